Background: an optimization exercise with open tools, aiming at small area. Do not read the settings as production practice.
At most, simulation tests tie the RTL to the original design; equivalence was not proved.
The runs stand in the order in which they began. Some may have run side by side, so a run need not build on the results above it, and the first need not be the original design.
The series may have gaps, and a smaller design here may also do less where the tests do not look.
Function not checked in runs 3 to 7: the RTL went through the layout flow alone.
Power figures rest on the tool's default switching activity, not on a simulated workload.

**config.mk**
```make
export PLATFORM = sky130hd
export DESIGN_NAME = clock_project_top
export DESIGN_NICKNAME = clock_project_top
export VERILOG_FILES = /design/flow/design.v
export SDC_FILE = /design/flow/constraint.sdc
export NUM_CORES = 4
export LEC_CHECK = 0
export CAP_MARGIN = 20
export CORE_MARGIN = 2
export CORE_UTILIZATION = 40
export SLEW_MARGIN = 20
```
**constraint.sdc**
```tcl
create_clock -name core_clock -period 20.0 [get_ports {CLK100MHZ}]
set_input_delay 4.0000 -clock core_clock [delete_from_list [all_inputs] [get_ports {CLK100MHZ}]]
set_output_delay 4.0000 -clock core_clock [all_outputs]
set_load 0.01 [all_outputs]
```
**design.v**
```verilog
`timescale 1ns / 1ps
module debouncer(
        input btn,
        input clk,
        input por,
        output d_btn
        );
    reg delay1, delay2, delay3;
    always @(posedge clk)
    if (por)
    begin
        delay1 <= 1'b0;
        delay2 <= 1'b0;
        delay3 <= 1'b0;
    end
    else
    begin
        delay1 <= btn;
        delay2 <= delay1;
        delay3 <= delay2;
    end
    assign d_btn = delay1 & delay2 & ~delay3;
endmodule
`timescale 1ns / 1ps
module hexled(
    input [5:0] val,
    input rst,
    output [5:0] led
); 
    reg [5:0] disp;
    always @(*) 
        begin
            if (rst)
                disp <= 6'b0;   
            else
                disp <= val;       
        end
    assign led = disp;    
endmodule
`timescale 1ns / 1ps
module hex7seg #(
    parameter CNT_W = 18
) (
    input [31:0] val,
    input cclk, rst, por,
    output [7:0] seg,  
    output [7:0] dig   
);
    reg [CNT_W-1:0] cnt; 
    always @(posedge cclk)  
        if (rst | por) 
           cnt <= {CNT_W{1'b0}};
        else 
           cnt <= cnt + 1;
    wire [2:0] mpx;
    assign mpx = cnt[CNT_W-1:CNT_W-3];
    assign dig = 8'b00000001 << mpx; 
    reg [3:0] digit;
    always @(*) 
        case(mpx)
            3'b000: digit = val[3:0];     
            3'b001: digit = val[7:4];     
            3'b010: digit = val[11:8];    
            3'b011: digit = val[15:12];   
            3'b100: digit = val[19:16];   
            3'b101: digit = val[23:20];   
            3'b110: digit = val[27:24];   
            3'b111: digit = val[31:28];   
        endcase
    reg [7:0] disp;
    wire dp;
    assign dp = ~(mpx == 3'b010 || mpx == 3'b110);
    always @(*) 
        case(digit)
            4'h0: disp = {dp, 7'b0000001};  
            4'h1: disp = {dp, 7'b1001111};  
            4'h2: disp = {dp, 7'b0010010};  
            4'h3: disp = {dp, 7'b0000110};  
            4'h4: disp = {dp, 7'b1001100};  
            4'h5: disp = {dp, 7'b0100100};  
            4'h6: disp = {dp, 7'b0100000};  
            4'h7: disp = {dp, 7'b0001111};  
            4'h8: disp = {dp, 7'b0000000};  
            4'h9: disp = {dp, 7'b0000100};  
            default: disp = 8'hFF; 
        endcase
    assign seg = disp;
endmodule
`timescale 1ns / 1ps
module rategen #(
        parameter CLK_FREQ = 100_000_000
    ) (
        input clk, rst, por,
        output cy
    );
    reg [29:0] Q;  
    always @(posedge clk) 
        begin 
            if (rst | cy | por) 
                Q <= 0;
             else 
                Q <= Q + 1;
       end
    assign cy = (Q == CLK_FREQ - 1);
endmodule
`timescale 1ns / 1ps
module bcd_unit_counter #(
        parameter R = 0, N = 59, D = 0
    ) (
        input clk, rst, por,
        input ce, 
        input load_en,
        input [5:0] load_data,       
        output [5:0] q,
        output cout
    );
    reg [5:0] q_reg;
    wire q_reg_cout;
  always @(posedge clk) 
        if (por)
            q_reg <= 6'd0;
        else if (rst)
            q_reg <= D;
        else if (load_en)
            q_reg <= load_data;
        else if (ce) 
            if (q_reg_cout)
                q_reg <= R;
            else
                q_reg <= q_reg + 1;
    assign q_reg_cout = (q_reg == N); 
    assign q = q_reg;
    assign cout = q_reg_cout;
endmodule
`timescale 1ns / 1ps
module day_counter(
        input clk,
        input rst,
        input por,
        input ce,              
        input [3:0] month_tens,
        input [3:0] month_units,input load_en,
        input [4:0] load_day,
        output reg [3:0] du,   
        output reg [3:0] dt,   
        output reg cout        
    );
    reg [4:0] max_days; 
    wire [5:0] current_day; 
    assign current_day = dt*10 + du;
    always @(*)
        case({month_tens, month_units})
            8'h01, 8'h03, 8'h05, 8'h07, 8'h08, 8'h10, 8'h12: max_days = 31;
            8'h04, 8'h06, 8'h09, 8'h11: max_days = 30;
            8'h02: max_days = 28; 
            default: max_days = 28;
        endcase
    always @(posedge clk) 
        begin
            if (por)
                begin
                    du <= 4'd0;
                    dt <= 4'd0;
                    cout <= 0;
                end
            else if (rst) 
                begin
                    du <= 4'd7;
                    dt <= 4'd1;
                    cout <= 0;
                end 
            else if (load_en)
                begin
                    du <= load_day % 10;
                    dt <= load_day / 10;
                    cout <= 0;
                end
            else if (ce) 
                begin
                    if (current_day == max_days) 
                        begin
                            du <= 4'd1;
                            dt <= 4'd0;
                            cout <= 1;
                        end
                    else
                        begin
                            cout <= 0;
                            if (du == 4'd9) 
                                begin
                                    du <= 4'd0;
                                    dt <= dt + 1;
                                end 
                            else
                                du <= du + 1;
                        end
                end
        end
endmodule
`timescale 1ns / 1ps
module time_core #(
        parameter CLK_FREQ = 100_000_000,
        parameter CNT_W = 18
    ) (
        input clk,
        input rst,
        input por,
        input load_settings,       
        input [5:0] load_sec,
        input [5:0] load_min,
        input [4:0] load_hour,
        input [4:0] load_day,
        input [3:0] load_month,
        output [3:0] actual_month,
        output [4:0] actual_day, actual_hour,
        output [5:0] actual_min, actual_sec,       
        output [7:0] segm,   
        output [7:0] dign,
        output [5:0] led
    );
    wire [5:0] sec, min, l;
        wire [4:0] hour;  
        wire [3:0] month;  
    wire [31:0] hex;
    wire [7:0] seg, dig;
    wire day_ce, hour_ce, min_ce, sec_ce;
    wire [3:0] mot, mou, dt, du, ht, hu, mit, miu;
    wire ce;
    rategen #(.CLK_FREQ(CLK_FREQ)) rategenerator(.clk(clk), .rst(rst), .por(por), .cy(ce));
    bcd_unit_counter #(0, 59, 0) counter_sec (
        .clk(clk), 
        .rst(rst), 
        .por(por),
        .ce(ce),
        .load_en(load_settings),
        .load_data(load_sec),
        .q(sec), 
        .cout(sec_ce)
    );
    bcd_unit_counter #(0, 59, 20) counter_min (
        .clk(clk), 
        .rst(rst), 
        .por(por),
        .ce(ce&sec_ce),
        .load_en(load_settings),
        .load_data(load_min),
        .q(min), 
        .cout(min_ce)
    );        
   bcd_unit_counter #(0, 23, 4) counter_hour (
        .clk(clk), 
        .rst(rst), 
        .por(por),
        .ce(ce&sec_ce&min_ce),
        .load_en(load_settings),
        .load_data({1'b0, load_hour}),
        .q(hour), 
        .cout(hour_ce)
    );
    day_counter day_counter (
        .clk(clk),
        .rst(rst),
        .por(por),
        .ce(ce&sec_ce&min_ce&hour_ce),
        .load_en(load_settings),
        .load_day(load_day),
        .month_tens(mot),
        .month_units(mou),
        .du(du),
        .dt(dt),
        .cout(day_ce)
    );
     bcd_unit_counter #(1, 12, 8) counter_month (
        .clk(clk), 
        .rst(rst), 
        .por(por),
        .ce(ce&sec_ce&min_ce&hour_ce&day_ce),
        .load_en(load_settings),
        .load_data({2'b0, load_month}), 
        .q(month), 
        .cout()
    );
    hex7seg #(.CNT_W(CNT_W)) segdecoder ( 
        .val(hex), 
        .cclk(clk), 
        .rst(rst), 
        .por(por),
        .seg(seg), 
        .dig(dig)
    );
    hexled seconds_display (
        .val(sec),
        .rst(rst),
        .led(l)    
    );
    assign miu = min % 10;
    assign mit = min / 10;
    assign hu = hour % 10;
    assign ht = hour / 10;
    assign mou = month % 10;
    assign mot = month / 10;
    assign actual_month = month;
    assign actual_day   = dt * 10 + du;
    assign actual_hour  = hour;
    assign actual_min   = min;
    assign actual_sec  = sec;
    assign hex = { mot, mou, dt, du, ht, hu, mit, miu };
    assign segm = seg;
    assign dign = ~dig; 
    assign led = l;
endmodule
`timescale 1ns / 1ps
module set_control #(
        parameter CNT_W = 18,
        parameter BLINK_BIT = 25
    ) (
        input clk,
        input por,
        input rst, ent, ret, bstep,
        input is_alarm_going_off,
        input [5:0] sw,
        output [7:0] segm, dign,
        output [5:0] led,
        output set_done,
        output [5:0] out_sec,
        output [5:0] out_min,
        output [4:0] out_hour,
        output [4:0] out_day,
        output [3:0] out_month
    );
    parameter MONTHS  = 3'b000;
    parameter DAYS    = 3'b001;
    parameter HOURS   = 3'b010;
    parameter MINUTES = 3'b011;
    parameter SECONDS = 3'b100;
    parameter DONE    = 3'b101;
    reg done;
    reg [2:0] state;
    reg [5:0] set_sec, set_min;
    reg [4:0] set_hour, set_day;
    reg [3:0] set_month;
    reg [5:0] disp_sec, disp_min;
    reg [4:0] disp_hour, disp_day;
    reg [3:0] disp_month;
    wire [31:0] hex;
    wire [7:0] seg, dig;
    wire [3:0] mot, mou, dt, du, ht, hu, mit, miu;
    wire [5:0] seconds;
    always @(posedge clk)
        begin 
            if (por)
                begin
                    state <= MONTHS;
                    done  <= 0;
                    set_month <= 0;
                    set_day <= 0;
                    set_hour <= 0;
                    set_min <= 0;
                    set_sec <= 0;
                end
            else if (rst) 
                begin
                    state <= MONTHS;
                    done  <= 0;
                    set_month <= 1; 
                    set_day <= 1;
                    set_hour <= 0; 
                    set_min <= 0; 
                    set_sec <= 0;
                end
            else 
                begin
                    if (ret)
                        state <= MONTHS;
                    else if (bstep) 
                        begin
                            case (state)
                                MONTHS:  state <= MONTHS;
                                DAYS:    state <= MONTHS;
                                HOURS:   state <= DAYS;
                                MINUTES: state <= HOURS;
                                SECONDS: state <= MINUTES;
                                DONE:    state <= SECONDS;
                            endcase
                        end            
                    else if (ent && is_alarm_going_off == 0)
                        begin
                            case (state)
                                MONTHS: 
                                    begin 
                                        set_month <= sw[3:0];
                                        if (set_month > 12) 
                                            set_month <= 12;
                                        else if (set_month < 1) 
                                            set_month <= 1;
                                        state <= DAYS;
                                    end
                                DAYS: 
                                    begin
                                        set_day <= sw[4:0];
                                        if (set_day < 1) 
                                            set_day <= 1;
                                        else
                                            begin
                                                case (set_month)
                                                    4'd1, 4'd3, 4'd5, 4'd7, 4'd8, 4'd10, 4'd12: 
                                                        set_day <= (set_day > 31) ? 31 : set_day;
                                                    4'd4, 4'd6, 4'd9, 4'd11: 
                                                        set_day <= (set_day > 30) ? 30 : set_day;
                                                    4'd2: 
                                                        set_day <= (set_day > 28) ? 28 : set_day;                      
                                                    default:
                                                        set_day <= (set_day > 28) ? 28 : set_day;
                                                endcase
                                            end
                                        state <= HOURS;
                                    end  
                                HOURS: 
                                    begin 
                                        set_hour <= (sw[4:0] > 23) ? 23 : sw[4:0];
                                        state <= MINUTES;
                                    end
                                MINUTES: 
                                    begin
                                        set_min <= (sw[5:0] > 59) ? 59 : sw[5:0];
                                        state <= SECONDS;
                                    end
                                SECONDS: 
                                    begin
                                        set_sec <= (sw[5:0] > 59) ? 59 : sw[5:0];
                                        state <= DONE;
                                    end
                                DONE:
                                    begin
                                        done <= 1;
                                        state <= MONTHS;
                                    end
                            endcase 
                        end
                    else
                        done <= 0;
                end
        end
    reg [BLINK_BIT:0] blink_cnt;
    wire blink_enable;
    reg [7:0] dig_mask;
    always @(posedge clk) 
        begin
            if (por)
                blink_cnt <= 0;
            else
                blink_cnt <= blink_cnt + 1;
        end
    assign blink_enable = blink_cnt[BLINK_BIT];
    always @(*)
        begin 
            disp_month = (set_month < 1) ? 1 : set_month; 
            disp_day   = (set_day < 1) ? 1 : set_day; 
            disp_hour  = set_hour;
            disp_min   = set_min;
            disp_sec   = set_sec;
            dig_mask   = 8'b11111111;
            begin
                case (state)
                    MONTHS: 
                        begin
                            disp_month = sw[3:0];
                            if (disp_month > 12) disp_month = 12;
                            else if (disp_month < 1) disp_month = 1;
                            if (blink_enable) dig_mask = 8'b00111111;
                            else dig_mask = 8'b11111111;
                        end
                    DAYS: 
                        begin
                            disp_day = sw[4:0];
                            if (disp_day < 1) disp_day = 1;
                            else
                                begin
                                    case (disp_month)
                                        4'd1, 4'd3, 4'd5, 4'd7, 4'd8, 4'd10, 4'd12: 
                                            disp_day = (disp_day > 31) ? 31 : disp_day;
                                        4'd4, 4'd6, 4'd9, 4'd11: 
                                            disp_day = (disp_day > 30) ? 30 : disp_day;
                                        4'd2: 
                                            disp_day = (disp_day > 28) ? 28 : disp_day;                      
                                        default:
                                            disp_day = (disp_day > 28) ? 28 : disp_day;
                                    endcase
                                end
                            if (blink_enable) dig_mask = 8'b11001111;
                            else dig_mask = 8'b11111111;
                        end
                    HOURS: 
                        begin
                            disp_hour = (sw[4:0] > 23) ? 23 : sw[4:0]; 
                            if (blink_enable) dig_mask = 8'b11110011;
                            else dig_mask = 8'b11111111;
                        end
                    MINUTES: 
                        begin
                            disp_min = (sw[5:0] > 59) ? 59 : sw[5:0];
                            if (blink_enable) dig_mask = 8'b11111100;
                            else dig_mask = 8'b11111111;
                        end
                    SECONDS:
                        begin
                            disp_sec = (sw[5:0] > 59) ? 59 : sw[5:0];
                            if (blink_enable) disp_sec = 6'b0;
                            else dig_mask = 8'b11111111; 
                        end
                    default: dig_mask = 8'b11111111;
                endcase 
            end
        end
        hex7seg #(.CNT_W(CNT_W)) segdecoder ( 
            .val(hex), 
            .cclk(clk), 
            .rst(rst), 
            .por(por),
            .seg(seg), 
            .dig(dig)
        );
        hexled seconds_display (
            .val(seconds),
            .rst(rst),
            .led(led)    
        );
        assign miu = disp_min % 10;
        assign mit = disp_min / 10;
        assign hu  = disp_hour % 10;
        assign ht  = disp_hour / 10;
        assign du  = disp_day % 10;
        assign dt  = disp_day / 10;
        assign mou = disp_month % 10;
        assign mot = disp_month / 10;
        assign out_sec   = set_sec;
        assign out_min   = set_min;
        assign out_hour  = set_hour;
        assign out_day   = set_day;
        assign out_month = set_month;
        assign hex = { mot, mou, dt, du, ht, hu, mit, miu };
        assign segm = seg;
        assign dign = ~(dig & dig_mask);
        assign set_done = done;
        assign seconds  = disp_sec;
endmodule
`timescale 1ns / 1ps
module RGB_controller #(
        parameter CLK_FREQ = 100_000_000
    ) (
        input  GCLK,  
        input  por,
        input  [3:0] alarm_state_in,  
        output reg [2:0] RGB_LED_1_O, 
        output reg [2:0] RGB_LED_2_O
    );
    parameter [7:0] MAX_BRIGHTNESS = 8'd4;
    parameter ALARM_IDLE_MODE   = 4'b1000;  
    parameter ALARM_ACTIVE_MODE = 4'b1001;  
    parameter ALARM_WAKE_MODE   = 4'b1010;  
    localparam [7:0]  WINDOW       = 8'b11111111;
    localparam [19:0] DELTA_COUNT_MAX = CLK_FREQ / 100;
    localparam [25:0] BLINK_COUNT_MAX = CLK_FREQ / 2;
    localparam [8:0]  VAL_COUNT_MAX = 9'b101111111;
    reg [7:0]  windowcount;
    reg [19:0] deltacount;
    reg [8:0]  valcount;
    reg [7:0] incVal;
    reg [7:0] decVal;
    reg [7:0] redVal, greenVal, blueVal;
    reg [7:0] redVal2, greenVal2, blueVal2;
    reg [25:0] blink_counter; 
    reg blink_enable;
    always @(posedge GCLK) begin
        if (por)
            windowcount <= 0;
        else if (windowcount < WINDOW)
            windowcount <= windowcount + 1;
        else
            windowcount <= 0;
    end
    always @(posedge GCLK) begin
        if (por)
            deltacount <= 0;
        else if (deltacount < DELTA_COUNT_MAX)
            deltacount <= deltacount + 1;
        else
            deltacount <= 0;
    end
    always @(posedge GCLK) begin
        if (por)
            valcount <= 0;
        else if (deltacount == 0) begin
            if (valcount < VAL_COUNT_MAX)
                valcount <= valcount + 1;
            else
                valcount <= 0;
        end
    end
    always @(*) begin
        incVal = {1'b0, valcount[6:0]};
        decVal[7] = 1'b0;
        decVal[6:0] = ~valcount[6:0];
    end
    always @(posedge GCLK) begin
        if (por) begin
            blink_counter <= 0;
            blink_enable <= 1'b0;
        end
        else if (blink_counter < BLINK_COUNT_MAX)  
            blink_counter <= blink_counter + 1;
        else begin
            blink_counter <= 0;
            blink_enable <= ~blink_enable; 
        end
    end
    always @(*) begin
        redVal   = 8'd0;
        greenVal = 8'd0;
        blueVal  = 8'd0;
        case (alarm_state_in)
            ALARM_WAKE_MODE: begin  
                if (blink_enable)
                    begin
                        redVal   = 8'hFF;
                        greenVal = 8'd0;
                        blueVal  = 8'd0;
                    end
            end
            ALARM_ACTIVE_MODE: begin  
                case (valcount[8:7])
                    2'b00: begin
                        redVal   = (incVal   > MAX_BRIGHTNESS) ? MAX_BRIGHTNESS : incVal;
                        greenVal = (decVal   > MAX_BRIGHTNESS) ? MAX_BRIGHTNESS : decVal;
                        blueVal  = 8'd0;
                    end
                    2'b01: begin
                        redVal   = (decVal   > MAX_BRIGHTNESS) ? MAX_BRIGHTNESS : decVal;
                        greenVal = 8'd0;
                        blueVal  = (incVal   > MAX_BRIGHTNESS) ? MAX_BRIGHTNESS : incVal;
                    end
                    default: begin
                        redVal   = 8'd0;
                        greenVal = (incVal   > MAX_BRIGHTNESS) ? MAX_BRIGHTNESS : incVal;
                        blueVal  = (decVal   > MAX_BRIGHTNESS) ? MAX_BRIGHTNESS : decVal;
                    end
                endcase 
            end
            default: begin 
            end
        endcase
        redVal2   = redVal;
        greenVal2 = greenVal;
        blueVal2  = blueVal;
    end
    always @(posedge GCLK) begin
        if (por) begin
            RGB_LED_1_O <= 3'b000;
            RGB_LED_2_O <= 3'b000;
        end else begin
        RGB_LED_1_O[2] <= (redVal   > windowcount);
        RGB_LED_1_O[1] <= (greenVal > windowcount);
        RGB_LED_1_O[0] <= (blueVal  > windowcount);
        RGB_LED_2_O[2] <= (redVal2   > windowcount);
        RGB_LED_2_O[1] <= (greenVal2 > windowcount);
        RGB_LED_2_O[0] <= (blueVal2  > windowcount);
        end
    end
endmodule
`timescale 1ns / 1ps
module alarm_control #(
        parameter CLK_FREQ = 100_000_000,
        parameter CNT_W = 18,
        parameter BLINK_BIT = 25
    ) (
        input clk,
        input por,
        input rst, ent, ret, bstep,
        input [4:0] uart_alarm_hour, 
        input [5:0] uart_alarm_minute,
        input is_uart_set,
        input [5:0] sw,
        input [4:0] actual_hour,
        input [5:0] actual_min, actual_sec,
        output [7:0] segm, dign,
        output alm_set_done,
        output is_alarm_going_off,
        output [2:0] rgb_led_1, rgb_led_2
    );
    parameter ALARM_SET_HOURS   = 4'b0000;
    parameter ALARM_SET_MINUTES = 4'b0001;
    parameter ALARM_SET_DONE    = 4'b0010;
    parameter ALARM_IDLE_MODE   = 4'b1000; 
    parameter ALARM_ACTIVE_MODE = 4'b1001; 
    parameter ALARM_WAKE_MODE   = 4'b1010;
    reg [3:0] alarm_state; 
    reg [3:0] set_state;  
    reg alm_set_done_flag;
    wire ent_wake_off_pulse;
    wire is_alarm_going_off_w;
    wire is_alarm_time;
    wire [2:0] rgb_l_1, rbg_l_2;
    wire [31:0] hex; 
    wire [7:0] seg, dig;
    wire [3:0] ht, hu, mt, mu;
    reg [5:0] alm_min;
    reg [4:0] alm_hour;
    reg [5:0] display_min;
    reg [4:0] display_hour;
    reg ent_prev, bstep_prev;
    wire ent_pulse, bstep_pulse;
    assign ent_pulse = ent && ~ent_prev;
    assign bstep_pulse = bstep && ~bstep_prev;
    assign alm_set_done = alm_set_done_flag;
    assign is_alarm_going_off = (alarm_state == ALARM_WAKE_MODE);
    assign is_alarm_time = (alarm_state == ALARM_ACTIVE_MODE) &&
                           (actual_hour == alm_hour) && 
                           (actual_min == alm_min) &&
                           (actual_sec == 6'd0);
    assign ent_wake_off_pulse = (alarm_state == ALARM_WAKE_MODE) ? ent_pulse : 1'b0;
    always @(posedge clk)
        begin 
            if (rst | por) 
                begin
                    set_state   <= ALARM_SET_HOURS;
                    alarm_state <= ALARM_IDLE_MODE;
                    alm_hour    <= 4'd0; 
                    alm_min     <= 6'd0;
                    alm_set_done_flag <= 1'b0;
                    ent_prev <= 1'b0;
                    bstep_prev <= 1'b0;
                end
            else
                begin
                    ent_prev <= ent;
                    bstep_prev <= bstep;
                    alm_set_done_flag <= 1'b0;
                    if (is_alarm_time) begin
                        alarm_state <= ALARM_WAKE_MODE;
                    end
                    else if (ent_wake_off_pulse) begin
                        alarm_state <= ALARM_IDLE_MODE;
                    end
                    else if ((alarm_state == ALARM_IDLE_MODE) && ent_pulse) begin
                        alarm_state <= ALARM_SET_HOURS;
                        set_state   <= ALARM_SET_HOURS;
                    end
                    else if (is_uart_set) begin
                        alm_hour <= uart_alarm_hour;
                        alm_min  <= uart_alarm_minute;
                        alarm_state <= ALARM_ACTIVE_MODE; 
                    end
                    else begin
                        case (alarm_state)
                            ALARM_IDLE_MODE: begin
                            end
                            ALARM_SET_HOURS, ALARM_SET_MINUTES, ALARM_SET_DONE: begin
                                if (ret) begin
                                    alarm_state <= ALARM_IDLE_MODE; 
                                    set_state   <= ALARM_SET_HOURS;
                                end
                                else if (bstep_pulse)
                                    begin
                                        case (set_state)
                                            ALARM_SET_HOURS:   set_state <= ALARM_SET_HOURS;
                                            ALARM_SET_MINUTES: set_state <= ALARM_SET_HOURS;
                                            ALARM_SET_DONE:    set_state <= ALARM_SET_MINUTES;
                                        endcase 
                                    end
                                else if (ent_pulse)
                                    begin
                                        case (set_state)
                                            ALARM_SET_HOURS: 
                                                begin
                                                    alm_hour <= (sw[4:0] > 23) ? 23 : sw[4:0];
                                                    set_state <= ALARM_SET_MINUTES;
                                                end
                                            ALARM_SET_MINUTES:
                                                begin
                                                    alm_min  <= (sw[5:0] > 59) ? 59 : sw[5:0];
                                                    set_state <= ALARM_SET_DONE;
                                                end
                                            ALARM_SET_DONE:
                                                begin 
                                                    alarm_state <= ALARM_ACTIVE_MODE;
                                                    set_state   <= ALARM_SET_HOURS;
                                                    alm_set_done_flag <= 1'b1;
                                                end 
                                        endcase 
                                    end
                            end 
                            ALARM_ACTIVE_MODE: begin
                                if (ret)
                                    alarm_state <= ALARM_IDLE_MODE;
                            end
                            ALARM_WAKE_MODE: begin
                            end
                            default: alarm_state <= ALARM_IDLE_MODE;
                        endcase
                    end
                end
        end
    reg [BLINK_BIT:0] blink_cnt;
    wire blink_enable;
    reg [7:0] dig_mask;
    always @(posedge clk) 
        begin
            if (por)
                blink_cnt <= 0;
            else
                blink_cnt <= blink_cnt + 1;
        end
    assign blink_enable = blink_cnt[BLINK_BIT];
    always @(*)
        begin 
            if (alarm_state >= ALARM_SET_HOURS && alarm_state <= ALARM_SET_DONE) begin
                display_hour = alm_hour;
                display_min  = alm_min;
            end else begin
                display_hour = alm_hour;
                display_min  = alm_min;
            end
            dig_mask = 8'b11111111;
            if (alarm_state >= ALARM_SET_HOURS && alarm_state <= ALARM_SET_DONE) begin 
                case (set_state)
                    ALARM_SET_HOURS:
                        begin 
                            display_hour = (sw[4:0] > 23) ? 23 : sw[4:0]; 
                            if (blink_enable)
                                dig_mask = 8'b11110011; 
                            else
                                dig_mask = 8'b11111111;
                        end
                    ALARM_SET_MINUTES: 
                        begin
                            display_min  = (sw[5:0]) > 59 ? 59 : sw[5:0];
                            if (blink_enable)
                                dig_mask = 8'b11111100;
                            else
                                dig_mask = 8'b11111111;
                        end
                    default: dig_mask = 8'b11111111;
                endcase 
            end
        end
        hex7seg #(.CNT_W(CNT_W)) segdecoder ( 
            .val(hex), 
            .cclk(clk), 
            .rst(rst), 
            .por(por),
            .seg(seg), 
            .dig(dig)
        );
        RGB_controller #(.CLK_FREQ(CLK_FREQ)) RGB_contoller(
            .GCLK(clk),
            .por(por),
            .alarm_state_in(alarm_state), 
            .RGB_LED_1_O(rgb_led_1), 
            .RGB_LED_2_O(rgb_led_2)
        );
        assign mu = display_min % 10;
        assign mt = display_min / 10;
        assign hu = display_hour % 10;
        assign ht = display_hour / 10;
        assign hex = { 16'hFFFF, ht, hu, mt, mu };
        assign segm = seg;
        assign dign = ~(dig & dig_mask);
endmodule
`timescale 1ns / 1ps
module uart_rx #(
            parameter CLK_FREQ = 100_000_000,
            parameter BAUD_RATE = 9600
        )(
            input clk,
            input rst,
            input por,
            input rx_in,       
            output reg [7:0] rx_data, 
            output reg rx_done,     
            output reg rx_error     
    );
    localparam OVERSAMPLE = 16; 
    localparam CLK_PER_OS = CLK_FREQ / (BAUD_RATE * OVERSAMPLE); 
    reg [15:0] os_counter;
    reg os_tick;
    always @(posedge clk) begin
        if (rst | por) begin
            os_counter <= 0;
            os_tick <= 0;
        end else begin
            if (os_counter == CLK_PER_OS - 1) begin
                os_counter <= 0;
                os_tick <= 1;
            end else begin
                os_counter <= os_counter + 1;
                os_tick <= 0;
            end
        end
    end
    localparam IDLE = 3'd0;
    localparam START_BIT = 3'd1;
    localparam DATA_BITS = 3'd2;
    localparam STOP_BIT = 3'd3;
    reg [2:0] state;
    reg [3:0] bit_count;
    reg [7:0] data_buffer;
    reg [3:0] os_bit_count; 
    reg rx_in_r;
    always @(posedge clk)
        if (por)
            rx_in_r <= 1'b1;
        else
            rx_in_r <= rx_in;
    always @(posedge clk) begin
        rx_done <= 1'b0;
        rx_error <= 1'b0;
        if (por) begin
            state <= IDLE;
            bit_count <= 0;
            data_buffer <= 0;
            os_bit_count <= 0;
            rx_data <= 0;
        end else if (rst) begin
            state <= IDLE;
        end else if (os_tick) begin
            case (state)
                IDLE: begin
                    if (rx_in_r == 1'b0) begin
                        state <= START_BIT;
                        os_bit_count <= 1;
                    end
                end
                START_BIT: begin
                    if (os_bit_count == OVERSAMPLE / 2) begin 
                        if (rx_in_r == 1'b0) begin 
                            state <= DATA_BITS;
                            os_bit_count <= 0;
                            bit_count <= 0;
                            data_buffer <= 0;
                        end else begin
                            state <= IDLE;
                        end
                    end else begin
                        os_bit_count <= os_bit_count + 1;
                    end
                end
                DATA_BITS: begin
                    if (os_bit_count == OVERSAMPLE - 1) begin
                        data_buffer <= {rx_in_r, data_buffer[7:1]};
                        os_bit_count <= 0;
                        if (bit_count == 7) begin
                            state <= STOP_BIT;
                        end else begin
                            bit_count <= bit_count + 1;
                        end
                    end else begin
                        os_bit_count <= os_bit_count + 1;
                    end
                end
                STOP_BIT: begin
                    if (os_bit_count == OVERSAMPLE - 1) begin
                        if (rx_in_r == 1'b1) begin
                            rx_data <= data_buffer;
                            rx_done <= 1'b1;
                            state <= IDLE;
                        end else begin
                            rx_error <= 1'b1;
                            state <= IDLE;
                        end
                    end else begin
                        os_bit_count <= os_bit_count + 1;
                    end
                end
            endcase
        end
    end
endmodule
`timescale 1ns / 1ps
module uart_tx #(
        parameter CLK_FREQ = 100_000_000, 
        parameter BAUD_RATE = 9600         
    ) (
        input clk,           
        input rst,           
        input por,
        input tx_start,      
        input [7:0] tx_data,  
        output tx_busy,       
        output reg tx         
    );
    localparam BAUD_CNT_MAX = (CLK_FREQ / BAUD_RATE) - 1; 
    localparam [2:0] 
        IDLE  = 3'd0,
        START = 3'd1,
        DATA  = 3'd2,
        STOP  = 3'd3;
    reg [2:0] state;
    reg [$clog2(BAUD_CNT_MAX):0] baud_cnt; 
    reg [3:0] bit_cnt;                    
    reg [7:0] data_reg;                    
    wire baud_tick = (baud_cnt == BAUD_CNT_MAX);
    assign tx_busy = (state != IDLE);
    always @(posedge clk) begin
        if (por)
            begin
                state <= IDLE;
                tx    <= 1'b1;
                baud_cnt <= 0;
                bit_cnt <= 0;
                data_reg <= 0;
            end
        else if (rst) 
            begin
                state <= IDLE;
                tx    <= 1'b1; 
                baud_cnt <= 0;
                bit_cnt <= 0;
            end 
        else 
            begin
                if (state != IDLE) 
                    begin
                        if (baud_tick) 
                            baud_cnt <= 0;
                        else
                            baud_cnt <= baud_cnt + 1;
                    end 
                else 
                    begin
                        baud_cnt <= 0;
                    end
            case (state)
                IDLE: begin
                    tx <= 1'b1; 
                    if (tx_start) begin
                        data_reg <= tx_data; 
                        bit_cnt <= 0;
                        state <= START;       
                    end
                end
                START: begin
                    tx <= 1'b0; 
                    if (baud_tick) begin
                        state <= DATA;
                    end
                end
                DATA: begin
                    tx <= data_reg[0]; 
                    if (baud_tick) begin
                        data_reg <= data_reg >> 1; 
                        bit_cnt <= bit_cnt + 1;
                        if (bit_cnt == 7) begin
                            state <= STOP;
                        end
                    end
                end
                STOP: begin
                    tx <= 1'b1;
                    if (baud_tick) begin
                        state <= IDLE;
                    end
                end
                default: state <= IDLE;
            endcase
        end
    end
endmodule
`timescale 1ns / 1ps
module clock_project_top (
        input CLK100MHZ, 
        input por_n,
        input btn_rst, btn_set, btn_alm, btn_ent, btn_ret, btn_bstep,
        input [5:0] SW,
        input  rx,
        output tx,
        output reg [7:0] a_to_g,
        output reg [7:0] an,
        output reg [5:0] LED,
        output [2:0] I_RGB_LED, II_RGB_LED
    );
    localparam CLK_FREQ  = 307_200;
    localparam CNT_W     = 10;
    localparam BLINK_BIT = 18;
    wire por = ~por_n;
    parameter CLOCK = 2'b00;
    parameter SET   = 2'b01;
    parameter ALARM = 2'b10;
    parameter IDLE     = 3'b000;
    parameter MONTHS   = 3'b001;
    parameter DAYS     = 3'b010;
    parameter HOURS    = 3'b011;
    parameter MINUTES  = 3'b100;
    parameter SECONDS  = 3'b101;
    parameter ALARM_HOURS    = 3'b110;
    parameter ALARM_MINUTES  = 3'b111;
    parameter TX_IDLE  = 3'b000;
    parameter TX_MARKER= 3'b001;
    parameter TX_TYPE  = 3'b110;  
    parameter TX_VALUE = 3'b111;
    reg [1:0] mode;
    reg [1:0] next_mode;
    wire set_done, alm_set_done;
    wire is_alarm_going_off_w;
    wire [5:0] actual_min, actual_sec; 
    wire [4:0] actual_day, actual_hour;
    wire [3:0] actual_month;
    reg [3:0] month_reg;
    reg [4:0] day_reg;
    reg [4:0] hour_reg;
    reg [5:0] min_reg;
    reg [5:0] sec_reg;
    wire month_change = (actual_month != month_reg);
    wire day_change   = (actual_day   != day_reg);
    wire hour_change  = (actual_hour  != hour_reg);
    wire min_change   = (actual_min   != min_reg);
    wire sec_change   = (actual_sec   != sec_reg);
    reg is_uart_alarm_set;
    reg [4:0] uart_alarm_hour;
    reg [5:0] uart_alarm_minute;
    reg [3:0] new_month;
    reg [4:0] new_day;
    reg [4:0] new_hour;
    reg [5:0] new_minute;
    reg [5:0] new_second;
    reg [2:0] tx_state;
    reg [7:0] tx_type_r;
    reg [7:0] tx_value_r;
    reg uart_tx_start; 
    reg [7:0] uart_data_to_send;   
    wire uart_tx_busy;
    reg [2:0] uart_rx_state; 
    reg uart_set_pulse;
    wire [7:0] rx_data;
    wire rx_data_valid;
    reg final_load_time_en;
    reg [3:0] final_load_month;
    reg [4:0] final_load_day;
    reg [4:0] final_load_hour;
    reg [5:0] final_load_min;
    reg [5:0] final_load_sec;
    wire [5:0] set_sec, set_min;
    wire [4:0] set_hour, set_day;
    wire [3:0] set_month;
    wire btn_set_d, btn_alm_d, btn_ent_d, btn_ret_d, btn_bstep_d;
    reg btn_rst_time, btn_ent_set, btn_rst_set, btn_bstep_set, btn_bstep_alm, btn_ent_alm, btn_rst_alm;
    wire [7:0] seg_time, seg_set, seg_alarm;
    wire [7:0] dig_time, dig_set, dig_alarm;
    wire [5:0] led_time, led_set, led_alarm;
    reg load_settings_reg;
    reg set_done_prev, alm_set_done_prev;
    wire set_done_pulse, alm_set_done_pulse; 
    assign set_done_pulse = set_done & ~set_done_prev; 
    assign alm_set_done_pulse = alm_set_done & ~alm_set_done_prev;
    always @(posedge CLK100MHZ)        
        if (por)
        begin
            set_done_prev <= 1'b0;
            alm_set_done_prev <= 1'b0;
            mode <= CLOCK;
            load_settings_reg <= 1'b0;
        end
        else
        begin            
            set_done_prev <= set_done;
            alm_set_done_prev <= alm_set_done; 
            mode <= next_mode;
            if (set_done_pulse)
                load_settings_reg <= 1'b1;
            else 
                load_settings_reg <= 1'b0;
        end
    always @(*)
        begin
            next_mode     = mode;
            btn_rst_time  = 1'b0; 
            btn_ent_set   = 1'b0;
            btn_rst_set   = 1'b0;
            btn_bstep_set = 1'b0;
            btn_bstep_alm = 1'b0;
            btn_ent_alm   = 1'b0;
            btn_rst_alm   = 1'b0;
            final_load_time_en = load_settings_reg;
            final_load_month   = set_month;
            final_load_day     = set_day;
            final_load_hour    = set_hour;
            final_load_min     = set_min;
            final_load_sec     = set_sec;
            a_to_g = seg_time; 
            an     = dig_time;
            LED    = led_time;
            if (uart_set_pulse) begin
                final_load_time_en = 1'b1;
                final_load_month = new_month;
                final_load_day   = new_day;
                final_load_hour  = new_hour;
                final_load_min   = new_minute;
                final_load_sec   = new_second;
            end
            case (mode) 
                CLOCK: begin
                    btn_rst_time  = ~btn_rst; 
                    if (btn_set_d) 
                        next_mode = SET; 
                    else if (btn_alm_d)
                        next_mode = ALARM; 
                end
                SET: begin
                    btn_ent_set   = btn_ent_d;  
                    btn_rst_set   = ~btn_rst;    
                    btn_bstep_set = btn_bstep_d; 
                    a_to_g = seg_set;
                    an     = dig_set;
                    LED    = led_set;
                    if (set_done_pulse) 
                        next_mode = CLOCK;
                    else if (btn_ret_d) 
                        next_mode = CLOCK;
                    else if (~btn_rst)
                        next_mode = CLOCK;
                end
                ALARM: begin
                    btn_bstep_alm = btn_bstep_d; 
                    btn_rst_alm   = ~btn_rst;
                    btn_ent_alm   = btn_ent_d;
                    a_to_g = seg_alarm;
                    an     = dig_alarm;
                    LED    = 6'b0;
                    if (alm_set_done_pulse) 
                        next_mode = CLOCK; 
                    else if (btn_ret_d)
                        next_mode = CLOCK;
                    else if (~btn_rst)
                        next_mode = CLOCK;
                end
                default: begin
                    next_mode = CLOCK;
                end
            endcase
        end
    always @(posedge CLK100MHZ) 
        if (por)
        begin
            uart_set_pulse <= 1'b0;
            is_uart_alarm_set <= 1'b0;
            uart_rx_state <= IDLE;
            new_month <= 4'h0;
            new_day <= 5'h0;
            new_hour <= 5'h0;
            new_minute <= 6'h0;
            new_second <= 6'h0;
            uart_alarm_hour <= 5'h0;
            uart_alarm_minute <= 6'h0;
        end
        else
        begin
            uart_set_pulse <= 1'b0;
            is_uart_alarm_set <= 1'b0;
            if (rx_data_valid) 
                begin
                    case (uart_rx_state)
                        IDLE: begin
                            if (rx_data == 8'hAA) begin
                                uart_rx_state <= MONTHS;
                            end
                            else if (rx_data == 8'hBB) begin 
                                uart_rx_state <= ALARM_HOURS;
                            end
                        end
                        MONTHS: begin
                            if (rx_data >= 8'd1 && rx_data <= 8'd12) begin 
                                new_month <= rx_data;
                                uart_rx_state <= DAYS;
                            end else begin
                                uart_rx_state <= IDLE; 
                            end
                        end
                        DAYS: begin 
                            if (rx_data >= 8'd1 && rx_data <= 8'd31) begin
                                new_day <= rx_data;
                                uart_rx_state <= HOURS;
                            end else begin
                                uart_rx_state <= IDLE; 
                            end
                        end
                        HOURS: begin
                            if (rx_data < 8'd24) begin 
                                new_hour <= rx_data;
                                uart_rx_state <= MINUTES;
                            end else begin
                                uart_rx_state <= IDLE; 
                            end
                        end
                        MINUTES: begin 
                            if (rx_data < 8'd60) begin
                                new_minute <= rx_data;
                                uart_rx_state <= SECONDS; 
                            end else begin
                                uart_rx_state <= IDLE; 
                            end
                        end
                        SECONDS: begin
                            if (rx_data < 8'd60) begin
                                new_second <= rx_data;
                                uart_set_pulse <= 1'b1;
                                uart_rx_state <= IDLE;
                            end else begin
                                uart_rx_state <= IDLE; 
                            end
                        end
                        ALARM_HOURS: begin
                            if (rx_data < 8'd24) begin 
                                uart_alarm_hour <= rx_data;
                                uart_rx_state <= ALARM_MINUTES;
                            end else begin
                                uart_rx_state <= IDLE; 
                            end
                        end
                        ALARM_MINUTES: begin
                            if (rx_data < 8'd60) begin 
                                uart_alarm_minute <= rx_data;
                                is_uart_alarm_set <= 1'b1;
                                uart_rx_state <= IDLE;
                            end else begin
                                uart_rx_state <= IDLE; 
                            end
                        end                        
                        default: uart_rx_state <= IDLE;
                    endcase
                end
        end
    always @(posedge CLK100MHZ) 
        begin
            if (por)
                begin
                    uart_tx_start <= 1'b0;
                    tx_state <= TX_IDLE;
                    tx_type_r <= 8'b0;
                    tx_value_r <= 8'b0;
                    uart_data_to_send <= 8'b0;
                    month_reg <= 4'd0;
                    day_reg   <= 5'd0;
                    hour_reg  <= 5'd0;
                    min_reg   <= 6'd0;
                    sec_reg   <= 6'd0;
                end
            else if (~btn_rst) 
                begin
                    uart_tx_start <= 1'b0;
                    tx_state <= TX_IDLE;
                    month_reg <= 4'd0;
                    day_reg   <= 5'd0;
                    hour_reg  <= 5'd0;
                    min_reg   <= 6'd0;
                    sec_reg   <= 6'd0;
                end 
           else
                begin
                    if (~uart_tx_busy) begin 
                        case (tx_state)
                            TX_IDLE: begin
                                if (month_change) begin
                                    tx_type_r <= 8'hB4; 
                                    tx_value_r <= {4'b0000, actual_month};
                                    tx_state <= TX_TYPE;
                                    month_reg <= actual_month;
                                end
                                else if (day_change) begin
                                    tx_type_r <= 8'hB3; 
                                    tx_value_r <= {3'b000, actual_day};
                                    tx_state <= TX_TYPE;
                                    day_reg <= actual_day;
                                end
                                else if (hour_change) begin
                                    tx_type_r <= 8'hB2; 
                                    tx_value_r <= {3'b000, actual_hour};
                                    tx_state <= TX_TYPE;
                                    hour_reg <= actual_hour;
                                end
                                else if (min_change) begin
                                    tx_type_r <= 8'hB1; 
                                    tx_value_r <= {2'b00, actual_min};
                                    tx_state <= TX_TYPE;
                                    min_reg <= actual_min;
                                end
                                else if (sec_change) begin
                                    tx_type_r <= 8'hB0; 
                                    tx_value_r <= {2'b00, actual_sec};
                                    tx_state <= TX_TYPE;
                                    sec_reg <= actual_sec;
                                end
                            end
                            TX_TYPE: begin
                                uart_data_to_send <= tx_type_r;
                                uart_tx_start <= 1'b1;
                                tx_state <= TX_MARKER;
                            end
                            TX_MARKER: begin
                                uart_data_to_send <= 8'hBE;
                                uart_tx_start <= 1'b1;
                                tx_state <= TX_VALUE;
                            end
                            TX_VALUE: begin 
                                uart_data_to_send <= tx_value_r;
                                uart_tx_start <= 1'b1;
                                tx_state <= TX_IDLE;
                            end
                            default: tx_state <= TX_IDLE;
                        endcase
                    end
                else
                    uart_tx_start <= 1'b0;
            end
        end
    debouncer enter_debouncer(.btn(btn_ent), .clk(CLK100MHZ), .por(por), .d_btn(btn_ent_d));
    debouncer set_debouncer(.btn(btn_set), .clk(CLK100MHZ), .por(por), .d_btn(btn_set_d));
    debouncer alarm_debouncer(.btn(btn_alm), .clk(CLK100MHZ), .por(por), .d_btn(btn_alm_d));
    debouncer return_debouncer(.btn(btn_ret), .clk(CLK100MHZ), .por(por), .d_btn(btn_ret_d));
    debouncer back_step_debouncer(.btn(btn_bstep), .clk(CLK100MHZ), .por(por), .d_btn(btn_bstep_d));
    time_core #(.CLK_FREQ(CLK_FREQ), .CNT_W(CNT_W)) time_core(
        .clk(CLK100MHZ),
        .por(por),
        .rst(btn_rst_time),
        .load_settings(final_load_time_en), 
        .load_sec(final_load_sec),
        .load_min(final_load_min),
        .load_hour(final_load_hour),
        .load_day(final_load_day),
        .load_month(final_load_month),
        .actual_month(actual_month),
        .actual_day(actual_day),    
        .actual_hour(actual_hour),
        .actual_min(actual_min),
        .actual_sec(actual_sec),
        .segm(seg_time),
        .dign(dig_time),
        .led(led_time)
    );
    set_control #(.CNT_W(CNT_W), .BLINK_BIT(BLINK_BIT)) set_control (
        .clk(CLK100MHZ), 
        .por(por),
        .rst(btn_rst_set), 
        .ent(btn_ent_set),
        .ret(btn_ret_d),
        .bstep(btn_bstep_set),
        .is_alarm_going_off(is_alarm_going_off_w),
        .sw(SW),
        .segm(seg_set), 
        .dign(dig_set),
        .led(led_set),
        .set_done(set_done),
        .out_sec(set_sec),
        .out_min(set_min),
        .out_hour(set_hour),
        .out_day(set_day),
        .out_month(set_month)
    );
    alarm_control #(.CLK_FREQ(CLK_FREQ), .CNT_W(CNT_W), .BLINK_BIT(BLINK_BIT)) alarm_control(
        .clk(CLK100MHZ),
        .por(por),
        .rst(btn_rst_alm), 
        .ent(btn_ent_alm),
        .ret(btn_ret_d),
        .bstep(btn_bstep_alm),
        .actual_hour(actual_hour),
        .actual_min(actual_min),
        .actual_sec(actual_sec),
        .uart_alarm_hour(uart_alarm_hour),
        .uart_alarm_minute(uart_alarm_minute),
        .is_uart_set(is_uart_alarm_set),
        .sw(SW),
        .segm(seg_alarm), 
        .dign(dig_alarm),
        .alm_set_done(alm_set_done),
        .is_alarm_going_off(is_alarm_going_off_w),
        .rgb_led_1(I_RGB_LED),
        .rgb_led_2(II_RGB_LED)
    );
    uart_rx #(
            .CLK_FREQ  (CLK_FREQ),
            .BAUD_RATE (9600)
        ) uart_rx (
            .clk(CLK100MHZ),
            .rst(1'b0), 
            .por(por),
            .rx_in(rx),           
            .rx_data(rx_data),       
            .rx_done(rx_data_valid)
    );
    uart_tx #(
            .CLK_FREQ(CLK_FREQ), 
            .BAUD_RATE(9600)
        ) uart_tx (
            .clk(CLK100MHZ),        
            .rst(~btn_rst),         
            .por(por),
            .tx_start(uart_tx_start),
            .tx_data(uart_data_to_send),
            .tx_busy(uart_tx_busy),
            .tx(tx)                 
    );
endmodule
```
**run.sh**
```bash
#!/bin/bash
# synth_recipe.tcl (not shown) runs the flow's synth.tcl, then flattens the netlist and writes it again
# the make line also repeats each setting of config.mk as NAME=value (left out here)
make -C /OpenROAD-flow-scripts/flow DESIGN_CONFIG=/design/flow/config.mk WORK_HOME=/design/flow/orfs CLKGATE_MAP_FILE= SYNTH_SCRIPT=/design/flow/synth_recipe.tcl finish
```
==> flow_summary.toml, run 1 <==
[clocking]
cts_tree = "built"
cts_resized = 0
htreeDepth = 2
root_buffer = "clkbuf_16"
cts_made_buffers = 47
cts_setup_buffers = 0
clock_latency_ns = 0.60
cts.path.max_buffers = 3
path_clk_slew_ns = 0.07
clkSinkCount = 419
postCtsHoldBufs = 0

[power]
clockPowerShare = 0.472
p_comb_frac = 0.089
p_int_mw = 1.48
powerDensity_nw_per_um2 = 73.1
sequentialPowerShare = 0.439
p_switching_uw = 490
peakVddDrop_mv = 0.0696
p_sw_frac = 0.249
p_leak_nw = 9.97

[timing]
fmaxAchievable_mhz = 75.1
rsz0062_at_grt = "false"
whs_ns = 0.424
worst_pin_slew_ns = 1.10
tns_ns = 0
hold_violations = 0
clock_skew_ns = 0.0308
drv_slew = 0
period_share = 0.666
max_slew_margin = 0.268
setup_viol = 0
period_needed_ns = 13.32

[floorplan]
die_y_um = 251
core_area_um2 = 60400
io_pins = 44
rows = 90
die_w_um = 251
start_util = 0.405
die-area_um2 = 63000

[routing]
drc_errors = 0
route.detailed.wl_per_inst_um = 17.6
drtIter0Drc = 1427
num_vias = 21700
postRouteWirelength_um = 67700
vias_per_cell = 5.66
firstDrtPassIters = 5
ant_nets = 0

[setup_path]
max_stage_delay_ns = 0.55
worstSetupPathType = "input pin to output port"
start_kind = "input pin"
path_cells = "clkdlybuf4s50_1, buf_4, nor2b_1, nand3_1, nand3_1, o21a_1, ha_1, inv_1, a221oi_1, a311oi_2, nor2_1, or3_1, o211a_1, ha_1, a221oi_1, o21ai_1, nor2_1, o31a_1, a21bo_1, a31oi_1, clkdlybuf4s50_1"
path_delay_family = "compound AO/OA/AOI/OAI gates"
critical_path.max_fanout = 31
crit_arrival_ns = 9.32
critPathSlowestCell = "clkdlybuf4s50_1"
end_kind = "output port"
critPathBufInv = 4
cp.required_ns = 16.00

[yosys]
syn_inst = 3069
netlist_area_um2 = 24400
yosysUniqueCellTypes = 110
yosys_warnings = 17
synthFlopType = "dfxtp_1"
synth_edf_count = 0
ys_seq_area_frac = 0.344
synth-seq-cells = 419
synth_area_per_cell_um2 = 7.96
async_reset_ff_frac = 0

[global_routing]
antenna_found_initial = 1
grt_max_degree = 76
gr-total-overflow = 0
grt_pass1_wl_um = 109000
grt_pass1_vias = 20400
track_usage = 0.210

[cells_and_area]
fin_nets = 3138
regMostFlops = "time_core.rategenerator.Q"
layout_common_cells = "nor2_1 (444), dfxtp_1 (419), nand2_1 (269)"
regArea_um2 = 8390
reg.largest.list = "time_core.rategenerator.Q x30, alarm_control.RGB_contoller.blink_counter x26, alarm_control.RGB_contoller.deltacount x20"
nFillCells = 5965
drive_gt1_frac = 0.0621
largest_register_ffs = 30
multi_input_area_um2 = 15000
syn2layout_area_growth_pct = 10.5
final_common_cell = "nor2_1"

[placement]
dpl.hpwl_um = 48500
io_buffer_count = 43
gp_congestion = 0.931

[worst_hold_path]
hp-class = "flip-flop to flip-flop"

[run]
maxCapViolations = 0

[run_status]
status = "no timing/DRC/antenna violations"
[final cells by class]
| class | instances | area share |
|---|---|---|
| multi-input combinational | 2393 | 0.556 |
| sequential | 419 | 0.311 |
| clock buffer | 60 | 0.0492 |
| tap | 782 | 0.0363 |
| timing repair buffer | 64 | 0.0216 |
| inverter | 95 | 0.0133 |
| clock inverter | 27 | 0.0131 |
| antenna | 1 | 0.0000927 |
[final timing paths]
| kind | startpoint | to | slack, ns | cells after the start |
|---|---|---|---|---|
| setup / recovery | SW[3] | a_to_g[1] | 6.68 | 21 |
| setup reg to reg | time_core.rategenerator.Q[0]$_SDFF_PP0_ | time_core.day_counter.du[2]$_SDFFE_PN0P_ | 15.82 | 12 |
| hold / removal | set_done_prev$_SDFF_PN0_ | load_settings_reg$_SDFF_PN0_ | 0.42 | 1 |
| hold reg to reg | set_done_prev$_SDFF_PN0_ | load_settings_reg$_SDFF_PN0_ | 0.42 | 1 |
[worst reg2reg max path: cells and delay by family (launching register included)]
family | cells | cell delay, ns
AOI/OAI and AO/OA | 4 | 0.84
and+or+nand+nor | 7 | 2.67
adders and majority gates | 1 | 0.21
DFF | 1 | 0.37
[cell usage after synthesis, types with 8 or more instances]
cell / n / area share
nor2_1: 444 / 0.068
dfxtp_1: 419 / 0.34
nand2_1: 270 / 0.042
a21oi_1: 190 / 0.039
o21ai_0: 144 / 0.030
clkbuf_1: 141 / 0.022
nand3_1: 135 / 0.028
mux2i_1: 110 / 0.045
xor2_1: 107 / 0.038
ha_1: 102 / 0.052
inv_1: 91 / 0.014
xnor2_1: 76 / 0.027
nor3_1: 61 / 0.013
and3_1: 59 / 0.015
nand4_1: 46 / 0.012
and2_1: 43 / 0.011
nand2b_1: 40 / 0.010
a211oi_1: 38 / 0.012
a31oi_1: 34 / 0.0087
nor2b_1: 34 / 0.0087
or3_1: 32 / 0.0082
o211ai_1: 25 / 0.0077
nand3b_1: 23 / 0.0071
nor4_1: 21 / 0.0054
or2_2: 20 / 0.0051
a22oi_1: 19 / 0.0058
o22ai_1: 19 / 0.0049
buf_1: 17 / 0.0026
a21o_1: 16 / 0.0049
nor3b_1: 15 / 0.0046
buf_2: 14 / 0.0029
o21ai_1: 11 / 0.0023
a221oi_1: 10 / 0.0036
and4_1: 10 / 0.0036
mux2_2: 10 / 0.0046
o21a_1: 10 / 0.0031
o221a_2: 10 / 0.0046
buf_4: 9 / 0.0028
o31a_1: 9 / 0.0032
o31ai_1: 9 / 0.0028
a2bb2oi_1: 8 / 0.0029
o211a_1: 8 / 0.0033
[per-stage QoR]
stage               utilization  cells  setup WS [ns]  total power [mW]  instance area [um2]
global placement          0.419   3753           6.74              1.05                25300
CTS                       0.447   3840           6.69              2.00                27000
detailed placement        0.419   3753           6.71              1.06                25300
floorplan                     -   3092           8.38             0.997                24500
global route              0.447   3840           6.23              2.05                27000
finish                    0.447   3841           6.68              1.97                27000
[cell families (layout without fill, tap and decap cells)]
family / Yosys count / in the layout / synth area share
other: 1 / 25 / 0.000154
DFF: 419 / 419 / 0.344
adders and majority gates: 104 / 104 / 0.0535
buffers and inverters: 280 / 246 / 0.0464
muxes: 125 / 125 / 0.0534
and+or+nand+nor: 1298 / 1298 / 0.259
xor gates and xnor gates: 183 / 183 / 0.0656
AOI/OAI and AO/OA: 659 / 659 / 0.179
[routing by layer]
metal | part of all wire | up-vias | GRT usage | routed length, um
li1 | - | 10700 | - | -
met1 | 0.46 | 10300 | 0.282 | 31100
met2 | 0.45 | 581 | 0.340 | 30400
met3 | 0.057 | 133 | 0.0312 | 3860
met4 | 0.035 | 0 | 0.0791 | 2380
met5 | 0 | - | 0 | 0
[power groups by stage]
stage / Sequential, mW / Combinational (mW) / Clock (mW)
2_1_floorplan: 0.878 / 0.120 / 0
3_3_place_gp: 0.884 / 0.171 / 0
3_5_place_dp: 0.885 / 0.174 / 0
4_1_cts: 0.867 / 0.175 / 0.955
5_1_grt: 0.869 / 0.193 / 0.988
6_report: 0.867 / 0.175 / 0.931
==> run 2, diff against run 1 <==
==> design.v (replaced) <==
`timescale 1ns / 1ps
module clock_project_top (
        input CLK100MHZ,
        input por_n,
        input btn_rst, btn_set, btn_alm, btn_ent, btn_ret, btn_bstep,
        input [5:0] SW,
        input  rx,
        output tx,
        output reg [7:0] a_to_g,
        output reg [7:0] an,
        output reg [5:0] LED,
        output [2:0] I_RGB_LED, II_RGB_LED
    );
    parameter SEC_HI     = 299;
    parameter SCAN_W     = 10;
    parameter BLINK_BIT  = 18;
    parameter DELTA_MAX  = 3072;     
    parameter RBLINK_MAX = 153600;   
    localparam SEC_W   = SCAN_W + 9;
    localparam [SEC_W-1:0] SEC_LAST = ((SEC_HI + 1) << SCAN_W) - 1;
    localparam DELTA_W = $clog2(DELTA_MAX + 1);
    localparam RBLK_W  = $clog2(RBLINK_MAX + 1);
    wire clk = CLK100MHZ;
    wire por = ~por_n;
    reg [2:0] db_set, db_alm, db_ent, db_ret, db_bst;
    always @(posedge clk)
        if (por) begin
            db_set <= 3'b0;
            db_alm <= 3'b0;
            db_ent <= 3'b0;
            db_ret <= 3'b0;
            db_bst <= 3'b0;
        end else begin
            db_set <= {db_set[1:0], btn_set};
            db_alm <= {db_alm[1:0], btn_alm};
            db_ent <= {db_ent[1:0], btn_ent};
            db_ret <= {db_ret[1:0], btn_ret};
            db_bst <= {db_bst[1:0], btn_bstep};
        end
    wire set_p = db_set[0] & db_set[1] & ~db_set[2];
    wire alm_p = db_alm[0] & db_alm[1] & ~db_alm[2];
    wire ent_p = db_ent[0] & db_ent[1] & ~db_ent[2];
    wire ret_p = db_ret[0] & db_ret[1] & ~db_ret[2];
    wire bst_p = db_bst[0] & db_bst[1] & ~db_bst[2];
    reg [BLINK_BIT:0] fcnt;
    always @(posedge clk)
        if (por)
            fcnt <= 0;
        else
            fcnt <= fcnt + 1'b1;
    wire       blink   = fcnt[BLINK_BIT];
    wire [7:0] window  = fcnt[7:0];
    wire       os_tick = ~fcnt[0];
    reg [1:0] mode;
    wire m_set = mode[0];
    wire m_alm = mode[1];
    wire m_clk = ~(mode[0] | mode[1]);
    wire rst_time = m_clk & ~btn_rst;
    wire rst_set  = m_set & ~btn_rst;
    wire rst_alm  = m_alm & ~btn_rst;
    wire ent_set  = m_set & ent_p;
    wire bst_set  = m_set & bst_p;
    wire ent_alm  = m_alm & ent_p;
    wire bst_alm  = m_alm & bst_p;
    reg done, done_prev, load_set;
    reg alm_done;
    wire set_done_pulse = done & ~done_prev;
    reg [1:0] next_mode;
    always @(*) begin
        if (m_set)
            next_mode = (set_done_pulse | ret_p | ~btn_rst) ? 2'b00 : 2'b01;
        else if (m_alm)
            next_mode = (alm_done | ret_p | ~btn_rst) ? 2'b00 : 2'b10;
        else
            next_mode = set_p ? 2'b01 : (alm_p ? 2'b10 : 2'b00);
    end
    always @(posedge clk)
        if (por) begin
            mode      <= 2'b00;
            done_prev <= 1'b0;
            load_set  <= 1'b0;
        end else begin
            mode      <= next_mode;
            done_prev <= done;
            load_set  <= set_done_pulse;
        end
    reg       rx_r;
    reg [1:0] rxst;         
    reg [3:0] osb;
    reg [8:0] rsh;          
    reg       rx_done;
    wire [7:0] rxd = rsh[8:1];
    always @(posedge clk)
        if (por)
            rx_r <= 1'b1;
        else
            rx_r <= rx;
    always @(posedge clk) begin
        rx_done <= 1'b0;
        if (por)
            rxst <= 2'd0;
        else if (os_tick)
            case (rxst)
                2'd0: if (~rx_r) begin
                          rxst <= 2'd1;
                          osb  <= 4'd1;
                      end
                2'd1: if (osb == 4'd8) begin
                          if (~rx_r) begin
                              rxst <= 2'd2;
                              osb  <= 4'd0;
                          end else
                              rxst <= 2'd0;
                      end else
                          osb <= osb + 1'b1;
                2'd2: begin
                          osb <= osb + 1'b1;
                          if (osb == 4'd15 && rsh[1])
                              rxst <= 2'd3;
                      end
                2'd3: begin
                          osb <= osb + 1'b1;
                          if (osb == 4'd15) begin
                              rx_done <= rx_r;
                              rxst    <= 2'd0;
                          end
                      end
            endcase
    end
    always @(posedge clk)
        if (os_tick) begin
            if (rxst == 2'd1 && osb == 4'd8)
                rsh <= 9'h100;
            else if (rxst == 2'd2 && osb == 4'd15)
                rsh <= {rx_r, rsh[8:1]};
        end
    reg [2:0] cst;
    reg uart_set_pulse, uart_alm_pulse;
    reg [3:0] n_mon;
    reg [4:0] n_day, n_hour, ua_hour;
    reg [5:0] n_min;
    always @(posedge clk)
        if (por) begin
            cst            <= 3'd0;
            uart_set_pulse <= 1'b0;
            uart_alm_pulse <= 1'b0;
        end else begin
            uart_set_pulse <= 1'b0;
            uart_alm_pulse <= 1'b0;
            if (rx_done)
                case (cst)
                    3'd0: if (rxd == 8'hAA) cst <= 3'd1;
                          else if (rxd == 8'hBB) cst <= 3'd6;
                    3'd1: cst <= (rxd >= 8'd1 && rxd <= 8'd12) ? 3'd2 : 3'd0;
                    3'd2: cst <= (rxd >= 8'd1 && rxd <= 8'd31) ? 3'd3 : 3'd0;
                    3'd3: cst <= (rxd < 8'd24) ? 3'd4 : 3'd0;
                    3'd4: cst <= (rxd < 8'd60) ? 3'd5 : 3'd0;
                    3'd5: begin
                              uart_set_pulse <= (rxd < 8'd60);
                              cst <= 3'd0;
                          end
                    3'd6: cst <= (rxd < 8'd24) ? 3'd7 : 3'd0;
                    3'd7: begin
                              uart_alm_pulse <= (rxd < 8'd60);
                              cst <= 3'd0;
                          end
                endcase
        end
    always @(posedge clk)
        if (rx_done)
            case (cst)
                3'd1: n_mon   <= rxd[3:0];
                3'd2: n_day   <= rxd[4:0];
                3'd3: n_hour  <= rxd[4:0];
                3'd4: n_min   <= rxd[5:0];
                3'd6: ua_hour <= rxd[4:0];
                default: ;
            endcase
    wire [5:0] c59 = (SW > 6'd59) ? 6'd59 : SW;
    wire [4:0] c23 = (SW[4:0] > 5'd23) ? 5'd23 : SW[4:0];
    wire [3:0] c12 = (SW[3:0] > 4'd12) ? 4'd12 : ((SW[3:0] == 4'd0) ? 4'd1 : SW[3:0]);
    function [4:0] mdays4;
        input [3:0] m;
        case (m)
            4'd1, 4'd3, 4'd5, 4'd7, 4'd8, 4'd10, 4'd12: mdays4 = 5'd31;
            4'd4, 4'd6, 4'd9, 4'd11:                    mdays4 = 5'd30;
            default:                                     mdays4 = 5'd28;
        endcase
    endfunction
    localparam A_IDLE = 3'b000, A_ACT = 3'b001, A_WAKE = 3'b010,
               A_SH   = 3'b100, A_SM  = 3'b101, A_SD   = 3'b110;
    reg [2:0] ast;
    reg [4:0] alm_hour;
    reg [5:0] alm_min;
    wire ringing = (ast == A_WAKE);
    localparam S_MON = 3'd0, S_DAY = 3'd1, S_HOUR = 3'd2, S_MIN = 3'd3,
               S_SEC = 3'd4, S_DONE = 3'd5;
    reg [2:0] sst;
    reg [3:0] set_month;
    reg [4:0] set_day, set_hour;
    reg [5:0] set_min, set_sec;
    wire [4:0] sd_max = mdays4(set_month);
    always @(posedge clk)
        if (por) begin
            sst       <= S_MON;
            done      <= 1'b0;
            set_month <= 4'd0;
            set_day   <= 5'd0;
            set_hour  <= 5'd0;
            set_min   <= 6'd0;
            set_sec   <= 6'd0;
        end else if (rst_set) begin
            sst       <= S_MON;
            done      <= 1'b0;
            set_month <= 4'd1;
            set_day   <= 5'd1;
            set_hour  <= 5'd0;
            set_min   <= 6'd0;
            set_sec   <= 6'd0;
        end else if (ret_p)
            sst <= S_MON;
        else if (bst_set)
            case (sst)
                S_DAY:  sst <= S_MON;
                S_HOUR: sst <= S_DAY;
                S_MIN:  sst <= S_HOUR;
                S_SEC:  sst <= S_MIN;
                S_DONE: sst <= S_SEC;
                default: ;
            endcase
        else if (ent_set & ~ringing)
            case (sst)
                S_MON: begin
                    if (set_month > 4'd12) set_month <= 4'd12;
                    else if (set_month == 4'd0) set_month <= 4'd1;
                    else set_month <= SW[3:0];
                    sst <= S_DAY;
                end
                S_DAY: begin
                    if (set_day == 5'd0) set_day <= 5'd1;
                    else if (set_day > sd_max) set_day <= sd_max;
                    sst <= S_HOUR;
                end
                S_HOUR: begin
                    set_hour <= c23;
                    sst <= S_MIN;
                end
                S_MIN: begin
                    set_min <= c59;
                    sst <= S_SEC;
                end
                S_SEC: begin
                    set_sec <= c59;
                    sst <= S_DONE;
                end
                S_DONE: begin
                    done <= 1'b1;
                    sst <= S_MON;
                end
                default: ;
            endcase
        else
            done <= 1'b0;
    wire [3:0] sm_nz = (set_month == 4'd0) ? 4'd1 : set_month;
    wire [3:0] disp_month = (sst == S_MON) ? c12 : sm_nz;
    wire [4:0] dd_max = mdays4(sm_nz);
    wire [4:0] disp_day = (sst == S_DAY) ?
                          ((SW[4:0] == 5'd0) ? 5'd1 : ((SW[4:0] > dd_max) ? dd_max : SW[4:0])) :
                          ((set_day == 5'd0) ? 5'd1 : set_day);
    wire [4:0] disp_hour = (sst == S_HOUR) ? c23 : set_hour;
    wire [5:0] disp_min  = (sst == S_MIN) ? c59 : set_min;
    wire [5:0] disp_sec  = (sst == S_SEC) ? (blink ? 6'd0 : c59) : set_sec;
    reg [SEC_W-1:0] q;        
    reg [5:0] sec, min;
    reg [4:0] hour;
    reg [6:0] day;
    reg       day_cout;
    reg [5:0] month;
    wire cy    = ((q & SEC_LAST) == SEC_LAST);
    wire sec59 = ((sec & 6'd59) == 6'd59);
    wire min59 = ((min & 6'd59) == 6'd59);
    wire hr23  = ((hour & 5'd23) == 5'd23);
    reg [4:0] max_days;
    always @(*)
        case (month)
            6'd1, 6'd3, 6'd5, 6'd7, 6'd8, 6'd10, 6'd12: max_days = 5'd31;
            6'd4, 6'd6, 6'd9, 6'd11:                    max_days = 5'd30;
            default:                                     max_days = 5'd28;
        endcase
    wire load_time = load_set | uart_set_pulse;
    wire [5:0] l_sec   = uart_set_pulse ? rxd[5:0] : set_sec;
    wire [5:0] l_min   = uart_set_pulse ? n_min    : set_min;
    wire [4:0] l_hour  = uart_set_pulse ? n_hour   : set_hour;
    wire [4:0] l_day   = uart_set_pulse ? n_day    : set_day;
    wire [3:0] l_month = uart_set_pulse ? n_mon    : set_month;
    wire ce_min   = cy & sec59;
    wire ce_hour  = ce_min & min59;
    wire ce_day   = ce_hour & hr23;
    wire ce_month = ce_day & day_cout;
    always @(posedge clk)
        if (por | rst_time | cy)
            q <= 0;
        else
            q <= q + 1'b1;
    always @(posedge clk)
        if (por) begin
            sec      <= 6'd0;
            min      <= 6'd0;
            hour     <= 5'd0;
            day      <= 7'd0;
            day_cout <= 1'b0;
            month    <= 6'd0;
        end else if (rst_time) begin
            sec      <= 6'd0;
            min      <= 6'd20;
            hour     <= 5'd4;
            day      <= 7'd17;
            day_cout <= 1'b0;
            month    <= 6'd8;
        end else if (load_time) begin
            sec      <= l_sec;
            min      <= l_min;
            hour     <= l_hour;
            day      <= {2'b00, l_day};
            day_cout <= 1'b0;
            month    <= {2'b00, l_month};
        end else begin
            if (cy)
                sec <= sec59 ? 6'd0 : sec + 1'b1;
            if (ce_min)
                min <= min59 ? 6'd0 : min + 1'b1;
            if (ce_hour)
                hour <= hr23 ? 5'd0 : hour + 1'b1;
            if (ce_day) begin
                if (day[5:0] == {1'b0, max_days}) begin
                    day      <= 7'd1;
                    day_cout <= 1'b1;
                end else begin
                    day      <= day + 1'b1;
                    day_cout <= 1'b0;
                end
            end
            if (ce_month)
                month <= (month == 6'd12) ? 6'd1 : month + 1'b1;
        end
    wire is_alarm_time = (ast == A_ACT) && (hour == alm_hour) &&
                         (min == alm_min) && (sec == 6'd0);
    always @(posedge clk)
        if (por | rst_alm) begin
            ast      <= A_IDLE;
            alm_hour <= 5'd0;
            alm_min  <= 6'd0;
            alm_done <= 1'b0;
        end else begin
            alm_done <= 1'b0;
            if (is_alarm_time)
                ast <= A_WAKE;
            else if (ringing & ent_alm)
                ast <= A_IDLE;
            else if ((ast == A_IDLE) & ent_alm)
                ast <= A_SH;
            else if (uart_alm_pulse) begin
                alm_hour <= ua_hour;
                alm_min  <= rxd[5:0];
                ast      <= A_ACT;
            end else if (ast[2]) begin
                if (ret_p)
                    ast <= A_IDLE;
                else if (bst_alm) begin
                    if (ast == A_SM) ast <= A_SH;
                    else if (ast == A_SD) ast <= A_SM;
                end else if (ent_alm)
                    case (ast)
                        A_SH: begin
                            alm_hour <= c23;
                            ast <= A_SM;
                        end
                        A_SM: begin
                            alm_min <= c59;
                            ast <= A_SD;
                        end
                        A_SD: begin
                            ast <= A_ACT;
                            alm_done <= 1'b1;
                        end
                        default: ;
                    endcase
            end else if ((ast == A_ACT) & ret_p)
                ast <= A_IDLE;
        end
    wire [4:0] adisp_hour = (ast == A_SH) ? c23 : alm_hour;
    wire [5:0] adisp_min  = (ast == A_SM) ? c59 : alm_min;
    reg [DELTA_W-1:0] delta;
    reg [8:0]         valc;
    reg [RBLK_W-1:0]  rbc;
    reg               rblink;
    reg [2:0]         rgb;
    always @(posedge clk)
        if (por) begin
            delta  <= 0;
            valc   <= 9'd0;
            rbc    <= 0;
            rblink <= 1'b0;
        end else begin
            if ((delta & DELTA_MAX) == DELTA_MAX)
                delta <= 0;
            else
                delta <= delta + 1'b1;
            if (delta == 0)
                valc <= ((valc & 9'd383) == 9'd383) ? 9'd0 : valc + 1'b1;
            if ((rbc & RBLINK_MAX) == RBLINK_MAX) begin
                rbc    <= 0;
                rblink <= ~rblink;
            end else
                rbc <= rbc + 1'b1;
        end
    wire       wlow = ~|window[7:2];
    wire [6:0] incv = valc[6:0];
    wire [6:0] decv = ~valc[6:0];
    wire inc_on = wlow & ((|incv[6:2]) | (incv[1:0] > window[1:0]));
    wire dec_on = wlow & ((|decv[6:2]) | (decv[1:0] > window[1:0]));
    wire fade   = (ast == A_ACT);
    reg r_on, g_on, b_on;
    always @(*) begin
        r_on = 1'b0;
        g_on = 1'b0;
        b_on = 1'b0;
        if (ringing)
            r_on = rblink & ~&window;
        else if (fade)
            case (valc[8:7])
                2'b00: begin
                    r_on = inc_on;
                    g_on = dec_on;
                end
                2'b01: begin
                    r_on = dec_on;
                    b_on = inc_on;
                end
                default: begin
                    g_on = inc_on;
                    b_on = dec_on;
                end
            endcase
    end
    always @(posedge clk)
        if (por)
            rgb <= 3'b000;
        else
            rgb <= {r_on, g_on, b_on};
    assign I_RGB_LED  = rgb;
    assign II_RGB_LED = rgb;
    reg [1:0] tst;          
    reg [2:0] ttype;        
    reg       ustart;
    reg [3:0] r_mon;
    reg [4:0] r_day, r_hour;
    reg [5:0] r_min, r_sec;
    reg [9:0] tsh;          
    reg [4:0] baud;
    reg       tx_r;
    wire tbusy = |tsh;
    always @(posedge clk)
        if (por | ~btn_rst) begin
            ustart <= 1'b0;
            tst    <= 2'd0;
            r_mon  <= 4'd0;
            r_day  <= 5'd0;
            r_hour <= 5'd0;
            r_min  <= 6'd0;
            r_sec  <= 6'd0;
        end else if (~tbusy) begin
            case (tst)
                2'd0: begin
                    tst <= 2'd1;
                    if (month[3:0] != r_mon)
                        r_mon <= month[3:0];
                    else if (day[4:0] != r_day)
                        r_day <= day[4:0];
                    else if (hour != r_hour)
                        r_hour <= hour;
                    else if (min != r_min)
                        r_min <= min;
                    else if (sec != r_sec)
                        r_sec <= sec;
                    else
                        tst <= 2'd0;
                end
                2'd1: begin
                    ustart <= 1'b1;
                    tst <= 2'd2;
                end
                2'd2: begin
                    ustart <= 1'b1;
                    tst <= 2'd3;
                end
                2'd3: begin
                    ustart <= 1'b1;
                    tst <= 2'd0;
                end
            endcase
        end else
            ustart <= 1'b0;
    always @(posedge clk)
        if (~tbusy && tst == 2'd0) begin
            if (month[3:0] != r_mon)   ttype <= 3'd4;
            else if (day[4:0] != r_day) ttype <= 3'd3;
            else if (hour != r_hour)    ttype <= 3'd2;
            else if (min != r_min)      ttype <= 3'd1;
            else                        ttype <= 3'd0;
        end
    reg [5:0] tvalue;
    always @(*)
        case (ttype)
            3'd4:    tvalue = {2'b00, r_mon};
            3'd3:    tvalue = {1'b0, r_day};
            3'd2:    tvalue = {1'b0, r_hour};
            3'd1:    tvalue = r_min;
            default: tvalue = r_sec;
        endcase
    wire [7:0] tdata = (tst == 2'd2) ? {5'b10110, ttype} : {2'b00, tvalue};
    always @(posedge clk)
        if (por | ~btn_rst) begin
            tsh  <= 10'd0;
            baud <= 5'd0;
            tx_r <= 1'b1;
        end else if (~tbusy) begin
            baud <= 5'd0;
            tx_r <= 1'b1;
            if (ustart)
                tsh <= {1'b1, tdata, 1'b0};
        end else begin
            baud <= baud + 1'b1;
            tx_r <= tsh[0];
            if (&baud)
                tsh <= {1'b0, tsh[9:1]};
        end
    assign tx = tx_r;
    reg [SCAN_W-1:0] cnt_set, cnt_alm;
    always @(posedge clk)
        if (por | rst_set)
            cnt_set <= 0;
        else
            cnt_set <= cnt_set + 1'b1;
    always @(posedge clk)
        if (por | rst_alm)
            cnt_alm <= 0;
        else
            cnt_alm <= cnt_alm + 1'b1;
    wire [2:0] mpx = m_set ? cnt_set[SCAN_W-1:SCAN_W-3] :
                     m_alm ? cnt_alm[SCAN_W-1:SCAN_W-3] :
                             q[SCAN_W-1:SCAN_W-3];
    reg [6:0] fval;
    always @(*)
        case (mpx[2:1])
            2'd0: fval = m_set ? {1'b0, disp_min}  : m_alm ? {1'b0, adisp_min}  : {1'b0, min};
            2'd1: fval = m_set ? {2'b0, disp_hour} : m_alm ? {2'b0, adisp_hour} : {2'b0, hour};
            2'd2: fval = m_set ? {2'b0, disp_day}  : day;
            default: fval = m_set ? {3'b0, disp_month} : {1'b0, month};
        endcase
    wire [3:0] tens  = fval / 7'd10;
    wire [3:0] units = fval - tens * 4'd10;
    wire [3:0] digit = mpx[0] ? tens : units;
    reg [6:0] seg;
    always @(*)
        case (digit)
            4'd0: seg = 7'b0000001;
            4'd1: seg = 7'b1001111;
            4'd2: seg = 7'b0010010;
            4'd3: seg = 7'b0000110;
            4'd4: seg = 7'b1001100;
            4'd5: seg = 7'b0100100;
            4'd6: seg = 7'b0100000;
            4'd7: seg = 7'b0001111;
            4'd8: seg = 7'b0000000;
            default: seg = 7'b0000100;
        endcase
    wire blank_seg = m_alm & mpx[2];
    wire dp = ~(mpx[1] & ~mpx[0]);
    wire blank_dig = blink & (
        (m_set & ((sst == S_MON  && mpx[2:1] == 2'd3) ||
                  (sst == S_DAY  && mpx[2:1] == 2'd2) ||
                  (sst == S_HOUR && mpx[2:1] == 2'd1) ||
                  (sst == S_MIN  && mpx[2:1] == 2'd0))) |
        (m_alm & ((ast == A_SH && mpx[2:1] == 2'd1) ||
                  (ast == A_SM && mpx[2:1] == 2'd0))));
    always @(*) begin
        a_to_g = blank_seg ? 8'hFF : {dp, seg};
        an     = blank_dig ? 8'hFF : ~(8'b1 << mpx);
        LED    = (~btn_rst | m_alm) ? 6'd0 : (m_set ? disp_sec : sec);
    end
endmodule
==> run 2 against run 1 <==
Register-to-register slack gained 0.54 ns; synthesized area is 36% lower; highest routed layer unchanged; via count decreased by 38%.
==> flow_summary.toml, run 2 <==
[run_status]
status = "no timing/DRC/antenna violations"

[floorplan]
start_util = 0.404
die_y_um = 201
die_w_um = 201
rows = 72
core_area_um2 = 38500
io_pins = 44
die-area_um2 = 40400

[clocking]
root_buffer = "clkbuf_16"
cts.path.max_buffers = 3
postCtsHoldBufs = 0
clkSinkCount = 288
cts_setup_buffers = 0
path_clk_slew_ns = 0.06
htreeDepth = 2
cts_tree = "built"
clock_latency_ns = 0.53
cts_made_buffers = 34
cts_resized = 0

[placement]
gp_congestion = 0.960
io_buffer_count = 43
dpl.hpwl_um = 30200

[yosys]
async_reset_ff_frac = 0
synth_most_common_cell = "nor2_1"
synth_area_leaders = "dfxtp_1 (32%), edfxtp_1 (7.7%), nor2_1 (6.8%), nand2_1 (4.5%), xor2_1 (4.4%)"
yosysUniqueCellTypes = 92
yosys_warnings = 1
synthFlopType = "dfxtp_1"
synth_area_per_cell_um2 = 8.23
netlist_area_um2 = 15500
synth-seq-cells = 288
synth_top_area_share = 0.320
synth_top_area_cell = "dfxtp_1"
yosys-top-cells-count = "nor2_1 (283), dfxtp_1 (248), nand2_1 (186), a21oi_1 (109), clkbuf_1 (90)"
ys_seq_area_frac = 0.397
synth_edf_count = 40
syn_inst = 1887

[setup_path]
path_delay_family = "compound AO/OA/AOI/OAI gates"
max_stage_delay_ns = 0.77
worstSetupPathType = "input pin to output port"
cp.required_ns = 16.00
path_cells = "clkdlybuf4s50_1, a21oi_1, mux2i_1, o221a_2, a31oi_1, a31oi_4, or4_1, o211ai_1, ha_1, o41a_1, o31ai_1, nor2_1, o32ai_1, a22o_1, or2_1, ha_1, fa_1, nand2b_1, mux2_1, and4_1, mux2i_1, nand2_1, o21ai_1, clkdlybuf4s50_1"
critPathBufInv = 2
start_kind = "input pin"
critical_path.max_fanout = 18
critPathSlowestCell = "clkdlybuf4s50_1"
end_kind = "output port"
crit_arrival_ns = 10.50

[timing]
hold_violations = 0
drv_slew = 0
max_slew_margin = 0.382
period_share = 0.725
clock_skew_ns = 0.0177
tns_ns = 0
worst_pin_slew_ns = 0.924
fmaxAchievable_mhz = 69.0
period_needed_ns = 14.50
rsz0062_at_grt = "false"
setup_viol = 0

[cells_and_area]
nFillCells = 3883
syn2layout_area_growth_pct = 11.7
drive_gt1_frac = 0.0566
layout_common_cells = "nor2_1 (283), dfxtp_1 (247), nand2_1 (186)"
fin_nets = 1922
final_common_cell = "nor2_1"
reg.largest.list = "fcnt x19, q x19, rbc x18"

[routing]
route.detailed.wl_per_inst_um = 17.5
firstDrtPassIters = 5
num_vias = 13500
ant_nets = 0
postRouteWirelength_um = 42100
vias_per_cell = 5.59
drc_errors = 0
drtIter0Drc = 1075

[power]
power.total_mw = 1.34
powerDensity_nw_per_um2 = 77.2
p_leak_nw = 6.20
peakVddDrop_mv = 0.0488

[worst_hold_path]
hp-class = "flip-flop to flip-flop"

[global_routing]
track_usage = 0.206
antenna_found_initial = 1
gr-total-overflow = 0
grt_pass1_wl_um = 68200
grt_pass1_vias = 12700
grt_max_degree = 59

[run]
maxCapViolations = 0
run 2: worst paths after layout:
path                         from                    end  slack, ns  cells past startpoint
max                         SW[3]              a_to_g[3]       5.50                     24
min          done_prev$_SDFF_PN0_    load_set$_SDFF_PN0_       0.42                      1
max reg2reg   tsh[3]$_SDFFE_PP0P_  r_sec[0]$_SDFFE_PP0P_      16.36                      9
min reg2reg  done_prev$_SDFF_PN0_    load_set$_SDFF_PN0_       0.42                      1
run 2: area by class of cell:
type                    instances  area, um2  share of cell area
multi-input cells            1424       8680               0.500
flip-flops and latches        288       6170               0.356
clock buffers                  48        963              0.0555
diodes                          1       2.50            0.000144
well taps                     518        648              0.0374
clock inverters                14        119             0.00685
inverters                      60        225              0.0130
repair buffers                 58        543              0.0313
run 2: cells by family after synthesis:
kind of cell,Yosys count,share of synthesized area
AND/OR/NAND/NOR,808,0.247
AO/OA/AOI/OAI,372,0.156
flip-flops,288,0.397
buffers and inverters,175,0.0449
XOR/XNOR,131,0.0739
multiplexers,70,0.0462
adder cells (fa/ha/maj),43,0.0348
run 2: power breakdown:
group          switching, mW  internal [mW]  total (mW)
Sequential            0.0154          0.596       0.612
Clock                  0.248          0.352       0.600
Combinational         0.0744         0.0537       0.128
run 2: routing by layer:
| metal | vias to the layer above | global-route usage | share of wire |
|---|---|---|---|
| li1 | 6599 | - | - |
| met4 | 0 | 0.0717 | 0.032 |
| met5 | - | 0 | 0 |
| met2 | 396 | 0.341 | 0.46 |
| met3 | 104 | 0.0349 | 0.060 |
| met1 | 6368 | 0.270 | 0.45 |
run 2: worst register-to-register path: stages (launching register included):
cell and delay, ns:
dfxtp_1 0.32, nor4_1 0.31, nand3_1 0.40, inv_1 0.33, nand2_1 0.25, nor2_1 0.57, nand2_1 0.41, or3b_2 0.67
a21oi_1 0.20, nor2_1 0.06
run 2: metrics by stage:
step / instances / worst slack (ns) / util / hold WS, ns / instance area [um2]
2_1_floorplan: 1887 / 7.24 / - / 0.399 / 15500
6_report: 2411 / 5.50 / 0.451 / 0.422 / 17300
5_1_grt: 2411 / 5.10 / 0.451 / 0.437 / 17300
4_1_cts: 2410 / 5.57 / 0.451 / 0.422 / 17300
3_5_place_dp: 2348 / 5.58 / 0.422 / 0.414 / 16300
3_3_place_gp: 2348 / 5.69 / 0.422 / 0.416 / 16300
==> run 3, diff against run 2 <==
--- a/design.v
+++ b/design.v
@@ -280,13 +280,7 @@
     wire sec59 = ((sec & 6'd59) == 6'd59);
     wire min59 = ((min & 6'd59) == 6'd59);
     wire hr23  = ((hour & 5'd23) == 5'd23);
-    reg [4:0] max_days;
-    always @(*)
-        case (month)
-            6'd1, 6'd3, 6'd5, 6'd7, 6'd8, 6'd10, 6'd12: max_days = 5'd31;
-            6'd4, 6'd6, 6'd9, 6'd11:                    max_days = 5'd30;
-            default:                                     max_days = 5'd28;
-        endcase
+    wire [4:0] max_days = mdays4(month[3:0]);
     wire load_time = load_set | uart_set_pulse;
     wire [5:0] l_sec   = uart_set_pulse ? rxd[5:0] : set_sec;
     wire [5:0] l_min   = uart_set_pulse ? n_min    : set_min;
@@ -556,7 +550,7 @@
             2'd0: fval = m_set ? {1'b0, disp_min}  : m_alm ? {1'b0, adisp_min}  : {1'b0, min};
             2'd1: fval = m_set ? {2'b0, disp_hour} : m_alm ? {2'b0, adisp_hour} : {2'b0, hour};
             2'd2: fval = m_set ? {2'b0, disp_day}  : day;
-            default: fval = m_set ? {3'b0, disp_month} : {1'b0, month};
+            default: fval = m_set ? {3'b0, disp_month} : {3'b0, month[3:0]};
         endcase
     wire [3:0] tens  = fval / 7'd10;
     wire [3:0] units = fval - tens * 4'd10;
--- a/config.mk
+++ b/config.mk
@@ -5,7 +5,9 @@
 export SDC_FILE = /design/flow/constraint.sdc
 export NUM_CORES = 4
 export LEC_CHECK = 0
+export ABC_AREA = 1
 export CAP_MARGIN = 20
 export CORE_MARGIN = 2
-export CORE_UTILIZATION = 40
+export CORE_UTILIZATION = 70
+export PLACE_DENSITY = 0.75
 export SLEW_MARGIN = 20
==> run 3 against run 2 <==
Synthesized area is 1.0% lower; via count increased by 13%; critical endpoint is now a_to_g[0]; design area is 1.3% lower; flip-flop and latch count did not move; die area shrank 43%; fmax rose by 12%; first-iteration DRC count up 61%.
==> flow_summary.toml, run 3 <==
[placement]
dpl.hpwl_um = 31400
gp_congestion = 1.02
pre_cts_ws_ns = 7.14
io_buffer_count = 43
dpl.cell_count = 2421

[yosys]
yosys-top-cells-count = "nand2_1 (351), inv_1 (324), nor2_1 (250), dfxtp_1 (248), o21ai_0 (173)"
syn_inst = 2144
synth_top_area_share = 0.323
synth_area_leaders = "dfxtp_1 (32%), nand2_1 (8.6%), inv_1 (7.9%), edfxtp_1 (7.8%), nor2_1 (6.1%)"
synthFlopType = "dfxtp_1"
synth_edf_count = 40
yosysUniqueCellTypes = 60
yosys_warnings = 1
synth-seq-cells = 288
synth_top_area_cell = "dfxtp_1"
synth_area_per_cell_um2 = 7.17
async_reset_ff_frac = 0
synth_most_common_cell = "nand2_1"
netlist_area_um2 = 15400
ys_seq_area_frac = 0.401

[global_routing]
antenna_found_initial = 0
track_usage = 0.373
grt_pass1_vias = 14300
grt_pass1_wl_um = 71000
grt_max_degree = 41
gr-total-overflow = 0

[routing]
num_vias = 15200
drt-met1-wl_um = 17700
top_layer_used = "met4"
wl_met2_um = 20200
ant_nets = 0
postRouteWirelength_um = 44500
route.detailed.wl_per_inst_um = 18.0
drtIter0Drc = 1728
drc_errors = 0
met3WireLength_um = 4470
firstDrtPassIters = 6
vias_per_cell = 6.14

[clocking]
htreeDepth = 1
root_buffer = "clkbuf_16"
clock_latency_ns = 0.57
cts_made_buffers = 31
clkSinkCount = 288
cts_setup_buffers = 0
cts_tree = "built"
path_clk_slew_ns = 0.06
cts.path.max_buffers = 3
postCtsHoldBufs = 0
cts_resized = 0

[power]
p_switching_uw = 397
p_int_mw = 1.06
p_leak_nw = 7.01
p_comb_frac = 0.135
peakVddDrop_mv = 0.0942
powerDensity_nw_per_um2 = 84.8
p_sw_frac = 0.273
power.total_mw = 1.45
clockPowerShare = 0.430
sequentialPowerShare = 0.434

[timing]
whs_ns = 0.420
period_share = 0.648
fmaxAchievable_mhz = 77.2
hold_violations = 0
worst_pin_slew_ns = 1.07
setup_viol = 0
max_slew_margin = 0.280
period_needed_ns = 12.95
tns_ns = 0
clock_skew_ns = 0.00954
setup_slack_ns = 7.05
rsz0062_at_grt = "false"
drv_slew = 0

[setup_path]
critical_path.max_fanout = 10
start_kind = "input pin"
critPathSlowestCell = "clkdlybuf4s50_1"
crit_path_frequent_cell = "nand2_1"
worstSetupPathType = "input pin to output port"
worst-r2r-setup-slack_ns = 16.12
path_delay_family = "simple AND/OR/NAND/NOR gates"
cp.required_ns = 16.00
critPathBufInv = 4
end_kind = "output port"
r2r_cells = 9
crit_arrival_ns = 8.95
rr_endpoint = "q[18]$_SDFF_PP0_"
max_stage_delay_ns = 0.74
r2r-start = "mode[1]$_SDFF_PP0_"

[worst_hold_path]
worstHoldStart = "done_prev$_SDFF_PN0_"
hp-class = "flip-flop to flip-flop"
hold_path_end = "load_set$_SDFF_PN0_"
min_delay_path_depth = 1

[floorplan]
core_area_um2 = 21700
die-area_um2 = 23200
start_util = 0.709
die_y_um = 152
die_w_um = 152
rows = 54
io_pins = 44

[cells_and_area]
reg.largest.list = "fcnt x19, q x19, rbc x18"
syn2layout_area_growth_pct = 11.5
fin_cells = 2479
fin_nets = 2230
final_common_cell = "nand2_1"
layout_common_cells = "nand2_1 (351), inv_1 (324), nor2_1 (250)"
n_antenna_cell = 0
drive_gt1_frac = 0.0632

[run_status]
status = "no timing/DRC/antenna violations"

[run]
maxCapViolations = 0
## run 3: cell types whose count changed after synthesis, moves of 18 or more
cell,change
nand3_1,+18
o21ai_0,+103
nor2_1,-33
nand2_1,+165
inv_1,+266
mux2i_1,-58
nor3_1,+33
a21oi_1,+37
xor2_1,-42
clkbuf_1,-45
and2_1,-34
and3_1,-24
xnor2_1,-44
## run 3: cell type report
class                      count  area [um2]
multi-input combinational   1455        7660
clock buffer                  41         927
tap                          280         350
clock inverter                17         218
inverter                     343        1290
timing repair buffer          55         515
fill                        1546        4560
sequential                   288        6170
## run 3: logic make-up (layout without fill, tap and decap cells)
family                     count (synthesis)  in the layout  synth area share
muxes                                      1              1          0.000651
adders and majority gates                 41             41            0.0339
and+or+nand+nor                          906            906             0.262
buffers and inverters                    401            456             0.101
DFF                                      288            288             0.401
AOI/OAI and AO/OA                        462            462             0.176
xor gates and xnor gates                  45             45            0.0256
## run 3: metal layers
metal	GRT usage	up-vias
li1	-	7220
met5	0	-
met1	0.486	6962
met2	0.603	861
met3	0.0697	183
met4	0.174	0
## run 3: worst max path at each step
stage / from / to / slack [ns] / cells after the start
after CTS: SW[4] / a_to_g[3] / 7.12 / 28
after floorplan: SW[3] / a_to_g[2] / 8.77 / 27
after global placement: SW[4] / a_to_g[0] / 7.30 / 27
after detailed placement: SW[4] / a_to_g[3] / 7.14 / 28
final: SW[3] / a_to_g[0] / 7.05 / 27
after global routing: SW[3] / a_to_g[3] / 6.55 / 28
## run 3: per-stage QoR
stage | cell area, um2 | utilization
after floorplan | 15400 | -
after global placement | 16000 | 0.737
after detailed placement | 16000 | 0.737
after CTS | 17100 | 0.789
after global routing | 17100 | 0.790
final | 17100 | 0.790
## run 3: power groups by stage
stage / sequential (mW) / clock [mW] / combinational, mW
floorplan: 0.635 / 0 / 0.140
CTS: 0.630 / 0.625 / 0.193
finish: 0.631 / 0.625 / 0.196
detailed placement: 0.642 / 0 / 0.189
global placement: 0.641 / 0 / 0.182
global route: 0.633 / 0.652 / 0.220
==> run 4, diff against run 3 <==
--- a/config.mk
+++ b/config.mk
@@ -9,5 +9,7 @@
 export CAP_MARGIN = 20
 export CORE_MARGIN = 2
 export CORE_UTILIZATION = 70
+export CTS_BUF_LIST = sky130_fd_sc_hd__clkbuf_4
+export CTS_CLUSTER_SIZE = 20
 export PLACE_DENSITY = 0.75
 export SLEW_MARGIN = 20
==> run 4 against run 3 <==
Fmax is essentially flat; first-iteration DRC count fell by 16%; non-clock buffer count is the same; flip-flop and latch count unchanged; critical path depth stayed put; critical path type unchanged; clock skew rose by 0.043 ns; synthesized area unchanged; core utilization decreased by 0.85 points; setup slack better by 0.0097 ns; highest routed layer unchanged; register-to-register slack improved by 0.04 ns.
==> flow_summary.toml, run 4 <==
[timing]
tns_ns = 0
fmaxAchievable_mhz = 77.3
max_slew_margin = 0.325
rsz0062_at_grt = "false"
clock_skew_ns = 0.0527
drv_slew = 0
hold_violations = 0
period_needed_ns = 12.94
worst_pin_slew_ns = 1.00
setup_viol = 0
period_share = 0.647

[cells_and_area]
reg.largest.list = "fcnt x19, q x19, rbc x18"
drive_gt1_frac = 0.0872
fin_cells = 2552
post-route-util = 0.781
syn2layout_area_growth_pct = 10.3
final_common_cell = "nand2_1"
layout_common_cells = "nand2_1 (351), inv_1 (324), nor2_1 (250)"
fin_nets = 2273

[setup_path]
max_stage_delay_ns = 0.72
end_kind = "output port"
cp.required_ns = 16.00
critical_path.max_fanout = 10
start_kind = "input pin"
crit_path_frequent_cell = "nand2_1"
critPathSlowestCell = "clkdlybuf4s50_1"
r2r_cells = 9
crit_arrival_ns = 8.94
rr_endpoint = "q[2]$_SDFF_PP0_"
r2r-start = "mode[1]$_SDFF_PP0_"
worstSetupPathType = "input pin to output port"
worst-r2r-setup-slack_ns = 16.16

[run]
maxCapViolations = 0

[routing]
drtIter0Drc = 1447
ant_nets = 0
firstDrtPassIters = 6
drc_errors = 0
vias_per_cell = 6.01
route.detailed.wl_per_inst_um = 17.1
num_vias = 15300
postRouteWirelength_um = 43700

[power]
p_switching_uw = 395
p_leak_nw = 7.00
powerDensity_nw_per_um2 = 79.3
power.total_mw = 1.34
p_sw_frac = 0.294
peakVddDrop_mv = 0.0622
sequentialPowerShare = 0.469
clockPowerShare = 0.386
p_comb_frac = 0.145
p_int_uw = 948

[placement]
io_buffer_count = 43
gp_congestion = 1.02
dpl.hpwl_um = 31400
dpl.cell_count = 2421

[clocking]
cts_tree = "built"
clkSinkCount = 288
cts_setup_buffers = 0
cts.path.max_buffers = 3
cts_made_buffers = 74
htreeDepth = 3
postCtsHoldBufs = 0
clock_latency_ns = 0.71
path_clk_slew_ns = 0.06
cts_resized = 0
root_buffer = "clkbuf_4"

[yosys]
ys_seq_area_frac = 0.401
yosysUniqueCellTypes = 60
yosys-top-cells-count = "nand2_1 (351), inv_1 (324), nor2_1 (250), dfxtp_1 (248), o21ai_0 (173)"
synth_area_per_cell_um2 = 7.17
synth_top_area_share = 0.323
async_reset_ff_frac = 0
synth-seq-cells = 288
synth_area_leaders = "dfxtp_1 (32%), nand2_1 (8.6%), inv_1 (7.9%), edfxtp_1 (7.8%), nor2_1 (6.1%)"
syn_inst = 2144
yosys_warnings = 1
synth_edf_count = 40
synth_top_area_cell = "dfxtp_1"
netlist_area_um2 = 15400
synthFlopType = "dfxtp_1"
synth_most_common_cell = "nand2_1"

[floorplan]
die-area_um2 = 23200
die_w_um = 152
die_y_um = 152
rows = 54
io_pins = 44
start_util = 0.709
core_area_um2 = 21700

[global_routing]
grt_pass1_vias = 14200
grt_pass1_wl_um = 69500
grt_max_degree = 41
antenna_found_initial = 1
track_usage = 0.367
gr-total-overflow = 0

[worst_hold_path]
worstHoldStart = "db_ent[1]$_SDFF_PN0_"
min_delay_path_depth = 2
hp-class = "flip-flop to flip-flop"
hold_path_end = "db_ent[2]$_SDFF_PN0_"

[run_status]
status = "no timing/DRC/antenna violations"
-- run 4: cell counts after synthesis --
No cell type changed its count.
-- run 4: layer usage --
metal,track usage,part of all wire,up-vias
met3,0.0788,0.10,175
met4,0.186,0.048,0
met1,0.480,0.40,6957
met2,0.579,0.44,845
met5,0,0,-
li1,-,-,7361
-- run 4: cell families (layout without fill, tap and decap cells) --
family / count (synthesis) / after routing / synth area share
adders and majority gates: 41 / 41 / 0.0339
DFF: 288 / 288 / 0.401
xor gates and xnor gates: 45 / 45 / 0.0256
buffers and inverters: 401 / 527 / 0.101
AOI/OAI and AO/OA: 462 / 462 / 0.176
muxes: 1 / 1 / 0.000651
and+or+nand+nor: 906 / 906 / 0.262
other: 0 / 2 / 0
-- run 4: worst max-delay path: cells and delay by family --
| kind | cells | cell delay (ns) |
|---|---|---|
| AO/OA/AOI/OAI | 5 | 1.03 |
| buffers and inverters | 4 | 1.38 |
| adder cells (fa/ha/maj) | 3 | 0.79 |
| AND/OR/NAND/NOR | 15 | 1.74 |
-- run 4: cell type report --
cell class                      instances  area (um2)
Antenna cell                            2        5.00
Clock buffer                          107         803
Clock inverter                         22         151
Fill cell                            1637        4750
Inverter                              343        1290
Multi-Input combinational cell       1455        7660
Sequential cell                       288        6170
Tap cell                              280         350
Timing Repair Buffer                   55         515
-- run 4: per-stage QoR --
| stage | hold WS (ns) | instance area [um2] | worst slack (ns) |
|---|---|---|---|
| 3_5_place_dp | 0.409 | 16000 | 7.14 |
| 4_1_cts | 0.420 | 16900 | 7.12 |
| 5_1_grt | 0.443 | 16900 | 6.59 |
| 6_report | 0.423 | 16900 | 7.06 |
| 2_1_floorplan | 0.391 | 15400 | 8.77 |
| 3_3_place_gp | 0.408 | 16000 | 7.30 |
-- run 4: worst max path at each step --
stage                     cells after the start        end  slack, ns  start
after global placement                       27  a_to_g[0]       7.30  SW[4]
after global routing                         28  a_to_g[3]       6.59  SW[3]
after CTS                                    28  a_to_g[3]       7.12  SW[4]
final                                        27  a_to_g[0]       7.06  SW[3]
after detailed placement                     28  a_to_g[3]       7.14  SW[4]
after floorplan                              27  a_to_g[2]       8.77  SW[3]
-- run 4: power by group through the flow --
stage | combinational [mW] | clock [mW] | sequential [mW]
after floorplan | 0.140 | 0 | 0.635
after detailed placement | 0.189 | 0 | 0.642
after CTS | 0.191 | 0.524 | 0.629
after global routing | 0.218 | 0.558 | 0.632
after global placement | 0.182 | 0 | 0.641
final | 0.194 | 0.519 | 0.630
==> run 5, diff against run 4 <==
--- a/design.v
+++ b/design.v
@@ -137,7 +137,7 @@
     reg [2:0] cst;
     reg uart_set_pulse, uart_alm_pulse;
     reg [3:0] n_mon;
-    reg [4:0] n_day, n_hour, ua_hour;
+    reg [4:0] n_day, n_hour;    
     reg [5:0] n_min;
     always @(posedge clk)
         if (por) begin
@@ -173,7 +173,7 @@
                 3'd2: n_day   <= rxd[4:0];
                 3'd3: n_hour  <= rxd[4:0];
                 3'd4: n_min   <= rxd[5:0];
-                3'd6: ua_hour <= rxd[4:0];
+                3'd6: n_day   <= rxd[4:0];
                 default: ;
             endcase
     wire [5:0] c59 = (SW > 6'd59) ? 6'd59 : SW;
@@ -262,14 +262,9 @@
         else
             done <= 1'b0;
     wire [3:0] sm_nz = (set_month == 4'd0) ? 4'd1 : set_month;
-    wire [3:0] disp_month = (sst == S_MON) ? c12 : sm_nz;
     wire [4:0] dd_max = mdays4(sm_nz);
-    wire [4:0] disp_day = (sst == S_DAY) ?
-                          ((SW[4:0] == 5'd0) ? 5'd1 : ((SW[4:0] > dd_max) ? dd_max : SW[4:0])) :
-                          ((set_day == 5'd0) ? 5'd1 : set_day);
-    wire [4:0] disp_hour = (sst == S_HOUR) ? c23 : set_hour;
-    wire [5:0] disp_min  = (sst == S_MIN) ? c59 : set_min;
-    wire [5:0] disp_sec  = (sst == S_SEC) ? (blink ? 6'd0 : c59) : set_sec;
+    wire [4:0] c_day = (SW[4:0] == 5'd0) ? 5'd1 : ((SW[4:0] > dd_max) ? dd_max : SW[4:0]);
+    wire [5:0] disp_sec = (sst == S_SEC) ? (blink ? 6'd0 : c59) : set_sec;
     reg [SEC_W-1:0] q;        
     reg [5:0] sec, min;
     reg [4:0] hour;
@@ -354,7 +349,7 @@
             else if ((ast == A_IDLE) & ent_alm)
                 ast <= A_SH;
             else if (uart_alm_pulse) begin
-                alm_hour <= ua_hour;
+                alm_hour <= n_day;
                 alm_min  <= rxd[5:0];
                 ast      <= A_ACT;
             end else if (ast[2]) begin
@@ -382,8 +377,6 @@
             end else if ((ast == A_ACT) & ret_p)
                 ast <= A_IDLE;
         end
-    wire [4:0] adisp_hour = (ast == A_SH) ? c23 : alm_hour;
-    wire [5:0] adisp_min  = (ast == A_SM) ? c59 : alm_min;
     reg [DELTA_W-1:0] delta;
     reg [8:0]         valc;
     reg [RBLK_W-1:0]  rbc;
@@ -544,14 +537,25 @@
     wire [2:0] mpx = m_set ? cnt_set[SCAN_W-1:SCAN_W-3] :
                      m_alm ? cnt_alm[SCAN_W-1:SCAN_W-3] :
                              q[SCAN_W-1:SCAN_W-3];
+    wire [1:0] pos = mpx[2:1];
+    wire edit = (m_set & ~sst[2] & (sst[1:0] == ~pos)) |
+                (m_alm & (((ast == A_SH) & (pos == 2'd1)) | ((ast == A_SM) & (pos == 2'd0))));
     reg [6:0] fval;
     always @(*)
-        case (mpx[2:1])
-            2'd0: fval = m_set ? {1'b0, disp_min}  : m_alm ? {1'b0, adisp_min}  : {1'b0, min};
-            2'd1: fval = m_set ? {2'b0, disp_hour} : m_alm ? {2'b0, adisp_hour} : {2'b0, hour};
-            2'd2: fval = m_set ? {2'b0, disp_day}  : day;
-            default: fval = m_set ? {3'b0, disp_month} : {3'b0, month[3:0]};
-        endcase
+        if (edit)
+            case (pos)
+                2'd0:    fval = {1'b0, c59};
+                2'd1:    fval = {2'b0, c23};
+                2'd2:    fval = {2'b0, c_day};
+                default: fval = {3'b0, c12};
+            endcase
+        else
+            case (pos)
+                2'd0:    fval = m_set ? {1'b0, set_min}  : m_alm ? {1'b0, alm_min}  : {1'b0, min};
+                2'd1:    fval = m_set ? {2'b0, set_hour} : m_alm ? {2'b0, alm_hour} : {2'b0, hour};
+                2'd2:    fval = m_set ? ((set_day == 5'd0) ? 7'd1 : {2'b0, set_day}) : day;
+                default: fval = m_set ? {3'b0, sm_nz} : {3'b0, month[3:0]};
+            endcase
     wire [3:0] tens  = fval / 7'd10;
     wire [3:0] units = fval - tens * 4'd10;
     wire [3:0] digit = mpx[0] ? tens : units;
@@ -571,13 +575,7 @@
         endcase
     wire blank_seg = m_alm & mpx[2];
     wire dp = ~(mpx[1] & ~mpx[0]);
-    wire blank_dig = blink & (
-        (m_set & ((sst == S_MON  && mpx[2:1] == 2'd3) ||
-                  (sst == S_DAY  && mpx[2:1] == 2'd2) ||
-                  (sst == S_HOUR && mpx[2:1] == 2'd1) ||
-                  (sst == S_MIN  && mpx[2:1] == 2'd0))) |
-        (m_alm & ((ast == A_SH && mpx[2:1] == 2'd1) ||
-                  (ast == A_SM && mpx[2:1] == 2'd0))));
+    wire blank_dig = blink & edit;
     always @(*) begin
         a_to_g = blank_seg ? 8'hFF : {dp, seg};
         an     = blank_dig ? 8'hFF : ~(8'b1 << mpx);
==> flow/run.sh (new file) <==
#!/bin/bash
set -euo pipefail
W=$(pwd)

# ORFS scripts folder with the ABC script replaced
mkdir -p "$W/scripts_area"
for f in "$FLOW_HOME"/scripts/*; do
    ln -sf "$f" "$W/scripts_area/"
done
rm -f "$W/scripts_area/abc_area.script" "$W/scripts_area/abc_speed.script"
cp "$W/flow/abc_area.script" "$W/scripts_area/abc_area.script"
cp "$W/flow/abc_area.script" "$W/scripts_area/abc_speed.script"

# synthesis (registers as the standard synthesis makes them)
bash standard.sh SCRIPTS_DIR="$W/scripts_area" ADDER_MAP_FILE= synth > "$W/synth.log" 2>&1

# floorplan to final layout, standard scripts
bash standard.sh finish > "$W/layout.log" 2>&1
==> flow/abc_area.script (new file) <==
strash
&get -n
&fraig -x
&put
scorr
dc2
dretime
strash
&get -n
&dch -f
&nf -R 1000
&put
strash
&get -n
&dch -f
&nf -R 1000
&put
==> standard.sh (new file) <==
#!/bin/bash
# synth_recipe.tcl (not shown) runs the flow's synth.tcl, then flattens the netlist and writes it again
# the make line also repeats each setting of config.mk as NAME=value (left out here)
make -C /OpenROAD-flow-scripts/flow DESIGN_CONFIG=/design/flow/config.mk WORK_HOME=/design/flow/orfs CLKGATE_MAP_FILE= SYNTH_SCRIPT=/design/flow/synth_recipe.tcl "${@:-finish}"
==> config.mk (replaced) <==
export PLATFORM = sky130hd
export DESIGN_NAME = clock_project_top
export DESIGN_NICKNAME = clock_project_top
export VERILOG_FILES = /design/flow/design.v
export SDC_FILE = /design/flow/constraint.sdc
export NUM_CORES = 4
export LEC_CHECK = 0
export CAP_MARGIN = 20
export CORE_MARGIN = 2
export CORE_UTILIZATION = 40
export SLEW_MARGIN = 20
removed: run.sh
==> run 5 against run 4 <==
Setup slack better by 0.21 ns; design area down 12%; register-to-register slack about the same; clock-buffer cell count down 54; critical path depth down 8; routed wire length down 13%; largest cell class unchanged; largest power group unchanged.
==> flow_summary.toml, run 5 <==
[global_routing]
grt_pass1_wl_um = 60700
antenna_found_initial = 0
track_usage = 0.227
grt_pass1_vias = 10900
grt_max_degree = 55
gr-total-overflow = 0

[routing]
ant_nets = 0
firstDrtPassIters = 6
drtIter0Drc = 1115
postRouteWirelength_um = 38000
vias_per_cell = 5.86
drc_errors = 0
route.detailed.wl_per_inst_um = 18.7
num_vias = 11900

[yosys]
synth-seq-cells = 283
synth_edf_count = 35
ys_seq_area_frac = 0.469
synthFlopType = "dfxtp_1"
synth_area_per_cell_um2 = 8.46
async_reset_ff_frac = 0
synth_most_common_cell = "dfxtp_1"
synth_top_area_share = 0.387
yosys-top-cells-count = "dfxtp_1 (248), nor2_1 (210), a21oi_1 (195), nand2_1 (120), o21ai_0 (114)"
synth_area_leaders = "dfxtp_1 (39%), edfxtp_1 (8.2%), a21oi_1 (7.6%), nor2_1 (6.1%), o21ai_0 (4.5%)"
syn_inst = 1516
yosysUniqueCellTypes = 60
synth_top_area_cell = "dfxtp_1"
netlist_area_um2 = 12800
yosys_warnings = 1

[clocking]
root_buffer = "clkbuf_16"
cts_made_buffers = 31
postCtsHoldBufs = 0
cts.path.max_buffers = 3
cts_setup_buffers = 0
clock_latency_ns = 0.57
cts_tree = "built"
cts_resized = 0
path_clk_slew_ns = 0.06
htreeDepth = 1
clkSinkCount = 283

[floorplan]
die-area_um2 = 33500
die_w_um = 183
core_area_um2 = 31600
start_util = 0.406
rows = 65
die_y_um = 183
io_pins = 44

[cells_and_area]
syn2layout_area_growth_pct = 15.9
reg.largest.list = "fcnt x19, q x19, rbc x18"
drive_gt1_frac = 0.0423
layout_common_cells = "dfxtp_1 (247), nor2_1 (210), a21oi_1 (195)"
final_common_cell = "dfxtp_1"
fin_nets = 1622
n_antenna_cell = 0
post-route-util = 0.471

[placement]
pre_cts_ws_ns = 7.39
gp_congestion = 0.915
io_buffer_count = 43
dpl.hpwl_um = 27000

[timing]
fmaxAchievable_mhz = 78.6
hold_violations = 0
clock_skew_ns = 0.0114
setup_slack_ns = 7.27
setup_viol = 0
period_share = 0.637
worst_pin_slew_ns = 1.09
whs_ns = 0.406
max_slew_margin = 0.266
rsz0062_at_grt = "false"
drv_slew = 0
period_needed_ns = 12.73
tns_ns = 0

[setup_path]
path_cells = "clkdlybuf4s50_1, nand3b_1, o21ai_0, o21ai_0, a211oi_1, a21oi_1, xnor2_1, nor2_1, o21a_1, nor2_1, nand2b_1, nor2_1, o21ai_0, nor2b_1, xnor2_1, mux2_1, and3_1, o31ai_1, clkdlybuf4s50_1"
max_stage_delay_ns = 0.69
critical_path.max_fanout = 10
critPathSlowestCell = "clkdlybuf4s50_1"
crit_arrival_ns = 8.73
cp.required_ns = 16.00
worstSetupPathType = "input pin to output port"
start_kind = "input pin"
end_kind = "output port"

[run_status]
status = "no timing/DRC/antenna violations"

[power]
power.total_mw = 1.24
powerDensity_nw_per_um2 = 83.4
peakVddDrop_mv = 0.0637
p_leak_nw = 5.29

[worst_hold_path]
hp-class = "flip-flop to flip-flop"

[run]
maxCapViolations = 0
[run 5: changes by cell type after synthesis, sizes merged, moves of 40 or more]
cell,delta
ha,-40
and2,+45
nand2,-252
inv,-338
nand3,-86
clkbuf,-45
o21ai,-64
and3,+49
a21oi,+48
nor2,-50
[run 5: kinds of logic after synthesis]
kind of cell | synth area share
compound gates | 0.229
simple gates | 0.235
flops | 0.469
xor+xnor | 0.0335
mux | 0.0183
buf+inv | 0.0135
fa+ha+maj | 0.000781
[run 5: area by class of cell]
cell class | count | area, um2
sequential | 283 | 6020
fill | 3077 | 16700
inverter | 40 | 150
clock inverter | 5 | 28.8
timing repair buffer | 61 | 561
clock buffer | 53 | 948
multi-input combinational | 1190 | 6650
tap | 402 | 503
[run 5: where the power goes]
part	total, mW	internal [mW]	switching (mW)
sequential	0.598	0.586	0.0121
clock	0.548	0.319	0.229
combinational	0.0926	0.0353	0.0573
[run 5: worst max-delay path: cells and delay by family]
kind / cells / cell delay, ns
AND/OR/NAND/NOR: 7 / 1.17
XOR/XNOR: 2 / 0.42
AO/OA/AOI/OAI: 7 / 1.49
buffers and inverters: 2 / 1.27
multiplexers: 1 / 0.38
[run 5: per-layer routing]
metal / routed length, um / vias to the layer above / global-route usage
met2: 17200 / 407 / 0.360
met3: 2670 / 80 / 0.0417
li1: - / 5801 / -
met1: 17000 / 5636 / 0.312
met4: 1170 / 0 / 0.0739
met5: 0 / - / 0
[run 5: path summary, 6_finish.rpt]
path | slack [ns] | cells after the start | endpoint | start
worst max-delay path | 7.27 | 19 | a_to_g[1] | SW[4]
worst min-delay path | 0.41 | 1 | load_set$_SDFF_PN0_ | done_prev$_SDFF_PN0_
worst max register to register | 16.15 | 11 | hour[0]$_SDFFE_PP0P_ | q[0]$_SDFF_PP0_
worst min register to register | 0.41 | 1 | load_set$_SDFF_PN0_ | done_prev$_SDFF_PN0_
[run 5: stage by stage]
stage | cell area [um2] | instances
floorplan | 12800 | 1516
global placement | 13900 | 1976
detailed placement | 13900 | 1976
CTS | 14800 | 2034
global route | 14900 | 2034
finish | 14900 | 2034
==> run 6, diff against run 5 <==
--- a/design.v
+++ b/design.v
@@ -16,10 +16,32 @@
     parameter BLINK_BIT  = 18;
     parameter DELTA_MAX  = 3072;     
     parameter RBLINK_MAX = 153600;   
+    function [11:0] lfsr12_term;
+        input integer n;
+        integer i;
+        reg [11:0] s;
+        begin
+            s = 12'd0;
+            for (i = 0; i < n; i = i + 1)
+                s = {s[10:0], ~(s[11] ^ s[5] ^ s[3] ^ s[0])};
+            lfsr12_term = s;
+        end
+    endfunction
+    function [17:0] lfsr18_term;
+        input integer n;
+        integer i;
+        reg [17:0] s;
+        begin
+            s = 18'd0;
+            for (i = 0; i < n; i = i + 1)
+                s = {s[16:0], ~(s[17] ^ s[10])};
+            lfsr18_term = s;
+        end
+    endfunction
     localparam SEC_W   = SCAN_W + 9;
     localparam [SEC_W-1:0] SEC_LAST = ((SEC_HI + 1) << SCAN_W) - 1;
-    localparam DELTA_W = $clog2(DELTA_MAX + 1);
-    localparam RBLK_W  = $clog2(RBLINK_MAX + 1);
+    localparam [11:0] DELTA_TERM = lfsr12_term(DELTA_MAX);
+    localparam [17:0] RBLK_TERM  = lfsr18_term(RBLINK_MAX);
     wire clk = CLK100MHZ;
     wire por = ~por_n;
     reg [2:0] db_set, db_alm, db_ent, db_ret, db_bst;
@@ -197,15 +219,15 @@
                S_SEC = 3'd4, S_DONE = 3'd5;
     reg [2:0] sst;
     reg [3:0] set_month;
-    reg [4:0] set_day, set_hour;
+    reg [4:0] set_hour;
+    reg       set_day1;     
     reg [5:0] set_min, set_sec;
-    wire [4:0] sd_max = mdays4(set_month);
     always @(posedge clk)
         if (por) begin
             sst       <= S_MON;
             done      <= 1'b0;
             set_month <= 4'd0;
-            set_day   <= 5'd0;
+            set_day1  <= 1'b0;
             set_hour  <= 5'd0;
             set_min   <= 6'd0;
             set_sec   <= 6'd0;
@@ -213,7 +235,7 @@
             sst       <= S_MON;
             done      <= 1'b0;
             set_month <= 4'd1;
-            set_day   <= 5'd1;
+            set_day1  <= 1'b1;
             set_hour  <= 5'd0;
             set_min   <= 6'd0;
             set_sec   <= 6'd0;
@@ -237,8 +259,7 @@
                     sst <= S_DAY;
                 end
                 S_DAY: begin
-                    if (set_day == 5'd0) set_day <= 5'd1;
-                    else if (set_day > sd_max) set_day <= sd_max;
+                    set_day1 <= 1'b1;
                     sst <= S_HOUR;
                 end
                 S_HOUR: begin
@@ -280,7 +301,7 @@
     wire [5:0] l_sec   = uart_set_pulse ? rxd[5:0] : set_sec;
     wire [5:0] l_min   = uart_set_pulse ? n_min    : set_min;
     wire [4:0] l_hour  = uart_set_pulse ? n_hour   : set_hour;
-    wire [4:0] l_day   = uart_set_pulse ? n_day    : set_day;
+    wire [4:0] l_day   = uart_set_pulse ? n_day    : {4'b0, set_day1};
     wire [3:0] l_month = uart_set_pulse ? n_mon    : set_month;
     wire ce_min   = cy & sec59;
     wire ce_hour  = ce_min & min59;
@@ -377,9 +398,9 @@
             end else if ((ast == A_ACT) & ret_p)
                 ast <= A_IDLE;
         end
-    reg [DELTA_W-1:0] delta;
+    reg [11:0]        delta;
     reg [8:0]         valc;
-    reg [RBLK_W-1:0]  rbc;
+    reg [17:0]        rbc;
     reg               rblink;
     reg [2:0]         rgb;
     always @(posedge clk)
@@ -389,17 +410,17 @@
             rbc    <= 0;
             rblink <= 1'b0;
         end else begin
-            if ((delta & DELTA_MAX) == DELTA_MAX)
-                delta <= 0;
+            if (delta == DELTA_TERM)
+                delta <= 12'd0;
             else
-                delta <= delta + 1'b1;
-            if (delta == 0)
+                delta <= {delta[10:0], ~(delta[11] ^ delta[5] ^ delta[3] ^ delta[0])};
+            if (delta == 12'd0)
                 valc <= ((valc & 9'd383) == 9'd383) ? 9'd0 : valc + 1'b1;
-            if ((rbc & RBLINK_MAX) == RBLINK_MAX) begin
-                rbc    <= 0;
+            if (rbc == RBLK_TERM) begin
+                rbc    <= 18'd0;
                 rblink <= ~rblink;
             end else
-                rbc <= rbc + 1'b1;
+                rbc <= {rbc[16:0], ~(rbc[17] ^ rbc[10])};
         end
     wire       wlow = ~|window[7:2];
     wire [6:0] incv = valc[6:0];
@@ -553,7 +574,7 @@
             case (pos)
                 2'd0:    fval = m_set ? {1'b0, set_min}  : m_alm ? {1'b0, alm_min}  : {1'b0, min};
                 2'd1:    fval = m_set ? {2'b0, set_hour} : m_alm ? {2'b0, alm_hour} : {2'b0, hour};
-                2'd2:    fval = m_set ? ((set_day == 5'd0) ? 7'd1 : {2'b0, set_day}) : day;
+                2'd2:    fval = m_set ? 7'd1 : day;
                 default: fval = m_set ? {3'b0, sm_nz} : {3'b0, month[3:0]};
             endcase
     wire [3:0] tens  = fval / 7'd10;
--- a/flow/run.sh
+++ b/flow/run.sh
@@ -1,4 +1,13 @@
 #!/bin/bash
+# Own layout flow: the standard flow (standard.sh), except
+#  - synthesis maps the logic with an area-oriented ABC script
+#    (flow/abc_area.script) and leaves adders to ABC instead of the
+#    half/full-adder cell map; registers are made exactly as in the
+#    standard synthesis;
+#  - port buffers use the smallest buffer cell;
+#  - clock tree: larger sink clusters, no dummy loads.
+# Each step's full output goes to a log file in this folder (and ORFS's
+# own per-step logs under orfs/logs/).
 set -euo pipefail
 W=$(pwd)
 
@@ -11,8 +20,10 @@
 cp "$W/flow/abc_area.script" "$W/scripts_area/abc_area.script"
 cp "$W/flow/abc_area.script" "$W/scripts_area/abc_speed.script"
 
-# synthesis (registers as the standard synthesis makes them)
+# synthesis
 bash standard.sh SCRIPTS_DIR="$W/scripts_area" ADDER_MAP_FILE= synth > "$W/synth.log" 2>&1
 
 # floorplan to final layout, standard scripts
+export BUFFER_PORTS_ARGS="-buffer_cell sky130_fd_sc_hd__buf_1"
+export CTS_ARGS="-sink_clustering_enable -repair_clock_nets -dont_use_dummy_load -sink_clustering_size 20 -sink_clustering_max_diameter 60"
 bash standard.sh finish > "$W/layout.log" 2>&1
==> run 6 against run 5 <==
Clock power decreased by 26%; power down 13%; combinational power decreased by 15%; first-iteration DRC count up 2.1%; still clean; sequential share of layout area rose by 2.5 points; setup slack gained 0.64 ns; clock-buffer cell count shrank 29.
==> flow_summary.toml, run 6 <==
[run]
maxCapViolations = 0

[yosys]
synth_area_leaders = "dfxtp_1 (39%), edfxtp_1 (8.4%), a21oi_1 (6.1%), nor2_1 (6.1%), o21ai_0 (4.2%)"
synth_mux_area_frac = 0.0249
syn_inst = 1449
synth_top_family_by_area = "simple AND/OR/NAND/NOR gates"
synth_compound_area_frac = 0.214
async_reset_ff_frac = 0
synth_xor_area_frac = 0.0343
synth-seq-cells = 281
synth_top_area_share = 0.393
synth-simple-area-share = 0.237
ys_seq_area_frac = 0.477
yosysUniqueCellTypes = 60
netlist_area_um2 = 12500
yosys-top-cells-count = "dfxtp_1 (246), nor2_1 (204), a21oi_1 (153), nand2_1 (118), o21ai_0 (106)"
synth_area_per_cell_um2 = 8.64
synth_most_common_cell = "dfxtp_1"
yosys_warnings = 1
synth-adder-area-share = 0.000799
synth_top_area_cell = "dfxtp_1"
synth_edf_count = 35
synthFlopType = "dfxtp_1"

[setup_path]
cp.required_ns = 16.00
crit_arrival_ns = 8.09
end_kind = "output port"
start_kind = "input pin"
worstSetupPathType = "input pin to output port"
critical_path.max_fanout = 9

[timing]
fmaxAchievable_mhz = 82.7
drv_slew = 0
rsz0062_at_grt = "false"
worst_pin_slew_ns = 1.18
hold_violations = 0
period_share = 0.605
period_needed_ns = 12.09
clock_skew_ns = 0.0531
setup_slack_ns = 7.91
setup_viol = 0
tns_ns = 0
max_slew_margin = 0.204

[cells_and_area]
post-route-util = 0.452
n_antenna_cell = 0
syn2layout_area_growth_pct = 11.0
layout_common_cells = "dfxtp_1 (245), nor2_1 (203), a21oi_1 (153)"
final_common_cell = "dfxtp_1"
reg.largest.list = "fcnt x19, q x19, rbc x18"
nFillCells = 3081
drive_gt1_frac = 0.0301
fin_nets = 1546

[routing]
drtIter0Drc = 1138
ant_nets = 0
firstDrtPassIters = 9
drc_errors = 0
postRouteWirelength_um = 35900
num_vias = 11400
vias_per_cell = 5.90
route.detailed.wl_per_inst_um = 18.6

[run_status]
status = "no timing/DRC/antenna violations"

[clocking]
cts.path.max_buffers = 3
clock_latency_ns = 0.55
clkSinkCount = 281
path_clk_slew_ns = 0.06
cts_resized = 0
cts_setup_buffers = 0
root_buffer = "clkbuf_16"
cts_tree = "built"
postCtsHoldBufs = 0
htreeDepth = 1
cts_made_buffers = 24

[floorplan]
io_pins = 44
die-area_um2 = 32700
die_w_um = 181
rows = 64
core_area_um2 = 30700
start_util = 0.407
die_y_um = 181

[power]
p_leak_nw = 4.77
peakVddDrop_mv = 0.0745
powerDensity_nw_per_um2 = 77.2

[global_routing]
antenna_found_initial = 0
grt_pass1_wl_um = 56700
gr-total-overflow = 0
grt_max_degree = 59
grt_pass1_vias = 10500
track_usage = 0.214

[placement]
io_buffer_count = 43
dpl.hpwl_um = 25700
pre_cts_ws_ns = 8.06
gp_congestion = 0.935

[worst_hold_path]
hp-class = "flip-flop to flip-flop"
[run 6: changes by cell type in the layout (fill, tap and decap cells not counted), moves of 8 or more]
cell             change
and3_1              -19
and2_0              +22
mux2i_1             +10
nor3_1              -26
nand4_1             +14
clkbuf_1            -13
a21oi_1             -42
clkdlybuf4s50_1     -42
buf_1               +42
o21a_1               -8
clkbuf_8             -9
[run 6: kinds of logic (layout without fill, tap and decap cells)]
family          Yosys count  after routing
fa+ha+maj                 1              1
buf+inv                  36            116
simple gates            618            618
compound gates          433            433
xor+xnor                 49             49
mux                      31             31
flops                   281            281
[run 6: stage by stage]
| stage | power [mW] | std cells | instance area [um2] | hold slack, ns |
|---|---|---|---|---|
| 6_report | 1.07 | 1925 | 13900 | 0.426 |
| 5_1_grt | 1.11 | 1925 | 13900 | 0.429 |
| 4_1_cts | 1.08 | 1925 | 13900 | 0.418 |
| 3_5_place_dp | 0.681 | 1901 | 13300 | 0.413 |
| 3_3_place_gp | 0.680 | 1901 | 13300 | 0.406 |
| 2_1_floorplan | 0.654 | 1449 | 12500 | 0.399 |
[run 6: path summary, 6_finish.rpt]
check / start / cells past startpoint / end / slack, ns
max: SW[4] / 21 / a_to_g[1] / 7.91
min reg2reg: done_prev$_SDFF_PN0_ / 1 / load_set$_SDFF_PN0_ / 0.43
min: done_prev$_SDFF_PN0_ / 1 / load_set$_SDFF_PN0_ / 0.43
max reg2reg: q[0]$_SDFF_PP0_ / 13 / month[5]$_SDFFE_PP0P_ / 16.79
[run 6: final cells by class]
cell class / count / area [um2] / share of cell area
multi-input cells: 1132 / 6420 / 0.462
flip-flops and latches: 281 / 5980 / 0.430
clock buffers: 24 / 601 / 0.0432
well taps: 396 / 495 / 0.0357
repair buffers: 59 / 283 / 0.0203
inverters: 33 / 124 / 0.00891
[run 6: layer usage]
metal / routed length (um) / up-vias / track usage
met3: 2370 / 79 / 0.0351
li1: - / 5536 / -
met5: 0 / - / 0
met2: 16000 / 412 / 0.345
met4: 1380 / 0 / 0.0780
met1: 16100 / 5323 / 0.290
[run 6: critical path, cell delays in order]
cell and delay (ns):
buf_1 0.35, a31o_1 0.30, o21ai_0 0.17, mux2_1 0.37, a21oi_1 0.14, a21oi_1 0.09
nand2b_1 0.18, xnor2_1 0.25, o211a_1 0.22, and2_0 0.17, nand2b_1 0.12, nand3_1 0.10
o21ai_0 0.22, and2_0 0.28, nor2_1 0.07, nand2_1 0.06, o21ai_0 0.21, o21ai_0 0.30
nand2b_1 0.09, o21ai_0 0.21, buf_1 0.20
[run 6: power breakdown]
group          leakage (nW)  switching (mW)  internal (mW)
logic                  2.16          0.0513         0.0271
registers              2.31          0.0106          0.580
clock network         0.296           0.193          0.210
total                  4.77           0.255          0.818
==> run 7, diff against run 6 <==
--- a/flow/run.sh
+++ b/flow/run.sh
@@ -25,5 +25,5 @@
 
 # floorplan to final layout, standard scripts
 export BUFFER_PORTS_ARGS="-buffer_cell sky130_fd_sc_hd__buf_1"
-export CTS_ARGS="-sink_clustering_enable -repair_clock_nets -dont_use_dummy_load -sink_clustering_size 20 -sink_clustering_max_diameter 60"
+export CTS_ARGS="-sink_clustering_enable -repair_clock_nets -dont_use_dummy_load"
 bash standard.sh finish > "$W/layout.log" 2>&1
==> flow/rtl/RGB_controller.v (new file) <==
// Merged into clock_project_top.v
==> flow/rtl/alarm_control.v (new file) <==
// Merged into clock_project_top.v
==> flow/rtl/bcd_unit_counter.v (new file) <==
// Merged into clock_project_top.v
==> flow/rtl/clock_project_top.v (new file) <==
`timescale 1ns / 1ps

/*
 * Module: clock_project_top
 * -------------------------
 * Desk clock with setting mode, alarm, multiplexed 7-segment display,
 * UART time/alarm loading and UART change reports.
 *
 * Area-reduced rewrite of the original multi-module design:
 *   - one shared display multiplexer and one 7-segment decoder for all
 *     three modes (the field to show is selected first, then converted
 *     to BCD once)
 *   - the clock-mode scan counter is the low part of the 1 Hz divider
 *     (one second is a whole number of display scans)
 *   - the setting and alarm blink counters, the RGB PWM window counter
 *     and the UART oversampling phase share one free-running counter
 *   - day of month kept in binary
 *   - UART receiver and transmitter use marker-bit shift registers
 *     instead of bit counters; the transmit sequencer takes the value
 *     byte from the last-reported time registers
 */
module clock_project_top (
        input CLK100MHZ,
        input por_n,
        input btn_rst, btn_set, btn_alm, btn_ent, btn_ret, btn_bstep,
        input [5:0] SW,
        input  rx,
        output tx,
        output reg [7:0] a_to_g,
        output reg [7:0] an,
        output reg [5:0] LED,
        output [2:0] I_RGB_LED, II_RGB_LED
    );

    // one second = (SEC_HI + 1) display scans of 2^SCAN_W cycles
    parameter SEC_HI     = 299;
    parameter SCAN_W     = 10;
    parameter BLINK_BIT  = 18;
    parameter DELTA_MAX  = 3072;    // RGB fade step - 1
    parameter RBLINK_MAX = 153600;  // RGB red blink toggle - 1


    // The RGB fade step and red blink dividers only need their wrap state,
    // so they count in XNOR LFSRs (from 0) instead of binary; *_TERM is the
    // state reached after DELTA_MAX / RBLINK_MAX steps.
    function [11:0] lfsr12_term;
        input integer n;
        integer i;
        reg [11:0] s;
        begin
            s = 12'd0;
            for (i = 0; i < n; i = i + 1)
                s = {s[10:0], ~(s[11] ^ s[5] ^ s[3] ^ s[0])};
            lfsr12_term = s;
        end
    endfunction

    function [17:0] lfsr18_term;
        input integer n;
        integer i;
        reg [17:0] s;
        begin
            s = 18'd0;
            for (i = 0; i < n; i = i + 1)
                s = {s[16:0], ~(s[17] ^ s[10])};
            lfsr18_term = s;
        end
    endfunction

    localparam SEC_W   = SCAN_W + 9;
    localparam [SEC_W-1:0] SEC_LAST = ((SEC_HI + 1) << SCAN_W) - 1;
    localparam [11:0] DELTA_TERM = lfsr12_term(DELTA_MAX);
    localparam [17:0] RBLK_TERM  = lfsr18_term(RBLINK_MAX);

    wire clk = CLK100MHZ;
    wire por = ~por_n;

    // ------------------------------------------------------------------
    // button edge detectors: {delay3, delay2, delay1}
    reg [2:0] db_set, db_alm, db_ent, db_ret, db_bst;

    always @(posedge clk)
        if (por) begin
            db_set <= 3'b0;
            db_alm <= 3'b0;
            db_ent <= 3'b0;
            db_ret <= 3'b0;
            db_bst <= 3'b0;
        end else begin
            db_set <= {db_set[1:0], btn_set};
            db_alm <= {db_alm[1:0], btn_alm};
            db_ent <= {db_ent[1:0], btn_ent};
            db_ret <= {db_ret[1:0], btn_ret};
            db_bst <= {db_bst[1:0], btn_bstep};
        end

    wire set_p = db_set[0] & db_set[1] & ~db_set[2];
    wire alm_p = db_alm[0] & db_alm[1] & ~db_alm[2];
    wire ent_p = db_ent[0] & db_ent[1] & ~db_ent[2];
    wire ret_p = db_ret[0] & db_ret[1] & ~db_ret[2];
    wire bst_p = db_bst[0] & db_bst[1] & ~db_bst[2];

    // ------------------------------------------------------------------
    // free-running counter: setting/alarm blink, RGB PWM window, UART
    // receiver oversampling phase
    reg [BLINK_BIT:0] fcnt;

    always @(posedge clk)
        if (por)
            fcnt <= 0;
        else
            fcnt <= fcnt + 1'b1;

    wire       blink   = fcnt[BLINK_BIT];
    wire [7:0] window  = fcnt[7:0];
    wire       os_tick = ~fcnt[0];

    // ------------------------------------------------------------------
    // mode: 00 clock, 01 setting, 10 alarm
    reg [1:0] mode;
    wire m_set = mode[0];
    wire m_alm = mode[1];
    wire m_clk = ~(mode[0] | mode[1]);

    wire rst_time = m_clk & ~btn_rst;
    wire rst_set  = m_set & ~btn_rst;
    wire rst_alm  = m_alm & ~btn_rst;
    wire ent_set  = m_set & ent_p;
    wire bst_set  = m_set & bst_p;
    wire ent_alm  = m_alm & ent_p;
    wire bst_alm  = m_alm & bst_p;

    reg done, done_prev, load_set;
    reg alm_done;
    wire set_done_pulse = done & ~done_prev;

    reg [1:0] next_mode;
    always @(*) begin
        if (m_set)
            next_mode = (set_done_pulse | ret_p | ~btn_rst) ? 2'b00 : 2'b01;
        else if (m_alm)
            next_mode = (alm_done | ret_p | ~btn_rst) ? 2'b00 : 2'b10;
        else
            next_mode = set_p ? 2'b01 : (alm_p ? 2'b10 : 2'b00);
    end

    always @(posedge clk)
        if (por) begin
            mode      <= 2'b00;
            done_prev <= 1'b0;
            load_set  <= 1'b0;
        end else begin
            mode      <= next_mode;
            done_prev <= done;
            load_set  <= set_done_pulse;
        end

    // ------------------------------------------------------------------
    // UART receiver (16x oversampling, one tick every other cycle)
    reg       rx_r;
    reg [1:0] rxst;        // 0 idle, 1 start, 2 data, 3 stop
    reg [3:0] osb;
    reg [8:0] rsh;         // {data, marker}
    reg       rx_done;
    wire [7:0] rxd = rsh[8:1];

    always @(posedge clk)
        if (por)
            rx_r <= 1'b1;
        else
            rx_r <= rx;

    always @(posedge clk) begin
        rx_done <= 1'b0;
        if (por)
            rxst <= 2'd0;
        else if (os_tick)
            case (rxst)
                2'd0: if (~rx_r) begin
                          rxst <= 2'd1;
                          osb  <= 4'd1;
                      end
                2'd1: if (osb == 4'd8) begin
                          if (~rx_r) begin
                              rxst <= 2'd2;
                              osb  <= 4'd0;
                          end else
                              rxst <= 2'd0;
                      end else
                          osb <= osb + 1'b1;
                2'd2: begin
                          osb <= osb + 1'b1;
                          if (osb == 4'd15 && rsh[1])
                              rxst <= 2'd3;
                      end
                2'd3: begin
                          osb <= osb + 1'b1;
                          if (osb == 4'd15) begin
                              rx_done <= rx_r;
                              rxst    <= 2'd0;
                          end
                      end
            endcase
    end

    always @(posedge clk)
        if (os_tick) begin
            if (rxst == 2'd1 && osb == 4'd8)
                rsh <= 9'h100;
            else if (rxst == 2'd2 && osb == 4'd15)
                rsh <= {rx_r, rsh[8:1]};
        end

    // ------------------------------------------------------------------
    // UART command decoder
    reg [2:0] cst;
    reg uart_set_pulse, uart_alm_pulse;
    reg [3:0] n_mon;
    reg [4:0] n_day, n_hour;   // n_day also holds the alarm hour
    reg [5:0] n_min;

    always @(posedge clk)
        if (por) begin
            cst            <= 3'd0;
            uart_set_pulse <= 1'b0;
            uart_alm_pulse <= 1'b0;
        end else begin
            uart_set_pulse <= 1'b0;
            uart_alm_pulse <= 1'b0;
            if (rx_done)
                case (cst)
                    3'd0: if (rxd == 8'hAA) cst <= 3'd1;
                          else if (rxd == 8'hBB) cst <= 3'd6;
                    3'd1: cst <= (rxd >= 8'd1 && rxd <= 8'd12) ? 3'd2 : 3'd0;
                    3'd2: cst <= (rxd >= 8'd1 && rxd <= 8'd31) ? 3'd3 : 3'd0;
                    3'd3: cst <= (rxd < 8'd24) ? 3'd4 : 3'd0;
                    3'd4: cst <= (rxd < 8'd60) ? 3'd5 : 3'd0;
                    3'd5: begin
                              uart_set_pulse <= (rxd < 8'd60);
                              cst <= 3'd0;
                          end
                    3'd6: cst <= (rxd < 8'd24) ? 3'd7 : 3'd0;
                    3'd7: begin
                              uart_alm_pulse <= (rxd < 8'd60);
                              cst <= 3'd0;
                          end
                endcase
        end

    // fields are only read after a complete command has rewritten them
    always @(posedge clk)
        if (rx_done)
            case (cst)
                3'd1: n_mon   <= rxd[3:0];
                3'd2: n_day   <= rxd[4:0];
                3'd3: n_hour  <= rxd[4:0];
                3'd4: n_min   <= rxd[5:0];
                3'd6: n_day   <= rxd[4:0];
                default: ;
            endcase

    // ------------------------------------------------------------------
    // switch clamps shared by setting and alarm modes
    wire [5:0] c59 = (SW > 6'd59) ? 6'd59 : SW;
    wire [4:0] c23 = (SW[4:0] > 5'd23) ? 5'd23 : SW[4:0];
    wire [3:0] c12 = (SW[3:0] > 4'd12) ? 4'd12 : ((SW[3:0] == 4'd0) ? 4'd1 : SW[3:0]);

    function [4:0] mdays4;
        input [3:0] m;
        case (m)
            4'd1, 4'd3, 4'd5, 4'd7, 4'd8, 4'd10, 4'd12: mdays4 = 5'd31;
            4'd4, 4'd6, 4'd9, 4'd11:                    mdays4 = 5'd30;
            default:                                     mdays4 = 5'd28;
        endcase
    endfunction

    // ------------------------------------------------------------------
    // alarm: 000 idle, 001 armed, 010 ringing, 100/101/110 set hour/minute/confirm
    localparam A_IDLE = 3'b000, A_ACT = 3'b001, A_WAKE = 3'b010,
               A_SH   = 3'b100, A_SM  = 3'b101, A_SD   = 3'b110;

    reg [2:0] ast;
    reg [4:0] alm_hour;
    reg [5:0] alm_min;
    wire ringing = (ast == A_WAKE);

    // ------------------------------------------------------------------
    // setting control
    localparam S_MON = 3'd0, S_DAY = 3'd1, S_HOUR = 3'd2, S_MIN = 3'd3,
               S_SEC = 3'd4, S_DONE = 3'd5;

    reg [2:0] sst;
    reg [3:0] set_month;
    reg [4:0] set_hour;
    reg       set_day1;    // the day step never takes the switches: stored day is 0 or 1
    reg [5:0] set_min, set_sec;


    always @(posedge clk)
        if (por) begin
            sst       <= S_MON;
            done      <= 1'b0;
            set_month <= 4'd0;
            set_day1  <= 1'b0;
            set_hour  <= 5'd0;
            set_min   <= 6'd0;
            set_sec   <= 6'd0;
        end else if (rst_set) begin
            sst       <= S_MON;
            done      <= 1'b0;
            set_month <= 4'd1;
            set_day1  <= 1'b1;
            set_hour  <= 5'd0;
            set_min   <= 6'd0;
            set_sec   <= 6'd0;
        end else if (ret_p)
            sst <= S_MON;
        else if (bst_set)
            case (sst)
                S_DAY:  sst <= S_MON;
                S_HOUR: sst <= S_DAY;
                S_MIN:  sst <= S_HOUR;
                S_SEC:  sst <= S_MIN;
                S_DONE: sst <= S_SEC;
                default: ;
            endcase
        else if (ent_set & ~ringing)
            case (sst)
                S_MON: begin
                    if (set_month > 4'd12) set_month <= 4'd12;
                    else if (set_month == 4'd0) set_month <= 4'd1;
                    else set_month <= SW[3:0];
                    sst <= S_DAY;
                end
                S_DAY: begin
                    set_day1 <= 1'b1;
                    sst <= S_HOUR;
                end
                S_HOUR: begin
                    set_hour <= c23;
                    sst <= S_MIN;
                end
                S_MIN: begin
                    set_min <= c59;
                    sst <= S_SEC;
                end
                S_SEC: begin
                    set_sec <= c59;
                    sst <= S_DONE;
                end
                S_DONE: begin
                    done <= 1'b1;
                    sst <= S_MON;
                end
                default: ;
            endcase
        else
            done <= 1'b0;

    wire [3:0] sm_nz = (set_month == 4'd0) ? 4'd1 : set_month;
    wire [4:0] dd_max = mdays4(sm_nz);
    wire [4:0] c_day = (SW[4:0] == 5'd0) ? 5'd1 : ((SW[4:0] > dd_max) ? dd_max : SW[4:0]);
    wire [5:0] disp_sec = (sst == S_SEC) ? (blink ? 6'd0 : c59) : set_sec;

    // ------------------------------------------------------------------
    // time keeping
    reg [SEC_W-1:0] q;       // 1 Hz divider; low SCAN_W bits scan the display
    reg [5:0] sec, min;
    reg [4:0] hour;
    reg [6:0] day;
    reg       day_cout;
    reg [5:0] month;

    // counters never pass their wrap value, so only its one bits are tested
    wire cy    = ((q & SEC_LAST) == SEC_LAST);
    wire sec59 = ((sec & 6'd59) == 6'd59);
    wire min59 = ((min & 6'd59) == 6'd59);
    wire hr23  = ((hour & 5'd23) == 5'd23);

    // the day counter and the display see only the low 4 bits of month
    wire [4:0] max_days = mdays4(month[3:0]);

    wire load_time = load_set | uart_set_pulse;
    wire [5:0] l_sec   = uart_set_pulse ? rxd[5:0] : set_sec;
    wire [5:0] l_min   = uart_set_pulse ? n_min    : set_min;
    wire [4:0] l_hour  = uart_set_pulse ? n_hour   : set_hour;
    wire [4:0] l_day   = uart_set_pulse ? n_day    : {4'b0, set_day1};
    wire [3:0] l_month = uart_set_pulse ? n_mon    : set_month;

    wire ce_min   = cy & sec59;
    wire ce_hour  = ce_min & min59;
    wire ce_day   = ce_hour & hr23;
    wire ce_month = ce_day & day_cout;

    always @(posedge clk)
        if (por | rst_time | cy)
            q <= 0;
        else
            q <= q + 1'b1;

    always @(posedge clk)
        if (por) begin
            sec      <= 6'd0;
            min      <= 6'd0;
            hour     <= 5'd0;
            day      <= 7'd0;
            day_cout <= 1'b0;
            month    <= 6'd0;
        end else if (rst_time) begin
            sec      <= 6'd0;
            min      <= 6'd20;
            hour     <= 5'd4;
            day      <= 7'd17;
            day_cout <= 1'b0;
            month    <= 6'd8;
        end else if (load_time) begin
            sec      <= l_sec;
            min      <= l_min;
            hour     <= l_hour;
            day      <= {2'b00, l_day};
            day_cout <= 1'b0;
            month    <= {2'b00, l_month};
        end else begin
            if (cy)
                sec <= sec59 ? 6'd0 : sec + 1'b1;
            if (ce_min)
                min <= min59 ? 6'd0 : min + 1'b1;
            if (ce_hour)
                hour <= hr23 ? 5'd0 : hour + 1'b1;
            if (ce_day) begin
                if (day[5:0] == {1'b0, max_days}) begin
                    day      <= 7'd1;
                    day_cout <= 1'b1;
                end else begin
                    day      <= day + 1'b1;
                    day_cout <= 1'b0;
                end
            end
            if (ce_month)
                month <= (month == 6'd12) ? 6'd1 : month + 1'b1;
        end

    // ------------------------------------------------------------------
    // alarm control
    wire is_alarm_time = (ast == A_ACT) && (hour == alm_hour) &&
                         (min == alm_min) && (sec == 6'd0);

    always @(posedge clk)
        if (por | rst_alm) begin
            ast      <= A_IDLE;
            alm_hour <= 5'd0;
            alm_min  <= 6'd0;
            alm_done <= 1'b0;
        end else begin
            alm_done <= 1'b0;
            if (is_alarm_time)
                ast <= A_WAKE;
            else if (ringing & ent_alm)
                ast <= A_IDLE;
            else if ((ast == A_IDLE) & ent_alm)
                ast <= A_SH;
            else if (uart_alm_pulse) begin
                alm_hour <= n_day;
                alm_min  <= rxd[5:0];
                ast      <= A_ACT;
            end else if (ast[2]) begin
                if (ret_p)
                    ast <= A_IDLE;
                else if (bst_alm) begin
                    if (ast == A_SM) ast <= A_SH;
                    else if (ast == A_SD) ast <= A_SM;
                end else if (ent_alm)
                    case (ast)
                        A_SH: begin
                            alm_hour <= c23;
                            ast <= A_SM;
                        end
                        A_SM: begin
                            alm_min <= c59;
                            ast <= A_SD;
                        end
                        A_SD: begin
                            ast <= A_ACT;
                            alm_done <= 1'b1;
                        end
                        default: ;
                    endcase
            end else if ((ast == A_ACT) & ret_p)
                ast <= A_IDLE;
        end


    // ------------------------------------------------------------------
    // RGB LEDs
    reg [11:0]        delta;
    reg [8:0]         valc;
    reg [17:0]        rbc;
    reg               rblink;
    reg [2:0]         rgb;

    always @(posedge clk)
        if (por) begin
            delta  <= 0;
            valc   <= 9'd0;
            rbc    <= 0;
            rblink <= 1'b0;
        end else begin
            if (delta == DELTA_TERM)
                delta <= 12'd0;
            else
                delta <= {delta[10:0], ~(delta[11] ^ delta[5] ^ delta[3] ^ delta[0])};
            if (delta == 12'd0)
                valc <= ((valc & 9'd383) == 9'd383) ? 9'd0 : valc + 1'b1;
            if (rbc == RBLK_TERM) begin
                rbc    <= 18'd0;
                rblink <= ~rblink;
            end else
                rbc <= {rbc[16:0], ~(rbc[17] ^ rbc[10])};
        end

    wire       wlow = ~|window[7:2];
    wire [6:0] incv = valc[6:0];
    wire [6:0] decv = ~valc[6:0];
    wire inc_on = wlow & ((|incv[6:2]) | (incv[1:0] > window[1:0]));
    wire dec_on = wlow & ((|decv[6:2]) | (decv[1:0] > window[1:0]));
    wire fade   = (ast == A_ACT);

    reg r_on, g_on, b_on;
    always @(*) begin
        r_on = 1'b0;
        g_on = 1'b0;
        b_on = 1'b0;
        if (ringing)
            r_on = rblink & ~&window;
        else if (fade)
            case (valc[8:7])
                2'b00: begin
                    r_on = inc_on;
                    g_on = dec_on;
                end
                2'b01: begin
                    r_on = dec_on;
                    b_on = inc_on;
                end
                default: begin
                    g_on = inc_on;
                    b_on = dec_on;
                end
            endcase
    end

    always @(posedge clk)
        if (por)
            rgb <= 3'b000;
        else
            rgb <= {r_on, g_on, b_on};

    assign I_RGB_LED  = rgb;
    assign II_RGB_LED = rgb;

    // ------------------------------------------------------------------
    // UART report sequencer
    reg [1:0] tst;         // 0 idle, 1 type, 2 marker, 3 value
    reg [2:0] ttype;       // report type byte is 0xB0 + ttype
    reg       ustart;
    reg [3:0] r_mon;
    reg [4:0] r_day, r_hour;
    reg [5:0] r_min, r_sec;

    reg [9:0] tsh;         // {marker, data, start bit}; zero when idle
    reg [4:0] baud;
    reg       tx_r;
    wire tbusy = |tsh;

    always @(posedge clk)
        if (por | ~btn_rst) begin
            ustart <= 1'b0;
            tst    <= 2'd0;
            r_mon  <= 4'd0;
            r_day  <= 5'd0;
            r_hour <= 5'd0;
            r_min  <= 6'd0;
            r_sec  <= 6'd0;
        end else if (~tbusy) begin
            case (tst)
                2'd0: begin
                    tst <= 2'd1;
                    if (month[3:0] != r_mon)
                        r_mon <= month[3:0];
                    else if (day[4:0] != r_day)
                        r_day <= day[4:0];
                    else if (hour != r_hour)
                        r_hour <= hour;
                    else if (min != r_min)
                        r_min <= min;
                    else if (sec != r_sec)
                        r_sec <= sec;
                    else
                        tst <= 2'd0;
                end
                2'd1: begin
                    ustart <= 1'b1;
                    tst <= 2'd2;
                end
                2'd2: begin
                    ustart <= 1'b1;
                    tst <= 2'd3;
                end
                2'd3: begin
                    ustart <= 1'b1;
                    tst <= 2'd0;
                end
            endcase
        end else
            ustart <= 1'b0;

    always @(posedge clk)
        if (~tbusy && tst == 2'd0) begin
            if (month[3:0] != r_mon)   ttype <= 3'd4;
            else if (day[4:0] != r_day) ttype <= 3'd3;
            else if (hour != r_hour)    ttype <= 3'd2;
            else if (min != r_min)      ttype <= 3'd1;
            else                        ttype <= 3'd0;
        end

    // the transmitter takes a byte one cycle after the sequencer's type
    // step (sequencer then in its marker step) or value step (then idle)
    reg [5:0] tvalue;
    always @(*)
        case (ttype)
            3'd4:    tvalue = {2'b00, r_mon};
            3'd3:    tvalue = {1'b0, r_day};
            3'd2:    tvalue = {1'b0, r_hour};
            3'd1:    tvalue = r_min;
            default: tvalue = r_sec;
        endcase
    wire [7:0] tdata = (tst == 2'd2) ? {5'b10110, ttype} : {2'b00, tvalue};

    always @(posedge clk)
        if (por | ~btn_rst) begin
            tsh  <= 10'd0;
            baud <= 5'd0;
            tx_r <= 1'b1;
        end else if (~tbusy) begin
            baud <= 5'd0;
            tx_r <= 1'b1;
            if (ustart)
                tsh <= {1'b1, tdata, 1'b0};
        end else begin
            baud <= baud + 1'b1;
            tx_r <= tsh[0];
            if (&baud)
                tsh <= {1'b0, tsh[9:1]};
        end

    assign tx = tx_r;

    // ------------------------------------------------------------------
    // display
    reg [SCAN_W-1:0] cnt_set, cnt_alm;

    always @(posedge clk)
        if (por | rst_set)
            cnt_set <= 0;
        else
            cnt_set <= cnt_set + 1'b1;

    always @(posedge clk)
        if (por | rst_alm)
            cnt_alm <= 0;
        else
            cnt_alm <= cnt_alm + 1'b1;

    wire [2:0] mpx = m_set ? cnt_set[SCAN_W-1:SCAN_W-3] :
                     m_alm ? cnt_alm[SCAN_W-1:SCAN_W-3] :
                             q[SCAN_W-1:SCAN_W-3];

    // field shown: 0 minute, 1 hour, 2 day, 3 month
    wire [1:0] pos = mpx[2:1];

    // field being edited from the switches (also the one blinked off)
    wire edit = (m_set & ~sst[2] & (sst[1:0] == ~pos)) |
                (m_alm & (((ast == A_SH) & (pos == 2'd1)) | ((ast == A_SM) & (pos == 2'd0))));

    reg [6:0] fval;
    always @(*)
        if (edit)
            case (pos)
                2'd0:    fval = {1'b0, c59};
                2'd1:    fval = {2'b0, c23};
                2'd2:    fval = {2'b0, c_day};
                default: fval = {3'b0, c12};
            endcase
        else
            case (pos)
                2'd0:    fval = m_set ? {1'b0, set_min}  : m_alm ? {1'b0, alm_min}  : {1'b0, min};
                2'd1:    fval = m_set ? {2'b0, set_hour} : m_alm ? {2'b0, alm_hour} : {2'b0, hour};
                2'd2:    fval = m_set ? 7'd1 : day;
                default: fval = m_set ? {3'b0, sm_nz} : {3'b0, month[3:0]};
            endcase

    wire [3:0] tens  = fval / 7'd10;
    wire [3:0] units = fval - tens * 4'd10;
    wire [3:0] digit = mpx[0] ? tens : units;

    reg [6:0] seg;
    always @(*)
        case (digit)
            4'd0: seg = 7'b0000001;
            4'd1: seg = 7'b1001111;
            4'd2: seg = 7'b0010010;
            4'd3: seg = 7'b0000110;
            4'd4: seg = 7'b1001100;
            4'd5: seg = 7'b0100100;
            4'd6: seg = 7'b0100000;
            4'd7: seg = 7'b0001111;
            4'd8: seg = 7'b0000000;
            default: seg = 7'b0000100;
        endcase

    wire blank_seg = m_alm & mpx[2];
    wire dp = ~(mpx[1] & ~mpx[0]);

    wire blank_dig = blink & edit;

    always @(*) begin
        a_to_g = blank_seg ? 8'hFF : {dp, seg};
        an     = blank_dig ? 8'hFF : ~(8'b1 << mpx);
        LED    = (~btn_rst | m_alm) ? 6'd0 : (m_set ? disp_sec : sec);
    end

endmodule
==> flow/rtl/day_counter.v (new file) <==
// Merged into clock_project_top.v
==> flow/rtl/debouncer.v (new file) <==
// Merged into clock_project_top.v
==> flow/rtl/hex7seg.v (new file) <==
// Merged into clock_project_top.v
==> flow/rtl/hexled.v (new file) <==
// Merged into clock_project_top.v
==> flow/rtl/rategen.v (new file) <==
// Merged into clock_project_top.v
==> flow/rtl/set_control.v (new file) <==
// Merged into clock_project_top.v
==> flow/rtl/time_core.v (new file) <==
// Merged into clock_project_top.v
==> flow/rtl/uart_rx.v (new file) <==
// Merged into clock_project_top.v
==> flow/rtl/uart_tx.v (new file) <==
// Merged into clock_project_top.v
==> run 7 against run 6 <==
Still clean on timing, DRC and antenna; synthesized cell count stayed put; clock-buffer cell count up 5; critical path type unchanged; global-route usage grew 0.055 points; design area increased by 0.90%; fmax increased by 0.12%; final cell count increased by 0.26%; highest routed layer unchanged; setup slack improved by 0.014 ns; via count grew 0.53%.
==> flow_summary.toml, run 7 <==
[run_status]
status = "no timing/DRC/antenna violations"

[clocking]
postCtsHoldBufs = 0
cts_resized = 0
clock_latency_ns = 0.56
cts_tree = "built"
cts_setup_buffers = 0
path_clk_slew_ns = 0.06
htreeDepth = 1
cts.path.max_buffers = 3
cts_made_buffers = 29
clkSinkCount = 281
root_buffer = "clkbuf_16"

[setup_path]
end_kind = "output port"
critPathSlowestCell = "mux2_1"
path_delay_family = "compound AO/OA/AOI/OAI gates"
critPathBufInv = 2
critical_path.max_fanout = 9
start_kind = "input pin"
crit_arrival_ns = 8.08
path_cells = "buf_1, a31o_1, o21ai_0, mux2_1, a21oi_1, a21oi_1, nand2b_1, xnor2_1, o211a_1, and2_0, nand2b_1, nand3_1, o21ai_0, and2_0, nor2_1, nand2_1, o21ai_0, o21ai_0, nand2b_1, o21ai_0, buf_1"
cp.required_ns = 16.00
worstSetupPathType = "input pin to output port"
crit_path_frequent_cell = "o21ai_0"
r2r_cells = 13
cp.depth = 21
max_stage_delay_ns = 0.37

[power]
power.total_mw = 1.12
peakVddDrop_mv = 0.0597
powerDensity_nw_per_um2 = 80.1
p_leak_nw = 4.83

[global_routing]
gr-total-overflow = 0
grt_pass1_vias = 10500
antenna_found_initial = 0
track_usage = 0.214
grt_pass1_wl_um = 57100
grt_max_degree = 59

[yosys]
syn_inst = 1449
synth_most_common_cell = "dfxtp_1"
synth_area_per_cell_um2 = 8.64
synth_top_area_cell = "dfxtp_1"
yosys-top-cells-count = "dfxtp_1 (246), nor2_1 (204), a21oi_1 (153), nand2_1 (118), o21ai_0 (106)"
synth_edf_count = 35
synth-seq-cells = 281
synth_area_leaders = "dfxtp_1 (39%), edfxtp_1 (8.4%), a21oi_1 (6.1%), nor2_1 (6.1%), o21ai_0 (4.2%)"
netlist_area_um2 = 12500
ys_seq_area_frac = 0.477
async_reset_ff_frac = 0
synth_top_area_share = 0.393
yosysUniqueCellTypes = 60
synthFlopType = "dfxtp_1"
yosys_warnings = 1

[timing]
period_share = 0.604
rsz0062_at_grt = "false"
drv_slew = 0
max_slew_margin = 0.211
period_needed_ns = 12.08
worst_pin_slew_ns = 1.17
tns_ns = 0
setup_viol = 0
hold_violations = 0
clock_skew_ns = 0.0481
fmaxAchievable_mhz = 82.8

[floorplan]
rows = 64
io_pins = 44
die_w_um = 181
die-area_um2 = 32700
core_area_um2 = 30700
start_util = 0.407
die_y_um = 181

[worst_hold_path]
min_delay_path_depth = 1
hp-class = "flip-flop to flip-flop"

[routing]
num_vias = 11400
firstDrtPassIters = 6
route.detailed.wl_per_inst_um = 18.6
vias_per_cell = 5.91
drtIter0Drc = 1101
ant_nets = 0
drc_errors = 0
postRouteWirelength_um = 36000

[cells_and_area]
nFillCells = 3075
final_common_cell = "dfxtp_1"
fin_nets = 1551
multi_input_area_um2 = 6420
n_antenna_cell = 0
fin_cells = 1930
drive_gt1_frac = 0.0332
regArea_um2 = 5980
layout_common_cells = "dfxtp_1 (245), nor2_1 (203), a21oi_1 (153)"
syn2layout_area_growth_pct = 12.0
reg.largest.list = "fcnt x19, q x19, rbc x18"

[run]
maxCapViolations = 0

[placement]
dpl.cell_count = 1901
dpl.hpwl_um = 25700
gp_congestion = 0.935
io_buffer_count = 43
==> run 7: cell types whose count changed in the layout (fill, tap and decap cells not counted), sizes merged <==
cell    previous run  this run
clkbuf            25        30
==> run 7: path summary, 6_finish.rpt <==
path	start	slack (ns)	endpoint
max	SW[4]	7.92	a_to_g[1]
max reg2reg	q[0]$_SDFF_PP0_	16.77	month[5]$_SDFFE_PP0P_
min	done_prev$_SDFF_PN0_	0.43	load_set$_SDFF_PN0_
min reg2reg	done_prev$_SDFF_PN0_	0.43	load_set$_SDFF_PN0_
==> run 7: metal layers <==
layer | routed length (um) | GRT usage | vias up
li1 | - | - | 5555
met1 | 16100 | 0.293 | 5358
met2 | 16200 | 0.348 | 415
met3 | 2430 | 0.0316 | 82
met4 | 1200 | 0.0722 | 0
met5 | 0 | 0 | -
==> run 7: kinds of logic (layout without fill, tap and decap cells) <==
| logic type | Yosys count | in the layout | share of synthesized area |
|---|---|---|---|
| buffers and inverters | 36 | 121 | 0.0117 |
| AOI/OAI and AO/OA | 433 | 433 | 0.214 |
| DFF | 281 | 281 | 0.477 |
| xor gates and xnor gates | 49 | 49 | 0.0343 |
| and+or+nand+nor | 618 | 618 | 0.237 |
| muxes | 31 | 31 | 0.0249 |
| adders and majority gates | 1 | 1 | 0.000799 |
==> run 7: layout make-up <==
cell class	count	area share
multi-input cells	1132	0.458
inverters	33	0.00883
repair buffers	59	0.0202
clock buffers	29	0.0517
flip-flops and latches	281	0.426
well taps	396	0.0353
==> run 7: report_power, final <==
| part | switching, mW | internal [mW] | leakage [nW] |
|---|---|---|---|
| sequential | 0.0107 | 0.581 | 2.31 |
| clock | 0.201 | 0.252 | 0.357 |
| combinational | 0.0515 | 0.0271 | 2.16 |
==> run 7: stage by stage <==
stage	utilization	worst slack, ns	hold slack [ns]	instance area, um2
CTS	0.456	8.03	0.422	14000
detailed placement	0.432	8.06	0.413	13300
finish	0.456	7.92	0.428	14000
floorplan	-	8.89	0.399	12500
global placement	0.432	8.26	0.406	13300
global route	0.456	7.53	0.435	14000
==> run 8, diff against run 7 <==
--- a/design.v
+++ b/design.v
@@ -14,34 +14,10 @@
     parameter SEC_HI     = 299;
     parameter SCAN_W     = 10;
     parameter BLINK_BIT  = 18;
-    parameter DELTA_MAX  = 3072;     
-    parameter RBLINK_MAX = 153600;   
-    function [11:0] lfsr12_term;
-        input integer n;
-        integer i;
-        reg [11:0] s;
-        begin
-            s = 12'd0;
-            for (i = 0; i < n; i = i + 1)
-                s = {s[10:0], ~(s[11] ^ s[5] ^ s[3] ^ s[0])};
-            lfsr12_term = s;
-        end
-    endfunction
-    function [17:0] lfsr18_term;
-        input integer n;
-        integer i;
-        reg [17:0] s;
-        begin
-            s = 18'd0;
-            for (i = 0; i < n; i = i + 1)
-                s = {s[16:0], ~(s[17] ^ s[10])};
-            lfsr18_term = s;
-        end
-    endfunction
+    parameter [11:0] DELTA_TERM = 12'h1c1;
+    parameter [17:0] RBLK_TERM  = 18'h28ee7;
     localparam SEC_W   = SCAN_W + 9;
     localparam [SEC_W-1:0] SEC_LAST = ((SEC_HI + 1) << SCAN_W) - 1;
-    localparam [11:0] DELTA_TERM = lfsr12_term(DELTA_MAX);
-    localparam [17:0] RBLK_TERM  = lfsr18_term(RBLINK_MAX);
     wire clk = CLK100MHZ;
     wire por = ~por_n;
     reg [2:0] db_set, db_alm, db_ent, db_ret, db_bst;
@@ -107,7 +83,8 @@
             load_set  <= set_done_pulse;
         end
     reg       rx_r;
-    reg [1:0] rxst;         
+    reg       rxst0, rxst1;
+    wire [1:0] rxst = {rxst1, rxst0};
     reg [3:0] osb;
     reg [8:0] rsh;          
     reg       rx_done;
@@ -117,35 +94,33 @@
             rx_r <= 1'b1;
         else
             rx_r <= rx;
+    reg [1:0] rxst_nx;
+    always @(*)
+        case (rxst)
+            2'd0:    rxst_nx = rx_r ? 2'd0 : 2'd1;
+            2'd1:    rxst_nx = (osb != 4'd8) ? 2'd1 : (rx_r ? 2'd0 : 2'd2);
+            2'd2:    rxst_nx = (osb == 4'd15 && rsh[1]) ? 2'd3 : 2'd2;
+            default: rxst_nx = (osb == 4'd15) ? 2'd0 : 2'd3;
+        endcase
+    always @(posedge clk)
+        if (por) begin
+            rxst0 <= 1'b0;
+            rxst1 <= 1'b0;
+        end else if (os_tick) begin
+            rxst0 <= rxst_nx[0];
+            rxst1 <= rxst_nx[1];
+        end
     always @(posedge clk) begin
         rx_done <= 1'b0;
-        if (por)
-            rxst <= 2'd0;
-        else if (os_tick)
+        if (~por && os_tick)
             case (rxst)
-                2'd0: if (~rx_r) begin
-                          rxst <= 2'd1;
-                          osb  <= 4'd1;
-                      end
-                2'd1: if (osb == 4'd8) begin
-                          if (~rx_r) begin
-                              rxst <= 2'd2;
-                              osb  <= 4'd0;
-                          end else
-                              rxst <= 2'd0;
-                      end else
-                          osb <= osb + 1'b1;
-                2'd2: begin
-                          osb <= osb + 1'b1;
-                          if (osb == 4'd15 && rsh[1])
-                              rxst <= 2'd3;
-                      end
-                2'd3: begin
+                2'd0: osb <= 4'd1;
+                2'd1: if (osb == 4'd8) osb <= 4'd0;
+                      else osb <= osb + 1'b1;
+                default: begin
                           osb <= osb + 1'b1;
-                          if (osb == 4'd15) begin
+                          if (rxst[0] && osb == 4'd15)
                               rx_done <= rx_r;
-                              rxst    <= 2'd0;
-                          end
                       end
             endcase
     end
--- a/flow/run.sh
+++ b/flow/run.sh
@@ -25,5 +25,5 @@
 
 # floorplan to final layout, standard scripts
 export BUFFER_PORTS_ARGS="-buffer_cell sky130_fd_sc_hd__buf_1"
-export CTS_ARGS="-sink_clustering_enable -repair_clock_nets -dont_use_dummy_load"
+export CTS_ARGS="-sink_clustering_enable -repair_clock_nets -dont_use_dummy_load -sink_clustering_size 25 -sink_clustering_max_diameter 100"
 bash standard.sh finish > "$W/layout.log" 2>&1
--- a/flow/abc_area.script
+++ b/flow/abc_area.script
@@ -7,6 +7,9 @@
 dretime
 strash
 &get -n
+&deepsyn -T 120
+&put
+&get -n
 &dch -f
 &nf -R 1000
 &put
removed: flow/rtl/RGB_controller.v
removed: flow/rtl/alarm_control.v
removed: flow/rtl/bcd_unit_counter.v
removed: flow/rtl/clock_project_top.v
removed: flow/rtl/day_counter.v
removed: flow/rtl/debouncer.v
removed: flow/rtl/hex7seg.v
removed: flow/rtl/hexled.v
removed: flow/rtl/rategen.v
removed: flow/rtl/set_control.v
removed: flow/rtl/time_core.v
removed: flow/rtl/uart_rx.v
removed: flow/rtl/uart_tx.v
==> run 8 against run 7 <==
Flip-flop and latch count unchanged; register-to-register slack got worse by 1.2 ns; sequential power is essentially flat; largest power group unchanged; still clean; sequential share of layout area rose by 2.8 points; die area down 3.6%; critical endpoint is now a_to_g[3].
==> flow_summary.toml, run 8 <==
[setup_path]
crit_path_start = "SW[3]"
crit_arrival_ns = 7.79
worstSetupPathType = "input pin to output port"
endpoint = "a_to_g[3]"
critPathSlowestCell = "buf_1"
start_kind = "input pin"
r2r-start = "q[0]$_SDFF_PP0_"
rr_endpoint = "month[2]$_SDFFE_PP0P_"
end_kind = "output port"
crit_path_frequent_cell = "o21ai_0"
worst-r2r-setup-slack_ns = 15.54
path_cells = "buf_1, and2_0, nand2_1, o21ai_0, nand2_1, o21ai_0, nand2_1, xnor2_1, and3_1, or2_0, o21ai_0, o22ai_1, clkinv_1, and2_0, or3_1, nand3_1, o21ai_0, buf_1"
critical_path.max_fanout = 11
cp.required_ns = 16.00
max_stage_delay_ns = 0.49
r2r_cells = 16

[yosys]
synth_top_area_cell = "dfxtp_1"
synth_area_leaders = "dfxtp_1 (41%), edfxtp_1 (8.7%), a21oi_1 (4.4%), nor2_1 (4.2%), o21ai_0 (4.2%)"
yosys_warnings = 1
async_reset_ff_frac = 0
synth-seq-cells = 281
synth_edf_count = 35
ys_seq_area_frac = 0.496
yosysUniqueCellTypes = 54
synth_most_common_cell = "dfxtp_1"
synth_area_per_cell_um2 = 8.94
syn_inst = 1349
netlist_area_um2 = 12100
yosys-top-cells-count = "dfxtp_1 (246), nor2_1 (135), nand2_1 (119), a21oi_1 (107), o21ai_0 (101)"
synth_top_area_share = 0.408
synthFlopType = "dfxtp_1"

[routing]
drtIter0Drc = 981
num_vias = 10500
vias_per_cell = 5.86
route.detailed.wl_per_inst_um = 18.8
ant_nets = 0
drc_errors = 0
postRouteWirelength_um = 33900
firstDrtPassIters = 5

[cells_and_area]
layout_common_cells = "dfxtp_1 (246), nor2_1 (134), nand2_1 (119)"
fin_nets = 1428
n_antenna_cell = 0
reg.largest.list = "fcnt x19, q x19, rbc x18"
stdcell_area_um2 = 13200
final_common_cell = "dfxtp_1"
drive_gt1_frac = 0.0177
syn2layout_area_growth_pct = 9.06

[clocking]
root_buffer = "clkbuf_16"
htreeDepth = 1
cts_setup_buffers = 0
cts_made_buffers = 16
clock_latency_ns = 0.51
path_clk_slew_ns = 0.10
cts_tree = "built"
cts_resized = 0
postCtsHoldBufs = 0
clkSinkCount = 281
cts.path.max_buffers = 3

[worst_hold_path]
hp-class = "flip-flop to flip-flop"

[timing]
period_needed_ns = 11.79
worst_pin_slew_ns = 1.02
whs_ns = 0.417
tns_ns = 0
period_share = 0.589
hold_violations = 0
clock_skew_ns = 0.0400
setup_viol = 0
max_slew_margin = 0.315
rsz0062_at_grt = "false"
drv_slew = 0
fmaxAchievable_mhz = 84.8

[floorplan]
die-area_um2 = 31500
die_w_um = 178
core_area_um2 = 29600
die_y_um = 178
rows = 63
start_util = 0.407
io_pins = 44

[placement]
io_buffer_count = 43
gp_congestion = 0.943
dpl.hpwl_um = 24900
placed_area_um2 = 12700

[power]
clockPowerShare = 0.331
p_comb_frac = 0.067
peakVddDrop_mv = 0.0585
p_sw_frac = 0.241
p_int_uw = 745
p_leak_nw = 4.70
p_switching_uw = 237
sequentialPowerShare = 0.601
powerDensity_nw_per_um2 = 74.6

[global_routing]
grt_max_degree = 71
antenna_found_initial = 0
gr-total-overflow = 0
track_usage = 0.214
grt_pass1_vias = 9709
grt_pass1_wl_um = 53500

[run_status]
status = "no timing/DRC/antenna violations"

[run]
maxCapViolations = 0
run 8: cell count changes in the layout (fill, tap and decap cells not counted), moves of 11 or more:
cell       before  now
a211oi_1       26    9
a21oi_1       153  107
a22o_1          2   45
and3_1         35   52
buf_4          16    5
clkbuf_16      29   16
mux2i_1        30    6
nor2_1        203  134
nor3_1         67   78
run 8: critical path, delay by kind of cell:
| kind | cells | cell delay, ns |
|---|---|---|
| and+or+nand+nor | 9 | 1.76 |
| xor gates and xnor gates | 1 | 0.32 |
| buffers and inverters | 3 | 0.79 |
| AOI/OAI and AO/OA | 5 | 0.90 |
run 8: through the flow:
step                instances  power (mW)  setup slack, ns   util
CTS                      1800       0.992             8.31  0.443
global route             1801        1.02             7.91  0.444
finish                   1801       0.982             8.21  0.444
floorplan                1349       0.644             9.42      -
global placement         1784       0.667             8.47  0.430
detailed placement       1784       0.668             8.33  0.430
run 8: cell type report:
type,instances,area (um2)
tap,390,488
clock buffer,16,400
sequential,281,5980
timing repair buffer,49,205
fill,2924,16500
inverter,43,161
multi-input combinational,1022,5920
run 8: worst min path at each step:
stage                         startpoint  slack (ns)  depth (start not counted)                   to
floorplan           done_prev$_SDFF_PN0_        0.38                          1  load_set$_SDFF_PN0_
global placement    done_prev$_SDFF_PN0_        0.40                          1  load_set$_SDFF_PN0_
detailed placement  done_prev$_SDFF_PN0_        0.41                          1  load_set$_SDFF_PN0_
CTS                 done_prev$_SDFF_PN0_        0.42                          1  load_set$_SDFF_PN0_
global route        done_prev$_SDFF_PN0_        0.43                          1  load_set$_SDFF_PN0_
finish              done_prev$_SDFF_PN0_        0.42                          1  load_set$_SDFF_PN0_
run 8: power groups by stage:
stage               clock network (mW)  registers, mW  logic [mW]
floorplan                            0          0.599      0.0448
global placement                     0          0.603      0.0641
detailed placement                   0          0.603      0.0651
CTS                              0.336          0.590      0.0654
global route                     0.354          0.592      0.0740
finish                           0.325          0.590      0.0660
run 8: cells by family (layout without fill, tap and decap cells):
logic type / Yosys count / count (layout) / share of synthesized area
flops: 281 / 281 / 0.496
compound gates: 399 / 399 / 0.215
xor+xnor: 41 / 41 / 0.0298
buf+inv: 46 / 108 / 0.0153
simple gates: 575 / 575 / 0.238
mux: 7 / 7 / 0.00591
run 8: per-layer routing:
layer | vias up | part of all wire | GRT usage
li1 | 5149 | - | -
met1 | 4971 | 0.45 | 0.293
met2 | 358 | 0.45 | 0.346
met3 | 69 | 0.064 | 0.0293
met4 | 0 | 0.037 | 0.0772
met5 | - | 0 | 0
==> run 9, diff against run 8 <==
--- a/config.mk
+++ b/config.mk
@@ -5,7 +5,7 @@
 export SDC_FILE = /design/flow/constraint.sdc
 export NUM_CORES = 4
 export LEC_CHECK = 0
-export CAP_MARGIN = 20
+export CAP_MARGIN = 0
 export CORE_MARGIN = 2
 export CORE_UTILIZATION = 40
-export SLEW_MARGIN = 20
+export SLEW_MARGIN = 0
==> run 9 against run 8 <==
Still clean on timing, DRC and antenna; core utilization shrank 0.068 points; routed wire length hardly changed; synthesized cell count stayed put; sequential power barely moved; sequential share of layout area increased by 0.069 points; combinational power about the same; highest routed layer unchanged.
==> flow_summary.toml, run 9 <==
[run_status]
status = "no timing/DRC/antenna violations"

[power]
sequentialPowerShare = 0.602
p_sw_frac = 0.241
p_comb_frac = 0.067
p_switching_uw = 236
clockPowerShare = 0.331
p_int_uw = 745
peakVddDrop_mv = 0.0585
p_leak_nw = 4.69
powerDensity_nw_per_um2 = 74.7

[global_routing]
antenna_found_initial = 0
grt_pass1_wl_um = 53500
gr-total-overflow = 0
track_usage = 0.214
grt_pass1_vias = 9709
grt_max_degree = 71

[yosys]
synth_edf_count = 35
yosys-top-cells-count = "dfxtp_1 (246), nor2_1 (135), nand2_1 (119), a21oi_1 (107), o21ai_0 (101)"
synth-seq-cells = 281
synthFlopType = "dfxtp_1"
syn_inst = 1349
yosysUniqueCellTypes = 54
ys_seq_area_frac = 0.496
synth_top_area_cell = "dfxtp_1"
netlist_area_um2 = 12100
synth_top_area_share = 0.408
async_reset_ff_frac = 0
synth_area_leaders = "dfxtp_1 (41%), edfxtp_1 (8.7%), a21oi_1 (4.4%), nor2_1 (4.2%), o21ai_0 (4.2%)"
synth_most_common_cell = "dfxtp_1"
synth_area_per_cell_um2 = 8.94
yosys_warnings = 1

[routing]
num_vias = 10500
ant_nets = 0
drc_errors = 0
postRouteWirelength_um = 33900
route.detailed.wl_per_inst_um = 18.9
drtIter0Drc = 1020
firstDrtPassIters = 8
vias_per_cell = 5.85

[timing]
drv_slew = 0
fmaxAchievable_mhz = 84.7
max_slew_margin = 0.251
rsz0062_at_grt = "false"
tns_ns = 0
period_needed_ns = 11.80
worst_pin_slew_ns = 1.11
clock_skew_ns = 0.0400
period_share = 0.590
hold_violations = 0
setup_viol = 0

[setup_path]
path_cells = "buf_1, and2_0, nand2_1, o21ai_0, nand2_1, o21ai_0, nand2_1, xnor2_1, and3_1, or2_0, o21ai_0, o22ai_1, clkinv_1, and2_0, or3_1, nand3_1, o21ai_0, buf_1"
crit_arrival_ns = 7.80
cp.required_ns = 16.00
start_kind = "input pin"
rr_endpoint = "month[2]$_SDFFE_PP0P_"
endpoint = "a_to_g[3]"
critPathSlowestCell = "buf_1"
worst-r2r-setup-slack_ns = 15.51
r2r-start = "q[0]$_SDFF_PP0_"
end_kind = "output port"
max_stage_delay_ns = 0.46
crit_path_start = "SW[3]"
worstSetupPathType = "input pin to output port"
critical_path.max_fanout = 11
crit_path_frequent_cell = "o21ai_0"
r2r_cells = 16

[cells_and_area]
fin_nets = 1427
final_common_cell = "dfxtp_1"
post-route-util = 0.443
layout_common_cells = "dfxtp_1 (246), nor2_1 (135), nand2_1 (119)"
drive_gt1_frac = 0.0163
reg.largest.list = "fcnt x19, q x19, rbc x18"
n_antenna_cell = 0
syn2layout_area_growth_pct = 8.89

[clocking]
cts.path.max_buffers = 3
cts_setup_buffers = 0
path_clk_slew_ns = 0.09
root_buffer = "clkbuf_16"
htreeDepth = 1
cts_tree = "built"
clock_latency_ns = 0.51
clkSinkCount = 281
cts_made_buffers = 16
postCtsHoldBufs = 0
cts_resized = 0

[floorplan]
rows = 63
core_area_um2 = 29600
die-area_um2 = 31500
die_y_um = 178
io_pins = 44
die_w_um = 178
start_util = 0.407

[worst_hold_path]
hp-class = "flip-flop to flip-flop"

[run]
maxCapViolations = 0

[placement]
gp_congestion = 0.943
dpl.hpwl_um = 24900
io_buffer_count = 43
run 9: cell counts after synthesis:
No cell type changed its count.
run 9: how the worst min path moves through the flow:
stage                                     from                  end  slack, ns  depth (start not counted)
after floorplan           done_prev$_SDFF_PN0_  load_set$_SDFF_PN0_       0.38                          1
after global placement    done_prev$_SDFF_PN0_  load_set$_SDFF_PN0_       0.40                          1
after detailed placement  done_prev$_SDFF_PN0_  load_set$_SDFF_PN0_       0.41                          1
after CTS                 done_prev$_SDFF_PN0_  load_set$_SDFF_PN0_       0.42                          1
after global routing      done_prev$_SDFF_PN0_  load_set$_SDFF_PN0_       0.43                          1
final                     done_prev$_SDFF_PN0_  load_set$_SDFF_PN0_       0.42                          1
run 9: per-layer routing:
layer,GRT usage,vias to the layer above,routed length (um)
li1,-,5139,-
met1,0.293,4938,15100
met2,0.346,373,15200
met3,0.0293,77,2300
met4,0.0772,0,1320
met5,0,-,0
run 9: stage by stage:
step           area, um2  hold slack (ns)  worst slack [ns]  cells  power [mW]
2_1_floorplan      12100            0.380              9.42   1349       0.644
3_3_place_gp       12700            0.396              8.47   1784       0.667
4_1_cts            13100            0.425              8.31   1800       0.992
3_5_place_dp       12700            0.406              8.33   1784       0.668
5_1_grt            13100            0.433              7.91   1800        1.02
6_report           13100            0.418              8.20   1800       0.981
run 9: cell families (layout without fill, tap and decap cells):
family                    Yosys count  count (layout)  share of synthesized area
AOI/OAI and AO/OA                 399             399                      0.215
xor gates and xnor gates           41              41                     0.0298
buffers and inverters              46             107                     0.0153
DFF                               281             281                      0.496
muxes                               7               7                    0.00591
and+or+nand+nor                   575             575                      0.238
run 9: power groups by stage:
stage	Sequential, mW	Combinational (mW)	Clock (mW)
2_1_floorplan	0.599	0.0448	0
3_3_place_gp	0.603	0.0641	0
3_5_place_dp	0.603	0.0651	0
4_1_cts	0.590	0.0654	0.336
5_1_grt	0.592	0.0737	0.354
6_report	0.590	0.0657	0.325
run 9: critical path, delay by kind of cell:
| kind | cells | cell delay (ns) |
|---|---|---|
| AO/OA/AOI/OAI | 5 | 0.92 |
| XOR/XNOR | 1 | 0.34 |
| buffers and inverters | 3 | 0.76 |
| AND/OR/NAND/NOR | 9 | 1.77 |
run 9: layout make-up:
class | count | area (um2)
Clock buffer | 16 | 400
Fill cell | 2929 | 16500
Inverter | 43 | 161
Multi-Input combinational cell | 1022 | 5900
Sequential cell | 281 | 5980
Tap cell | 390 | 488
Timing Repair Buffer | 48 | 200
==> run 10, diff against run 9 <==
--- a/flow/run.sh
+++ b/flow/run.sh
@@ -25,5 +25,5 @@
 
 # floorplan to final layout, standard scripts
 export BUFFER_PORTS_ARGS="-buffer_cell sky130_fd_sc_hd__buf_1"
-export CTS_ARGS="-sink_clustering_enable -repair_clock_nets -dont_use_dummy_load -sink_clustering_size 25 -sink_clustering_max_diameter 100"
+export CTS_ARGS="-sink_clustering_enable -repair_clock_nets -dont_use_dummy_load -sink_clustering_size 30 -sink_clustering_max_diameter 100"
 bash standard.sh finish > "$W/layout.log" 2>&1
--- a/config.mk
+++ b/config.mk
@@ -5,7 +5,8 @@
 export SDC_FILE = /design/flow/constraint.sdc
 export NUM_CORES = 4
 export LEC_CHECK = 0
-export CAP_MARGIN = 0
+export CAP_MARGIN = 10
 export CORE_MARGIN = 2
-export CORE_UTILIZATION = 40
-export SLEW_MARGIN = 0
+export CORE_UTILIZATION = 65
+export PLACE_DENSITY = 0.72
+export SLEW_MARGIN = 10
==> run 10 against run 9 <==
Still clean; power down 3.9%; critical path depth unchanged; clock power shrank 12%.
==> flow_summary.toml, run 10 <==
[clocking]
cts.path.max_buffers = 3
htreeDepth = 1
cts_setup_buffers = 0
path_clk_slew_ns = 0.11
root_buffer = "clkbuf_16"
clock_latency_ns = 0.50
cts_resized = 0
postCtsHoldBufs = 0
clkSinkCount = 281
cts_made_buffers = 13
cts_tree = "built"

[cells_and_area]
syn2layout_area_growth_pct = 6.57
multi_input_area_um2 = 5900
nFillCells = 1451
final_common_cell = "dfxtp_1"
post-route-util = 0.710
regArea_um2 = 5980
n_antenna_cell = 0
layout_common_cells = "dfxtp_1 (246), nor2_1 (135), nand2_1 (119)"
reg.largest.list = "fcnt x19, q x19, rbc x18"
fin_nets = 1423
drive_gt1_frac = 0.0135

[yosys]
synth-seq-cells = 281
synth_edf_count = 35
syn_inst = 1349
synth_area_leaders = "dfxtp_1 (41%), edfxtp_1 (8.7%), a21oi_1 (4.4%), nor2_1 (4.2%), o21ai_0 (4.2%)"
yosys-top-cells-count = "dfxtp_1 (246), nor2_1 (135), nand2_1 (119), a21oi_1 (107), o21ai_0 (101)"
yosys_warnings = 1
netlist_area_um2 = 12100
synth_most_common_cell = "dfxtp_1"
synthFlopType = "dfxtp_1"
yosysUniqueCellTypes = 54
ys_seq_area_frac = 0.496
async_reset_ff_frac = 0
synth_top_area_cell = "dfxtp_1"
synth_area_per_cell_um2 = 8.94
synth_top_area_share = 0.408

[power]
clockPowerShare = 0.304
powerDensity_nw_per_um2 = 73.4
p_sw_frac = 0.238
p_comb_frac = 0.070
peakVddDrop_mv = 0.0759
p_int_uw = 719
p_switching_uw = 224
p_leak_nw = 4.65
sequentialPowerShare = 0.626

[routing]
postRouteWirelength_um = 32500
num_vias = 10700
drtIter0Drc = 952
drc_errors = 0
ant_nets = 0
firstDrtPassIters = 6
vias_per_cell = 6.53
route.detailed.wl_per_inst_um = 19.9

[floorplan]
core_area_um2 = 18100
die_y_um = 140
io_pins = 44
die-area_um2 = 19700
rows = 49
die_w_um = 140
start_util = 0.667

[global_routing]
gr-total-overflow = 0
grt_max_degree = 60
grt_pass1_wl_um = 51800
grt_pass1_vias = 9961
antenna_found_initial = 0
track_usage = 0.328

[setup_path]
crit_arrival_ns = 7.63
start_kind = "input pin"
end_kind = "output port"
worstSetupPathType = "input pin to output port"
cp.required_ns = 16.00
critical_path.max_fanout = 11

[timing]
fmaxAchievable_mhz = 86.0
rsz0062_at_grt = "false"
period_share = 0.581
setup_viol = 0
worst_pin_slew_ns = 1.12
clock_skew_ns = 0.0512
drv_slew = 0
hold_violations = 0
period_needed_ns = 11.63
setup_slack_ns = 8.37
max_slew_margin = 0.242
tns_ns = 0

[run]
maxCapViolations = 0

[placement]
io_buffer_count = 43
gp_congestion = 0.987
pre_cts_ws_ns = 8.47
dpl.hpwl_um = 24100

[worst_hold_path]
hp-class = "flip-flop to flip-flop"

[run_status]
status = "no timing/DRC/antenna violations"
-- run 10: critical path, cell delays in order --
cell and delay (ns):
buf_1 0.46, and2_0 0.33, nand2_1 0.10, o21ai_0 0.17, nand2_1 0.07, o21ai_0 0.16, nand2_1 0.17, xnor2_1 0.32
and3_1 0.25, or2_0 0.15, o21ai_0 0.10, o22ai_1 0.32, clkinv_1 0.15, and2_0 0.16, or3_1 0.39, nand3_1 0.10
o21ai_0 0.08, buf_1 0.14
-- run 10: kinds of logic after synthesis --
logic type	share of synthesized area
DFF	0.496
muxes	0.00591
xor gates and xnor gates	0.0298
and+or+nand+nor	0.238
AOI/OAI and AO/OA	0.215
buffers and inverters	0.0153
-- run 10: final timing paths --
kind	startpoint	endpoint	slack [ns]	cells past startpoint
max	SW[3]	a_to_g[6]	8.37	18
min	done_prev$_SDFF_PN0_	load_set$_SDFF_PN0_	0.40	1
max reg2reg	q[0]$_SDFF_PP0_	month[2]$_SDFFE_PP0P_	15.32	16
min reg2reg	done_prev$_SDFF_PN0_	load_set$_SDFF_PN0_	0.40	1
-- run 10: final cells by class --
type / instances / share of cell area
Sequential cell: 281 / 0.465
Multi-Input combinational cell: 1022 / 0.459
Clock buffer: 13 / 0.0253
Tap cell: 229 / 0.0223
Timing Repair Buffer: 47 / 0.0153
Inverter: 43 / 0.0126
-- run 10: stage by stage --
stage,hold WS (ns),cell area (um2),total power [mW],std cells
3_3_place_gp,0.394,12500,0.666,1621
3_5_place_dp,0.391,12500,0.668,1621
4_1_cts,0.403,12800,0.946,1634
6_report,0.400,12800,0.943,1635
5_1_grt,0.417,12800,0.973,1635
2_1_floorplan,0.380,12100,0.644,1349
-- run 10: power groups by stage --
stage / logic (mW) / registers [mW] / clock network, mW
after global placement: 0.0635 / 0.602 / 0
after floorplan: 0.0448 / 0.599 / 0
after global routing: 0.0741 / 0.592 / 0.307
final: 0.0661 / 0.590 / 0.287
after CTS: 0.0653 / 0.590 / 0.290
after detailed placement: 0.0650 / 0.603 / 0
-- run 10: metal layers --
layer / up-vias / GRT usage / part of all wire
met1: 5016 / 0.435 / 0.42
met5: - / 0 / 0
met2: 426 / 0.536 / 0.46
met3: 96 / 0.0653 / 0.087
li1: 5138 / - / -
met4: 0 / 0.123 / 0.041
==> run 11, diff against run 10 <==
--- a/flow/run.sh
+++ b/flow/run.sh
@@ -25,5 +25,5 @@
 
 # floorplan to final layout, standard scripts
 export BUFFER_PORTS_ARGS="-buffer_cell sky130_fd_sc_hd__buf_1"
-export CTS_ARGS="-sink_clustering_enable -repair_clock_nets -dont_use_dummy_load -sink_clustering_size 30 -sink_clustering_max_diameter 100"
+export CTS_ARGS="-sink_clustering_enable -repair_clock_nets -dont_use_dummy_load -sink_clustering_size 16 -sink_clustering_max_diameter 70 -buf_list sky130_fd_sc_hd__clkbuf_8"
 bash standard.sh finish > "$W/layout.log" 2>&1
--- a/config.mk
+++ b/config.mk
@@ -7,6 +7,5 @@
 export LEC_CHECK = 0
 export CAP_MARGIN = 10
 export CORE_MARGIN = 2
-export CORE_UTILIZATION = 65
-export PLACE_DENSITY = 0.72
+export CORE_UTILIZATION = 40
 export SLEW_MARGIN = 10
==> run 11 against run 10 <==
Worst hold slack improved by 0.029 ns; synthesized area rose by 0.78%; clock-buffer cell count rose by 11; critical endpoint is now a_to_g[4].
==> flow_summary.toml, run 11 <==
[power]
peakVddDrop_mv = 0.0663
powerDensity_nw_per_um2 = 72.3
p_leak_nw = 4.66
power.total_uw = 955

[setup_path]
critical_path.max_fanout = 13
critPathSlowestCell = "buf_1"
start_kind = "input pin"
worstSetupPathType = "input pin to output port"
max_stage_delay_ns = 0.51
path_delay_family = "compound AO/OA/AOI/OAI gates"
critPathBufInv = 3
cp.required_ns = 16.00
end_kind = "output port"
path_cells = "buf_1, nand2b_1, mux2_1, a31oi_1, nor2b_1, a21oi_1, and2_0, a211o_1, o2111ai_1, a211oi_1, o21ai_0, o31ai_1, nand2_1, clkinv_1, or3_1, o21ai_0, buf_1"
crit_arrival_ns = 7.95

[clocking]
htreeDepth = 1
cts_made_buffers = 24
path_clk_slew_ns = 0.09
cts_resized = 0
clock_latency_ns = 0.57
postCtsHoldBufs = 0
cts_tree = "built"
cts_setup_buffers = 0
clkSinkCount = 281
root_buffer = "clkbuf_8"
cts.path.max_buffers = 3

[yosys]
yosys_warnings = 1
netlist_area_um2 = 12200
async_reset_ff_frac = 0
yosys-top-cells-count = "dfxtp_1 (246), nor2_1 (125), nand2_1 (122), a21oi_1 (103), o21ai_0 (91)"
yosysUniqueCellTypes = 57
synthFlopType = "dfxtp_1"
synth-seq-cells = 281
synth_top_area_share = 0.405
synth_area_per_cell_um2 = 8.99
synth_most_common_cell = "dfxtp_1"
ys_seq_area_frac = 0.492
synth_edf_count = 35
syn_inst = 1351
synth_top_area_cell = "dfxtp_1"
synth_area_leaders = "dfxtp_1 (41%), edfxtp_1 (8.6%), a21oi_1 (4.2%), nor2_1 (3.9%), nand2_1 (3.8%)"

[floorplan]
die-area_um2 = 31800
io_pins = 44
die_y_um = 178
die_w_um = 178
start_util = 0.408
rows = 63
core_area_um2 = 29800

[timing]
tns_ns = 0
drv_slew = 0
fmaxAchievable_mhz = 83.7
hold_violations = 0
worst_pin_slew_ns = 1.09
rsz0062_at_grt = "false"
max_slew_margin = 0.266
period_share = 0.598
clock_skew_ns = 0.0446
setup_slack_ns = 8.05
period_needed_ns = 11.95
setup_viol = 0

[routing]
vias_per_cell = 5.85
top_layer_used = "met4"
drtIter0Drc = 930
ant_nets = 0
met3WireLength_um = 2230
route.detailed.wl_per_inst_um = 19.1
drc_errors = 0
wl_met2_um = 14900
postRouteWirelength_um = 34600
num_vias = 10600
firstDrtPassIters = 5
drt-met1-wl_um = 16700

[run]
maxCapViolations = 0

[global_routing]
grt_pass1_vias = 9660
antenna_found_initial = 0
grt_max_degree = 75
grt_pass1_wl_um = 54400
track_usage = 0.217
gr-total-overflow = 0

[cells_and_area]
reg.largest.list = "fcnt x19, q x19, rbc x18"
final_common_cell = "dfxtp_1"
drive_gt1_frac = 0.0260
fin_nets = 1442
post-route-util = 0.443
layout_common_cells = "dfxtp_1 (246), nor2_1 (124), nand2_1 (122)"
syn2layout_area_growth_pct = 8.61

[placement]
gp_congestion = 0.952
io_buffer_count = 43
dpl.hpwl_um = 25000
pre_cts_ws_ns = 8.16

[worst_hold_path]
hp-class = "flip-flop to flip-flop"

[run_status]
status = "no timing/DRC/antenna violations"
==> run 11: layout make-up <==
cell class	instances	area, um2
fillers	2975	16600
diodes	1	2.50
well taps	390	488
clock buffers	24	330
flip-flops and latches	281	5980
multi-input cells	1030	6020
repair buffers	53	238
inverters	37	139
==> run 11: worst paths after layout <==
check                           slack [ns]  cells past startpoint                  end           startpoint
worst max-delay path                  8.05                     17            a_to_g[4]                SW[4]
worst min-delay path                  0.43                      1      tx_r$_SDFF_PP1_  tsh[0]$_SDFFE_PP0P_
worst max register to register       14.63                     18  day[2]$_SDFFE_PP0P_      q[0]$_SDFF_PP0_
worst min register to register        0.43                      1      tx_r$_SDFF_PP1_  tsh[0]$_SDFFE_PP0P_
==> run 11: per-stage QoR <==
stage	hold WS [ns]	instance area, um2	cells
after floorplan	0.380	12200	1351
after global placement	0.410	12900	1791
after detailed placement	0.417	12900	1791
after CTS	0.426	13200	1815
after global routing	0.446	13200	1815
final	0.429	13200	1816
==> run 11: report_power, final <==
| part | switching (mW) | leakage (nW) | internal (mW) |
|---|---|---|---|
| combinational | 0.0490 | 2.18 | 0.0257 |
| clock | 0.181 | 0.173 | 0.107 |
| sequential | 0.0119 | 2.31 | 0.580 |
| total | 0.242 | 4.66 | 0.713 |
==> run 11: routing by layer <==
layer	vias up	GRT usage
li1	5184	-
met1	5023	0.321
met2	351	0.329
met3	67	0.0326
met4	0	0.0593
met5	-	0
==> run 11: logic make-up (layout without fill, tap and decap cells) <==
| logic type | count (synthesis) | in the layout | share of synthesized area |
|---|---|---|---|
| AO/OA/AOI/OAI | 390 | 390 | 0.209 |
| XOR/XNOR | 53 | 53 | 0.0382 |
| buffers and inverters | 40 | 114 | 0.0133 |
| flip-flops | 281 | 281 | 0.492 |
| multiplexers | 6 | 6 | 0.00515 |
| other | 0 | 1 | 0 |
| AND/OR/NAND/NOR | 581 | 581 | 0.242 |
==> run 12, diff against run 11 <==
--- a/flow/run.sh
+++ b/flow/run.sh
@@ -25,5 +25,5 @@
 
 # floorplan to final layout, standard scripts
 export BUFFER_PORTS_ARGS="-buffer_cell sky130_fd_sc_hd__buf_1"
-export CTS_ARGS="-sink_clustering_enable -repair_clock_nets -dont_use_dummy_load -sink_clustering_size 16 -sink_clustering_max_diameter 70 -buf_list sky130_fd_sc_hd__clkbuf_8"
+export CTS_ARGS="-sink_clustering_enable -repair_clock_nets -dont_use_dummy_load -sink_clustering_size 27 -sink_clustering_max_diameter 90"
 bash standard.sh finish > "$W/layout.log" 2>&1
--- a/config.mk
+++ b/config.mk
@@ -7,5 +7,6 @@
 export LEC_CHECK = 0
 export CAP_MARGIN = 10
 export CORE_MARGIN = 2
-export CORE_UTILIZATION = 40
+export CORE_UTILIZATION = 65
+export PLACE_DENSITY = 0.72
 export SLEW_MARGIN = 10
==> run 12 against run 11 <==
Design area decreased by 2.4%; die area decreased by 38%; clock skew decreased by 0.022 ns; via count rose by 0.24%; setup slack improved by 0.33 ns; highest routed layer unchanged; global-route usage up 11 points; core utilization up 27 points; sequential power barely moved; first-iteration DRC count rose by 10%; register-to-register slack better by 0.71 ns; final cell count down 9.9%.
==> flow_summary.toml, run 12 <==
[run_status]
status = "no timing/DRC/antenna violations"

[power]
p_leak_nw = 4.66
powerDensity_nw_per_um2 = 74.0
power.total_uw = 952
peakVddDrop_mv = 0.0650

[clocking]
postCtsHoldBufs = 0
clock_latency_ns = 0.50
htreeDepth = 1
cts_setup_buffers = 0
cts_made_buffers = 14
root_buffer = "clkbuf_16"
cts.path.max_buffers = 3
cts_tree = "built"
clkSinkCount = 281
cts_resized = 0
path_clk_slew_ns = 0.10

[timing]
fmaxAchievable_mhz = 86.0
drv_slew = 0
whs_ns = 0.404
clock_skew_ns = 0.0228
max_slew_margin = 0.263
period_share = 0.581
setup_viol = 0
tns_ns = 0
worst_pin_slew_ns = 1.09
rsz0062_at_grt = "false"
period_needed_ns = 11.63
hold_violations = 0

[cells_and_area]
n_antenna_cell = 0
syn2layout_area_growth_pct = 6.78
fin_cells = 1636
final_common_cell = "dfxtp_1"
fin_nets = 1424
nFillCells = 1443
layout_common_cells = "dfxtp_1 (246), nor2_1 (135), nand2_1 (119)"
reg.largest.list = "fcnt x19, q x19, rbc x18"
drive_gt1_frac = 0.0142

[placement]
io_buffer_count = 43
dpl.cell_count = 1621
gp_congestion = 0.987
dpl.hpwl_um = 24100

[worst_hold_path]
hp-class = "flip-flop to flip-flop"
hold_path_end = "load_set$_SDFF_PN0_"
min_delay_path_depth = 1
worstHoldStart = "done_prev$_SDFF_PN0_"

[routing]
ant_nets = 0
drc_errors = 0
num_vias = 10700
postRouteWirelength_um = 32300
route.detailed.wl_per_inst_um = 19.7
vias_per_cell = 6.51
firstDrtPassIters = 7
drtIter0Drc = 1025

[setup_path]
r2r_cells = 16
worstSetupPathType = "input pin to output port"
rr_endpoint = "month[2]$_SDFFE_PP0P_"
cp.required_ns = 16.00
r2r-start = "q[0]$_SDFF_PP0_"
end_kind = "output port"
worst-r2r-setup-slack_ns = 15.34
critical_path.max_fanout = 11
start_kind = "input pin"
crit_arrival_ns = 7.63

[floorplan]
die_w_um = 140
start_util = 0.667
rows = 49
die_y_um = 140
core_area_um2 = 18100
io_pins = 44
die-area_um2 = 19700

[yosys]
yosys_warnings = 1
synth_area_per_cell_um2 = 8.94
yosys-top-cells-count = "dfxtp_1 (246), nor2_1 (135), nand2_1 (119), a21oi_1 (107), o21ai_0 (101)"
synthFlopType = "dfxtp_1"
synth-seq-cells = 281
synth_most_common_cell = "dfxtp_1"
yosysUniqueCellTypes = 54
synth_edf_count = 35
ys_seq_area_frac = 0.496
netlist_area_um2 = 12100
synth_top_area_cell = "dfxtp_1"
synth_area_leaders = "dfxtp_1 (41%), edfxtp_1 (8.7%), a21oi_1 (4.4%), nor2_1 (4.2%), o21ai_0 (4.2%)"
syn_inst = 1349
async_reset_ff_frac = 0
synth_top_area_share = 0.408

[global_routing]
track_usage = 0.327
grt_pass1_vias = 9933
antenna_found_initial = 0
grt_max_degree = 60
grt_pass1_wl_um = 51600
gr-total-overflow = 0

[run]
maxCapViolations = 0
[run 12: changes by cell type after synthesis, sizes merged, moves of 6 or more]
cell    before  now
o21ai       91  101
nor2       125  135
o31ai        8    2
nand2b      21   13
xnor2       34   26
clkinv      37   43
[run 12: cell families after synthesis]
kind of cell / count (synthesis) / share of synthesized area
AO/OA/AOI/OAI: 399 / 0.215
buffers and inverters: 46 / 0.0153
flip-flops: 281 / 0.496
multiplexers: 7 / 0.00591
AND/OR/NAND/NOR: 575 / 0.238
XOR/XNOR: 41 / 0.0298
[run 12: routing by layer]
metal / vias up / wire (um) / global-route usage
met5: - / 0 / 0
met4: 0 / 1320 / 0.126
met3: 93 / 2690 / 0.0629
met2: 418 / 14700 / 0.533
met1: 5003 / 13600 / 0.434
li1: 5136 / - / -
[run 12: worst max-delay path: stages]
cell and delay [ns]:
buf_1 0.45, and2_0 0.34, nand2_1 0.10, o21ai_0 0.17, nand2_1 0.08, o21ai_0 0.16
nand2_1 0.17, xnor2_1 0.32, and3_1 0.25, or2_0 0.15, o21ai_0 0.10, o22ai_1 0.32
clkinv_1 0.15, and2_0 0.16, or3_1 0.39, nand3_1 0.10, o21ai_0 0.08, buf_1 0.14
[run 12: area by class of cell]
cell class | count | area, um2 | area share
multi-input cells | 1022 | 5900 | 0.459
flip-flops and latches | 281 | 5980 | 0.464
clock buffers | 14 | 350 | 0.0272
inverters | 43 | 161 | 0.0125
repair buffers | 47 | 196 | 0.0153
well taps | 229 | 287 | 0.0223
[run 12: how the worst max path moves through the flow]
stage	end	from	slack, ns
2_1_floorplan	a_to_g[3]	SW[3]	9.42
3_5_place_dp	a_to_g[3]	SW[3]	8.47
5_1_grt	a_to_g[3]	SW[3]	7.98
6_report	a_to_g[6]	SW[3]	8.37
4_1_cts	a_to_g[3]	SW[3]	8.46
3_3_place_gp	a_to_g[3]	SW[3]	8.51
[run 12: report_power, final]
part / total [mW] / switching, mW / leakage [nW] / internal [mW]
registers: 0.590 / 0.0113 / 2.31 / 0.579
logic: 0.0660 / 0.0440 / 2.18 / 0.0220
clock network: 0.296 / 0.170 / 0.173 / 0.127
[run 12: per-stage QoR]
| step | worst slack, ns | cell area (um2) | util |
|---|---|---|---|
| 2_1_floorplan | 9.42 | 12100 | - |
| 3_3_place_gp | 8.51 | 12500 | 0.692 |
| 3_5_place_dp | 8.47 | 12500 | 0.692 |
| 4_1_cts | 8.46 | 12900 | 0.711 |
| 5_1_grt | 7.98 | 12900 | 0.712 |
| 6_report | 8.37 | 12900 | 0.712 |
==> run 13, diff against run 12 <==
==> flow/run.sh (replaced) <==
#!/bin/bash
# Own layout flow: the standard flow (standard.sh), except
#  - synthesis maps the logic with an area-oriented ABC script
#    (flow/abc_area.script: deepsyn, two rounds of &dch/&nf area mapping,
#    then don't-care based area recovery with mfs3) and leaves adders to
#    ABC instead of the half/full-adder cell map; registers are made
#    exactly as in the standard synthesis. Should ABC fail on that
#    script, synthesis is rerun with flow/abc_area_safe.script (the same
#    without mfs3);
#  - port buffers use the smallest buffer cell;
#  - clock tree: larger sink clusters, no dummy loads.
# Each step's full output goes to a log file in this folder (and ORFS's
# own per-step logs under orfs/logs/).
set -euo pipefail
W=$(pwd)

# ORFS scripts folder with the ABC script replaced
mkdir -p "$W/scripts_area"
for f in "$FLOW_HOME"/scripts/*; do
    ln -sf "$f" "$W/scripts_area/"
done
use_abc_script() {
    rm -f "$W/scripts_area/abc_area.script" "$W/scripts_area/abc_speed.script"
    cp "$1" "$W/scripts_area/abc_area.script"
    cp "$1" "$W/scripts_area/abc_speed.script"
}

# synthesis
use_abc_script "$W/flow/abc_area.script"
if ! bash standard.sh SCRIPTS_DIR="$W/scripts_area" ADDER_MAP_FILE= synth > "$W/synth.log" 2>&1; then
    use_abc_script "$W/flow/abc_area_safe.script"
    bash standard.sh SCRIPTS_DIR="$W/scripts_area" ADDER_MAP_FILE= synth > "$W/synth_safe.log" 2>&1
fi

# floorplan to final layout, standard scripts
export BUFFER_PORTS_ARGS="-buffer_cell sky130_fd_sc_hd__buf_1"
export CTS_ARGS="-sink_clustering_enable -repair_clock_nets -dont_use_dummy_load -sink_clustering_size 27 -sink_clustering_max_diameter 90"
bash standard.sh finish > "$W/layout.log" 2>&1
--- a/flow/abc_area.script
+++ b/flow/abc_area.script
@@ -18,3 +18,4 @@
 &dch -f
 &nf -R 1000
 &put
+mfs3 -a -H 6 -R 2
==> flow/abc_area_safe.script (new file) <==
strash
&get -n
&fraig -x
&put
scorr
dc2
dretime
strash
&get -n
&deepsyn -T 120
&put
&get -n
&dch -f
&nf -R 1000
&put
strash
&get -n
&dch -f
&nf -R 1000
&put
==> run 13 against run 12 <==
Sequential power about the same; worst hold slack better by 0.0067 ns; via count up 1.6%; final cell count up 0.79%; fmax down 0.71%; design area up 1.1%; die area up 0.76%; synthesized area up 0.78%; critical path depth unchanged; core utilization down 0.89 points; non-clock buffer count up 6; largest power group unchanged.
==> flow_summary.toml, run 13 <==
[run_status]
status = "no timing/DRC/antenna violations"

[timing]
max_slew_margin = 0.210
period_needed_ns = 11.71
setup_slack_ns = 8.29
clock_skew_ns = 0.0329
tns_ns = 0
hold_violations = 0
rsz0062_at_grt = "false"
period_share = 0.585
worst_pin_slew_ns = 1.18
drv_slew = 0
setup_viol = 0
fmaxAchievable_mhz = 85.4

[routing]
wl_met2_um = 14600
ant_nets = 0
postRouteWirelength_um = 32900
drtIter0Drc = 1099
met3WireLength_um = 2870
firstDrtPassIters = 5
top_layer_used = "met4"
route.detailed.wl_per_inst_um = 19.9
num_vias = 10800
drt-met1-wl_um = 14100
vias_per_cell = 6.56
drc_errors = 0

[run]
maxCapViolations = 0

[clocking]
postCtsHoldBufs = 0
cts.path.max_buffers = 3
path_clk_slew_ns = 0.10
clock_latency_ns = 0.49
htreeDepth = 1
cts_made_buffers = 14
cts_resized = 0
cts_tree = "built"
root_buffer = "clkbuf_16"
cts_setup_buffers = 0
clkSinkCount = 281

[yosys]
netlist_area_um2 = 12200
synth_edf_count = 35
synth_top_area_share = 0.405
synth_area_per_cell_um2 = 8.99
synth_most_common_cell = "dfxtp_1"
yosys-top-cells-count = "dfxtp_1 (246), nor2_1 (125), nand2_1 (122), a21oi_1 (103), o21ai_0 (91)"
synth_top_area_cell = "dfxtp_1"
yosys_warnings = 1
async_reset_ff_frac = 0
syn_inst = 1351
ys_seq_area_frac = 0.492
yosysUniqueCellTypes = 57
synthFlopType = "dfxtp_1"
synth-seq-cells = 281
synth_area_leaders = "dfxtp_1 (41%), edfxtp_1 (8.6%), a21oi_1 (4.2%), nor2_1 (3.9%), nand2_1 (3.8%)"

[power]
powerDensity_nw_per_um2 = 73.9
power.total_uw = 962
peakVddDrop_mv = 0.0655
p_leak_nw = 4.66

[setup_path]
critPathBufInv = 3
crit_arrival_ns = 7.71
end_kind = "output port"
max_stage_delay_ns = 0.48
critical_path.max_fanout = 14
path_cells = "buf_1, and3_1, nand2_1, nand3_1, o21ai_0, nor2_1, a21oi_1, and2_0, a211o_1, o2111ai_1, a211oi_1, o21ai_0, o31ai_1, nand2_1, clkinv_1, or3_1, o21ai_0, buf_1"
cp.required_ns = 16.00
crit_path_frequent_cell = "o21ai_0"
critPathSlowestCell = "buf_1"
worstSetupPathType = "input pin to output port"
start_kind = "input pin"
path_delay_family = "simple AND/OR/NAND/NOR gates"

[floorplan]
die_y_um = 141
die_w_um = 141
start_util = 0.656
die-area_um2 = 19800
io_pins = 44
rows = 50
core_area_um2 = 18500

[worst_hold_path]
hp-class = "flip-flop to flip-flop"

[placement]
gp_congestion = 1.02
dpl.hpwl_um = 23900
pre_cts_ws_ns = 8.34
io_buffer_count = 43

[cells_and_area]
multi_input_area_um2 = 6020
fin_nets = 1432
reg.largest.list = "fcnt x19, q x19, rbc x18"
regArea_um2 = 5980
n_antenna_cell = 0
drive_gt1_frac = 0.0184
layout_common_cells = "dfxtp_1 (246), nor2_1 (125), nand2_1 (122)"
nFillCells = 1552
final_common_cell = "dfxtp_1"
syn2layout_area_growth_pct = 7.13
post-route-util = 0.703

[global_routing]
grt_pass1_wl_um = 52000
antenna_found_initial = 0
track_usage = 0.327
grt_max_degree = 73
gr-total-overflow = 0
grt_pass1_vias = 9693
run 13: kinds of logic (layout without fill, tap and decap cells):
group | Yosys count | count (layout) | synth area share
AO/OA/AOI/OAI | 390 | 390 | 0.209
XOR/XNOR | 53 | 53 | 0.0382
buffers and inverters | 40 | 104 | 0.0133
AND/OR/NAND/NOR | 581 | 581 | 0.242
multiplexers | 6 | 6 | 0.00515
flip-flops | 281 | 281 | 0.492
run 13: final timing paths:
path                                           start                   to  slack (ns)  cells after the start
worst max-delay path                           SW[3]            a_to_g[4]        8.29                     18
worst min register to register  done_prev$_SDFF_PN0_  load_set$_SDFF_PN0_        0.41                      1
worst min-delay path            done_prev$_SDFF_PN0_  load_set$_SDFF_PN0_        0.41                      1
worst max register to register       q[0]$_SDFF_PP0_  day[2]$_SDFFE_PP0P_       14.57                     18
run 13: cell type report:
class,instances,area share
Sequential cell,281,0.459
Clock buffer,14,0.0269
Multi-Input combinational cell,1030,0.463
Timing Repair Buffer,53,0.0183
Tap cell,234,0.0225
Inverter,37,0.0107
run 13: through the flow:
stage               cell area (um2)  instances  hold WS, ns
global route                  13000       1649        0.439
CTS                           13000       1649        0.413
floorplan                     12200       1351        0.380
finish                        13000       1649        0.411
global placement              12700       1635        0.391
detailed placement            12700       1635        0.399
run 13: where the power goes:
part,internal [mW],switching (mW),leakage [nW]
registers,0.580,0.0119,2.31
logic,0.0256,0.0487,2.17
clock network,0.127,0.170,0.173
run 13: routing by layer:
layer | vias to the layer above | GRT usage
li1 | 5168 | -
met1 | 5101 | 0.461
met2 | 465 | 0.510
met3 | 84 | 0.0591
met4 | 0 | 0.118
met5 | - | 0
==> run 14, diff against run 13 <==
--- a/flow/run.sh
+++ b/flow/run.sh
@@ -4,9 +4,9 @@
 #    (flow/abc_area.script: deepsyn, two rounds of &dch/&nf area mapping,
 #    then don't-care based area recovery with mfs3) and leaves adders to
 #    ABC instead of the half/full-adder cell map; registers are made
-#    exactly as in the standard synthesis. Should ABC fail on that
-#    script, synthesis is rerun with flow/abc_area_safe.script (the same
-#    without mfs3);
+#    exactly as in the standard synthesis. mfs3 can abort ABC, so should
+#    that happen synthesis is rerun with flow/abc_area_mfs.script (plain
+#    mfs3 -a) and then with flow/abc_area_safe.script (no mfs3);
 #  - port buffers use the smallest buffer cell;
 #  - clock tree: larger sink clusters, no dummy loads.
 # Each step's full output goes to a log file in this folder (and ORFS's
@@ -24,13 +24,13 @@
     cp "$1" "$W/scripts_area/abc_area.script"
     cp "$1" "$W/scripts_area/abc_speed.script"
 }
+synth_with() {
+    use_abc_script "$W/flow/$1.script"
+    bash standard.sh SCRIPTS_DIR="$W/scripts_area" ADDER_MAP_FILE= synth > "$W/synth_$1.log" 2>&1
+}
 
 # synthesis
-use_abc_script "$W/flow/abc_area.script"
-if ! bash standard.sh SCRIPTS_DIR="$W/scripts_area" ADDER_MAP_FILE= synth > "$W/synth.log" 2>&1; then
-    use_abc_script "$W/flow/abc_area_safe.script"
-    bash standard.sh SCRIPTS_DIR="$W/scripts_area" ADDER_MAP_FILE= synth > "$W/synth_safe.log" 2>&1
-fi
+synth_with abc_area || synth_with abc_area_mfs || synth_with abc_area_safe
 
 # floorplan to final layout, standard scripts
 export BUFFER_PORTS_ARGS="-buffer_cell sky130_fd_sc_hd__buf_1"
==> flow/abc_area_mfs.script (new file) <==
strash
&get -n
&fraig -x
&put
scorr
dc2
dretime
strash
&get -n
&deepsyn -T 120
&put
&get -n
&dch -f
&nf -R 1000
&put
strash
&get -n
&dch -f
&nf -R 1000
&put
mfs3 -a
==> run 14 against run 13 <==
Critical endpoint unchanged; power is the same; clock power is essentially flat; clock-buffer cell count is the same; routed wire length is the same; critical path type unchanged.
==> flow_summary.toml, run 14 <==
[global_routing]
antenna_found_initial = 0
track_usage = 0.327
grt_pass1_vias = 9693
gr-total-overflow = 0
grt_max_degree = 73
grt_pass1_wl_um = 52000

[floorplan]
rows = 50
die-area_um2 = 19800
die_w_um = 141
core_area_um2 = 18500
io_pins = 44
die_y_um = 141
start_util = 0.656

[cells_and_area]
n_antenna_cell = 0
nFillCells = 1552
post-route-util = 0.703
syn2layout_area_growth_pct = 7.13
final_common_cell = "dfxtp_1"
layout_common_cells = "dfxtp_1 (246), nor2_1 (125), nand2_1 (122)"
regArea_um2 = 5980
multi_input_area_um2 = 6020
drive_gt1_frac = 0.0184
reg.largest.list = "fcnt x19, q x19, rbc x18"
stdcell_area_um2 = 13000
fin_nets = 1432

[clocking]
cts_tree = "built"
clock_latency_ns = 0.49
cts_resized = 0
cts_setup_buffers = 0
path_clk_slew_ns = 0.10
htreeDepth = 1
postCtsHoldBufs = 0
cts_made_buffers = 14
cts.path.max_buffers = 3
clkSinkCount = 281
root_buffer = "clkbuf_16"

[setup_path]
worstSetupPathType = "input pin to output port"
cp.required_ns = 16.00
r2r-start = "q[0]$_SDFF_PP0_"
start_kind = "input pin"
rr_endpoint = "day[2]$_SDFFE_PP0P_"
crit_arrival_ns = 7.71
worst-r2r-setup-slack_ns = 14.57
r2r_cells = 18
critical_path.max_fanout = 14
end_kind = "output port"

[timing]
drv_slew = 0
tns_ns = 0
period_needed_ns = 11.71
period_share = 0.585
worst_pin_slew_ns = 1.18
rsz0062_at_grt = "false"
setup_viol = 0
whs_ns = 0.411
hold_violations = 0
fmaxAchievable_mhz = 85.4
max_slew_margin = 0.210
clock_skew_ns = 0.0329

[yosys]
yosysUniqueCellTypes = 57
synth_area_leaders = "dfxtp_1 (41%), edfxtp_1 (8.6%), a21oi_1 (4.2%), nor2_1 (3.9%), nand2_1 (3.8%)"
async_reset_ff_frac = 0
synth_edf_count = 35
synth_top_area_share = 0.405
netlist_area_um2 = 12200
synth_most_common_cell = "dfxtp_1"
synth_area_per_cell_um2 = 8.99
synth_top_area_cell = "dfxtp_1"
yosys_warnings = 1
synth-seq-cells = 281
syn_inst = 1351
ys_seq_area_frac = 0.492
synthFlopType = "dfxtp_1"
yosys-top-cells-count = "dfxtp_1 (246), nor2_1 (125), nand2_1 (122), a21oi_1 (103), o21ai_0 (91)"

[placement]
gp_congestion = 1.02
dpl.hpwl_um = 23900
io_buffer_count = 43
placed_area_um2 = 12700

[power]
powerDensity_nw_per_um2 = 73.9
peakVddDrop_mv = 0.0655
p_leak_nw = 4.66

[run_status]
status = "no timing/DRC/antenna violations"

[routing]
firstDrtPassIters = 5
drtIter0Drc = 1099
ant_nets = 0
route.detailed.wl_per_inst_um = 19.9
drc_errors = 0
vias_per_cell = 6.56
postRouteWirelength_um = 32900
num_vias = 10800

[worst_hold_path]
hp-class = "flip-flop to flip-flop"
worstHoldStart = "done_prev$_SDFF_PN0_"
min_delay_path_depth = 1
hold_path_end = "load_set$_SDFF_PN0_"

[run]
maxCapViolations = 0
run 14: cell counts in the layout (fill, tap and decap cells not counted):
Identical to the previous run, type by type.
run 14: logic make-up (layout without fill, tap and decap cells):
| group | Yosys count | after routing | share of synthesized area |
|---|---|---|---|
| AO/OA/AOI/OAI | 390 | 390 | 0.209 |
| XOR/XNOR | 53 | 53 | 0.0382 |
| buffers and inverters | 40 | 104 | 0.0133 |
| flip-flops | 281 | 281 | 0.492 |
| multiplexers | 6 | 6 | 0.00515 |
| AND/OR/NAND/NOR | 581 | 581 | 0.242 |
run 14: per-stage QoR:
stage	setup slack (ns)	total power, mW	instances
after global placement	8.43	0.675	1635
after detailed placement	8.34	0.677	1635
final	8.29	0.962	1649
after floorplan	9.20	0.651	1351
after CTS	8.35	0.965	1649
after global routing	7.85	0.996	1649
run 14: cell type report:
type | instances | share of cell area
Multi-Input combinational cell | 1030 | 0.463
Sequential cell | 281 | 0.459
Clock buffer | 14 | 0.0269
Inverter | 37 | 0.0107
Tap cell | 234 | 0.0225
Timing Repair Buffer | 53 | 0.0183
run 14: report_power, final:
part	internal (mW)	switching [mW]
sequential	0.580	0.0119
combinational	0.0256	0.0487
clock	0.127	0.170
run 14: worst max path at each step:
stage,from,slack (ns),cells after the start,end
finish,SW[3],8.29,18,a_to_g[4]
global route,SW[3],7.85,18,a_to_g[4]
CTS,SW[3],8.35,18,a_to_g[4]
detailed placement,SW[3],8.34,18,a_to_g[4]
global placement,SW[3],8.43,18,a_to_g[4]
floorplan,SW[4],9.20,15,a_to_g[4]
run 14: critical path, cell delays in order:
cell and delay, ns:
buf_1 0.48, and3_1 0.30, nand2_1 0.09, nand3_1 0.13, o21ai_0 0.15, nor2_1 0.41
a21oi_1 0.08, and2_0 0.22, a211o_1 0.32, o2111ai_1 0.25, a211oi_1 0.07, o21ai_0 0.16
o31ai_1 0.13, nand2_1 0.12, clkinv_1 0.08, or3_1 0.36, o21ai_0 0.16, buf_1 0.17
run 14: layer usage:
layer	vias up	share of wire	global-route usage
li1	5168	-	-
met1	5101	0.43	0.461
met2	465	0.44	0.510
met3	84	0.087	0.0591
met4	0	0.040	0.118
met5	-	0	0
==> run 15, diff against run 14 <==
--- a/flow/run.sh
+++ b/flow/run.sh
@@ -1,7 +1,7 @@
 #!/bin/bash
 # Own layout flow: the standard flow (standard.sh), except
 #  - synthesis maps the logic with an area-oriented ABC script
-#    (flow/abc_area.script: deepsyn, two rounds of &dch/&nf area mapping,
+#    (flow/abc_area.script: deepsyn for 4 minutes, two rounds of &dch/&nf area mapping,
 #    then don't-care based area recovery with mfs3) and leaves adders to
 #    ABC instead of the half/full-adder cell map; registers are made
 #    exactly as in the standard synthesis. mfs3 can abort ABC, so should
--- a/flow/abc_area.script
+++ b/flow/abc_area.script
@@ -7,7 +7,7 @@
 dretime
 strash
 &get -n
-&deepsyn -T 120
+&deepsyn -T 240
 &put
 &get -n
 &dch -f
--- a/flow/abc_area_mfs.script
+++ b/flow/abc_area_mfs.script
@@ -7,7 +7,7 @@
 dretime
 strash
 &get -n
-&deepsyn -T 120
+&deepsyn -T 240
 &put
 &get -n
 &dch -f
==> flow/abc_area_safe.script (replaced) <==
strash
&get -n
&fraig -x
&put
scorr
dc2
dretime
strash
&get -n
&deepsyn -T 240
&put
&get -n
&dch -f
&nf -R 1000
&put
strash
&get -n
&dch -f
&nf -R 1000
&put
==> run 15 against run 14 <==
Combinational power increased by 2%; flip-flop and latch count unchanged; power decreased by 0.26%; largest cell class is now registers; clock power about the same; setup slack improved by 0.069 ns; synthesized cell count decreased by 0.15%; via count decreased by 3.3%; final cell count decreased by 0.30%.
==> flow_summary.toml, run 15 <==
[yosys]
syn_inst = 1349
yosys-top-cells-count = "dfxtp_1 (246), nor2_1 (140), nand2_1 (132), a21oi_1 (99), o21ai_0 (93)"
synth_top_area_share = 0.408
synth-simple-area-share = 0.240
synth_area_leaders = "dfxtp_1 (41%), edfxtp_1 (8.7%), nor2_1 (4.4%), a21oi_1 (4.1%), nand2_1 (4.1%)"
synth_compound_area_frac = 0.207
synth-seq-cells = 281
async_reset_ff_frac = 0
yosys_warnings = 1
synth_most_common_cell = "dfxtp_1"
netlist_area_um2 = 12100
yosysUniqueCellTypes = 54
synth_top_family_by_area = "simple AND/OR/NAND/NOR gates"
synthFlopType = "dfxtp_1"
synth_area_per_cell_um2 = 8.95
ys_seq_area_frac = 0.495
synth_mux_area_frac = 0.00746
synth_xor_area_frac = 0.0355
synth_edf_count = 35
synth_top_area_cell = "dfxtp_1"
synth-adder-area-share = 0

[cells_and_area]
nFillCells = 1434
reg.largest.list = "fcnt x19, q x19, rbc x18"
layout_common_cells = "dfxtp_1 (246), nor2_1 (140), nand2_1 (132)"
drive_gt1_frac = 0.0205
post-route-util = 0.716
final_common_cell = "dfxtp_1"
fin_nets = 1432
regArea_um2 = 5980
syn2layout_area_growth_pct = 7.26
n_antenna_cell = 0
multi_input_area_um2 = 5920

[timing]
worst_pin_slew_ns = 1.09
period_needed_ns = 11.64
rsz0062_at_grt = "false"
clock_skew_ns = 0.0502
hold_violations = 0
setup_viol = 0
tns_ns = 0
whs_ns = 0.428
period_share = 0.582
drv_slew = 0
fmaxAchievable_mhz = 85.9
max_slew_margin = 0.266

[setup_path]
crit_arrival_ns = 7.64
end_kind = "output port"
endpoint = "a_to_g[4]"
path_cells = "buf_1, buf_4, and3_1, nand2_1, and2_0, a21oi_1, a21oi_1, or2_0, nor2_1, or3_1, a21oi_1, nor2_1, a211o_1, o21ai_0, clkinv_1, nand3_1, nand2_1, o21ai_0, nor2b_1, buf_1"
start_kind = "input pin"
worst-r2r-setup-slack_ns = 15.02
cp.depth = 20
rr_endpoint = "month[2]$_SDFFE_PP0P_"
path_delay_family = "simple AND/OR/NAND/NOR gates"
r2r-start = "q[0]$_SDFF_PP0_"
critPathSlowestCell = "or3_1"
cp.required_ns = 16.00
critical_path.max_fanout = 12
critPathBufInv = 4
r2r_cells = 17
worstSetupPathType = "input pin to output port"
max_stage_delay_ns = 0.42
crit_path_start = "SW[3]"
crit_path_frequent_cell = "a21oi_1"

[clocking]
cts_resized = 0
root_buffer = "clkbuf_16"
htreeDepth = 1
cts_made_buffers = 14
path_clk_slew_ns = 0.10
cts_setup_buffers = 0
cts.path.max_buffers = 3
postCtsHoldBufs = 0
clkSinkCount = 281
cts_tree = "built"
clock_latency_ns = 0.51

[floorplan]
io_pins = 44
die_y_um = 140
rows = 49
start_util = 0.668
die_w_um = 140
core_area_um2 = 18100
die-area_um2 = 19700

[worst_hold_path]
hp-class = "flip-flop to flip-flop"

[routing]
ant_nets = 0
drtIter0Drc = 1167
vias_per_cell = 6.37
drc_errors = 0
firstDrtPassIters = 7
num_vias = 10500
route.detailed.wl_per_inst_um = 18.5
postRouteWirelength_um = 30400

[global_routing]
antenna_found_initial = 0
grt_pass1_wl_um = 48800
track_usage = 0.306
gr-total-overflow = 0
grt_max_degree = 60
grt_pass1_vias = 9554

[run]
maxCapViolations = 0

[power]
peakVddDrop_mv = 0.0740
powerDensity_nw_per_um2 = 74.1
p_leak_nw = 4.74
power.total_uw = 960

[run_status]
status = "no timing/DRC/antenna violations"

[placement]
io_buffer_count = 43
dpl.hpwl_um = 22300
gp_congestion = 1.04
==> run 15: routing by layer <==
layer  vias to the layer above  global-route usage  share of wire
li1                       5079                   -              -
met1                      4797               0.425           0.43
met2                       486               0.488           0.44
met3                       103              0.0403          0.084
met4                         0               0.120          0.046
met5                         -                   0              0
==> run 15: cells by family after synthesis <==
logic type	Yosys count
and+or+nand+nor	582
AOI/OAI and AO/OA	381
DFF	281
xor gates and xnor gates	49
buffers and inverters	47
muxes	9
==> run 15: power by group <==
group	internal (mW)	switching (mW)
Clock	0.126	0.167
Sequential	0.580	0.0113
Combinational	0.0264	0.0491
==> run 15: how the worst min path moves through the flow <==
stage	start	endpoint	slack, ns	cells after the start
after CTS	done_prev$_SDFF_PN0_	load_set$_SDFF_PN0_	0.43	1
final	done_prev$_SDFF_PN0_	load_set$_SDFF_PN0_	0.43	1
after detailed placement	done_prev$_SDFF_PN0_	load_set$_SDFF_PN0_	0.42	1
after global placement	alm_done$_SDFF_PP0_	mode[1]$_SDFF_PP0_	0.42	1
after floorplan	done_prev$_SDFF_PN0_	load_set$_SDFF_PN0_	0.38	1
after global routing	done_prev$_SDFF_PN0_	load_set$_SDFF_PN0_	0.45	1
==> run 15: cell type report <==
cell class	count	area share
Clock buffer	14	0.0271
Inverter	44	0.0128
Multi-Input combinational cell	1021	0.457
Sequential cell	281	0.461
Tap cell	229	0.0221
Timing Repair Buffer	55	0.0193
==> run 15: through the flow <==
| step | instances | setup slack [ns] | cell area (um2) |
|---|---|---|---|
| after global routing | 1644 | 8.10 | 12900 |
| after detailed placement | 1629 | 8.44 | 12600 |
| after global placement | 1629 | 8.59 | 12600 |
| after floorplan | 1349 | 9.07 | 12100 |
| final | 1644 | 8.36 | 12900 |
| after CTS | 1643 | 8.41 | 12900 |
==> run 15: worst register-to-register path: cells and delay by family (launching register included) <==
kind / cells / cell delay [ns]
AO/OA/AOI/OAI: 1 / 0.34
flip-flops: 1 / 0.38
AND/OR/NAND/NOR: 15 / 3.94
buffers and inverters: 1 / 0.22

[what the ideal ports hide]
The results above use ideal ports. As a check the final layouts listed here were re-extracted and re-timed, cells and wires unchanged.
Step 1 sets driving cells, clkbuf_16 on the clock port and buf_2 on the other inputs (assumed; they add their load-dependent delay and slew).
Step 2 moves the port delays by t, midway between the first and last clock arrival at a register: inputs arrive t later, outputs are due t later. That takes back most of the time a late clock gives input paths.
Three values: ideal ports, drivers, drivers and shift; two values: the first two.
| run | t, ns | slack for setup (ns) | clock arrival spread, ns | slew at the worst register clock pin (ns) | worst slew at a driven data input, ns |
|---|---|---|---|---|---|
| run 1 | 0.641 | 6.680 / 6.658 / 6.658 | 0.031 / 0.031 | 0.07 / 0.07 | 0.04 |
| run 2 | 0.577 | 5.500 / 5.473 / 5.473 | 0.020 / 0.020 | 0.07 / 0.07 | 0.07 |
| run 3 | 0.617 | 7.050 / 7.023 / 7.023 | 0.011 / 0.011 | 0.06 / 0.06 | 0.05 |
| run 4 | 0.726 | 7.059 / 7.021 / 7.021 | 0.055 / 0.055 | 0.08 / 0.08 | 0.05 |
| run 5 | 0.612 | 7.270 / 7.239 / 7.239 | 0.012 / 0.012 | 0.06 / 0.06 | 0.05 |
| run 6 | 0.570 | 7.909 / 7.883 / 7.883 | 0.067 / 0.067 | 0.08 / 0.08 | 0.03 |
| run 7 | 0.586 | 7.923 / 7.897 / 7.897 | 0.052 / 0.052 | 0.06 / 0.06 | 0.03 |
| run 8 | 0.541 | 8.213 / 8.188 / 8.188 | 0.042 / 0.042 | 0.10 / 0.10 | 0.06 |
| run 9 | 0.540 | 8.199 / 8.174 / 8.174 | 0.041 / 0.041 | 0.10 / 0.10 | 0.06 |
| run 10 | 0.526 | 8.372 / 8.331 / 8.330 | 0.062 / 0.061 | 0.12 / 0.12 | 0.05 |
| run 11 | 0.590 | 8.048 / 8.022 / 8.022 | 0.062 / 0.061 | 0.10 / 0.10 | 0.05 |
| run 12 | 0.536 | 8.375 / 8.333 / 8.333 | 0.024 / 0.023 | 0.10 / 0.10 | 0.05 |
| run 13 | 0.524 | 8.292 / 8.246 / 8.246 | 0.034 / 0.034 | 0.11 / 0.11 | 0.06 |
| run 14 | 0.524 | 8.292 / 8.246 / 8.246 | 0.034 / 0.034 | 0.11 / 0.11 | 0.06 |
| run 15 | 0.528 | 8.361 / 8.338 / 8.338 | 0.050 / 0.050 | 0.10 / 0.10 | 0.04 |
After both steps every run listed still meets setup and hold.
